What follows belongs to an exercise in optimizing a design on an open flow for small area; a production flow would make more cautious choices. Where RTL was checked, it was by simulation tests only, not by an equivalence proof against the original. The runs stand in the order in which they began. Some may have run side by side, so a run need not build on the results above it, and the first need not be the original design. Some runs may be left out. An edit can pass the tests and still lose a function that they never use. Only the layout flow was run in runs 4, 7 and 8; the RTL was not checked for function there. No driver is modelled on the clock port, so clocking that relies on it looks cheaper here than on a real chip. Power and IR drop assume default switching activity.

<file path="flow/config.mk">
export PLATFORM = sky130hd
export DESIGN_NAME = keyboard_instance
export DESIGN_NICKNAME = keyboard_instance
export VERILOG_FILES = /design/flow/design.v
export SDC_FILE = /design/flow/constraint.sdc
export NUM_CORES = 4
export LEC_CHECK = 0
export CAP_MARGIN = 20
export CORE_MARGIN = 2
export CORE_UTILIZATION = 40
export SLEW_MARGIN = 20
</file>
<file path="flow/constraint.sdc">
create_clock -name core_clock -period 10.0 [get_ports {clk_50M}]
set_input_delay 2.0000 -clock core_clock [delete_from_list [all_inputs] [get_ports {clk_50M}]]
set_output_delay 2.0000 -clock core_clock [all_outputs]
set_load 0.01 [all_outputs]
</file>
<file path="flow/design.v">
module keyboard_scan(clk,RSTn,col,row,key,light);
    input clk;
    input RSTn;
    input [3:0] col;             
    output reg [3:0] row ;              
    output reg [15:0] key;  
    output light;   
    parameter SCAN_HALF = 4;
    reg [31:0] cnt;
    reg scan_clk;
    wire scan_tick = (cnt == SCAN_HALF);
    wire scan_rise = scan_tick & ~scan_clk;
    wire scan_fall = scan_tick &  scan_clk;
    always@(posedge clk or negedge RSTn) begin
        if(!RSTn) begin
            cnt <= 0;
            scan_clk <= 0;
        end
        else if(scan_tick) begin
            cnt <= 0;
            scan_clk <= ~scan_clk;
        end
        else
            cnt <= cnt + 1;
    end
    always@(posedge clk or negedge RSTn)
    begin
    	if(!RSTn)
    		row <= 4'b1110; 
    	else if(scan_rise)
        	row <= {row[2:0],row[3]};
    end
    assign light=RSTn;
    always@(posedge clk or negedge RSTn) 
        if(!RSTn)
            key <= 16'hffff;
        else if(scan_fall)
        case(row)
            4'b0111 : key[15:12] <= col;
            4'b1011 : key[11:8] <= col;
            4'b1101 : key[7:4] <= col;
            4'b1110 : key[3:0] <= col;
            default : key <= 0;
        endcase
endmodule
module key_filter(clk,RSTn,key_in,key_deb);
    input clk;
    input RSTn;
    input [15:0] key_in;
    output [15:0] key_deb;
    parameter CNTMAX = 999;
    reg [19:0] cnt;
    always@(posedge clk or negedge RSTn) begin
        if(~RSTn)
            cnt <= 0;
        else if(cnt == CNTMAX)
            cnt <= 0;
        else
            cnt <= cnt + 1'b1;
     end
     reg [15:0] key_reg0;
     reg [15:0] key_reg1;
     reg [15:0] key_reg2; 
     always@(posedge clk or negedge RSTn) begin
        if(~RSTn) begin
            key_reg0 <= 16'hffff;
            key_reg1 <= 16'hffff;
            key_reg2 <= 16'hffff;
        end
        else if(cnt == CNTMAX) begin
            key_reg0 <= key_in;
            key_reg1 <= key_reg0;
            key_reg2 <= key_reg1;
        end
    end
    assign key_deb = (~key_reg0 & ~key_reg1 & ~key_reg2) | (~key_reg0 & ~key_reg1 & key_reg2);
endmodule
module onehot2binary(clk,RSTn,onehot,binary,times,tries,secrect,buzzer,switch);
    input clk;
    input RSTn;
    input [15:0] onehot;
    output reg[11:0] binary;
    output reg [1:0] times;
    output reg [4:0] tries;
    output reg [11:0]secrect;
    output reg buzzer; 
    output reg switch;
    parameter TICK            = 26'd49_999;
    parameter BUZ_KEY_HALF    = 50;
    parameter BUZ_KEY_LEN     = 10000;
    parameter BUZ_OK_HALF     = 25;
    parameter BUZ_OK_LEN      = 30000;
    parameter BUZ_SLOW_HALF   = 100;
    parameter BUZ_FAIL_GAP0   = 5000;
    parameter BUZ_FAIL_GAP1   = 10000;
    parameter BUZ_FAIL_LEN    = 15000;
    parameter BUZ_CNT_LEN     = 5000;
    reg [3:0] cur_binary;
    reg [3:0] pv_binary;
    reg [31:0] buzzer_counter;
    reg [31:0] buzzer_counter2;
    reg buzzer_active;   
    reg buzzer_success;
    reg buzzer_fail;
    reg start_conut;
    reg buzzer_count;
    reg [3:0]wrong_times;
    reg is_set;
    reg [25:0] clk_div_counter; 
	always @(posedge clk or negedge RSTn) begin
      if (!RSTn) begin
        binary <= 12'b111111111111;
        times <= 2'b00;
        tries <= 5'h0;
        secrect <= 12'b001001000110;
        buzzer <= 1'b0;
        switch <= 1'b0;
        cur_binary <= 4'b1111;
        pv_binary <= 4'b1111;
        buzzer_counter <= 32'd0;
        buzzer_counter2 <= 32'd0;
        buzzer_active <= 1'b0;
        buzzer_success <= 1'b0;
        buzzer_fail <= 1'b0;
        start_conut <= 1'b0;
        buzzer_count <= 1'b0;
        wrong_times <= 4'b0000;
        is_set <= 1'b0;
        clk_div_counter <= 26'd0;
      end else begin
       if(start_conut) begin
        if (clk_div_counter == TICK) begin
            clk_div_counter <= 26'b0;
            if (binary[7:0] == 8'b0) begin
                start_conut <= 0;
                binary[11:0] = 12'b111111111111;
            end 
            else if (binary[3:0] == 4'b0000) begin
                binary[7:4] = binary[7:4] - 1;
                binary[3:0] = 4'b1001;
                buzzer_count <= 1;
                buzzer_counter <= 0;
                buzzer_counter2 <= 0;
                buzzer <= 1;   
            end
            else begin
                binary[3:0] = binary[3:0] - 1;
                buzzer_count <= 1;
                buzzer_counter <= 0;
                buzzer_counter2 <= 0;
                buzzer <= 1;   
            end
        end 
        else begin
            clk_div_counter <= clk_div_counter + 1;
        end
    end
            if (buzzer_active) begin
                buzzer_counter2<=buzzer_counter2+1;
                buzzer_counter<=buzzer_counter+1;
                if (buzzer_counter2 >= BUZ_KEY_HALF) begin
                buzzer <= ~buzzer;
                buzzer_counter2 <= 0;
            end
            if (buzzer_counter >= BUZ_KEY_LEN) begin
                buzzer_active <= 0;
                buzzer <= 0;
            end
        end 
        else if (buzzer_success) begin
                buzzer_counter2<=buzzer_counter2+1;
                buzzer_counter<=buzzer_counter+1;
                if (buzzer_counter2 >= BUZ_OK_HALF) begin  
                buzzer <= ~buzzer;  
                buzzer_counter2 <= 0;  
            end
            if (buzzer_counter >= BUZ_OK_LEN) begin  
                buzzer_success <= 0;
                buzzer <= 0;
            end
        end
        else if (buzzer_fail) begin
                buzzer_counter2<=buzzer_counter2+1;
                buzzer_counter<=buzzer_counter+1;
                if (buzzer_counter2 >= BUZ_SLOW_HALF) begin
                buzzer <= ~buzzer;
                buzzer_counter2 <= 0;
            end
            if (BUZ_FAIL_GAP0<buzzer_counter&& buzzer_counter< BUZ_FAIL_GAP1) begin
                buzzer <= 0;
            end
            if (buzzer_counter >= BUZ_FAIL_LEN) begin
                buzzer_fail <= 0;
                buzzer <= 0;
            end
        end
         else if (buzzer_count) begin
                buzzer_counter2<=buzzer_counter2+1;
                buzzer_counter<=buzzer_counter+1;
                if (buzzer_counter2 >= BUZ_SLOW_HALF) begin
                buzzer <= ~buzzer;
                buzzer_counter2 <= 0;
            end
            if (buzzer_counter >= BUZ_CNT_LEN) begin
                buzzer_count <= 0;
                buzzer <= 0;
            end
        end
        else begin
            buzzer <= 0;
        end
        pv_binary <=cur_binary;
     if(binary==12'b101111001100)   
		if(onehot==16'h0100)
           binary=12'b111111111111; 
     if(binary!=12'b101111001100&& !start_conut)    
        case(onehot)
            16'h0001 : begin
                if (times == 2'b11)begin
                    if(binary==secrect && !is_set)begin
                        switch<=1;
                        binary=12'b101111001100;
                        buzzer_success <= 1;
                        buzzer_counter <= 0;
                        buzzer_counter2 <= 0;
                        buzzer <= 1;   
                        times=0;   
                    end
                    else if (is_set)begin
                        secrect=binary;
                        is_set=0;
                        binary=12'b111111111111;
                        tries=0;
                        times=0;
                        buzzer_success<=1;
                    end
                    else if(binary!=secrect)begin
                    	binary=12'b111111111111;
                    	times=2'b00;
                    	tries=tries+1;
                        buzzer_fail <= 1;
                        buzzer_counter <= 0;
                        buzzer_counter2 <= 0;
                        buzzer <= 1;      
                        if(tries==4'h3)begin
                            wrong_times=wrong_times+1;
                        	case (wrong_times)
                                4'b0001: binary=12'b000000000101;
                                4'b0010: binary=12'b000000010000;
                                4'b0011: binary=12'b000000100000;
                                default: binary=12'b000001100000;
                            endcase
                            start_conut<=1;
                            tries<=0;
                        end
					end
                end
                end
            16'h0008 : cur_binary <= 4'b0000;
            16'h0010 : begin
                binary[11:0]={3{4'hd}};
                is_set=1;
                times=0;
                tries=4'b1111;
            end
            16'h0020 : cur_binary <= 4'b0011;
            16'h0040 : cur_binary <= 4'b0010;
            16'h0080 : cur_binary <= 4'b0001;
            16'h0100 : begin
            		binary=12'b111111111111;
                    times=2'b00;
                    tries=4'b0;
                    switch<=0;
            	end        
            16'h0200 : cur_binary <= 4'b0110;
            16'h0400 : cur_binary <= 4'b0101;
            16'h0800 : cur_binary <= 4'b0100;
            16'h1000 : cur_binary <= 4'b1110;
            16'h2000 : cur_binary <= 4'b1001;
            16'h4000 :
            begin
                binary=12'b000000000000;
                tries=0;
                buzzer_fail<=1;
            end 
            16'h8000 : cur_binary <= 4'b0111;
            16'h0000 : cur_binary <= 4'b1111;
        endcase
        if(pv_binary !=cur_binary)begin 
        buzzer_active <= 1;
        buzzer_counter <= 0;
        buzzer_counter2 <= 0;
        buzzer <= 1;   
        if(cur_binary!=4'b1111 &&binary!=12'b0 &&cur_binary!=4'b1110) begin
        case (times)
          2'b00: binary[3:0]=cur_binary;
          2'b01: begin 
              binary[7:4]=binary[3:0];
              binary[3:0]=cur_binary;
          end
          2'b10: begin 
              binary[11:8]=binary[7:4];
              binary[7:4]=binary[3:0];
              binary[3:0]=cur_binary;
          end
        endcase
        if (times < 2'b11) begin
          times <= times + 1;
        end
        end
        else if(cur_binary==4'b1110 &&binary!=12'b0)begin
        case (times)
                2'b01:begin
                    binary=12'b111111111111;
                    times=2'b00;
                end  
                2'b10:begin
                    binary[3:0]=binary[7:4];
                    binary[7:4]=4'b1111;
                    times=2'b01;
                end  
                2'b11:begin
                    binary[3:0]=binary[7:4];
                    binary[7:4]=binary[11:8];
                    binary[11:8]=4'b1111;
                    times=2'b10;
                end  
            endcase
        end
     end   
      end
    end
endmodule
module Digitron_TimeDisplay_module
(
	CLK,RSTn,times,data,secrect,tries, Digitron_Out, DigitronCS_Out
);
	 input CLK;
	 input RSTn;
	 input [1:0]times;
	 input [11:0]data;
	 input [11:0]secrect;	
	 input [3:0]tries;	
	 output [7:0]Digitron_Out; 
	 output [3:0]DigitronCS_Out; 
	 reg [7:0]Count;
	 reg [3:0]SingleNum;
	 reg [7:0]W_Digitron_Out;
	 reg [3:0]W_DigitronCS_Out;
	always @ ( posedge CLK or negedge RSTn )
		if (!RSTn)
			Count <= 8'd0;
		else
			Count <= Count+1'b1;				
	 always@(*)
	 begin
			case (Count[7:6])
			2'b00:
				W_DigitronCS_Out = 4'b1110 ;
			2'b01:
				W_DigitronCS_Out = 4'b1101 ;		
			2'b10:
				W_DigitronCS_Out = 4'b1011 ;
			default:
				W_DigitronCS_Out = 4'b0111 ;	
			endcase
	 end
	 always@(*)
	 begin
			case(Count[7:6])
			2'b00: SingleNum = data[3:0];
			2'b01: SingleNum = data[7:4];
			2'b10: SingleNum = data[11:8];
			default: if(data==12'b101111001100)
                        SingleNum = 4'ha;
                     else if(tries<4'h6)
                        SingleNum = tries;	
                     else
                        SingleNum = 4'h0;
			endcase						
			case(SingleNum)
            	4'h0 : W_Digitron_Out = 8'h3f;
            	4'h1 : W_Digitron_Out = 8'h06;	
            	4'h2 : W_Digitron_Out = 8'h5b;
            	4'h3 : W_Digitron_Out = 8'h4f;
            	4'h4 : W_Digitron_Out = 8'h66;
            	4'h5 : W_Digitron_Out = 8'h6d;
            	4'h6 : W_Digitron_Out = 8'h7d;
            	4'h7 : W_Digitron_Out = 8'h07;
            	4'h8 : W_Digitron_Out = 8'h7f;
            	4'h9 : W_Digitron_Out = 8'h6f;
                4'ha : W_Digitron_Out = 8'h73;
                4'hb : W_Digitron_Out = 8'h77;
                4'hc : W_Digitron_Out = 8'h6d;
				4'hd : W_Digitron_Out = 8'h40;
            	default : W_Digitron_Out = 8'h00;
			endcase
	 end
	 assign Digitron_Out = W_Digitron_Out;
	 assign DigitronCS_Out = W_DigitronCS_Out;
endmodule
module Led_effect (
      clk_50M,   
      RSTn,
     switch,     
    leds     
);
    input clk_50M; 
    input RSTn;
    input switch; 
    output reg [6:0] leds;
    parameter DIV = 2500;
    reg [31:0] clk_divider; 
    reg slow_clk;          
    reg [3:0] counter;     
    reg direction;         
    wire slow_rise = (clk_divider == DIV) & ~slow_clk;
    always @(posedge clk_50M or negedge RSTn) begin
        if (!RSTn) begin
            clk_divider <= 0;
            slow_clk <= 0;
        end else begin
            clk_divider <= clk_divider + 1;
            if (clk_divider == DIV) begin  
                clk_divider <= 0;
                slow_clk <= ~slow_clk; 
            end
        end
    end
    always @(posedge clk_50M or negedge RSTn) begin
        if (!RSTn) begin
            leds <= 7'b0000000;
            counter <= 4'd0;
            direction <= 1'b0;
        end else if (slow_rise) begin
        if (!switch) begin
            leds <= 7'b0000000;  
        end else begin
            if (direction == 0) begin
                leds <= 7'b0000001 << counter;  
                counter <= counter + 1;
                if (counter == 6) begin
                    direction <= 1;  
                end
            end else begin
                leds <= 7'b0000001 << counter;
                counter <= counter - 1;
                if (counter == 0) begin
                    direction <= 0;
                end
            end
        end
        end
    end
endmodule
module keyboard_instance(clk_50M,buzzer,RSTn,col,row,Digitron_Out,DigitronCS_Out,light,leds);
    input clk_50M;
    input RSTn ; 
    input [3:0] col;
    output [3:0] row;
    output [7:0] Digitron_Out;
    output [3:0] DigitronCS_Out;
    output light;
    output buzzer;
    output [6:0] leds;
    wire [15:0] key;
    keyboard_scan U1(
        .clk(clk_50M),
        .RSTn(RSTn),
        .col(col),
        .row(row),
        .light(light),
        .key(key)
    );
    wire [15:0] key_deb;
    key_filter U2(
        .clk(clk_50M),
        .RSTn(RSTn),
        .key_in(key),
        .key_deb(key_deb)
    );
    wire [11:0] data_disp; 
    wire [3:0] tries; 
    wire [1:0] times;
    wire switch;
    wire [11:0] secrect;
    onehot2binary U3(
        .clk(clk_50M),
        .RSTn(RSTn),
        .onehot(key_deb),
        .binary(data_disp),
        .times(times),
        .tries(tries),
        .buzzer(buzzer),
        .secrect(secrect),
        .switch(switch)
    );	    
    Digitron_TimeDisplay_module U5
    (
    	.CLK(clk_50M), 
    	.RSTn(RSTn),
    	.data(data_disp), 
        .secrect(secrect),
    	.Digitron_Out(Digitron_Out), 
    	.DigitronCS_Out(DigitronCS_Out),
        .times(times),
        .tries(tries)
    );
    Led_effect U6
    (
        .clk_50M(clk_50M),
        .RSTn(RSTn),
        .leds(leds),
        .switch(switch)
    );
endmodule
</file>
<file path="flow/run.sh">
#!/bin/bash
# synth_recipe.tcl (not shown) runs the flow's synth.tcl, then flattens the netlist and writes it again
# the make line also repeats each setting of config.mk as NAME=value (left out here)
make -C /OpenROAD-flow-scripts/flow DESIGN_CONFIG=/design/flow/config.mk WORK_HOME=/design/flow/orfs CLKGATE_MAP_FILE= SYNTH_SCRIPT=/design/flow/synth_recipe.tcl finish
</file>
==> results of run 1 <==
## critical path, delay by kind of cell, from the launching register on
family,cells,cell delay [ps]
multiplexers,2,950
AO/OA/AOI/OAI,5,1800
flip-flops,1,420
AND/OR/NAND/NOR,5,2450
## routing by layer
layer / part of all wire [%] / wire, um
met4: 2.6 / 982
met5: 0 / 0
met1: 47 / 17400
met3: 4.1 / 1520
met2: 46 / 17300
## sequential cells by signal, indices dropped and copies added, names as in the netlist, 5 cells and up
name	cells
U2.key_reg0	16
U3.secrect	12
U6.leds	7
U1.key	16
U5.Count	8
U3.binary	12
U2.cnt	20
U1.cnt	32
U6.clk_divider	32
U3.buzzer_counter	32
U3.tries	5
U3.clk_div_counter	26
U2.key_reg1	16
U3.buzzer_counter2	32
## how the worst min path moves through the flow
stage | slack, ps | cells after the start | endpoint | from
global placement | 410 | 0 | U3.pv_binary[1] | U3.cur_binary[1]
global route | 420 | 0 | U3.pv_binary[1] | U3.cur_binary[1]
floorplan | 350 | 0 | U3.pv_binary[0] | U3.cur_binary[0]
detailed placement | 410 | 0 | U3.pv_binary[1] | U3.cur_binary[1]
finish | 420 | 0 | U3.pv_binary[3] | U3.cur_binary[3]
CTS | 420 | 0 | U3.pv_binary[1] | U3.cur_binary[1]
## kinds of logic after synthesis
family | Yosys count | share of synthesized area (%)
flip-flops | 299 | 47.1
multiplexers | 66 | 4.57
AND/OR/NAND/NOR | 752 | 23.5
AO/OA/AOI/OAI | 301 | 12.1
other | 1 | 0.0233
adder cells (fa/ha/maj) | 36 | 2.85
XOR/XNOR | 136 | 7.50
buffers and inverters | 97 | 2.41
## metrics by stage
step	hold slack [ps]	std cells	utilization [%]	area, sq um	setup WS, ps
after floorplan	353	1688	-	16100	4980
after global placement	409	2201	42.6	16900	4470
after detailed placement	409	2201	42.6	16900	4370
after CTS	417	2269	45.7	18100	3970
after global routing	419	2271	45.7	18200	3930
final	416	2271	45.7	18200	4280
## final cells by class
cell class	count	area [sq um]	area share [%]
clock inverters	15	135	0.744
inverters	44	165	0.909
repair buffers	43	410	2.26
flip-flops and latches	299	7580	41.7
clock buffers	53	1100	6.05
well taps	525	657	3.61
multi-input cells	1292	8130	44.7
## layout by cell type (no fill, tap or decap), types with 11 or more instances in the layout
| master | netlist | final |
|---|---|---|
| xor2_1 | 48 | 48 |
| nand3_1 | 73 | 73 |
| xnor2_1 | 87 | 87 |
| nor2b_1 | 11 | 11 |
| o22ai_1 | 15 | 15 |
| and3_1 | 52 | 52 |
| dfrtp_1 | 224 | 224 |
| nor4_1 | 38 | 38 |
| nor3_1 | 39 | 39 |
| o31ai_1 | 14 | 14 |
| a21o_1 | 13 | 13 |
| and2_1 | 14 | 14 |
| buf_4 | 2 | 12 |
| nand4_1 | 55 | 55 |
| mux2_2 | 56 | 56 |
| inv_1 | 44 | 44 |
| a21oi_1 | 50 | 50 |
| dfstp_2 | 75 | 75 |
| and4_1 | 12 | 12 |
| nand2_1 | 204 | 204 |
| clkdlybuf4s50_1 | 0 | 28 |
| ha_1 | 35 | 35 |
| a31oi_1 | 19 | 19 |
| nor2_1 | 179 | 178 |
| clkbuf_16 | 0 | 39 |
| or3_1 | 15 | 15 |
| o21ai_0 | 105 | 104 |
==> impl_metrics.ini, run 1 <==
[setup_path]
reg2reg_from = U3.clk_div_counter[11]
crit_chain = or4b_1, or4_4, nor3_1, mux2i_1, a21bo_2, o31a_1, a221o_1, or3_4, nor2_1, a21oi_1, o21ai_1, mux2_2
cp_max_fo = 13
startpoint_type = flip-flop
r2r-end = U3.tries[3]
ff2ff_path_depth = 12
crit_type = flip-flop to flip-flop
cp_slowest_cell = or4_4
cp_slowest_stage_delay_ps = 670
crit_path_start = U3.clk_div_counter[11]
cp-end-kind = flip-flop
cp.arrival_ps = 6140
endpoint = U3.tries[3]
reg2reg_slack_ps = 4280
worstPathRequired_ps = 10410

[logic_synthesis]
yosysWarnings = 6
synth_edf_count = 0
synth.avg_cell_area_sq_um = 9.52
netlist_instances = 1688
synth-main-ff-cell = dfrtp_1
synth_cell_types = 83
yosysMostFrequentCell = dfrtp_1
syn_nets = 1730
synthTopCellsByCount = 224 x dfrtp_1, 204 x nand2_1, 179 x nor2_1
synth_area_leaders = dfrtp_1 35%, dfstp_2 12%, nand2_1 4.8%
syn-cell-area_sq_um = 16100
yosysSeqAreaShare_pct = 47.1
async_flop_share_pct = 100
synth_top_area_share_pct = 34.9
ys_ff_latch = 299
synth.largest_area_cell = dfrtp_1

[clock_network]
htree_levels = 2
tritoncts = yes
clk_latency_ps = 540
postCtsHoldBufs = 0
post-cts-setup-buffers = 0
cts-root-buf = clkbuf_16
cts_buffer_depth = 3
cts.clk_slew.worst_paths_ps = 60
cts.sinks = 299
cts-resized-gates = 0
cts_buffers = 37

[global_routing]
antenna_found_initial = 0
grt_max_degree = 93
busiest_layer = met2
met3_usage_pct = 2.85
grt_pass1_wl_mm = 63.0
grt_use_met2_pct = 29.6
use_met1_pct = 25.0
grt_overflow = 0
grt_pass1_vias = 12449
grtUsageTotal_pct = 18.3

[routing]
routedWlPerCell_um = 16.4
dr.pass1.iters = 5
final_antenna_net_count = 0
vias = 12496
drc_errors = 0
vias_per_cell = 5.50
wirelength_mm = 37.1
first_iter_violations = 770

[min_path]
hold_class = flip-flop to flip-flop

[run_status]
status = finished clean

[sta]
slew_headroom_pct = 31.6
rsz0062_at_grt = no
period_minus_slack_ps = 5720
worst_pin_slew_ps = 1030
hold_viol_final = 0
fin_tns_setup_ps = 0
timing.final.crit_share_pct = 57.2
maxSlewViolCount = 0
setup_viol = 0
clock.fmax_mhz = 175
fin_skew_ps = 19.5

[floorplan]
die_x_um = 204
start_util_pct = 40.5
rows = 73
die_area_sq_um = 41800
die_h_um = 204
fp.coreArea_sq_um = 39700
io_pins = 31

[placed_design]
dp_hpwl_mm = 26.0
port_buffers = 29
gp_congestion = 0.900

[final_layout]
nFillCells = 3808
synthToLayoutAreaGrowth_pct = 13.0
drive_above_1_share_pct = 13.3
n_antenna_cell = 0
nNetsFinal = 1759

[run]
cap_violations = 0
Power of run 1 is not shown: the default activity estimate is doubtful for this run.
==> inputs of run 2 (changes only) <==
==> flow/design.v (replaced) <==
module keyboard_scan(clk,RSTn,row,light,u,v);
    input clk;
    input RSTn;
    output [3:0] row;
    output light;
    output reg [3:0] u;
    output reg [6:0] v;
    always@(posedge clk or negedge RSTn) begin
        if(!RSTn) begin
            u <= 4'd5;
            v <= 7'd0;
        end
        else if(u == 4'd9) begin
            u <= 4'd0;
            v <= (v == 7'd99) ? 7'd0 : v + 1'b1;
        end
        else
            u <= u + 1'b1;
    end
    assign row = ~(4'b0001 << v[1:0]);
    assign light = RSTn;
endmodule
module key_filter(clk,RSTn,col,u,v,kd);
    input clk;
    input RSTn;
    input [3:0] col;
    input [3:0] u;
    input [6:0] v;
    output reg [4:0] kd;
    reg [15:0] P;
    reg [4:0] acc;
    wire samp   = (u == 4'd4);
    wire window = (v[6:2] == 5'd24);         
    wire tick   = samp & (v == 7'd0);         
    wire [1:0] r = v[1:0];
    wire [3:0] prow = P[4*r +: 4];
    wire [3:0] d = ~col & prow;
    wire d_any = |d;
    wire d_one = (d == 4'b0001) | (d == 4'b0010) | (d == 4'b0100) | (d == 4'b1000);
    wire [1:0] d_idx = {d[3] | d[2], d[3] | d[1]};
    wire [4:0] acc_in = (r == 2'd0) ? 5'b00000 : acc;
    wire [4:0] acc_nx = !d_any ? acc_in :
                        (d_one && acc_in == 5'b00000) ? {1'b1, r, d_idx} : 5'b00001;
    always@(posedge clk)
        if(samp & window)
            acc <= acc_nx;
    always@(posedge clk or negedge RSTn) begin
        if(!RSTn) begin
            P <= 16'h0000;
            kd <= 5'b00000;
        end
        else begin
            if(samp & window)
                P[4*r +: 4] <= ~col;
            if(tick)
                kd <= acc;
        end
    end
endmodule
module onehot2binary(clk,RSTn,kd,p0,binary,tries,buzzer,switch);
    input clk;
    input RSTn;
    input [4:0] kd;
    input p0;
    output reg[11:0] binary;
    output reg [1:0] tries;
    output reg buzzer;
    output reg switch;
    parameter BUZ_KEY_HALF    = 50;
    parameter BUZ_KEY_LEN     = 10000;
    parameter BUZ_OK_HALF     = 25;
    parameter BUZ_OK_LEN      = 30000;
    parameter BUZ_SLOW_HALF   = 100;
    parameter BUZ_FAIL_GAP0   = 5000;
    parameter BUZ_FAIL_GAP1   = 10000;
    parameter BUZ_FAIL_LEN    = 15000;
    parameter BUZ_CNT_LEN     = 5000;
    reg [1:0] times;
    reg [11:0] secrect;
    reg [3:0] cur_binary;
    reg [3:0] cur_n;
    reg chg;
    reg [31:0] buzzer_counter;
    reg [6:0] buzzer_counter2;
    reg buzzer_active;
    reg buzzer_success;
    reg buzzer_fail;
    reg start_conut;
    reg buzzer_count;
    reg [3:0]wrong_times;
    reg is_set;
    reg [5:0] k;
	always @(posedge clk or negedge RSTn) begin
      if (!RSTn) begin
        binary <= 12'b111111111111;
        times <= 2'b00;
        tries <= 2'h0;
        secrect <= 12'b001001000110;
        buzzer <= 1'b0;
        switch <= 1'b0;
        cur_binary <= 4'b1111;
        chg <= 1'b0;
        buzzer_counter <= 32'd0;
        buzzer_counter2 <= 7'd0;
        buzzer_active <= 1'b0;
        buzzer_success <= 1'b0;
        buzzer_fail <= 1'b0;
        start_conut <= 1'b0;
        buzzer_count <= 1'b0;
        wrong_times <= 4'b0000;
        is_set <= 1'b0;
        k <= 6'd0;
      end else begin
       cur_n = cur_binary;
       if(start_conut) begin
        if (p0 && k == 6'd49) begin
            k <= 6'd0;
            if (binary[7:0] == 8'b0) begin
                start_conut <= 0;
                binary[11:0] = 12'b111111111111;
            end
            else if (binary[3:0] == 4'b0000) begin
                binary[7:4] = binary[7:4] - 1;
                binary[3:0] = 4'b1001;
                buzzer_count <= 1;
                buzzer_counter <= 0;
                buzzer_counter2 <= 0;
                buzzer <= 1;
            end
            else begin
                binary[3:0] = binary[3:0] - 1;
                buzzer_count <= 1;
                buzzer_counter <= 0;
                buzzer_counter2 <= 0;
                buzzer <= 1;
            end
        end
        else if (p0) begin
            k <= k + 1'b1;
        end
    end
            if (buzzer_active) begin
                buzzer_counter2<=buzzer_counter2+1;
                buzzer_counter<=buzzer_counter+1;
                if (buzzer_counter2 >= BUZ_KEY_HALF) begin
                buzzer <= ~buzzer;
                buzzer_counter2 <= 0;
            end
            if (buzzer_counter >= BUZ_KEY_LEN) begin
                buzzer_active <= 0;
                buzzer <= 0;
            end
        end
        else if (buzzer_success) begin
                buzzer_counter2<=buzzer_counter2+1;
                buzzer_counter<=buzzer_counter+1;
                if (buzzer_counter2 >= BUZ_OK_HALF) begin
                buzzer <= ~buzzer;
                buzzer_counter2 <= 0;
            end
            if (buzzer_counter >= BUZ_OK_LEN) begin
                buzzer_success <= 0;
                buzzer <= 0;
            end
        end
        else if (buzzer_fail) begin
                buzzer_counter2<=buzzer_counter2+1;
                buzzer_counter<=buzzer_counter+1;
                if (buzzer_counter2 >= BUZ_SLOW_HALF) begin
                buzzer <= ~buzzer;
                buzzer_counter2 <= 0;
            end
            if (BUZ_FAIL_GAP0<buzzer_counter&& buzzer_counter< BUZ_FAIL_GAP1) begin
                buzzer <= 0;
            end
            if (buzzer_counter >= BUZ_FAIL_LEN) begin
                buzzer_fail <= 0;
                buzzer <= 0;
            end
        end
         else if (buzzer_count) begin
                buzzer_counter2<=buzzer_counter2+1;
                buzzer_counter<=buzzer_counter+1;
                if (buzzer_counter2 >= BUZ_SLOW_HALF) begin
                buzzer <= ~buzzer;
                buzzer_counter2 <= 0;
            end
            if (buzzer_counter >= BUZ_CNT_LEN) begin
                buzzer_count <= 0;
                buzzer <= 0;
            end
        end
        else begin
            buzzer <= 0;
        end
     if(binary==12'b101111001100)
		if(kd==5'b11000)
           binary=12'b111111111111;
     if(binary!=12'b101111001100&& !start_conut)
        case(kd)
            5'b10000 : begin
                if (times == 2'b11)begin
                    if(binary==secrect && !is_set)begin
                        switch<=1;
                        binary=12'b101111001100;
                        buzzer_success <= 1;
                        buzzer_counter <= 0;
                        buzzer_counter2 <= 0;
                        buzzer <= 1;
                        times=0;
                    end
                    else if (is_set)begin
                        secrect=binary;
                        is_set=0;
                        binary=12'b111111111111;
                        tries=0;
                        times=0;
                        buzzer_success<=1;
                    end
                    else if(binary!=secrect)begin
                    	binary=12'b111111111111;
                    	times=2'b00;
                    	tries=tries+1;
                        buzzer_fail <= 1;
                        buzzer_counter <= 0;
                        buzzer_counter2 <= 0;
                        buzzer <= 1;
                        if(tries==2'h3)begin
                            wrong_times=wrong_times+1;
                        	case (wrong_times)
                                4'b0001: binary=12'b000000000101;
                                4'b0010: binary=12'b000000010000;
                                4'b0011: binary=12'b000000100000;
                                default: binary=12'b000001100000;
                            endcase
                            start_conut<=1;
                            tries<=0;
                        end
					end
                end
                end
            5'b10011 : cur_n = 4'b0000;
            5'b10100 : begin
                binary[11:0]={3{4'hd}};
                is_set=1;
                times=0;
                tries=2'b00;
            end
            5'b10101 : cur_n = 4'b0011;
            5'b10110 : cur_n = 4'b0010;
            5'b10111 : cur_n = 4'b0001;
            5'b11000 : begin
            		binary=12'b111111111111;
                    times=2'b00;
                    tries=2'b0;
                    switch<=0;
            	end
            5'b11001 : cur_n = 4'b0110;
            5'b11010 : cur_n = 4'b0101;
            5'b11011 : cur_n = 4'b0100;
            5'b11100 : cur_n = 4'b1110;
            5'b11101 : cur_n = 4'b1001;
            5'b11110 :
            begin
                binary=12'b000000000000;
                tries=0;
                buzzer_fail<=1;
            end
            5'b11111 : cur_n = 4'b0111;
            5'b00000 : cur_n = 4'b1111;
            default : ;
        endcase
        cur_binary <= cur_n;
        chg <= (cur_n != cur_binary);
        if(chg)begin
        buzzer_active <= 1;
        buzzer_counter <= 0;
        buzzer_counter2 <= 0;
        buzzer <= 1;
        if(cur_binary!=4'b1111 &&binary!=12'b0 &&cur_binary!=4'b1110) begin
        case (times)
          2'b00: binary[3:0]=cur_binary;
          2'b01: begin
              binary[7:4]=binary[3:0];
              binary[3:0]=cur_binary;
          end
          2'b10: begin
              binary[11:8]=binary[7:4];
              binary[7:4]=binary[3:0];
              binary[3:0]=cur_binary;
          end
        endcase
        if (times < 2'b11) begin
          times <= times + 1;
        end
        end
        else if(cur_binary==4'b1110 &&binary!=12'b0)begin
        case (times)
                2'b01:begin
                    binary=12'b111111111111;
                    times=2'b00;
                end
                2'b10:begin
                    binary[3:0]=binary[7:4];
                    binary[7:4]=4'b1111;
                    times=2'b01;
                end
                2'b11:begin
                    binary[3:0]=binary[7:4];
                    binary[7:4]=binary[11:8];
                    binary[11:8]=4'b1111;
                    times=2'b10;
                end
            endcase
        end
     end
      end
    end
endmodule
module Digitron_TimeDisplay_module
(
	CLK,RSTn,data,tries, Digitron_Out, DigitronCS_Out
);
	 input CLK;
	 input RSTn;
	 input [11:0]data;
	 input [1:0]tries;
	 output reg [7:0]Digitron_Out;
	 output reg [3:0]DigitronCS_Out;
	 reg [7:0]Count;
	 reg [3:0]SingleNum;
	always @ ( posedge CLK or negedge RSTn )
		if (!RSTn)
			Count <= 8'd0;
		else
			Count <= Count+1'b1;
	 always@(*)
	 begin
			case (Count[7:6])
			2'b00:   DigitronCS_Out = 4'b1110 ;
			2'b01:   DigitronCS_Out = 4'b1101 ;
			2'b10:   DigitronCS_Out = 4'b1011 ;
			default: DigitronCS_Out = 4'b0111 ;
			endcase
	 end
	 always@(*)
	 begin
			case(Count[7:6])
			2'b00: SingleNum = data[3:0];
			2'b01: SingleNum = data[7:4];
			2'b10: SingleNum = data[11:8];
			default: if(data==12'b101111001100)
                        SingleNum = 4'ha;
                     else
                        SingleNum = {2'b00, tries};
			endcase
			case(SingleNum)
            	4'h0 : Digitron_Out = 8'h3f;
            	4'h1 : Digitron_Out = 8'h06;
            	4'h2 : Digitron_Out = 8'h5b;
            	4'h3 : Digitron_Out = 8'h4f;
            	4'h4 : Digitron_Out = 8'h66;
            	4'h5 : Digitron_Out = 8'h6d;
            	4'h6 : Digitron_Out = 8'h7d;
            	4'h7 : Digitron_Out = 8'h07;
            	4'h8 : Digitron_Out = 8'h7f;
            	4'h9 : Digitron_Out = 8'h6f;
                4'ha : Digitron_Out = 8'h73;
                4'hb : Digitron_Out = 8'h77;
                4'hc : Digitron_Out = 8'h6d;
				4'hd : Digitron_Out = 8'h40;
            	default : Digitron_Out = 8'h00;
			endcase
	 end
endmodule
module Led_effect (
      clk_50M,
      RSTn,
      even,
      switch,
      leds
);
    input clk_50M;
    input RSTn;
    input even;
    input switch;
    output reg [6:0] leds;
    parameter DIV = 2500;
    reg [11:0] clk_divider;
    reg [3:0] p;
    reg on;
    wire slow_rise = (clk_divider == DIV) & even;
    always @(posedge clk_50M or negedge RSTn) begin
        if (!RSTn)
            clk_divider <= 0;
        else if (clk_divider == DIV)
            clk_divider <= 0;
        else
            clk_divider <= clk_divider + 1'b1;
    end
    always @(posedge clk_50M or negedge RSTn) begin
        if (!RSTn) begin
            p <= 4'd0;
            on <= 1'b0;
        end else if (slow_rise) begin
            on <= switch;
            if (switch)
                p <= p + 1'b1;
        end
    end
    always @(*) begin
        case (p)
            4'd1:  leds = 7'b0000001;
            4'd2:  leds = 7'b0000010;
            4'd3:  leds = 7'b0000100;
            4'd4:  leds = 7'b0001000;
            4'd5:  leds = 7'b0010000;
            4'd6:  leds = 7'b0100000;
            4'd7:  leds = 7'b1000000;
            4'd9:  leds = 7'b1000000;
            4'd10: leds = 7'b0100000;
            4'd11: leds = 7'b0010000;
            4'd12: leds = 7'b0001000;
            4'd13: leds = 7'b0000100;
            4'd14: leds = 7'b0000010;
            4'd15: leds = 7'b0000001;
            default: leds = 7'b0000000;
        endcase
        if (!on)
            leds = 7'b0000000;
    end
endmodule
module keyboard_instance(clk_50M,buzzer,RSTn,col,row,Digitron_Out,DigitronCS_Out,light,leds);
    input clk_50M;
    input RSTn ; 
    input [3:0] col;
    output [3:0] row;
    output [7:0] Digitron_Out;
    output [3:0] DigitronCS_Out;
    output light;
    output buzzer;
    output [6:0] leds;
    wire [3:0] u;
    wire [6:0] v;
    keyboard_scan U1(
        .clk(clk_50M),
        .RSTn(RSTn),
        .row(row),
        .light(light),
        .u(u),
        .v(v)
    );
    wire [4:0] kd;
    key_filter U2(
        .clk(clk_50M),
        .RSTn(RSTn),
        .col(col),
        .u(u),
        .v(v),
        .kd(kd)
    );
    wire [11:0] data_disp;
    wire [1:0] tries;
    wire switch;
    wire p0 = (u == 4'd5) & (v == 7'd0);
    onehot2binary U3(
        .clk(clk_50M),
        .RSTn(RSTn),
        .kd(kd),
        .p0(p0),
        .binary(data_disp),
        .tries(tries),
        .buzzer(buzzer),
        .switch(switch)
    );
    Digitron_TimeDisplay_module U5
    (
    	.CLK(clk_50M),
    	.RSTn(RSTn),
    	.data(data_disp),
    	.Digitron_Out(Digitron_Out),
    	.DigitronCS_Out(DigitronCS_Out),
        .tries(tries)
    );
    Led_effect U6
    (
        .clk_50M(clk_50M),
        .RSTn(RSTn),
        .even(u[0]),
        .switch(switch),
        .leds(leds)
    );
endmodule
==> impl_metrics.ini, run 2 <==
[run_status]
status = finished clean

[setup_path]
cp-end-kind = flip-flop
crit_type = flip-flop to flip-flop
startpoint_type = flip-flop
cp.arrival_ps = 6600
cp_max_fo = 16
r2r-end = U3.binary[4]
reg2reg_from = U1.v[0]
ff2ff_path_depth = 16
reg2reg_slack_ps = 3720
worstPathRequired_ps = 10320

[floorplan]
die_x_um = 163
rows = 58
die_h_um = 163
io_pins = 31
die_area_sq_um = 26600
start_util_pct = 40.5
fp.coreArea_sq_um = 25000

[sta]
hold_viol_final = 0
setup_viol = 0
slew_headroom_pct = 38.0
worst_pin_slew_ps = 923
fin_tns_setup_ps = 0
fin_skew_ps = 20.1
period_minus_slack_ps = 6280
rsz0062_at_grt = no
timing.final.crit_share_pct = 62.8
clock.fmax_mhz = 159
maxSlewViolCount = 0

[routing]
wirelength_mm = 26.2
vias = 8899
final_antenna_net_count = 0
vias_per_cell = 5.80
dr.pass1.iters = 5
drc_errors = 0
routedWlPerCell_um = 17.1
first_iter_violations = 718

[final_layout]
nNetsFinal = 1236
top_regs = U3.buzzer_counter: 32 flops, U2.P: 16 flops
layout_common_cells = 131 x nand2_1, 125 x dfrtp_1, 121 x nor2_1
drive_above_1_share_pct = 9.56
max_flop_register = U3.buzzer_counter
largest_reg_flops = 32
nFillCells = 2436
final_common_cell = nand2_1
n_antenna_cell = 0
synthToLayoutAreaGrowth_pct = 11.0

[logic_synthesis]
yosysWarnings = 5
synth_edf_count = 5
ys_ff_latch = 152
synth-main-ff-cell = dfrtp_1
async_flop_share_pct = 96.7
syn-cell-area_sq_um = 10100
synth_cell_types = 89
synthTopCellsByCount = 131 x nand2_1, 125 x dfrtp_1, 122 x nor2_1
synth.largest_area_cell = dfrtp_1
yosysMostFrequentCell = nand2_1
syn_nets = 1240
yosysSeqAreaShare_pct = 38.0
synth.avg_cell_area_sq_um = 8.49
synth_area_leaders = dfrtp_1 31%, dfstp_2 5.7%, ha_1 4.9%
netlist_instances = 1194
synth_top_area_share_pct = 30.8

[placed_design]
port_buffers = 29
dp_hpwl_mm = 18.5
gp_congestion = 0.892

[run]
cap_violations = 0

[clock_network]
tritoncts = yes
cts.clk_slew.worst_paths_ps = 70
postCtsHoldBufs = 0
cts.sinks = 152
cts_buffer_depth = 2
clk_latency_ps = 440
cts-resized-gates = 0
cts_buffers = 17
cts-root-buf = clkbuf_16
htree_levels = 4
post-cts-setup-buffers = 0

[global_routing]
grt_overflow = 0
grt_pass1_wl_mm = 43.2
grtUsageTotal_pct = 20.1
grt_pass1_vias = 8307
grt_max_degree = 86
antenna_found_initial = 0

[min_path]
hold_depth = 1
holdPathEnd = U5.Count[0]
hold_start = U5.Count[0]
hold_class = flip-flop to flip-flop
-- run 2: cell count changes after synthesis, moves of 32 or more --
cell	change
dfrtp_1	-99
mux2_2	-44
dfstp_2	-53
xnor2_1	-61
nand4_1	-32
nand2_1	-73
nor2_1	-57
-- run 2: kinds of logic (layout without fill, tap and decap cells) --
family | after synthesis | count (layout) | synth area share [%]
flip-flops | 152 | 152 | 38.0
AND/OR/NAND/NOR | 512 | 512 | 25.7
AO/OA/AOI/OAI | 312 | 312 | 19.3
other | 1 | 1 | 0.0370
buffers and inverters | 102 | 111 | 4.17
XOR/XNOR | 48 | 48 | 4.15
multiplexers | 27 | 27 | 3.68
adder cells (fa/ha/maj) | 40 | 40 | 4.94
-- run 2: worst max-delay path, cell delays in order (launching register included) --
cell and delay [ps]:
dfrtp_1 590, inv_1 310, ha_1 280, nor3b_2 440, and4_1 650, a21oi_1 150
or3_4 430, nor4_4 600, mux2i_1 250, and4b_1 250, and3_1 400, o21ai_1 120
a31oi_1 480, nand3_1 200, o41a_4 630, o21ai_1 230, a22oi_1 160
-- run 2: area by class of cell --
cell class | count | area [sq um] | share of cell area, %
clock buffers | 18 | 439 | 3.90
flip-flops and latches | 152 | 3860 | 34.3
well taps | 330 | 413 | 3.67
clock inverters | 14 | 175 | 1.56
multi-input cells | 940 | 5870 | 52.2
inverters | 44 | 165 | 1.47
repair buffers | 35 | 337 | 2.99
-- run 2: routing by layer --
layer  GRT usage (%)  wire length [um]
met1            28.7             12700
met2            31.0             11700
met3            3.78              1380
met4            6.19               446
met5               0                 0
-- run 2: how the worst max path moves through the flow --
| stage | start | to | slack (ps) |
|---|---|---|---|
| after floorplan | U1.v[0] | U3.binary[1] | 5120 |
| after global placement | U1.v[0] | U3.binary[4] | 4110 |
| after detailed placement | U1.v[0] | U3.binary[4] | 3910 |
| after CTS | U1.v[0] | U3.binary[4] | 3900 |
| after global routing | U1.v[0] | U3.binary[4] | 3340 |
| final | U1.v[0] | U3.binary[4] | 3720 |
-- run 2: stage by stage --
| stage | area (sq um) | cells | hold slack, ps | util (%) | setup slack [ps] |
|---|---|---|---|---|---|
| final | 11300 | 1533 | 476 | 45.0 | 3720 |
| after global routing | 11300 | 1533 | 502 | 45.0 | 3340 |
| after CTS | 11200 | 1533 | 472 | 44.9 | 3900 |
| after detailed placement | 10600 | 1501 | 463 | 42.5 | 3910 |
| after global placement | 10600 | 1501 | 457 | 42.5 | 4110 |
| after floorplan | 10100 | 1194 | 435 | - | 5120 |
Power of run 2 is not shown: the default activity estimate is doubtful for this run.
==> inputs of run 3 (changes only) <==
==> flow/design.v (replaced) <==
module keyboard_scan(clk,RSTn,row,light,u,v);
    parameter V = 100;
    parameter VW = 7;
    input clk;
    input RSTn;
    output [3:0] row;
    output light;
    output reg [3:0] u;
    output reg [VW-1:0] v;
    always@(posedge clk or negedge RSTn) begin
        if(!RSTn) begin
            u <= 4'd0;
            v <= 0;
        end
        else begin
            u <= (u == 4'd9) ? 4'd0 : u + 1'b1;
            if (u == 4'd4)
                v <= (v == V-1) ? 0 : v + 1'b1;
        end
    end
    assign row = ~(4'b0001 << v[1:0]);
    assign light = RSTn;
endmodule
module key_filter(clk,RSTn,col,u,v,kd);
    parameter V = 100;
    parameter VW = 7;
    input clk;
    input RSTn;
    input [3:0] col;
    input [3:0] u;
    input [VW-1:0] v;
    output reg [4:0] kd;
    reg [15:0] P;
    reg [4:0] acc;
    reg first;
    wire samp   = (u == 4'd9);
    wire window = (v >= V-4);
    wire tick   = samp & (v == 0);
    wire [1:0] r = v[1:0];
    wire [3:0] d = ~col & P[3:0];
    wire d_any = |d;
    wire d_one = (d == 4'b0001) | (d == 4'b0010) | (d == 4'b0100) | (d == 4'b1000);
    wire [1:0] d_idx = {d[3] | d[2], d[3] | d[1]};
    wire [4:0] acc_in = (r == 2'd0) ? 5'b00000 : acc;
    wire [4:0] acc_nx = !d_any ? acc_in :
                        (d_one && acc_in == 5'b00000) ? {1'b1, r, d_idx} : 5'b00001;
    always@(posedge clk)
        if(samp & window) begin
            acc <= acc_nx;
            P <= {~col, P[15:4]};
        end
    always@(posedge clk or negedge RSTn) begin
        if(!RSTn) begin
            kd <= 5'b00000;
            first <= 1'b1;
        end
        else if(tick) begin
            kd <= first ? 5'b00000 : acc;
            first <= 1'b0;
        end
    end
endmodule
module onehot2binary(clk,RSTn,valid,kd,p0,binary,tries,buzzer,switch);
    parameter KP = 50;               
    input clk;
    input RSTn;
    input valid;
    input [4:0] kd;
    input p0;
    output reg[11:0] binary;
    output reg [1:0] tries;
    output reg buzzer;
    output reg switch;
    parameter BUZ_KEY_HALF    = 50;
    parameter BUZ_KEY_LEN     = 10000;
    parameter BUZ_OK_HALF     = 25;
    parameter BUZ_OK_LEN      = 30000;
    parameter BUZ_SLOW_HALF   = 100;
    parameter BUZ_FAIL_GAP0   = 5000;
    parameter BUZ_FAIL_GAP1   = 10000;
    parameter BUZ_FAIL_LEN    = 15000;
    parameter BUZ_CNT_LEN     = 5000;
    localparam [11:0] PASS = 12'b101111001100;
    reg [1:0] times;
    reg [11:0] secrect;
    reg [3:0] cur_binary;
    reg chg;
    reg [31:0] buzzer_counter;
    reg [6:0] buzzer_counter2;
    reg buzzer_active;
    reg buzzer_success;
    reg buzzer_fail;
    reg start_conut;
    reg buzzer_count;
    reg [3:0] wrong_times;
    reg is_set;
    reg [5:0] k;
    wire k_ent = (kd == 5'b10000);
    wire k_set = (kd == 5'b10100);
    wire k_clr = (kd == 5'b11000);
    wire k_14  = (kd == 5'b11110);
    reg  [3:0] kval;
    reg  kcur;
    always @(*) begin
        kcur = 1'b1;
        case (kd)
            5'b10011: kval = 4'b0000;
            5'b10101: kval = 4'b0011;
            5'b10110: kval = 4'b0010;
            5'b10111: kval = 4'b0001;
            5'b11001: kval = 4'b0110;
            5'b11010: kval = 4'b0101;
            5'b11011: kval = 4'b0100;
            5'b11100: kval = 4'b1110;
            5'b11101: kval = 4'b1001;
            5'b11111: kval = 4'b0111;
            5'b00000: kval = 4'b1111;
            default: begin kval = 4'b1111; kcur = 1'b0; end
        endcase
    end
    wire pass  = (binary == PASS);
    wire act   = !start_conut && (!pass || k_clr);    
    wire ent3  = act && k_ent && (times == 2'b11);
    wire match = (binary == secrect);
    wire ok    = ent3 && !is_set && match;
    wire store = ent3 && is_set;
    wire wrong = ent3 && !is_set && !match;
    wire lock  = wrong && (tries == 2'd2);
    wire tick  = start_conut && p0 && (k == KP-1);
    wire cdone = (binary[7:0] == 8'b0);
    wire bz    = (binary == 12'b0);
    wire digit = (cur_binary != 4'b1111) && (cur_binary != 4'b1110);
    wire bksp  = (cur_binary == 4'b1110);
    reg [11:0] lockval;
    always @(*)
        case (wrong_times + 1'b1)
            4'b0001: lockval = 12'b000000000101;
            4'b0010: lockval = 12'b000000010000;
            4'b0011: lockval = 12'b000000100000;
            default: lockval = 12'b000001100000;
        endcase
	always @(posedge clk or negedge RSTn) begin
      if (!RSTn) begin
        binary <= 12'b111111111111;
        times <= 2'b00;
        tries <= 2'h0;
        secrect <= 12'b001001000110;
        switch <= 1'b0;
        cur_binary <= 4'b1111;
        chg <= 1'b0;
        start_conut <= 1'b0;
        wrong_times <= 4'b0000;
        is_set <= 1'b0;
      end else begin
        if (chg) begin
            if (digit && !bz) begin
                case (times)
                    2'b00: binary[3:0] <= cur_binary;
                    2'b01: binary[7:0] <= {binary[3:0], cur_binary};
                    2'b10: binary <= {binary[7:0], cur_binary};
                    default: ;
                endcase
                if (times != 2'b11)
                    times <= times + 1'b1;
            end
            else if (bksp && !bz) begin
                case (times)
                    2'b01: binary <= 12'hfff;
                    2'b10: binary[7:0] <= {4'hf, binary[7:4]};
                    2'b11: binary <= {4'hf, binary[11:4]};
                    default: ;
                endcase
                if (times != 2'b00)
                    times <= times - 1'b1;
            end
        end
        else if (tick) begin
            if (cdone) begin
                start_conut <= 1'b0;
                binary <= 12'hfff;
            end
            else if (binary[3:0] == 4'b0000)
                binary[7:0] <= {binary[7:4] - 1'b1, 4'b1001};
            else
                binary[3:0] <= binary[3:0] - 1'b1;
        end
        else if (act) begin
            if (ok) begin
                switch <= 1'b1;
                binary <= PASS;
                times <= 2'b00;
            end
            if (store) begin
                secrect <= binary;
                is_set <= 1'b0;
                binary <= 12'hfff;
                tries <= 2'b00;
                times <= 2'b00;
            end
            if (wrong) begin
                binary <= lock ? lockval : 12'hfff;
                times <= 2'b00;
                tries <= lock ? 2'b00 : tries + 1'b1;
                if (lock) begin
                    wrong_times <= wrong_times + 1'b1;
                    start_conut <= 1'b1;
                end
            end
            if (k_set) begin
                binary <= {3{4'hd}};
                is_set <= 1'b1;
                times <= 2'b00;
                tries <= 2'b00;
            end
            if (k_clr) begin
                binary <= 12'hfff;
                times <= 2'b00;
                tries <= 2'b00;
                switch <= 1'b0;
            end
            if (k_14) begin
                binary <= 12'h000;
                tries <= 2'b00;
            end
            if (kcur)
                cur_binary <= kval;
        end
        chg <= act && kcur && (kval != cur_binary);
      end
    end
    always @(posedge clk)
        if (!valid || tick)
            k <= 6'd0;
        else if (start_conut && p0)
            k <= k + 1'b1;
    reg bz_n, act_n, suc_n, fail_n, cnt_n;
    reg [31:0] c_n;
    reg [6:0] c2_n;
    always @(*) begin
        bz_n = buzzer;
        act_n = buzzer_active;
        suc_n = buzzer_success;
        fail_n = buzzer_fail;
        cnt_n = buzzer_count;
        c_n = buzzer_counter;
        c2_n = buzzer_counter2;
        if (tick && !cdone) begin
            cnt_n = 1;
            c_n = 0;
            c2_n = 0;
            bz_n = 1;
        end
        if (buzzer_active) begin
            c2_n = buzzer_counter2 + 1'b1;
            c_n = buzzer_counter + 1'b1;
            if (buzzer_counter2 >= BUZ_KEY_HALF) begin
                bz_n = ~buzzer;
                c2_n = 0;
            end
            if (buzzer_counter >= BUZ_KEY_LEN) begin
                act_n = 0;
                bz_n = 0;
            end
        end
        else if (buzzer_success) begin
            c2_n = buzzer_counter2 + 1'b1;
            c_n = buzzer_counter + 1'b1;
            if (buzzer_counter2 >= BUZ_OK_HALF) begin
                bz_n = ~buzzer;
                c2_n = 0;
            end
            if (buzzer_counter >= BUZ_OK_LEN) begin
                suc_n = 0;
                bz_n = 0;
            end
        end
        else if (buzzer_fail) begin
            c2_n = buzzer_counter2 + 1'b1;
            c_n = buzzer_counter + 1'b1;
            if (buzzer_counter2 >= BUZ_SLOW_HALF) begin
                bz_n = ~buzzer;
                c2_n = 0;
            end
            if (BUZ_FAIL_GAP0 < buzzer_counter && buzzer_counter < BUZ_FAIL_GAP1)
                bz_n = 0;
            if (buzzer_counter >= BUZ_FAIL_LEN) begin
                fail_n = 0;
                bz_n = 0;
            end
        end
        else if (buzzer_count) begin
            c2_n = buzzer_counter2 + 1'b1;
            c_n = buzzer_counter + 1'b1;
            if (buzzer_counter2 >= BUZ_SLOW_HALF) begin
                bz_n = ~buzzer;
                c2_n = 0;
            end
            if (buzzer_counter >= BUZ_CNT_LEN) begin
                cnt_n = 0;
                bz_n = 0;
            end
        end
        else
            bz_n = 0;
        if (ok || wrong) begin
            c_n = 0;
            c2_n = 0;
            bz_n = 1;
        end
        if (ok || store)
            suc_n = 1;
        if (wrong || (act && k_14))
            fail_n = 1;
        if (chg) begin
            act_n = 1;
            c_n = 0;
            c2_n = 0;
            bz_n = 1;
        end
    end
    always @(posedge clk) begin
        if (!valid) begin
            buzzer_counter <= 32'd0;
            buzzer_counter2 <= 7'd0;
        end else begin
            buzzer_counter <= c_n;
            buzzer_counter2 <= c2_n;
        end
    end
	always @(posedge clk or negedge RSTn) begin
      if (!RSTn) begin
        buzzer <= 1'b0;
        buzzer_active <= 1'b0;
        buzzer_success <= 1'b0;
        buzzer_fail <= 1'b0;
        buzzer_count <= 1'b0;
      end else begin
        buzzer <= bz_n;
        buzzer_active <= act_n;
        buzzer_success <= suc_n;
        buzzer_fail <= fail_n;
        buzzer_count <= cnt_n;
      end
    end
endmodule
module Digitron_TimeDisplay_module
(
	CLK,RSTn,data,tries, Digitron_Out, DigitronCS_Out
);
	 input CLK;
	 input RSTn;
	 input [11:0]data;
	 input [1:0]tries;
	 output reg [7:0]Digitron_Out;
	 output reg [3:0]DigitronCS_Out;
	 reg [7:0]Count;
	 reg [3:0]SingleNum;
	always @ ( posedge CLK or negedge RSTn )
		if (!RSTn)
			Count <= 8'd0;
		else
			Count <= Count+1'b1;
	 always@(*)
	 begin
			case (Count[7:6])
			2'b00:   DigitronCS_Out = 4'b1110 ;
			2'b01:   DigitronCS_Out = 4'b1101 ;
			2'b10:   DigitronCS_Out = 4'b1011 ;
			default: DigitronCS_Out = 4'b0111 ;
			endcase
	 end
	 always@(*)
	 begin
			case(Count[7:6])
			2'b00: SingleNum = data[3:0];
			2'b01: SingleNum = data[7:4];
			2'b10: SingleNum = data[11:8];
			default: if(data==12'b101111001100)
                        SingleNum = 4'ha;
                     else
                        SingleNum = {2'b00, tries};
			endcase
			case(SingleNum)
            	4'h0 : Digitron_Out = 8'h3f;
            	4'h1 : Digitron_Out = 8'h06;
            	4'h2 : Digitron_Out = 8'h5b;
            	4'h3 : Digitron_Out = 8'h4f;
            	4'h4 : Digitron_Out = 8'h66;
            	4'h5 : Digitron_Out = 8'h6d;
            	4'h6 : Digitron_Out = 8'h7d;
            	4'h7 : Digitron_Out = 8'h07;
            	4'h8 : Digitron_Out = 8'h7f;
            	4'h9 : Digitron_Out = 8'h6f;
                4'ha : Digitron_Out = 8'h73;
                4'hb : Digitron_Out = 8'h77;
                4'hc : Digitron_Out = 8'h6d;
				4'hd : Digitron_Out = 8'h40;
            	default : Digitron_Out = 8'h00;
			endcase
	 end
endmodule
module Led_effect (
      clk_50M,
      RSTn,
      valid,
      even,
      switch,
      leds
);
    parameter DIV = 2500;
    input clk_50M;
    input RSTn;
    input valid;
    input even;
    input switch;
    output reg [6:0] leds;
    reg [11:0] clk_divider;
    reg [3:0] p;
    reg on;
    wire wrap = (clk_divider == DIV);
    wire slow_rise = wrap & even;
    always @(posedge clk_50M)
        if (!valid)
            clk_divider <= 1;
        else if (wrap)
            clk_divider <= 0;
        else
            clk_divider <= clk_divider + 1'b1;
    always @(posedge clk_50M or negedge RSTn) begin
        if (!RSTn) begin
            p <= 4'd0;
            on <= 1'b0;
        end else if (slow_rise) begin
            on <= switch;
            if (switch)
                p <= p + 1'b1;
        end
    end
    always @(*) begin
        case (p)
            4'd1:  leds = 7'b0000001;
            4'd2:  leds = 7'b0000010;
            4'd3:  leds = 7'b0000100;
            4'd4:  leds = 7'b0001000;
            4'd5:  leds = 7'b0010000;
            4'd6:  leds = 7'b0100000;
            4'd7:  leds = 7'b1000000;
            4'd9:  leds = 7'b1000000;
            4'd10: leds = 7'b0100000;
            4'd11: leds = 7'b0010000;
            4'd12: leds = 7'b0001000;
            4'd13: leds = 7'b0000100;
            4'd14: leds = 7'b0000010;
            4'd15: leds = 7'b0000001;
            default: leds = 7'b0000000;
        endcase
        if (!on)
            leds = 7'b0000000;
    end
endmodule
module keyboard_instance(clk_50M,buzzer,RSTn,col,row,Digitron_Out,DigitronCS_Out,light,leds);
    parameter FP = 1000;             
    parameter KP = 50;               
    parameter DIV = 2500;            
    localparam V = FP / 10;
    parameter VW = 7;                
    input clk_50M;
    input RSTn ; 
    input [3:0] col;
    output [3:0] row;
    output [7:0] Digitron_Out;
    output [3:0] DigitronCS_Out;
    output light;
    output buzzer;
    output [6:0] leds;
    reg valid;
    always @(posedge clk_50M or negedge RSTn)
        if (!RSTn)
            valid <= 1'b0;
        else
            valid <= 1'b1;
    wire [3:0] u;
    wire [VW-1:0] v;
    keyboard_scan #(.V(V), .VW(VW)) U1(
        .clk(clk_50M),
        .RSTn(RSTn),
        .row(row),
        .light(light),
        .u(u),
        .v(v)
    );
    wire [4:0] kd;
    key_filter #(.V(V), .VW(VW)) U2(
        .clk(clk_50M),
        .RSTn(RSTn),
        .col(col),
        .u(u),
        .v(v),
        .kd(kd)
    );
    wire [11:0] data_disp;
    wire [1:0] tries;
    wire switch;
    wire p0 = (u == 4'd0) & (v == 0);
    onehot2binary #(.KP(KP)) U3(
        .clk(clk_50M),
        .RSTn(RSTn),
        .valid(valid),
        .kd(kd),
        .p0(p0),
        .binary(data_disp),
        .tries(tries),
        .buzzer(buzzer),
        .switch(switch)
    );
    Digitron_TimeDisplay_module U5
    (
    	.CLK(clk_50M),
    	.RSTn(RSTn),
    	.data(data_disp),
    	.Digitron_Out(Digitron_Out),
    	.DigitronCS_Out(DigitronCS_Out),
        .tries(tries)
    );
    Led_effect #(.DIV(DIV)) U6
    (
        .clk_50M(clk_50M),
        .RSTn(RSTn),
        .valid(valid),
        .even(~u[0]),
        .switch(switch),
        .leds(leds)
    );
endmodule
==> impl_metrics.ini, run 3 <==
[setup_path]
crit_path_start = U3.binary[4]
reg2reg_from = U1.v[0]
cp-end-kind = primary output
worstPathRequired_ps = 8000
r2r-end = U3.secrect[3]
crit_chain = inv_1, ha_1, nand2_1, or4_1, a31oi_1, a21oi_1, inv_1, ha_1, nor2_1, o31ai_1, clkdlybuf4s50_1
crit_type = flip-flop to primary output
cp_slowest_cell = clkdlybuf4s50_1
ff2ff_path_depth = 8
cp_max_fo = 6
reg2reg_slack_ps = 6710
cp.arrival_ps = 3480
cp_slowest_stage_delay_ps = 580
startpoint_type = flip-flop

[routing]
drc_errors = 0
final_antenna_net_count = 0
first_iter_violations = 383
wirelength_mm = 19.1
vias = 6944
routedWlPerCell_um = 14.8
vias_per_cell = 5.37
dr.pass1.iters = 5

[final_layout]
nNetsFinal = 1043
drive_above_1_share_pct = 10.5
top_regs = U3.buzzer_counter: 32 flops, U2.P: 16 flops
fin_area_sq_um = 9980
layout_common_cells = 107 x nand2_1, 99 x nor2_1, 57 x dfxtp_1
final_util_pct = 45.6
largest_reg_flops = 32
max_flop_register = U3.buzzer_counter
n_antenna_cell = 0
synthToLayoutAreaGrowth_pct = 11.4
stdcell_count = 1292
final_common_cell = nand2_1

[sta]
fin_skew_ps = 10.8
timing.final.crit_share_pct = 54.8
rsz0062_at_grt = no
slew_headroom_pct = 38.7
fin_tns_setup_ps = 0
period_minus_slack_ps = 5480
final.setup.worst_slack_ps = 4520
hold_viol_final = 0
maxSlewViolCount = 0
hold_slack_ps = 419
clock.fmax_mhz = 183
setup_viol = 0
worst_pin_slew_ps = 911

[logic_synthesis]
async_flop_share_pct = 49.4
synth_area_leaders = dfrtp_1 15%, dfxtp_1 13%, edfxtp_1 7.0%
synthTopCellsByCount = 107 x nand2_1, 99 x nor2_1, 57 x dfxtp_1
synthSimpleGateAreaFrac_pct = 23.7
synth_edf_count = 21
synthAdderAreaFrac_pct = 5.31
synth-main-ff-cell = dfxtp_1
netlist_instances = 994
synth.largest_area_cell = dfrtp_1
ys_ff_latch = 154
synthMuxAreaShare_pct = 3.79
synth_xor_xnor_area_share_pct = 7.63
syn_nets = 1038
syn-cell-area_sq_um = 8950
yosysWarnings = 6
yosysSeqAreaShare_pct = 41.3
synth.avg_cell_area_sq_um = 9.01
yosysMostFrequentCell = nand2_1
synth_top_family_by_area = simple AND/OR/NAND/NOR gates
synth_compound_area_share_pct = 13.7
synth_top_area_share_pct = 15.4
synth_cell_types = 87

[power_and_ir_drop]
switching_share_pct = 23.3
power.internal_uw = 989
comb_power_share_pct = 2.1
power_density_nw_per_um2 = 129
p_leak_nw = 3.98
p_total_mw = 1.29
clockPowerShare_pct = 48.2
seq_power_share_pct = 49.7
vdd_ir_drop_max_v = 0.0000813
p_sw_uw = 300

[min_path]
hold_start = U2.P[7]
hold_class = flip-flop to flip-flop
hold_depth = 0
holdPathEnd = U2.P[3]

[floorplan]
die_h_um = 154
io_pins = 31
die_area_sq_um = 23600
fp.coreArea_sq_um = 21900
die_x_um = 154
start_util_pct = 40.9
rows = 54

[placed_design]
gp_congestion = 0.868
place_ws_ps = 4940
place_area_sq_um = 9410
port_buffers = 29
dp_hpwl_mm = 13.7
dp_cells = 1260

[clock_network]
tritoncts = yes
cts-root-buf = clkbuf_16
clk_latency_ps = 430
htree_levels = 4
post-cts-setup-buffers = 0
cts-resized-gates = 0
cts_buffers = 17
cts.clk_slew.worst_paths_ps = 70
postCtsHoldBufs = 0
cts_buffer_depth = 2
cts.sinks = 154

[global_routing]
grt_pass1_vias = 6506
grt_max_degree = 60
grtUsageTotal_pct = 16.6
grt_pass1_wl_mm = 32.4
grt_overflow = 0
antenna_found_initial = 0

[run_status]
status = finished clean

[run]
cap_violations = 0
[run 3: worst max-delay path by stage]
stage	cells after the start	slack (ps)	endpoint
floorplan	10	5660	Digitron_Out[3]
global placement	9	5040	Digitron_Out[5]
detailed placement	9	4940	Digitron_Out[6]
CTS	9	4460	Digitron_Out[6]
global route	11	4280	Digitron_Out[3]
finish	11	4520	Digitron_Out[3]
[run 3: cells by family (layout without fill, tap and decap cells)]
kind of cell / Yosys count / in the layout
and+or+nand+nor: 413 / 413
AOI/OAI and AO/OA: 183 / 183
DFF: 154 / 154
buffers and inverters: 96 / 114
xor gates and xnor gates: 78 / 78
adders and majority gates: 38 / 38
muxes: 30 / 30
other: 2 / 2
[run 3: routing by layer]
| metal | vias up | global-route usage [%] | wire [um] |
|---|---|---|---|
| met3 | 29 | 3.44 | 672 |
| met1 | 3279 | 23.0 | 9540 |
| met2 | 118 | 26.2 | 8570 |
| met4 | 0 | 5.37 | 352 |
| li1 | 3518 | - | - |
| met5 | - | 0 | 0 |
[run 3: area by class of cell]
cell class / instances / area, sq um
well taps: 280 / 350
fillers: 2128 / 11900
flip-flops and latches: 154 / 3700
clock buffers: 19 / 464
clock inverters: 13 / 105
inverters: 49 / 184
multi-input cells: 744 / 4860
repair buffers: 33 / 318
[run 3: worst max-delay path, delay by kind of cell (launching register included)]
| kind | cells | cell delay (ps) |
|---|---|---|
| AOI/OAI and AO/OA | 3 | 580 |
| adders and majority gates | 2 | 440 |
| buffers and inverters | 3 | 930 |
| DFF | 1 | 400 |
| and+or+nand+nor | 3 | 700 |
[run 3: power groups by stage]
stage	registers, mW	logic, mW	clock network, mW
after floorplan	0.651	0.0166	0
after global placement	0.653	0.0281	0
after detailed placement	0.652	0.0283	0
after CTS	0.640	0.0285	0.640
after global routing	0.640	0.0326	0.661
final	0.640	0.0276	0.621
==> inputs of run 4 (changes only) <==
--- a/flow/design.v
+++ b/flow/design.v
@@ -85,7 +85,8 @@
     reg [11:0] secrect;
     reg [3:0] cur_binary;
     reg chg;
-    reg [31:0] buzzer_counter;
+    reg [14:0] cl;
+    reg [16:0] ch;
     reg [6:0] buzzer_counter2;
     reg buzzer_active;
     reg buzzer_success;
@@ -234,7 +235,9 @@
         else if (start_conut && p0)
             k <= k + 1'b1;
     reg bz_n, act_n, suc_n, fail_n, cnt_n;
-    reg [31:0] c_n;
+    reg c_inc, c_clr;
+    wire chz = (ch == 17'd0);
+    wire [31:0] buzzer_counter = chz ? {17'd0, cl} : 32'hffffffff;   
     reg [6:0] c2_n;
     always @(*) begin
         bz_n = buzzer;
@@ -242,17 +245,19 @@
         suc_n = buzzer_success;
         fail_n = buzzer_fail;
         cnt_n = buzzer_count;
-        c_n = buzzer_counter;
+        c_inc = 1'b0;
+        c_clr = 1'b0;
         c2_n = buzzer_counter2;
         if (tick && !cdone) begin
             cnt_n = 1;
-            c_n = 0;
+            c_clr = 1'b1;
             c2_n = 0;
             bz_n = 1;
         end
         if (buzzer_active) begin
             c2_n = buzzer_counter2 + 1'b1;
-            c_n = buzzer_counter + 1'b1;
+            c_inc = 1'b1;
+            c_clr = 1'b0;
             if (buzzer_counter2 >= BUZ_KEY_HALF) begin
                 bz_n = ~buzzer;
                 c2_n = 0;
@@ -264,7 +269,8 @@
         end
         else if (buzzer_success) begin
             c2_n = buzzer_counter2 + 1'b1;
-            c_n = buzzer_counter + 1'b1;
+            c_inc = 1'b1;
+            c_clr = 1'b0;
             if (buzzer_counter2 >= BUZ_OK_HALF) begin
                 bz_n = ~buzzer;
                 c2_n = 0;
@@ -276,7 +282,8 @@
         end
         else if (buzzer_fail) begin
             c2_n = buzzer_counter2 + 1'b1;
-            c_n = buzzer_counter + 1'b1;
+            c_inc = 1'b1;
+            c_clr = 1'b0;
             if (buzzer_counter2 >= BUZ_SLOW_HALF) begin
                 bz_n = ~buzzer;
                 c2_n = 0;
@@ -290,7 +297,8 @@
         end
         else if (buzzer_count) begin
             c2_n = buzzer_counter2 + 1'b1;
-            c_n = buzzer_counter + 1'b1;
+            c_inc = 1'b1;
+            c_clr = 1'b0;
             if (buzzer_counter2 >= BUZ_SLOW_HALF) begin
                 bz_n = ~buzzer;
                 c2_n = 0;
@@ -303,7 +311,7 @@
         else
             bz_n = 0;
         if (ok || wrong) begin
-            c_n = 0;
+            c_clr = 1'b1;
             c2_n = 0;
             bz_n = 1;
         end
@@ -313,17 +321,26 @@
             fail_n = 1;
         if (chg) begin
             act_n = 1;
-            c_n = 0;
+            c_clr = 1'b1;
             c2_n = 0;
             bz_n = 1;
         end
     end
+    wire ch_fb = ch[16] ^ ch[13] ^ (ch[15:0] == 16'd0);
     always @(posedge clk) begin
         if (!valid) begin
-            buzzer_counter <= 32'd0;
+            cl <= 15'd0;
+            ch <= 17'd0;
             buzzer_counter2 <= 7'd0;
         end else begin
-            buzzer_counter <= c_n;
+            if (c_clr) begin
+                cl <= 15'd0;
+                ch <= 17'd0;
+            end else if (c_inc) begin
+                cl <= cl + 1'b1;
+                if (&cl)
+                    ch <= {ch[15:0], ch_fb};
+            end
             buzzer_counter2 <= c2_n;
         end
     end
==> flow/flow/run.sh (new file) <==
#!/bin/bash
# Own layout flow: the standard flow (standard.sh) with
#  - synthesis as standard, but ABC mapping with an area script (flow/area.abc)
#  - port buffers of the smallest buffer cell
#  - clock tree of small clock buffers, without dummy loads
# All tool output goes to ORFS's logs under orfs/logs and to flow.log here.
set -euo pipefail
HERE=$(pwd)
export MY_ABC_SCRIPT=$HERE/flow/area.abc
bash standard.sh \
  SYNTH_SCRIPT=$HERE/flow/synth_area.tcl \
  "BUFFER_PORTS_ARGS=-buffer_cell sky130_fd_sc_hd__buf_1" \
  "CTS_ARGS=-sink_clustering_enable -repair_clock_nets -dont_use_dummy_load -buf_list {sky130_fd_sc_hd__clkbuf_4 sky130_fd_sc_hd__clkbuf_8}" \
  finish > flow.log 2>&1
==> flow/flow/area.abc (new file) <==
strash
ifraig
dc2
dch -f
amap
strash
dch -f
amap
topo
==> flow/flow/synth_area.tcl (new file) <==
# The standard synthesis (synth_recipe.tcl), with ABC run on an
# area-oriented script (flow/area.abc) instead of ORFS's speed script.
# Registers, their names and cell types are as the standard synthesis makes them.
proc synth {args} { yosys synth -nofsm -noshare {*}$args }
proc abc {args} {
  set new [list]
  for {set i 0} {$i < [llength $args]} {incr i} {
    set a [lindex $args $i]
    if {$a eq "-script"} { incr i; lappend new -script $::env(MY_ABC_SCRIPT); continue }
    if {$a eq "-D"} { incr i; continue }
    lappend new $a
  }
  yosys abc {*}$new
}
source $::env(SCRIPTS_DIR)/synth.tcl
# left out here: clear keep_hierarchy, flatten, clean up, hide names made inside functions, write 1_2_yosys.v
==> flow/standard.sh (new file) <==
#!/bin/bash
# synth_recipe.tcl (not shown) runs the flow's synth.tcl, then flattens the netlist and writes it again
# the make line also repeats each setting of config.mk as NAME=value (left out here)
make -C /OpenROAD-flow-scripts/flow DESIGN_CONFIG=/design/flow/config.mk WORK_HOME=/design/flow/orfs CLKGATE_MAP_FILE= SYNTH_SCRIPT=/design/flow/synth_recipe.tcl "${@:-finish}"
removed: flow/run.sh
==> impl_metrics.ini, run 4 <==
[run_status]
status = finished clean

[final_layout]
final_common_cell = nor2_1
layout_common_cells = 196 x nor2_1, 137 x clkinv_1, 85 x a21oi_1
top_regs = U3.ch: 17 flops, U2.P: 16 flops, U3.cl: 15 flops
largest_reg_flops = 17
drive_above_1_share_pct = 4.61
nNetsFinal = 1065
max_flop_register = U3.ch
n_antenna_cell = 0
synthToLayoutAreaGrowth_pct = 9.04
nFillCells = 1963

[logic_synthesis]
synth.avg_cell_area_sq_um = 8.15
yosysWarnings = 6
synth-main-ff-cell = dfxtp_1
ys_ff_latch = 154
async_flop_share_pct = 49.4
synth_edf_count = 21
syn_nets = 1013
yosysSeqAreaShare_pct = 46.8
synth_area_leaders = dfrtp_1 17%, dfxtp_1 14%, nor2_1 9.4%
netlist_instances = 970
synth_cell_types = 46
synth.largest_area_cell = dfrtp_1
synthTopCellsByCount = 197 x nor2_1, 137 x clkinv_1, 85 x a21oi_1
yosysMostFrequentCell = nor2_1
synth_top_area_share_pct = 17.4
syn-cell-area_sq_um = 7900

[power_and_ir_drop]
comb_power_share_pct = 2.4
power_density_nw_per_um2 = 117
clockPowerShare_pct = 34.5
vdd_ir_drop_max_v = 0.0000750
switching_share_pct = 21.8
p_sw_uw = 220
power.internal_uw = 791
seq_power_share_pct = 63.1
p_leak_nw = 3.27

[floorplan]
die_x_um = 145
fp.coreArea_sq_um = 19400
start_util_pct = 40.7
die_area_sq_um = 20900
rows = 51
die_h_um = 145
io_pins = 31

[routing]
routedWlPerCell_um = 13.8
dr.pass1.iters = 5
final_antenna_net_count = 0
first_iter_violations = 502
wirelength_mm = 17.8
vias_per_cell = 5.27
vias = 6770
drc_errors = 0

[setup_path]
crit_type = flip-flop to primary output
ff2ff_path_depth = 15
worstPathRequired_ps = 8000
cp.arrival_ps = 3630
cp-end-kind = primary output
startpoint_type = flip-flop
cp_max_fo = 6

[sta]
final.setup.worst_slack_ps = 4370
fin_skew_ps = 30.8
period_minus_slack_ps = 5630
maxSlewViolCount = 0
fin_tns_setup_ps = 0
rsz0062_at_grt = no
slew_headroom_pct = 36.9
setup_viol = 0
clock.fmax_mhz = 178
worst_pin_slew_ps = 946
hold_viol_final = 0
timing.final.crit_share_pct = 56.3

[global_routing]
grt_overflow = 0
grtUsageTotal_pct = 18.1
grt_pass1_wl_mm = 29.9
grt_pass1_vias = 6247
antenna_found_initial = 0
grt_max_degree = 52

[run]
cap_violations = 0

[clock_network]
cts-resized-gates = 0
cts.sinks = 154
cts_buffers = 17
htree_levels = 4
post-cts-setup-buffers = 0
cts-root-buf = clkbuf_8
postCtsHoldBufs = 0
tritoncts = yes
clk_latency_ps = 460
cts.clk_slew.worst_paths_ps = 80
cts_buffer_depth = 2

[min_path]
hold_class = flip-flop to flip-flop
hold_depth = 0

[placed_design]
port_buffers = 29
dp_hpwl_mm = 13.1
place_ws_ps = 4850
gp_congestion = 0.957
[run 4: final cells by class]
| class | count | area (sq um) | area share (%) |
|---|---|---|---|
| repair buffers | 35 | 158 | 1.83 |
| multi-input cells | 677 | 3680 | 42.7 |
| clock buffers | 17 | 234 | 2.71 |
| well taps | 265 | 332 | 3.85 |
| flip-flops and latches | 154 | 3700 | 42.9 |
| inverters | 137 | 514 | 5.97 |
[run 4: worst paths after layout]
check,startpoint,end,slack [ps]
max in group asynchronous,RSTn,U3.start_conut,7500
min in group asynchronous,RSTn,U3.secrect[8],1520
setup / recovery,U3.binary[7],Digitron_Out[3],4370
setup reg to reg,U1.v[0],U3.binary[2],5640
hold / removal,U2.P[11],U2.P[7],430
hold reg to reg,U2.P[11],U2.P[7],430
[run 4: worst max-delay path, stage by stage (launching register included)]
cell	delay, ps
dfstp_2	590
clkinv_1	190
nor4_1	460
nor2_1	130
a221oi_1	740
clkinv_1	240
ha_1	260
nor2_1	210
a21oi_1	70
o22ai_1	140
buf_1	170
[run 4: metrics by stage]
stage | hold slack (ps) | instances | power [mW] | util [%] | area (sq um)
2_1_floorplan | 400 | 970 | 0.663 | - | 7900
3_3_place_gp | 404 | 1268 | 0.675 | 43.2 | 8380
3_5_place_dp | 408 | 1268 | 0.675 | 43.2 | 8380
4_1_cts | 427 | 1285 | 1.03 | 44.4 | 8620
5_1_grt | 432 | 1285 | 1.06 | 44.4 | 8620
6_report | 426 | 1285 | 1.01 | 44.4 | 8620
[run 4: power groups by stage]
stage,clock (mW),combinational [mW],sequential [mW]
2_1_floorplan,0,0.0137,0.649
5_1_grt,0.391,0.0294,0.638
6_report,0.349,0.0245,0.637
3_5_place_dp,0,0.0254,0.650
3_3_place_gp,0,0.0251,0.650
4_1_cts,0.365,0.0255,0.637
[run 4: per-layer routing]
| layer | wire, um | vias up | share of wire, % | track usage [%] |
|---|---|---|---|---|
| met2 | 7770 | 157 | 44 | 27.6 |
| met1 | 8760 | 3095 | 49 | 25.3 |
| met5 | 0 | - | 0 | 0 |
| met3 | 948 | 29 | 5.3 | 4.57 |
| met4 | 303 | 0 | 1.7 | 5.52 |
| li1 | - | 3489 | - | - |
[run 4: cells by family after synthesis]
family	share of synthesized area (%)
buffers and inverters	6.70
adder cells (fa/ha/maj)	5.86
flip-flops	46.8
AND/OR/NAND/NOR	20.9
XOR/XNOR	0.111
other	0.0950
AO/OA/AOI/OAI	19.6
==> inputs of run 5 (changes only) <==
--- a/flow/design.v
+++ b/flow/design.v
@@ -425,24 +425,26 @@
       leds
 );
     parameter DIV = 2500;
+    parameter [11:0] LF_END = 12'hbf2;
     input clk_50M;
     input RSTn;
     input valid;
     input even;
     input switch;
     output reg [6:0] leds;
-    reg [11:0] clk_divider;
+    reg [11:0] lf;
     reg [3:0] p;
     reg on;
-    wire wrap = (clk_divider == DIV);
+    wire wrap = (lf == LF_END);
     wire slow_rise = wrap & even;
+    wire fb = lf[11] ^ lf[5] ^ lf[3] ^ lf[0];
     always @(posedge clk_50M)
         if (!valid)
-            clk_divider <= 1;
+            lf <= 12'hffe;                
         else if (wrap)
-            clk_divider <= 0;
+            lf <= 12'hfff;
         else
-            clk_divider <= clk_divider + 1'b1;
+            lf <= {lf[10:0], fb};
     always @(posedge clk_50M or negedge RSTn) begin
         if (!RSTn) begin
             p <= 4'd0;
==> flow/flow/run.sh (replaced) <==
#!/bin/bash
# Own layout flow: the standard flow (standard.sh) with
#  - synthesis as standard, but ABC mapping with an area script (flow/area.abc)
#  - port buffers of the smallest buffer cell
#  - clock tree of small clock buffers, without dummy loads
# Tool output: ORFS's logs under orfs/logs, and make's output in flow.log here.
set -euo pipefail
HERE=$(pwd)
export MY_ABC_SCRIPT=$HERE/flow/area.abc
bash standard.sh \
  SYNTH_SCRIPT=$HERE/flow/synth_area.tcl \
  "BUFFER_PORTS_ARGS=-buffer_cell sky130_fd_sc_hd__buf_1" \
  "CTS_ARGS=-sink_clustering_enable -repair_clock_nets -dont_use_dummy_load -buf_list {sky130_fd_sc_hd__clkbuf_8}" \
  finish > flow.log 2>&1
==> flow/flow/area.abc (replaced) <==
strash
ifraig
dc2
&get -n
&deepsyn -T 20
&put
dch -f
amap -F 4 -A 8
strash
dch -f
amap -F 4 -A 8
topo
==> impl_metrics.ini, run 5 <==
[logic_synthesis]
synth.avg_cell_area_sq_um = 8.66
syn_nets = 921
yosysSeqAreaShare_pct = 48.6
synth_area_leaders = dfrtp_1 18%, dfxtp_1 15%, edfxtp_1 8.3%
yosysMostFrequentCell = clkinv_1
synth_cell_types = 46
synth_edf_count = 21
ys_ff_latch = 154
synth.largest_area_cell = dfrtp_1
synth_top_area_share_pct = 18.1
async_flop_share_pct = 49.4
yosysWarnings = 6
syn-cell-area_sq_um = 7620
synthTopCellsByCount = 166 x clkinv_1, 103 x nor2_1, 73 x o22ai_1
netlist_instances = 880
synth-main-ff-cell = dfxtp_1

[final_layout]
n_antenna_cell = 0
largest_reg_flops = 17
max_flop_register = U3.ch
final_util_pct = 44.3
layout_common_cells = 166 x clkinv_1, 103 x nor2_1, 73 x o22ai_1
synthToLayoutAreaGrowth_pct = 8.65
multiInputGateArea_sq_um = 3290
top_regs = U3.ch: 17 flops, U2.P: 16 flops, U3.cl: 15 flops
seqCellArea_sq_um = 3700
final_common_cell = clkinv_1
drive_above_1_share_pct = 4.74
nNetsFinal = 971
nFillCells = 1868

[sta]
setup_viol = 0
worst_pin_slew_ps = 968
slew_headroom_pct = 35.5
fin_tns_setup_ps = 0
timing.final.crit_share_pct = 54.8
rsz0062_at_grt = no
fin_skew_ps = 34.5
clock.fmax_mhz = 183
maxSlewViolCount = 0
period_minus_slack_ps = 5480
hold_viol_final = 0

[power_and_ir_drop]
switching_share_pct = 22.0
clockPowerShare_pct = 33.7
p_total_mw = 1.03
seq_power_share_pct = 63.0
p_leak_nw = 3.04
vdd_ir_drop_max_v = 0.0000773
p_sw_uw = 226
power_density_nw_per_um2 = 124
power.internal_uw = 801
comb_power_share_pct = 3.3

[routing]
first_iter_violations = 522
dr.pass1.iters = 7
final_antenna_net_count = 0
vias = 6354
vias_per_cell = 5.47
drc_errors = 0
wirelength_mm = 16.6
routedWlPerCell_um = 14.3

[clock_network]
tritoncts = yes
cts.clk_slew.worst_paths_ps = 70
post-cts-setup-buffers = 0
clk_latency_ps = 460
htree_levels = 4
cts-root-buf = clkbuf_8
cts.sinks = 154
cts-resized-gates = 0
cts_buffers = 17
postCtsHoldBufs = 0
cts_buffer_depth = 2

[min_path]
hold_class = flip-flop to flip-flop

[global_routing]
grt_overflow = 0
grtUsageTotal_pct = 17.4
antenna_found_initial = 0
grt_pass1_wl_mm = 28.3
grt_max_degree = 77
grt_pass1_vias = 5869

[setup_path]
worstPathRequired_ps = 8000
cp.arrival_ps = 3480
cp_slowest_cell = dfstp_2
path_buf_inv = 4
cp_max_fo = 8
cpLargestDelayFamily = buffers and inverters
crit_type = flip-flop to primary output
cp-end-kind = primary output
startpoint_type = flip-flop
crit_chain = clkinv_1, ha_1, nand4_1, nor4_1, nor2_1, clkinv_1, o21ai_0, clkinv_1, ha_1, nor2_1, o21a_1, nor2_1, buf_1
cp_slowest_stage_delay_ps = 560

[run]
cap_violations = 0

[floorplan]
die_area_sq_um = 20200
io_pins = 31
start_util_pct = 40.7
rows = 50
die_h_um = 142
die_x_um = 142
fp.coreArea_sq_um = 18700

[placed_design]
gp_congestion = 0.919
port_buffers = 29
dp_hpwl_mm = 12.5

[run_status]
status = finished clean
==> run 5: changes by cell type in the layout (fill, tap and decap cells not counted), moves of 6 or more <==
| cell | before | now |
|---|---|---|
| o22ai_1 | 41 | 73 |
| nand2_1 | 75 | 66 |
| clkinv_1 | 137 | 166 |
| or2_0 | 1 | 14 |
| nor3_1 | 46 | 35 |
| or4_1 | 9 | 1 |
| nor2_1 | 196 | 103 |
| a222oi_1 | 0 | 6 |
| a21oi_1 | 85 | 32 |
==> run 5: power groups by stage <==
stage / Clock, mW / Combinational, mW / Sequential (mW)
after floorplan: 0 / 0.0232 / 0.658
after global placement: 0 / 0.0352 / 0.659
after detailed placement: 0 / 0.0354 / 0.659
after CTS: 0.363 / 0.0356 / 0.647
after global routing: 0.386 / 0.0408 / 0.648
final: 0.346 / 0.0343 / 0.647
==> run 5: layer usage <==
metal | track usage, % | vias up | part of all wire (%)
met5 | 0 | - | 0
met4 | 5.11 | 0 | 1.6
met3 | 4.81 | 26 | 5.2
met2 | 26.6 | 156 | 44
met1 | 24.1 | 2932 | 49
li1 | - | 3240 | -
==> run 5: area by class of cell <==
class / instances / share of cell area [%]
Sequential cell: 154 / 44.7
Multi-Input combinational cell: 558 / 39.7
Inverter: 166 / 7.53
Tap cell: 234 / 3.54
Clock buffer: 17 / 2.83
Timing Repair Buffer: 33 / 1.72
==> run 5: kinds of logic after synthesis <==
logic type	after synthesis	synth area share (%)
buffers and inverters	168	8.38
other	2	0.0986
AND/OR/NAND/NOR	281	16.5
flip-flops	154	48.6
adder cells (fa/ha/maj)	35	5.75
AO/OA/AOI/OAI	240	20.7
==> run 5: per-stage QoR <==
step           worst slack (ps)  area [sq um]  hold slack [ps]  instances
6_report                   4520          8280              423       1162
5_1_grt                    4130          8280              434       1162
4_1_cts                    4530          8280              425       1162
3_5_place_dp               5050          8040              406       1145
3_3_place_gp               5110          8040              402       1145
2_1_floorplan              5540          7620              400        880
==> run 5: final timing paths <==
check | start | to | slack (ps) | cells after the start
worst max-delay path | U3.binary[4] | Digitron_Out[3] | 4520 | 13
worst min-delay path | U2.P[8] | U2.P[4] | 420 | 0
worst max register to register | U3.binary[0] | U3.binary[1] | 5410 | 13
worst min register to register | U2.P[8] | U2.P[4] | 420 | 0
max in group asynchronous | RSTn | U6.p[2] | 7540 | 2
min in group asynchronous | RSTn | U1.v[5] | 1800 | 2
==> inputs of run 6 (changes only) <==
==> flow/flow/run.sh (replaced) <==
#!/bin/bash
# Own layout flow: the standard flow (standard.sh) with
#  - synthesis as standard, but ABC mapping with an area script (flow/area.abc)
#  - port buffers of the smallest buffer cell
#  - clock tree of clkbuf_8 without dummy loads, then each clock buffer
#    downsized where the clock-pin slews stay well inside the limit
# Tool output: ORFS's logs under orfs/logs, make's output in flow_*.log and
# the clock-buffer step's output in shrink_clk.log, here.
set -euo pipefail
HERE=$(pwd)
export MY_ABC_SCRIPT=$HERE/flow/area.abc
ARGS=(SYNTH_SCRIPT=$HERE/flow/synth_area.tcl
  "BUFFER_PORTS_ARGS=-buffer_cell sky130_fd_sc_hd__buf_1"
  "CTS_ARGS=-sink_clustering_enable -repair_clock_nets -dont_use_dummy_load -buf_list {sky130_fd_sc_hd__clkbuf_8}")
bash standard.sh "${ARGS[@]}" cts > flow_cts.log 2>&1
RES=$HERE/orfs/results/sky130hd/keyboard_instance/base
PLATFORM_DIR=$FLOW_HOME/platforms/sky130hd RESULTS_DIR=$RES \
  openroad -no_init -exit $HERE/flow/shrink_clk.tcl > shrink_clk.log 2>&1
bash standard.sh "${ARGS[@]}" finish > flow_finish.log 2>&1
==> flow/flow/shrink_clk.tcl (new file) <==
set P $::env(PLATFORM_DIR)
set R $::env(RESULTS_DIR)
read_liberty $P/lib/sky130_fd_sc_hd__tt_025C_1v80.lib
read_db $R/4_cts.odb
read_sdc $R/4_cts.sdc
source $P/setRC.tcl
set_propagated_clock [all_clocks]
estimate_parasitics -placement

set target 0.112
proc worst_ck_slew {} {
  set w 0
  foreach pin [get_pins -hierarchical */CLK] {
    set s [get_property $pin slew_max]
    if {$s > $w} { set w $s }
  }
  return $w
}
proc cell_area {m} { return [get_property [get_lib_cells */$m] area] }

puts "shrink_clk: worst clock-pin slew before [worst_ck_slew]"
set cands {sky130_fd_sc_hd__clkbuf_1 sky130_fd_sc_hd__clkbuf_2 sky130_fd_sc_hd__clkbuf_4 sky130_fd_sc_hd__clkbuf_8}
foreach inst [get_cells clkbuf_*] {
  set orig [get_property $inst ref_name]
  set oa [cell_area $orig]
  foreach cand $cands {
    if {[cell_area $cand] >= $oa} { continue }
    replace_cell $inst $cand
    estimate_parasitics -placement
    if {[worst_ck_slew] <= $target} {
      puts "shrink_clk: [get_full_name $inst] $orig -> $cand"
      break
    }
    replace_cell $inst $orig
    estimate_parasitics -placement
  }
}
puts "shrink_clk: worst clock-pin slew after [worst_ck_slew]"
set_placement_padding -global -left 0 -right 0
detailed_placement
check_placement
write_db $R/4_cts.odb
==> impl_metrics.ini, run 6 <==
[run_status]
status = finished clean

[clock_network]
cts_buffer_depth = 2
cts.sinks = 154
cts_buffers = 17
cts.clk_slew.worst_paths_ps = 90
post-cts-setup-buffers = 0
clk_latency_ps = 770
tritoncts = yes
postCtsHoldBufs = 0
cts-root-buf = clkbuf_8
htree_levels = 4
cts-resized-gates = 0

[routing]
routedWlPerCell_um = 14.3
dr.pass1.iters = 6
vias = 6342
first_iter_violations = 524
wirelength_mm = 16.6
final_antenna_net_count = 0
drc_errors = 0
vias_per_cell = 5.45

[logic_synthesis]
async_flop_share_pct = 49.4
synth_edf_count = 21
syn-cell-area_sq_um = 7620
synth_area_leaders = dfrtp_1 18%, dfxtp_1 15%, edfxtp_1 8.3%
yosysSeqAreaShare_pct = 48.6
yosysWarnings = 6
synthTopCellsByCount = 166 x clkinv_1, 103 x nor2_1, 73 x o22ai_1
yosysMostFrequentCell = clkinv_1
netlist_instances = 880
synth_cell_types = 46
synth.avg_cell_area_sq_um = 8.66
ys_ff_latch = 154
synth_top_area_share_pct = 18.1
synth-main-ff-cell = dfxtp_1
synth.largest_area_cell = dfrtp_1
syn_nets = 921

[setup_path]
cp_max_fo = 8
worstPathRequired_ps = 8000
startpoint_type = flip-flop
crit_type = flip-flop to primary output
reg2reg_slack_ps = 5470
cp.arrival_ps = 3790
cp-end-kind = primary output

[sta]
slew_headroom_pct = 36.1
hold_viol_final = 0
worst_pin_slew_ps = 958
fin_tns_setup_ps = 0
timing.final.crit_share_pct = 57.9
clock.fmax_mhz = 173
rsz0062_at_grt = no
fin_skew_ps = 39.3
setup_viol = 0
period_minus_slack_ps = 5790
maxSlewViolCount = 0
hold_slack_ps = 423

[run]
cap_violations = 0

[floorplan]
io_pins = 31
start_util_pct = 40.7
die_h_um = 142
fp.coreArea_sq_um = 18700
rows = 50
die_area_sq_um = 20200
die_x_um = 142

[global_routing]
grt_max_degree = 77
grt_pass1_vias = 5875
grt_overflow = 0
grt_pass1_wl_mm = 28.3
grtUsageTotal_pct = 17.4
antenna_found_initial = 1

[power_and_ir_drop]
p_leak_nw = 3.03
vdd_ir_drop_max_v = 0.0000721
power_density_nw_per_um2 = 120

[final_layout]
top_regs = U3.ch: 17 flops, U2.P: 16 flops, U3.cl: 15 flops
stdcell_count = 1163
layout_common_cells = 166 x clkinv_1, 103 x nor2_1, 73 x o22ai_1
final_common_cell = clkinv_1
final_util_pct = 44.0
nFillCells = 1881
largest_reg_flops = 17
drive_above_1_share_pct = 4.74
nNetsFinal = 971
max_flop_register = U3.ch
synthToLayoutAreaGrowth_pct = 8.08

[min_path]
hold_class = flip-flop to flip-flop

[placed_design]
dp_hpwl_mm = 12.5
gp_congestion = 0.919
dp_cells = 1145
port_buffers = 29
## run 6: cell count changes in the layout (fill, tap and decap cells not counted)
cell / delta
clkbuf_2: +1
clkbuf_4: +6
clkbuf_8: -7
diode_2: +1
## run 6: report_power, final
group	internal (mW)	switching, mW
logic	0.0126	0.0216
registers	0.638	0.00798
clock network	0.118	0.193
## run 6: layout make-up
cell class	count	area (sq um)	share of cell area, %
Antenna cell	1	2.50	0.0304
Multi-Input combinational cell	558	3290	39.9
Inverter	166	623	7.57
Tap cell	234	293	3.56
Timing Repair Buffer	33	143	1.73
Clock buffer	17	188	2.28
Sequential cell	154	3700	44.9
## run 6: metal layers
| metal | share of wire (%) | vias to the layer above | global-route usage, % |
|---|---|---|---|
| li1 | - | 3249 | - |
| met4 | 1.6 | 0 | 5.11 |
| met3 | 4.7 | 26 | 4.81 |
| met5 | 0 | - | 0 |
| met2 | 45 | 137 | 26.6 |
| met1 | 49 | 2930 | 24.1 |
## run 6: logic make-up after synthesis
family / synth area share [%]
and+or+nand+nor: 16.5
AOI/OAI and AO/OA: 20.7
buffers and inverters: 8.38
DFF: 48.6
adders and majority gates: 5.75
other: 0.0986
## run 6: worst max-delay path: stages (launching register included)
cell and delay [ps]:
dfstp_2 560, clkinv_1 230, ha_1 310, nand4_1 90, nor4_1 90, nor2_1 150, clkinv_1 90, o21ai_0 510
clkinv_1 260, ha_1 260, nor2_1 150, o21a_1 170, nor2_1 50, buf_1 120
## run 6: worst paths after layout
check,start,to,cells past startpoint
setup / recovery,U3.binary[4],Digitron_Out[3],13
hold / removal,U2.P[9],U2.P[5],0
setup reg to reg,U3.binary[0],U3.binary[1],13
hold reg to reg,U2.P[9],U2.P[5],0
max in group asynchronous,RSTn,U3.buzzer_count,2
min in group asynchronous,RSTn,U1.v[5],2
## run 6: per-stage QoR
| stage | power, mW | instance area, sq um | setup WS, ps |
|---|---|---|---|
| 6_report | 0.991 | 8230 | 4210 |
| 5_1_grt | 1.04 | 8230 | 3770 |
| 4_1_cts | 1.05 | 8280 | 4530 |
| 3_5_place_dp | 0.695 | 8040 | 5050 |
| 3_3_place_gp | 0.695 | 8040 | 5110 |
| 2_1_floorplan | 0.681 | 7620 | 5540 |
==> inputs of run 7 (changes only) <==
--- a/flow/design.v
+++ b/flow/design.v
@@ -1,39 +1,45 @@
-module keyboard_scan(clk,RSTn,row,light,u,v);
+module keyboard_scan(clk,RSTn,par,row,light,s9,s0,v);
     parameter V = 100;
     parameter VW = 7;
     input clk;
     input RSTn;
+    input par;
     output [3:0] row;
     output light;
-    output reg [3:0] u;
+    output s9;
+    output s0;
     output reg [VW-1:0] v;
+    reg [2:0] m5;
+    assign s9 = (m5 == 3'd4) &  par;
+    assign s0 = (m5 == 3'd0) & ~par;
+    wire   s4 = (m5 == 3'd4) & ~par;
     always@(posedge clk or negedge RSTn) begin
         if(!RSTn) begin
-            u <= 4'd0;
+            m5 <= 3'd0;
             v <= 0;
         end
         else begin
-            u <= (u == 4'd9) ? 4'd0 : u + 1'b1;
-            if (u == 4'd4)
+            m5 <= (m5 == 3'd4) ? 3'd0 : m5 + 1'b1;
+            if (s4)
                 v <= (v == V-1) ? 0 : v + 1'b1;
         end
     end
     assign row = ~(4'b0001 << v[1:0]);
     assign light = RSTn;
 endmodule
-module key_filter(clk,RSTn,col,u,v,kd);
+module key_filter(clk,RSTn,col,s9,v,kd);
     parameter V = 100;
     parameter VW = 7;
     input clk;
     input RSTn;
     input [3:0] col;
-    input [3:0] u;
+    input s9;
     input [VW-1:0] v;
     output reg [4:0] kd;
     reg [15:0] P;
     reg [4:0] acc;
     reg first;
-    wire samp   = (u == 4'd9);
+    wire samp   = s9;
     wire window = (v >= V-4);
     wire tick   = samp & (v == 0);
     wire [1:0] r = v[1:0];
@@ -362,16 +368,18 @@
 endmodule
 module Digitron_TimeDisplay_module
 (
-	CLK,RSTn,data,tries, Digitron_Out, DigitronCS_Out
+	CLK,RSTn,par,data,tries, Digitron_Out, DigitronCS_Out
 );
 	 input CLK;
 	 input RSTn;
+	 output par;
 	 input [11:0]data;
 	 input [1:0]tries;
 	 output reg [7:0]Digitron_Out;
 	 output reg [3:0]DigitronCS_Out;
 	 reg [7:0]Count;
 	 reg [3:0]SingleNum;
+	 assign par = Count[0];         
 	always @ ( posedge CLK or negedge RSTn )
 		if (!RSTn)
 			Count <= 8'd0;
@@ -498,14 +506,16 @@
             valid <= 1'b0;
         else
             valid <= 1'b1;
-    wire [3:0] u;
+    wire s9, s0, par;
     wire [VW-1:0] v;
     keyboard_scan #(.V(V), .VW(VW)) U1(
         .clk(clk_50M),
         .RSTn(RSTn),
+        .par(par),
+        .s9(s9),
+        .s0(s0),
         .row(row),
         .light(light),
-        .u(u),
         .v(v)
     );
     wire [4:0] kd;
@@ -513,14 +523,14 @@
         .clk(clk_50M),
         .RSTn(RSTn),
         .col(col),
-        .u(u),
+        .s9(s9),
         .v(v),
         .kd(kd)
     );
     wire [11:0] data_disp;
     wire [1:0] tries;
     wire switch;
-    wire p0 = (u == 4'd0) & (v == 0);
+    wire p0 = s0 & (v == 0);
     onehot2binary #(.KP(KP)) U3(
         .clk(clk_50M),
         .RSTn(RSTn),
@@ -536,6 +546,7 @@
     (
     	.CLK(clk_50M),
     	.RSTn(RSTn),
+    	.par(par),
     	.data(data_disp),
     	.Digitron_Out(Digitron_Out),
     	.DigitronCS_Out(DigitronCS_Out),
@@ -546,7 +557,7 @@
         .clk_50M(clk_50M),
         .RSTn(RSTn),
         .valid(valid),
-        .even(~u[0]),
+        .even(~par),
         .switch(switch),
         .leds(leds)
     );
--- a/flow/flow/shrink_clk.tcl
+++ b/flow/flow/shrink_clk.tcl
@@ -7,7 +7,7 @@
 set_propagated_clock [all_clocks]
 estimate_parasitics -placement
 
-set target 0.112
+set target 0.115
 proc worst_ck_slew {} {
   set w 0
   foreach pin [get_pins -hierarchical */CLK] {
@@ -20,7 +20,13 @@
 
 puts "shrink_clk: worst clock-pin slew before [worst_ck_slew]"
 set cands {sky130_fd_sc_hd__clkbuf_1 sky130_fd_sc_hd__clkbuf_2 sky130_fd_sc_hd__clkbuf_4 sky130_fd_sc_hd__clkbuf_8}
+set leaves {}
+set roots {}
 foreach inst [get_cells clkbuf_*] {
+  if {[string match "clkbuf_0_*" [get_full_name $inst]]} { lappend roots $inst } else { lappend leaves $inst }
+}
+# leaves first, then the root
+foreach inst [concat $leaves $roots] {
   set orig [get_property $inst ref_name]
   set oa [cell_area $orig]
   foreach cand $cands {
==> impl_metrics.ini, run 7 <==
[routing]
routedWlPerCell_um = 14.2
wl_met2_mm = 7.07
met3_length_um = 756
first_iter_violations = 444
drt-met1-wl_mm = 8.27
routed.top_layer = met4
final_antenna_net_count = 0
drc_errors = 0
vias_per_cell = 5.44
wirelength_mm = 16.6
vias = 6340
dr.pass1.iters = 6

[final_layout]
fin_area_sq_um = 8190
drive_above_1_share_pct = 4.73
nFillCells = 1874
final_common_cell = clkinv_1
n_antenna_cell = 0
synthToLayoutAreaGrowth_pct = 7.60
top_regs = U3.ch: 17 flops, U2.P: 16 flops, U3.cl: 15 flops
nNetsFinal = 976
largest_reg_flops = 17
max_flop_register = U3.ch
layout_common_cells = 175 x clkinv_1, 97 x nor2_1, 76 x o22ai_1
stdcell_count = 1165

[setup_path]
startpoint_type = flip-flop
worstPathRequired_ps = 8000
reg2reg_slack_ps = 5480
ff2ff_path_depth = 12
crit_type = flip-flop to primary output
reg2reg_from = U3.binary[3]
cp-end-kind = primary output
cp_max_fo = 8
r2r-end = U3.ch[1]
cp.arrival_ps = 3520

[floorplan]
rows = 50
die_h_um = 142
io_pins = 31
die_area_sq_um = 20100
start_util_pct = 40.7
die_x_um = 142
fp.coreArea_sq_um = 18700

[clock_network]
cts_buffers = 17
post-cts-setup-buffers = 0
htree_levels = 4
postCtsHoldBufs = 0
cts.sinks = 153
cts-root-buf = clkbuf_8
tritoncts = yes
cts.clk_slew.worst_paths_ps = 110
clk_latency_ps = 440
cts-resized-gates = 0
cts_buffer_depth = 2

[logic_synthesis]
synth_edf_count = 21
syn-cell-area_sq_um = 7610
synthAdderAreaFrac_pct = 6.08
ys_ff_latch = 153
synthMuxAreaShare_pct = 0
synth.largest_area_cell = dfrtp_1
synth_cell_types = 45
synth.avg_cell_area_sq_um = 8.62
synth_xor_xnor_area_share_pct = 0
synthTopCellsByCount = 175 x clkinv_1, 97 x nor2_1, 76 x o22ai_1
syn_nets = 926
synth_top_family_by_area = compound AO/OA/AOI/OAI gates
yosysWarnings = 6
yosysSeqAreaShare_pct = 48.3
synth-main-ff-cell = dfxtp_1
yosysMostFrequentCell = clkinv_1
netlist_instances = 883
synth_compound_area_share_pct = 21.1
synth_top_area_share_pct = 17.8
async_flop_share_pct = 49.0
synth_area_leaders = dfrtp_1 18%, dfxtp_1 15%, clkinv_1 8.6%
synthSimpleGateAreaFrac_pct = 15.6

[sta]
fin_tns_setup_ps = 0
fin_skew_ps = 37.1
slew_headroom_pct = 24.1
hold_slack_ps = 417
rsz0062_at_grt = no
maxSlewViolCount = 0
clock.fmax_mhz = 181
period_minus_slack_ps = 5520
worst_pin_slew_ps = 1130
setup_viol = 0
hold_viol_final = 0
timing.final.crit_share_pct = 55.2

[placed_design]
dp_cells = 1148
port_buffers = 29
dp_hpwl_mm = 12.4
place_area_sq_um = 8030
gp_congestion = 0.995

[global_routing]
grt_pass1_wl_mm = 28.5
grt_overflow = 0
grt_pass1_vias = 5992
antenna_found_initial = 0
grt_max_degree = 77
grtUsageTotal_pct = 17.6

[power_and_ir_drop]
p_total_uw = 956
p_leak_nw = 3.00
power_density_nw_per_um2 = 117
vdd_ir_drop_max_v = 0.0000672

[min_path]
hold_class = flip-flop to flip-flop
holdPathEnd = U2.P[0]
hold_depth = 0
hold_start = U2.P[4]

[run]
cap_violations = 0

[run_status]
status = finished clean
run 7: cell count changes after synthesis, moves of 4 or more:
cell / change
a22oi_1: +4
clkinv_1: +9
nor2_1: -6
nand3_1: -4
or2_0: -4
a21oi_1: +7
nand2_1: -6
run 7: cell type report:
cell class | instances | area [sq um] | area share [%]
Clock buffer | 17 | 153 | 1.86
Inverter | 175 | 657 | 8.02
Multi-Input combinational cell | 553 | 3270 | 39.9
Sequential cell | 153 | 3670 | 44.9
Tap cell | 234 | 293 | 3.58
Timing Repair Buffer | 33 | 143 | 1.74
run 7: per-stage QoR:
step | worst slack, ps | util (%)
3_5_place_dp | 4880 | 42.9
2_1_floorplan | 5450 | -
4_1_cts | 4460 | 44.2
5_1_grt | 4230 | 43.8
6_report | 4480 | 43.8
3_3_place_gp | 4880 | 42.9
run 7: logic make-up after synthesis:
kind of cell    count (synthesis)
compound gates                250
buf+inv                       177
simple gates                  264
other cells                     2
fa+ha+maj                      37
flops                         153
run 7: worst max path at each step:
stage	from	endpoint	depth (start not counted)
2_1_floorplan	U3.binary[4]	Digitron_Out[2]	10
3_3_place_gp	RSTn	light	3
3_5_place_dp	RSTn	light	3
4_1_cts	U3.binary[4]	Digitron_Out[3]	13
5_1_grt	U3.binary[5]	Digitron_Out[1]	12
6_report	U3.binary[4]	Digitron_Out[4]	13
run 7: worst max-delay path, stage by stage (launching register included):
cell and delay, ps:
dfstp_2 590, clkinv_1 220, ha_1 300, nand4_1 90, nor4_1 70, nor2_1 150, clkinv_1 90, o21ai_0 480
clkinv_1 280, ha_1 270, o21ai_0 160, o21ai_0 90, a21boi_0 120, buf_1 160
run 7: power breakdown:
| part | switching (mW) | total, mW | internal [mW] |
|---|---|---|---|
| combinational | 0.0212 | 0.0319 | 0.0106 |
| clock | 0.186 | 0.282 | 0.0960 |
| sequential | 0.00796 | 0.642 | 0.634 |
run 7: per-layer routing:
metal / GRT usage, % / vias to the layer above
met1: 24.7 / 2901
met4: 7.32 / 0
met5: 0 / -
met2: 26.1 / 159
met3: 4.18 / 38
li1: - / 3242
==> inputs of run 8 (changes only) <==
==> flow/flow/area.abc (replaced) <==
strash
ifraig
dc2
&get -n
&deepsyn -T 20
&dch -f
&nf -R 1000
&put
topo
==> impl_metrics.ini, run 8 <==
[placed_design]
port_buffers = 29
dp_hpwl_mm = 11.4
place_area_sq_um = 8050
gp_congestion = 0.902

[run]
cap_violations = 0

[sta]
clock.fmax_mhz = 186
setup_viol = 0
hold_viol_final = 0
hold_slack_ps = 424
maxSlewViolCount = 0
worst_pin_slew_ps = 1090
fin_tns_setup_ps = 0
period_minus_slack_ps = 5380
fin_skew_ps = 50.4
slew_headroom_pct = 26.7
timing.final.crit_share_pct = 53.8
rsz0062_at_grt = no

[clock_network]
cts-resized-gates = 0
post-cts-setup-buffers = 0
cts_buffers = 17
clk_latency_ps = 590
cts.clk_slew.worst_paths_ps = 90
cts.sinks = 153
cts_buffer_depth = 2
cts-root-buf = clkbuf_8
tritoncts = yes
htree_levels = 4
postCtsHoldBufs = 0

[global_routing]
grt_pass1_wl_mm = 27.0
grt_max_degree = 53
grt_pass1_vias = 5513
grtUsageTotal_pct = 16.7
antenna_found_initial = 2
grt_overflow = 0

[setup_path]
worstPathRequired_ps = 8000
startpoint_type = flip-flop
crit_path_start = U3.binary[5]
crit_chain = clkinv_1, ha_1, nand4b_1, nor3_1, o31ai_1, clkinv_1, ha_1, o21ai_0, a21oi_1, buf_1
cp.arrival_ps = 3380
path_buf_inv = 3
reg2reg_from = U3.binary[0]
cp_slowest_cell = dfstp_2
cp_slowest_stage_delay_ps = 620
crit_type = flip-flop to primary output
cpLargestDelayFamily = compound AO/OA/AOI/OAI gates
cp-end-kind = primary output
cp.depth = 10
ff2ff_path_depth = 11
cp_max_fo = 8

[final_layout]
fin_area_sq_um = 8230
nFillCells = 1852
max_flop_register = U3.ch
final_common_cell = nor2_1
multiInputGateArea_sq_um = 3740
seqCellArea_sq_um = 3670
largest_reg_flops = 17
synthToLayoutAreaGrowth_pct = 8.10
top_regs = U3.ch: 17 flops, U2.P: 16 flops, U3.cl: 15 flops
nNetsFinal = 893
layout_common_cells = 80 x nor2_1, 77 x nand2_1, 64 x a21oi_1
drive_above_1_share_pct = 5.54

[routing]
routedWlPerCell_um = 14.6
wirelength_mm = 15.9
vias = 5958
vias_per_cell = 5.50
drc_errors = 0
dr.pass1.iters = 5
final_antenna_net_count = 0
first_iter_violations = 535

[floorplan]
io_pins = 31
rows = 50
die_h_um = 142
start_util_pct = 40.7
die_x_um = 142
die_area_sq_um = 20100
fp.coreArea_sq_um = 18700

[power_and_ir_drop]
power_density_nw_per_um2 = 116
p_leak_nw = 3.30
vdd_ir_drop_max_v = 0.0000935

[logic_synthesis]
synth_edf_count = 21
syn-cell-area_sq_um = 7610
netlist_instances = 799
synth-main-ff-cell = dfxtp_1
ys_ff_latch = 153
synth_top_area_share_pct = 17.8
synth.avg_cell_area_sq_um = 9.53
synth_area_leaders = dfrtp_1 18%, dfxtp_1 15%, edfxtp_1 8.3%
yosysWarnings = 6
yosysSeqAreaShare_pct = 48.3
synth.largest_area_cell = dfrtp_1
syn_nets = 842
synthTopCellsByCount = 80 x nor2_1, 77 x nand2_1, 65 x a21oi_1
yosysMostFrequentCell = nor2_1
synth_cell_types = 53
async_flop_share_pct = 49.0

[min_path]
hold_depth = 0
hold_start = U2.P[8]
hold_class = flip-flop to flip-flop

[run_status]
status = finished clean
-- run 8: changes by cell type after synthesis, moves of 8 or more --
cell / before / now
a21oi_1: 39 / 65
a22o_1: 0 / 25
and2_0: 0 / 8
and3_1: 4 / 15
clkinv_1: 175 / 52
mux2_1: 0 / 14
nand2_1: 60 / 77
nor2_1: 97 / 80
nor2b_1: 5 / 13
nor3_1: 39 / 29
o21ai_0: 53 / 36
o22ai_1: 76 / 7
xnor2_1: 0 / 25
xor2_1: 0 / 17
-- run 8: stage by stage --
stage | util (%) | total power, mW | worst slack, ps | instances
floorplan | - | 0.658 | 5510 | 799
global placement | 43.0 | 0.669 | 5380 | 1065
detailed placement | 43.1 | 0.670 | 5270 | 1065
CTS | 44.3 | 1.02 | 4760 | 1082
global route | 44.0 | 0.997 | 4350 | 1084
finish | 44.0 | 0.951 | 4620 | 1084
-- run 8: worst register-to-register path, stage by stage (launching register included) --
cell	delay [ps]
dfstp_2	420
clkinv_1	70
ha_1	160
clkinv_1	100
or3_1	400
nor4b_1	720
nor2_1	340
nor3_1	960
nor2_1	80
buf_4	240
nor3b_2	820
a22o_1	240
-- run 8: cells by family after synthesis --
family,count (synthesis),synth area share (%)
other,2,0.0987
AO/OA/AOI/OAI,201,17.1
AND/OR/NAND/NOR,295,18.7
buffers and inverters,54,2.76
flip-flops,153,48.3
adder cells (fa/ha/maj),37,6.08
XOR/XNOR,42,4.83
multiplexers,15,2.20
-- run 8: worst paths after layout --
kind	to	slack, ps
setup / recovery	Digitron_Out[3]	4620
hold / removal	U2.P[4]	420
setup reg to reg	U3.ch[0]	5370
hold reg to reg	U2.P[4]	420
max in group asynchronous	U2.kd[2]	7640
min in group asynchronous	U6.p[0]	1340
-- run 8: layout make-up --
type                       count  area share [%]
antenna                        2          0.0608
tap                          234            3.56
timing repair buffer          34            1.82
inverter                      52            2.37
clock buffer                  17            2.05
multi-input combinational    592            45.5
sequential                   153            44.7
-- run 8: per-layer routing --
layer / GRT usage (%) / part of all wire (%)
met2: 25.0 / 43
met4: 5.63 / 2.0
met5: 0 / 0
met3: 4.24 / 4.5
met1: 23.6 / 51
-- run 8: report_power, final --
group / total (mW) / leakage (nW) / internal (mW) / switching, mW
Sequential: 0.634 / 1.58 / 0.630 / 0.00413
Clock: 0.296 / 0.0959 / 0.105 / 0.191
Combinational: 0.0218 / 1.63 / 0.00711 / 0.0147
==> inputs of run 9 (changes only) <==
--- a/flow/design.v
+++ b/flow/design.v
@@ -50,11 +50,13 @@
     wire [4:0] acc_in = (r == 2'd0) ? 5'b00000 : acc;
     wire [4:0] acc_nx = !d_any ? acc_in :
                         (d_one && acc_in == 5'b00000) ? {1'b1, r, d_idx} : 5'b00001;
+    wire wr = samp & window;
+    wire [15:0] rot = {P[1:0], P[15:2]};
     always@(posedge clk)
-        if(samp & window) begin
+        P <= wr ? {~col[1:0], rot[13:2], ~col[3:2]} : rot;
+    always@(posedge clk)
+        if(wr)
             acc <= acc_nx;
-            P <= {~col, P[15:4]};
-        end
     always@(posedge clk or negedge RSTn) begin
         if(!RSTn) begin
             kd <= 5'b00000;
==> flow/flow/area.abc (replaced) <==
strash
ifraig
dc2
&get -n
&deepsyn -T 20
&put
dch -f
amap -F 4 -A 8
strash
dch -f
amap -F 4 -A 8
topo
==> impl_metrics.ini, run 9 <==
[final_layout]
drive_above_1_share_pct = 4.94
max_flop_register = U3.ch
nNetsFinal = 977
top_regs = U3.ch: 17 flops, U2.P: 16 flops, U3.cl: 15 flops
largest_reg_flops = 17
synthToLayoutAreaGrowth_pct = 8.01
final_common_cell = clkinv_1
layout_common_cells = 155 x clkinv_1, 115 x nor2_1, 73 x dfxtp_1

[floorplan]
die_h_um = 141
die_area_sq_um = 19800
start_util_pct = 41.2
io_pins = 31
die_x_um = 141
fp.coreArea_sq_um = 18100
rows = 49

[global_routing]
grt_overflow = 0
grt_pass1_wl_mm = 28.2
grtUsageTotal_pct = 17.5
grt_pass1_vias = 5885
grt_max_degree = 69
antenna_found_initial = 1

[run_status]
status = finished clean

[setup_path]
startpoint_type = flip-flop
cp.arrival_ps = 3620
timing.critical_path.mode_cell = clkinv_1
path_buf_inv = 4
crit_type = flip-flop to primary output
cpLargestDelayFamily = buffers and inverters
cp-end-kind = primary output
crit_chain = clkinv_1, ha_1, nand4_1, nor4_1, nor2_1, clkinv_1, o21ai_0, clkinv_1, ha_1, nor2_1, a31oi_1, o21ai_0, a31oi_1, buf_1
cp_slowest_stage_delay_ps = 560
cp_max_fo = 9
worstPathRequired_ps = 8000
cp_slowest_cell = dfstp_2

[clock_network]
post-cts-setup-buffers = 0
cts_buffer_depth = 2
cts.clk_slew.worst_paths_ps = 100
cts_buffers = 17
tritoncts = yes
htree_levels = 4
cts.sinks = 153
cts-root-buf = clkbuf_8
clk_latency_ps = 560
postCtsHoldBufs = 0
cts-resized-gates = 0

[sta]
fin_tns_setup_ps = 0
hold_viol_final = 0
clock.fmax_mhz = 178
timing.final.crit_share_pct = 56.2
rsz0062_at_grt = no
setup_viol = 0
maxSlewViolCount = 0
period_minus_slack_ps = 5620
worst_pin_slew_ps = 1020
slew_headroom_pct = 31.1
fin_skew_ps = 35.2

[min_path]
hold_class = flip-flop to flip-flop

[logic_synthesis]
synth_top_area_share_pct = 19.6
syn-cell-area_sq_um = 7470
synth_cell_types = 48
syn_nets = 924
async_flop_share_pct = 49.0
yosysWarnings = 6
synth_area_leaders = dfxtp_1 20%, dfrtp_1 18%, clkinv_1 7.8%
synthTopCellsByCount = 155 x clkinv_1, 115 x nor2_1, 73 x dfxtp_1
yosysSeqAreaShare_pct = 47.1
synth.avg_cell_area_sq_um = 8.48
synth.largest_area_cell = dfxtp_1
ys_ff_latch = 153
yosysMostFrequentCell = clkinv_1
synth-main-ff-cell = dfxtp_1
synth_edf_count = 5
netlist_instances = 881

[power_and_ir_drop]
p_leak_nw = 3.03
p_total_uw = 933
vdd_ir_drop_max_v = 0.0000787
power_density_nw_per_um2 = 116

[routing]
vias = 6227
first_iter_violations = 326
routedWlPerCell_um = 14.3
dr.pass1.iters = 5
vias_per_cell = 5.36
drc_errors = 0
final_antenna_net_count = 0
wirelength_mm = 16.7

[placed_design]
port_buffers = 29
dp_hpwl_mm = 12.4
gp_congestion = 0.918

[run]
cap_violations = 0
## run 9: cell types whose count changed after synthesis, sizes merged, moves of 14 or more
cell / delta
clkinv: +103
o22ai: +57
nor2: +35
nand2: -28
a22o: -25
xnor2: -25
o21ai: +21
xor2: -17
dfxtp: +16
edfxtp: -16
mux2: -14
## run 9: final timing paths
kind,to,from,slack [ps],cells past startpoint
max,Digitron_Out[3],U3.binary[4],4380,14
max in group asynchronous,U3.buzzer,RSTn,7610,2
max reg2reg,U3.binary[6],U3.binary[1],5810,18
min in group asynchronous,U1.v[0],RSTn,1270,1
min reg2reg,U2.P[4],U2.P[6],330,0
min,U2.P[4],U2.P[6],330,0
## run 9: cell families (layout without fill, tap and decap cells)
logic type               count (synthesis)  in the layout  share of synthesized area (%)
buffers and inverters                  157            208                           7.99
other                                    2              3                          0.101
flip-flops                             153            153                           47.1
adder cells (fa/ha/maj)                 37             37                           6.20
AND/OR/NAND/NOR                        268            268                           16.4
AO/OA/AOI/OAI                          264            264                           22.3
## run 9: worst reg2reg max path: stages (launching register included)
cell	delay (ps)
dfstp_2	400
clkinv_1	100
ha_1	190
clkinv_1	100
nor3_1	520
nand4_1	290
nor3_1	340
a31oi_1	170
nor2_1	510
clkinv_1	330
nor2_1	260
nor2_1	70
o22ai_1	160
nor2_1	90
clkinv_1	120
nor2_1	90
o21ai_0	140
a221oi_1	90
a21oi_1	140
## run 9: per-layer routing
| metal | global-route usage [%] | part of all wire (%) |
|---|---|---|
| met5 | 0 | 0 |
| met4 | 7.42 | 2.7 |
| met3 | 3.63 | 3.9 |
| met2 | 26.7 | 44 |
| met1 | 24.3 | 49 |
## run 9: metrics by stage
step / worst slack [ps] / util, % / instances / cell area (sq um) / hold slack (ps)
2_1_floorplan: 5460 / - / 881 / 7470 / 310
4_1_cts: 4490 / 44.9 / 1161 / 8140 / 330
5_1_grt: 4000 / 44.5 / 1162 / 8070 / 335
6_report: 4380 / 44.5 / 1162 / 8070 / 330
3_5_place_dp: 5020 / 43.6 / 1144 / 7910 / 312
3_3_place_gp: 5070 / 43.6 / 1144 / 7910 / 311
## run 9: area by class of cell
type | instances | area [sq um]
Multi-Input combinational cell | 571 | 3360
Antenna cell | 1 | 2.50
Inverter | 155 | 582
Clock buffer | 17 | 159
Tap cell | 229 | 287
Sequential cell | 153 | 3510
Fill cell | 1815 | 10100
Timing Repair Buffer | 36 | 165
## run 9: power by group
part / internal, mW / switching, mW / total [mW] / leakage [nW]
sequential: 0.620 / 0.00302 / 0.623 / 1.57
clock: 0.0985 / 0.188 / 0.287 / 0.0912
combinational: 0.00691 / 0.0166 / 0.0235 / 1.38
==> inputs of run 10 (changes only) <==
--- a/flow/flow/run.sh
+++ b/flow/flow/run.sh
@@ -10,7 +10,7 @@
 HERE=$(pwd)
 export MY_ABC_SCRIPT=$HERE/flow/area.abc
 ARGS=(SYNTH_SCRIPT=$HERE/flow/synth_area.tcl
-  "BUFFER_PORTS_ARGS=-buffer_cell sky130_fd_sc_hd__buf_1"
+  "BUFFER_PORTS_ARGS=-buffer_cell sky130_fd_sc_hd__buf_1" CAP_MARGIN=0 SLEW_MARGIN=0
   "CTS_ARGS=-sink_clustering_enable -repair_clock_nets -dont_use_dummy_load -buf_list {sky130_fd_sc_hd__clkbuf_8}")
 bash standard.sh "${ARGS[@]}" cts > flow_cts.log 2>&1
 RES=$HERE/orfs/results/sky130hd/keyboard_instance/base
==> impl_metrics.ini, run 10 <==
[run_status]
status = finished clean

[logic_synthesis]
yosysSeqAreaShare_pct = 47.1
yosysWarnings = 6
synth_area_leaders = dfxtp_1 20%, dfrtp_1 18%, clkinv_1 7.8%
ys_ff_latch = 153
yosysMostFrequentCell = clkinv_1
synth_top_area_share_pct = 19.6
synth_cell_types = 48
syn-cell-area_sq_um = 7470
synth.avg_cell_area_sq_um = 8.48
netlist_instances = 881
synth-main-ff-cell = dfxtp_1
async_flop_share_pct = 49.0
syn_nets = 924
synth.largest_area_cell = dfxtp_1
synthTopCellsByCount = 155 x clkinv_1, 115 x nor2_1, 73 x dfxtp_1
synth_edf_count = 5

[sta]
maxSlewViolCount = 0
worst_pin_slew_ps = 1020
timing.final.crit_share_pct = 56.2
fin_skew_ps = 35.2
hold_slack_ps = 330
fin_tns_setup_ps = 0
setup_viol = 0
clock.fmax_mhz = 178
period_minus_slack_ps = 5620
rsz0062_at_grt = no
hold_viol_final = 0
slew_headroom_pct = 31.1

[floorplan]
io_pins = 31
die_x_um = 141
die_h_um = 141
die_area_sq_um = 19800
start_util_pct = 41.2
rows = 49
fp.coreArea_sq_um = 18100

[clock_network]
cts_buffer_depth = 2
post-cts-setup-buffers = 0
cts_buffers = 17
cts.clk_slew.worst_paths_ps = 100
cts.sinks = 153
cts-root-buf = clkbuf_8
clk_latency_ps = 560
tritoncts = yes
cts-resized-gates = 0
postCtsHoldBufs = 0
htree_levels = 4

[routing]
vias = 6227
dr.pass1.iters = 5
wirelength_mm = 16.7
routedWlPerCell_um = 14.3
drc_errors = 0
vias_per_cell = 5.36
final_antenna_net_count = 0
first_iter_violations = 326

[final_layout]
drive_above_1_share_pct = 4.94
largest_reg_flops = 17
synthToLayoutAreaGrowth_pct = 8.01
top_regs = U3.ch: 17 flops, U2.P: 16 flops, U3.cl: 15 flops
layout_common_cells = 155 x clkinv_1, 115 x nor2_1, 73 x dfxtp_1
nFillCells = 1815
final_common_cell = clkinv_1
max_flop_register = U3.ch
final_util_pct = 44.5
nNetsFinal = 977

[global_routing]
grt_max_degree = 69
grt_pass1_vias = 5885
grtUsageTotal_pct = 17.5
antenna_found_initial = 1
grt_overflow = 0
grt_pass1_wl_mm = 28.2

[setup_path]
ff2ff_path_depth = 18
cp.arrival_ps = 3620
r2r-end = U3.binary[6]
crit_type = flip-flop to primary output
startpoint_type = flip-flop
cp-end-kind = primary output
worstPathRequired_ps = 8000
reg2reg_slack_ps = 5810
crit_path_start = U3.binary[4]
cp_max_fo = 9
reg2reg_from = U3.binary[1]
endpoint = Digitron_Out[3]

[min_path]
hold_class = flip-flop to flip-flop

[power_and_ir_drop]
power.internal_uw = 726
vdd_ir_drop_max_v = 0.0000787
p_total_uw = 933
p_leak_nw = 3.03
power_density_nw_per_um2 = 116
comb_power_share_pct = 2.5
p_sw_uw = 208
switching_share_pct = 22.2
clockPowerShare_pct = 30.7
seq_power_share_pct = 66.8

[run]
cap_violations = 0

[placed_design]
port_buffers = 29
gp_congestion = 0.918
dp_hpwl_mm = 12.4
run 10: cell counts in the layout (fill, tap and decap cells not counted):
Identical to the previous run, type by type.
run 10: power by group through the flow:
stage	Sequential, mW	Combinational [mW]	Clock (mW)
finish	0.623	0.0235	0.287
CTS	0.624	0.0242	0.361
floorplan	0.636	0.0129	0
global placement	0.636	0.0241	0
detailed placement	0.636	0.0241	0
global route	0.624	0.0274	0.323
run 10: metal layers:
layer	global-route usage, %	vias to the layer above	wire length, um
li1	-	3235	-
met1	24.3	2810	8230
met2	26.7	139	7320
met3	3.63	43	654
met4	7.42	0	458
met5	0	-	0
run 10: final cells by class:
| type | count | area (sq um) | area share [%] |
|---|---|---|---|
| timing repair buffer | 36 | 165 | 2.05 |
| multi-input combinational | 571 | 3360 | 41.6 |
| inverter | 155 | 582 | 7.21 |
| antenna | 1 | 2.50 | 0.0310 |
| clock buffer | 17 | 159 | 1.97 |
| tap | 229 | 287 | 3.55 |
| sequential | 153 | 3510 | 43.6 |
run 10: worst min-delay path by stage:
stage             start  endpoint  slack [ps]  depth (start not counted)
2_1_floorplan  U2.P[12]  U2.P[10]         310                          0
3_3_place_gp    U2.P[5]   U2.P[3]         310                          0
3_5_place_dp    U2.P[6]   U2.P[4]         310                          0
4_1_cts         U2.P[6]   U2.P[4]         330                          0
5_1_grt         U2.P[6]   U2.P[4]         340                          0
6_report        U2.P[6]   U2.P[4]         330                          0
run 10: stage by stage:
stage / area (sq um) / cells / worst slack [ps]
floorplan: 7470 / 881 / 5460
global placement: 7910 / 1144 / 5070
detailed placement: 7910 / 1144 / 5020
CTS: 8140 / 1161 / 4490
global route: 8070 / 1162 / 4000
finish: 8070 / 1162 / 4380
run 10: cells by family after synthesis:
logic type	count (synthesis)	synth area share, %
AND/OR/NAND/NOR	268	16.4
AO/OA/AOI/OAI	264	22.3
buffers and inverters	157	7.99
flip-flops	153	47.1
adder cells (fa/ha/maj)	37	6.20
other	2	0.101
run 10: worst max-delay path, stage by stage (launching register included):
cell and delay (ps):
dfstp_2 560, clkinv_1 230, ha_1 310, nand4_1 90, nor4_1 80, nor2_1 140, clkinv_1 90, o21ai_0 460
clkinv_1 280, ha_1 280, nor2_1 100, a31oi_1 60, o21ai_0 150, a31oi_1 70, buf_1 170
==> inputs of run 11 (changes only) <==
--- a/flow/design.v
+++ b/flow/design.v
@@ -148,95 +148,123 @@
             4'b0011: lockval = 12'b000000100000;
             default: lockval = 12'b000001100000;
         endcase
-	always @(posedge clk or negedge RSTn) begin
-      if (!RSTn) begin
-        binary <= 12'b111111111111;
-        times <= 2'b00;
-        tries <= 2'h0;
-        secrect <= 12'b001001000110;
-        switch <= 1'b0;
-        cur_binary <= 4'b1111;
-        chg <= 1'b0;
-        start_conut <= 1'b0;
-        wrong_times <= 4'b0000;
-        is_set <= 1'b0;
-      end else begin
+    reg [11:0] binary_n, secrect_n;
+    reg [1:0] times_n, tries_n;
+    reg [3:0] cur_binary_n, wrong_times_n;
+    reg switch_n, start_conut_n, is_set_n;
+    always @(*) begin
+        binary_n = binary;
+        times_n = times;
+        tries_n = tries;
+        secrect_n = secrect;
+        switch_n = switch;
+        cur_binary_n = cur_binary;
+        start_conut_n = start_conut;
+        wrong_times_n = wrong_times;
+        is_set_n = is_set;
         if (chg) begin
             if (digit && !bz) begin
                 case (times)
-                    2'b00: binary[3:0] <= cur_binary;
-                    2'b01: binary[7:0] <= {binary[3:0], cur_binary};
-                    2'b10: binary <= {binary[7:0], cur_binary};
+                    2'b00: binary_n[3:0] = cur_binary;
+                    2'b01: binary_n[7:0] = {binary[3:0], cur_binary};
+                    2'b10: binary_n = {binary[7:0], cur_binary};
                     default: ;
                 endcase
                 if (times != 2'b11)
-                    times <= times + 1'b1;
+                    times_n = times + 1'b1;
             end
             else if (bksp && !bz) begin
                 case (times)
-                    2'b01: binary <= 12'hfff;
-                    2'b10: binary[7:0] <= {4'hf, binary[7:4]};
-                    2'b11: binary <= {4'hf, binary[11:4]};
+                    2'b01: binary_n = 12'hfff;
+                    2'b10: binary_n[7:0] = {4'hf, binary[7:4]};
+                    2'b11: binary_n = {4'hf, binary[11:4]};
                     default: ;
                 endcase
                 if (times != 2'b00)
-                    times <= times - 1'b1;
+                    times_n = times - 1'b1;
             end
         end
         else if (tick) begin
             if (cdone) begin
-                start_conut <= 1'b0;
-                binary <= 12'hfff;
+                start_conut_n = 1'b0;
+                binary_n = 12'hfff;
             end
             else if (binary[3:0] == 4'b0000)
-                binary[7:0] <= {binary[7:4] - 1'b1, 4'b1001};
+                binary_n[7:0] = {binary[7:4] - 1'b1, 4'b1001};
             else
-                binary[3:0] <= binary[3:0] - 1'b1;
+                binary_n[3:0] = binary[3:0] - 1'b1;
         end
         else if (act) begin
             if (ok) begin
-                switch <= 1'b1;
-                binary <= PASS;
-                times <= 2'b00;
+                switch_n = 1'b1;
+                binary_n = PASS;
+                times_n = 2'b00;
             end
             if (store) begin
-                secrect <= binary;
-                is_set <= 1'b0;
-                binary <= 12'hfff;
-                tries <= 2'b00;
-                times <= 2'b00;
+                secrect_n = binary;
+                is_set_n = 1'b0;
+                binary_n = 12'hfff;
+                tries_n = 2'b00;
+                times_n = 2'b00;
             end
             if (wrong) begin
-                binary <= lock ? lockval : 12'hfff;
-                times <= 2'b00;
-                tries <= lock ? 2'b00 : tries + 1'b1;
+                binary_n = lock ? lockval : 12'hfff;
+                times_n = 2'b00;
+                tries_n = lock ? 2'b00 : tries + 1'b1;
                 if (lock) begin
-                    wrong_times <= wrong_times + 1'b1;
-                    start_conut <= 1'b1;
+                    wrong_times_n = wrong_times + 1'b1;
+                    start_conut_n = 1'b1;
                 end
             end
             if (k_set) begin
-                binary <= {3{4'hd}};
-                is_set <= 1'b1;
-                times <= 2'b00;
-                tries <= 2'b00;
+                binary_n = {3{4'hd}};
+                is_set_n = 1'b1;
+                times_n = 2'b00;
+                tries_n = 2'b00;
             end
             if (k_clr) begin
-                binary <= 12'hfff;
-                times <= 2'b00;
-                tries <= 2'b00;
-                switch <= 1'b0;
+                binary_n = 12'hfff;
+                times_n = 2'b00;
+                tries_n = 2'b00;
+                switch_n = 1'b0;
             end
             if (k_14) begin
-                binary <= 12'h000;
-                tries <= 2'b00;
+                binary_n = 12'h000;
+                tries_n = 2'b00;
             end
             if (kcur)
-                cur_binary <= kval;
+                cur_binary_n = kval;
         end
-        chg <= act && kcur && (kval != cur_binary);
+    end
+	always @(posedge clk or negedge RSTn) begin
+      if (!RSTn) begin
+        binary <= 12'b111111111111;
+        tries <= 2'h0;
+        chg <= 1'b0;
+        start_conut <= 1'b0;
+        wrong_times <= 4'b0000;
+        switch <= 1'b0;
+      end else begin
+        binary <= binary_n;
+        tries <= tries_n;
+        chg <= valid && act && kcur && (kval != cur_binary);
+        start_conut <= start_conut_n;
+        wrong_times <= wrong_times_n;
+        switch <= switch_n;
       end
     end
+    always @(posedge clk) begin
+        cur_binary <= cur_binary_n;
+        if (!valid) begin
+            times <= 2'b00;
+            secrect <= 12'b001001000110;
+            is_set <= 1'b0;
+        end else begin
+            times <= times_n;
+            secrect <= secrect_n;
+            is_set <= is_set_n;
+        end
+    end
     always @(posedge clk)
         if (!valid || tick)
             k <= 6'd0;
--- a/flow/flow/run.sh
+++ b/flow/flow/run.sh
@@ -10,7 +10,7 @@
 HERE=$(pwd)
 export MY_ABC_SCRIPT=$HERE/flow/area.abc
 ARGS=(SYNTH_SCRIPT=$HERE/flow/synth_area.tcl
-  "BUFFER_PORTS_ARGS=-buffer_cell sky130_fd_sc_hd__buf_1" CAP_MARGIN=0 SLEW_MARGIN=0
+  "BUFFER_PORTS_ARGS=-buffer_cell sky130_fd_sc_hd__buf_1"
   "CTS_ARGS=-sink_clustering_enable -repair_clock_nets -dont_use_dummy_load -buf_list {sky130_fd_sc_hd__clkbuf_8}")
 bash standard.sh "${ARGS[@]}" cts > flow_cts.log 2>&1
 RES=$HERE/orfs/results/sky130hd/keyboard_instance/base
==> impl_metrics.ini, run 11 <==
[clock_network]
cts.clk_slew.worst_paths_ps = 100
cts-resized-gates = 0
post-cts-setup-buffers = 0
postCtsHoldBufs = 0
cts_buffer_depth = 2
cts.sinks = 153
tritoncts = yes
htree_levels = 4
cts-root-buf = clkbuf_8
clk_latency_ps = 560
cts_buffers = 17

[floorplan]
io_pins = 31
rows = 49
die_area_sq_um = 19600
start_util_pct = 41.0
die_x_um = 140
fp.coreArea_sq_um = 18100
die_h_um = 140

[sta]
slew_headroom_pct = 45.0
clock.fmax_mhz = 177
worst_pin_slew_ps = 816
rsz0062_at_grt = no
timing.final.crit_share_pct = 56.4
fin_tns_setup_ps = 0
hold_viol_final = 0
setup_viol = 0
period_minus_slack_ps = 5640
maxSlewViolCount = 0
fin_skew_ps = 31.2

[setup_path]
crit_type = flip-flop to primary output
cp.depth = 10
reg2reg_slack_ps = 5880
cp_max_fo = 7
cp_slowest_cell = dfstp_2
ff2ff_path_depth = 15
cp-end-kind = primary output
path_buf_inv = 3
r2r-end = U3.binary[5]
crit_path_start = U3.binary[7]
cp.arrival_ps = 3640
cpLargestDelayFamily = compound AO/OA/AOI/OAI gates
endpoint = Digitron_Out[3]
reg2reg_from = U1.v[0]
startpoint_type = flip-flop
cp_slowest_stage_delay_ps = 620
crit_chain = clkinv_1, nor4_1, nor2_1, a222oi_1, o21ai_0, clkinv_1, ha_1, o21ai_0, o221ai_1, buf_1
worstPathRequired_ps = 8000

[placed_design]
gp_congestion = 0.901
dp_hpwl_mm = 12.3
port_buffers = 29

[logic_synthesis]
yosysMostFrequentCell = clkinv_1
synth_cell_types = 44
synth-main-ff-cell = dfxtp_1
syn_nets = 928
synth.avg_cell_area_sq_um = 8.36
synth_area_leaders = dfxtp_1 24%, dfrtp_1 15%, clkinv_1 8.2%
syn-cell-area_sq_um = 7410
synthTopCellsByCount = 162 x clkinv_1, 109 x nor2_1, 88 x dfxtp_1
synth.largest_area_cell = dfxtp_1
netlist_instances = 886
async_flop_share_pct = 36.6
synth_top_area_share_pct = 23.8
yosysSeqAreaShare_pct = 46.6
synth_edf_count = 9
yosysWarnings = 6
ys_ff_latch = 153

[routing]
drc_errors = 0
vias_per_cell = 5.44
routedWlPerCell_um = 14.2
dr.pass1.iters = 17
vias = 6337
wirelength_mm = 16.6
first_iter_violations = 597
final_antenna_net_count = 0

[global_routing]
grt_pass1_wl_mm = 28.3
grt_pass1_vias = 5881
antenna_found_initial = 1
grt_overflow = 0
grtUsageTotal_pct = 17.7
grt_max_degree = 57

[power_and_ir_drop]
clockPowerShare_pct = 29.7
power.internal_uw = 737
seq_power_share_pct = 65.6
comb_power_share_pct = 4.7
switching_share_pct = 23.3
power_density_nw_per_um2 = 120
vdd_ir_drop_max_v = 0.0000933
p_sw_uw = 225
p_leak_nw = 2.96

[run]
cap_violations = 0

[final_layout]
nNetsFinal = 979
drive_above_1_share_pct = 3.96
final_common_cell = clkinv_1
top_regs = U3.ch: 17 flops, U2.P: 16 flops, U3.cl: 15 flops
final_util_pct = 44.2
layout_common_cells = 162 x clkinv_1, 109 x nor2_1, 88 x dfxtp_1
synthToLayoutAreaGrowth_pct = 7.89
max_flop_register = U3.ch
largest_reg_flops = 17

[run_status]
status = finished clean

[min_path]
hold_depth = 0
hold_class = flip-flop to flip-flop
==> run 11: cell types whose count changed after synthesis, sizes merged, moves of 5 or more <==
cell	change
o32ai	+5
dfxtp	+15
nand4	+5
nand2	+9
dfrtp	-11
clkinv	+7
o22a	-5
dfstp	-8
a21oi	-17
a31oi	-6
nor3	+5
o21a	+7
nor2	-6
a221oi	+6
==> run 11: logic make-up (layout without fill, tap and decap cells) <==
| logic type | Yosys count | after routing | synth area share (%) |
|---|---|---|---|
| flip-flops | 153 | 153 | 46.6 |
| other | 2 | 3 | 0.101 |
| buffers and inverters | 164 | 213 | 8.41 |
| adder cells (fa/ha/maj) | 36 | 36 | 6.08 |
| AO/OA/AOI/OAI | 252 | 252 | 21.7 |
| AND/OR/NAND/NOR | 279 | 279 | 17.1 |
==> run 11: layout make-up <==
type,count,area (sq um)
Inverter,162,608
Clock buffer,17,159
Tap cell,229,287
Timing Repair Buffer,34,148
Sequential cell,153,3450
Fill cell,1818,10100
Antenna cell,1,2.50
Multi-Input combinational cell,569,3340
==> run 11: worst min path at each step <==
stage,slack (ps),from,endpoint
2_1_floorplan,310,U2.P[12],U2.P[10]
3_3_place_gp,310,U2.P[13],U2.P[11]
3_5_place_dp,310,U2.P[5],U2.P[3]
4_1_cts,330,U2.P[4],U2.P[2]
5_1_grt,340,U2.P[4],U2.P[2]
6_report,340,U2.P[6],U2.P[4]
==> run 11: power by group through the flow <==
| stage | sequential [mW] | clock (mW) | combinational (mW) |
|---|---|---|---|
| floorplan | 0.642 | 0 | 0.0290 |
| global placement | 0.644 | 0 | 0.0446 |
| detailed placement | 0.644 | 0 | 0.0446 |
| CTS | 0.631 | 0.363 | 0.0449 |
| global route | 0.632 | 0.323 | 0.0518 |
| finish | 0.631 | 0.286 | 0.0447 |
==> run 11: routing by layer <==
metal	routed length (um)	vias up	track usage, %
li1	-	3236	-
met1	8110	2899	24.6
met2	7260	170	26.9
met3	792	32	3.90
met4	404	0	7.34
met5	0	-	0
==> run 11: metrics by stage <==
stage | instance area (sq um) | power (mW) | std cells | hold WS, ps | setup slack (ps)
after global placement | 7830 | 0.688 | 1147 | 311 | 5100
after floorplan | 7410 | 0.671 | 886 | 310 | 5370
after detailed placement | 7830 | 0.689 | 1147 | 314 | 5000
final | 7990 | 0.962 | 1165 | 336 | 4360
after global routing | 7990 | 1.01 | 1165 | 342 | 3930
after CTS | 8060 | 1.04 | 1164 | 329 | 4500
==> run 11: worst register-to-register path, cell delays in order (launching register included) <==
cell and delay (ps):
dfrtp_1 440, clkinv_1 100, ha_1 150, clkinv_1 130, or4_1 520, nor3_1 430, clkinv_1 220, nor4_1 250
buf_4 220, nand2_1 140, or2_0 310, o211ai_1 230, clkinv_1 210, o21ai_0 270, clkinv_1 140, a32oi_1 270
==> inputs of run 12 (changes only) <==
--- a/flow/design.v
+++ b/flow/design.v
@@ -27,11 +27,12 @@
     assign row = ~(4'b0001 << v[1:0]);
     assign light = RSTn;
 endmodule
-module key_filter(clk,RSTn,col,s9,v,kd);
+module key_filter(clk,RSTn,valid,col,s9,v,kd);
     parameter V = 100;
     parameter VW = 7;
     input clk;
     input RSTn;
+    input valid;
     input [3:0] col;
     input s9;
     input [VW-1:0] v;
@@ -58,15 +59,16 @@
         if(wr)
             acc <= acc_nx;
     always@(posedge clk or negedge RSTn) begin
-        if(!RSTn) begin
+        if(!RSTn)
             kd <= 5'b00000;
-            first <= 1'b1;
-        end
-        else if(tick) begin
+        else if(tick)
             kd <= first ? 5'b00000 : acc;
-            first <= 1'b0;
-        end
     end
+    always@(posedge clk)
+        if(!valid)
+            first <= 1'b1;
+        else if(tick)
+            first <= 1'b0;
 endmodule
 module onehot2binary(clk,RSTn,valid,kd,p0,binary,tries,buzzer,switch);
     parameter KP = 50;               
@@ -242,14 +244,12 @@
         tries <= 2'h0;
         chg <= 1'b0;
         start_conut <= 1'b0;
-        wrong_times <= 4'b0000;
         switch <= 1'b0;
       end else begin
         binary <= binary_n;
         tries <= tries_n;
         chg <= valid && act && kcur && (kval != cur_binary);
         start_conut <= start_conut_n;
-        wrong_times <= wrong_times_n;
         switch <= switch_n;
       end
     end
@@ -259,10 +259,12 @@
             times <= 2'b00;
             secrect <= 12'b001001000110;
             is_set <= 1'b0;
+            wrong_times <= 4'b0000;
         end else begin
             times <= times_n;
             secrect <= secrect_n;
             is_set <= is_set_n;
+            wrong_times <= wrong_times_n;
         end
     end
     always @(posedge clk)
@@ -552,6 +554,7 @@
     key_filter #(.V(V), .VW(VW)) U2(
         .clk(clk_50M),
         .RSTn(RSTn),
+        .valid(valid),
         .col(col),
         .s9(s9),
         .v(v),
==> impl_metrics.ini, run 12 <==
[setup_path]
cp_slowest_cell = dfstp_2
cp_max_fo = 6
startpoint_type = flip-flop
crit_chain = clkinv_1, ha_1, clkinv_1, nor2_1, nand4_1, nand3_1, o21ai_0, clkinv_1, ha_1, nor2b_1, a222oi_1, buf_1
crit_type = flip-flop to primary output
timing.critical_path.mode_cell = clkinv_1
cp.arrival_ps = 3420
path_buf_inv = 4
cpLargestDelayFamily = compound AO/OA/AOI/OAI gates
worstPathRequired_ps = 8000
cp-end-kind = primary output
cp_slowest_stage_delay_ps = 570

[logic_synthesis]
synth_cell_types = 47
yosysMostFrequentCell = clkinv_1
synthAdderAreaFrac_pct = 6.09
synth_top_family_by_area = compound AO/OA/AOI/OAI gates
synth.largest_area_cell = dfxtp_1
async_flop_share_pct = 33.3
syn_nets = 935
ys_ff_latch = 153
synth_edf_count = 9
synth.avg_cell_area_sq_um = 8.28
synthMuxAreaShare_pct = 0
yosysSeqAreaShare_pct = 46.3
synthTopCellsByCount = 168 x clkinv_1, 120 x nor2_1, 93 x dfxtp_1
synth_compound_area_share_pct = 20.8
syn-cell-area_sq_um = 7400
synth_area_leaders = dfxtp_1 25%, dfrtp_1 13%, clkinv_1 8.5%
synth_top_area_share_pct = 25.2
synth-main-ff-cell = dfxtp_1
synth_xor_xnor_area_share_pct = 0
synthSimpleGateAreaFrac_pct = 18.0
netlist_instances = 893
yosysWarnings = 6

[sta]
worst_pin_slew_ps = 879
fin_skew_ps = 34.8
period_minus_slack_ps = 5420
hold_viol_final = 0
setup_viol = 0
maxSlewViolCount = 0
timing.final.crit_share_pct = 54.2
fin_tns_setup_ps = 0
clock.fmax_mhz = 185
slew_headroom_pct = 41.4
rsz0062_at_grt = no

[clock_network]
cts_buffers = 17
htree_levels = 4
cts-root-buf = clkbuf_8
cts-resized-gates = 0
tritoncts = yes
cts.clk_slew.worst_paths_ps = 110
postCtsHoldBufs = 0
cts_buffer_depth = 2
cts.sinks = 153
post-cts-setup-buffers = 0
clk_latency_ps = 440

[global_routing]
grt_overflow = 0
grt_pass1_vias = 5850
grt_max_degree = 53
grt_pass1_wl_mm = 27.5
antenna_found_initial = 0
grtUsageTotal_pct = 17.0

[final_layout]
nNetsFinal = 985
final_util_pct = 44.2
final_common_cell = clkinv_1
drive_above_1_share_pct = 3.61
max_flop_register = U3.ch
fin_area_sq_um = 7970
top_regs = U3.ch: 17 flops, U2.P: 16 flops, U3.cl: 15 flops
n_antenna_cell = 0
largest_reg_flops = 17
layout_common_cells = 168 x clkinv_1, 120 x nor2_1, 93 x dfxtp_1
synthToLayoutAreaGrowth_pct = 7.80

[routing]
drc_errors = 0
first_iter_violations = 487
wirelength_mm = 16.1
dr.pass1.iters = 6
vias_per_cell = 5.41
vias = 6329
routedWlPerCell_um = 13.8
final_antenna_net_count = 0

[min_path]
hold_class = flip-flop to flip-flop

[floorplan]
fp.coreArea_sq_um = 18000
die_x_um = 140
die_h_um = 140
start_util_pct = 41.0
rows = 49
io_pins = 31
die_area_sq_um = 19600

[placed_design]
dp_hpwl_mm = 12.1
gp_congestion = 0.897
port_buffers = 29
place_area_sq_um = 7810

[run]
cap_violations = 0

[power_and_ir_drop]
comb_power_share_pct = 5.1
power_density_nw_per_um2 = 122
p_sw_uw = 228
switching_share_pct = 23.4
p_leak_nw = 2.93
seq_power_share_pct = 65.0
vdd_ir_drop_max_v = 0.0000650
power.internal_uw = 746
clockPowerShare_pct = 29.9

[run_status]
status = finished clean
run 12: cell families (layout without fill, tap and decap cells):
group	count (synthesis)	after routing
DFF	153	153
AOI/OAI and AO/OA	239	239
adders and majority gates	36	36
and+or+nand+nor	293	293
buffers and inverters	170	218
other	2	2
run 12: per-layer routing:
layer  up-vias  track usage (%)  share of wire (%)
met5         -                0                  0
li1       3261                -                  -
met3        27             3.93                5.4
met2       178             26.0                 43
met1      2863             23.9                 50
met4         0             5.84                1.8
run 12: power by group through the flow:
stage / Clock, mW / Combinational [mW] / Sequential (mW)
2_1_floorplan: 0 / 0.0341 / 0.644
3_3_place_gp: 0 / 0.0500 / 0.647
3_5_place_dp: 0 / 0.0500 / 0.647
4_1_cts: 0.357 / 0.0500 / 0.634
5_1_grt: 0.329 / 0.0568 / 0.635
6_report: 0.291 / 0.0498 / 0.634
run 12: worst paths after layout:
kind | end | slack [ps] | from | depth (start not counted)
max | Digitron_Out[2] | 4580 | U3.binary[0] | 12
min in group asynchronous | U5.Count[2] | 1680 | RSTn | 2
max in group asynchronous | U1.v[3] | 7850 | RSTn | 2
max reg2reg | U3.ch[6] | 5580 | U3.binary[6] | 13
min reg2reg | U2.P[3] | 310 | U2.P[5] | 0
min | U2.P[3] | 310 | U2.P[5] | 0
run 12: final cells by class:
type                            count  area (sq um)
Fill cell                        1782         10100
Sequential cell                   153          3420
Multi-Input combinational cell    570          3330
Inverter                          168           631
Tap cell                          229           287
Clock buffer                       17           165
Timing Repair Buffer               33           140
run 12: metrics by stage:
stage / std cells / setup slack [ps] / total power, mW / hold slack, ps
2_1_floorplan: 893 / 5460 / 0.678 / 310
3_3_place_gp: 1153 / 5040 / 0.697 / 311
3_5_place_dp: 1153 / 5020 / 0.697 / 313
4_1_cts: 1170 / 4520 / 1.04 / 313
5_1_grt: 1170 / 4220 / 1.02 / 316
6_report: 1170 / 4580 / 0.975 / 309
run 12: worst reg2reg max path: stages, from the launching register on:
cell and delay [ps]:
dfstp_2 580, clkinv_1 210, nor4_1 320, nand4_1 240, o21ai_0 390, clkinv_1 260
nand4_1 180, or3_1 190, nor2_1 70, nor2_1 200, nand4_1 390, o21ai_0 420
nand3_1 610, o22ai_1 290
==> inputs of run 13 (changes only) <==
==> flow/flow/area.abc (replaced) <==
strash
ifraig
dc2
&get -n
&deepsyn -T 60
&put
dch -f
amap -F 4 -A 8
strash
dch -f
amap -F 4 -A 8
topo
==> impl_metrics.ini, run 13 <==
[logic_synthesis]
syn-cell-area_sq_um = 7320
synth_compound_area_share_pct = 22.1
synthSimpleGateAreaFrac_pct = 16.3
syn_nets = 910
synthTopCellsByCount = 164 x clkinv_1, 108 x nor2_1, 93 x dfxtp_1
synth-main-ff-cell = dfxtp_1
synth_xor_xnor_area_share_pct = 0
async_flop_share_pct = 33.3
yosysSeqAreaShare_pct = 46.7
yosysMostFrequentCell = clkinv_1
synth_cell_types = 50
synth_edf_count = 9
synth_area_leaders = dfxtp_1 25%, dfrtp_1 13%, clkinv_1 8.4%
synth_top_area_share_pct = 25.4
synth_top_family_by_area = compound AO/OA/AOI/OAI gates
synth.largest_area_cell = dfxtp_1
synth.avg_cell_area_sq_um = 8.44
synthAdderAreaFrac_pct = 6.15
netlist_instances = 868
yosysWarnings = 6
synthMuxAreaShare_pct = 0
ys_ff_latch = 153

[final_layout]
fin_area_sq_um = 7900
multiInputGateArea_sq_um = 3270
top_regs = U3.ch: 17 flops, U2.P: 16 flops, U3.cl: 15 flops
nFillCells = 1801
drive_above_1_share_pct = 3.82
layout_common_cells = 164 x clkinv_1, 108 x nor2_1, 93 x dfxtp_1
synthToLayoutAreaGrowth_pct = 7.87
stdcell_count = 1146
max_flop_register = U3.ch
seqCellArea_sq_um = 3420
nNetsFinal = 960
largest_reg_flops = 17
final_common_cell = clkinv_1

[setup_path]
worstPathRequired_ps = 8000
cp.arrival_ps = 3550
path_buf_inv = 2
crit_type = flip-flop to primary output
startpoint_type = flip-flop
cpLargestDelayFamily = simple AND/OR/NAND/NOR gates
cp-end-kind = primary output
cp_max_fo = 7
cp_slowest_cell = nor4_1
cp_slowest_stage_delay_ps = 450
timing.critical_path.mode_cell = ha_1
crit_chain = clkinv_1, ha_1, nand4_1, nor4_1, nor2_1, a222oi_1, o21ai_0, ha_1, or2_0, a221oi_1, buf_1

[power_and_ir_drop]
p_total_uw = 958
vdd_ir_drop_max_v = 0.0000854
p_leak_nw = 2.89
power_density_nw_per_um2 = 121

[run]
cap_violations = 0

[clock_network]
htree_levels = 4
cts.clk_slew.worst_paths_ps = 110
cts-root-buf = clkbuf_8
cts-resized-gates = 0
cts_buffer_depth = 2
cts_buffers = 17
clk_latency_ps = 560
post-cts-setup-buffers = 0
tritoncts = yes
postCtsHoldBufs = 0
cts.sinks = 153

[sta]
fin_skew_ps = 32.7
rsz0062_at_grt = no
clock.fmax_mhz = 180
hold_viol_final = 0
slew_headroom_pct = 50.4
setup_viol = 0
period_minus_slack_ps = 5550
maxSlewViolCount = 0
worst_pin_slew_ps = 736
fin_tns_setup_ps = 0
timing.final.crit_share_pct = 55.5

[floorplan]
die_h_um = 139
io_pins = 31
start_util_pct = 40.8
die_area_sq_um = 19400
die_x_um = 139
fp.coreArea_sq_um = 18000
rows = 49

[routing]
final_antenna_net_count = 0
wirelength_mm = 16.7
dr.pass1.iters = 7
routedWlPerCell_um = 14.5
drc_errors = 0
first_iter_violations = 521
vias = 6202
vias_per_cell = 5.41

[min_path]
hold_class = flip-flop to flip-flop

[placed_design]
port_buffers = 29
dp_cells = 1128
dp_hpwl_mm = 12.5
place_area_sq_um = 7740
gp_congestion = 0.919

[run_status]
status = finished clean

[global_routing]
grt_pass1_vias = 5874
grt_max_degree = 53
antenna_found_initial = 1
grtUsageTotal_pct = 17.8
grt_overflow = 0
grt_pass1_wl_mm = 28.3
==> run 13: cell count changes after synthesis, moves of 5 or more <==
cell | previous run | this run
a211oi_1 | 10 | 4
a21oi_1 | 32 | 42
a221oi_1 | 5 | 10
nand2_1 | 54 | 48
nor2_1 | 120 | 108
nor3_1 | 38 | 30
==> run 13: layer usage <==
layer  wire, um  GRT usage (%)  vias to the layer above
li1           -              -                     3197
met1       8160           24.0                     2815
met2       7330           27.6                      155
met3        784           3.79                       35
met4        387           7.71                        0
met5          0              0                        -
==> run 13: kinds of logic (layout without fill, tap and decap cells) <==
| family | count (synthesis) | in the layout |
|---|---|---|
| buffers and inverters | 166 | 214 |
| DFF | 153 | 153 |
| and+or+nand+nor | 263 | 263 |
| adders and majority gates | 36 | 36 |
| other | 2 | 3 |
| AOI/OAI and AO/OA | 248 | 248 |
==> run 13: worst paths after layout <==
check	cells past startpoint	end	start	slack, ps
worst min register to register	0	U2.P[2]	U2.P[4]	310
worst max register to register	13	U3.ch[8]	U1.v[1]	5570
min in group asynchronous	2	U2.kd[1]	RSTn	1560
worst min-delay path	0	U2.P[2]	U2.P[4]	310
max in group asynchronous	2	U3.buzzer_success	RSTn	7940
worst max-delay path	11	Digitron_Out[4]	U3.binary[0]	4450
==> run 13: cell type report <==
cell class	instances	share of cell area [%]
Tap cell	229	3.63
Sequential cell	153	43.3
Timing Repair Buffer	33	1.77
Multi-Input combinational cell	549	41.4
Clock buffer	17	2.01
Inverter	164	7.79
Antenna cell	1	0.0317
==> run 13: worst register-to-register path: stages, from the launching register on <==
cell and delay [ps]:
dfrtp_1 410, clkinv_1 110, ha_1 190, clkinv_1 120, or4_1 520, nor3_1 500, nor4b_1 320, buf_4 230
nand2_1 140, nand4_1 380, o21ai_0 400, clkinv_1 300, or3_1 510, o22ai_1 140
==> run 13: per-stage QoR <==
stage	hold slack, ps	util (%)	worst slack, ps
global route	302	44.0	4190
detailed placement	312	43.1	5100
CTS	328	44.4	4620
floorplan	310	-	5540
global placement	311	43.1	5100
finish	305	44.0	4450
==> run 13: report_power, final <==
| part | internal [mW] | leakage [nW] | switching (mW) |
|---|---|---|---|
| clock | 0.0985 | 0.0912 | 0.189 |
| sequential | 0.624 | 1.47 | 0.00628 |
| combinational | 0.0126 | 1.33 | 0.0285 |

==> afterwards: timing with drivers on the ports <==
The results above use ideal ports. As a check the final layouts listed here were re-extracted and re-timed, cells and wires unchanged. Step 1, drivers: a clkbuf_16 drives clk_50M and a buf_2 each remaining input, both assumed. Step 2, shift: input delay + t, output delay - t, t = (earliest + latest rising clock arrival at the registers) / 2. This alone moves slack from input paths to output paths. a / b / c = ideal ports / drivers / drivers and shift; a / b = the first two.
run	shift t [ns]	setup slack, ns	worst register clock-pin slew, ns	worst slew at a driven data input, ns
run 1	0.585	4.276 / 4.276 / 4.276	0.06 / 0.06	0.05
run 2	0.475	3.719 / 3.719 / 3.719	0.07 / 0.07	0.04
run 3	0.474	4.523 / 4.475 / 4.949	0.07 / 0.07	0.03
run 4	0.484	4.370 / 4.329 / 4.813	0.09 / 0.09	0.03
run 5	0.476	4.522 / 4.487 / 4.962	0.09 / 0.09	0.03
run 6	0.788	4.214 / 4.180 / 4.969	0.10 / 0.10	0.03
run 7	0.459	4.484 / 4.448 / 4.906	0.11 / 0.11	0.03
run 8	0.597	4.616 / 4.580 / 5.176	0.11 / 0.11	0.03
run 9	0.578	4.383 / 4.346 / 4.924	0.11 / 0.11	0.04
run 10	0.578	4.383 / 4.346 / 4.924	0.11 / 0.11	0.04
run 11	0.580	4.365 / 4.328 / 4.908	0.10 / 0.10	0.03
run 12	0.459	4.580 / 4.540 / 4.999	0.11 / 0.11	0.03
run 13	0.577	4.447 / 4.414 / 4.990	0.11 / 0.11	0.03
After both steps setup and hold are still met in every run listed.
